Background: an optimization exercise with open tools, aiming at small area. Do not read the settings as production practice.
At most, simulation tests tie the RTL to the original design; equivalence was not proved.
The runs stand in the order in which they began. Some may have run side by side, so a run need not build on the results above it, and the first need not be the original design.
The series may have gaps, and a smaller design here may also do less where the tests do not look.
Only the layout flow was run in runs 3 to 8; the RTL was not checked for function there.
No activity file was given, so power comes from the tool's default toggle rates.

<file path="flow/run.sh">
#!/bin/bash
# synth_recipe.tcl (not shown) runs the flow's synth.tcl, then flattens the netlist and writes it again
# the make line also repeats each setting of config.mk as NAME=value (left out here)
make -C /OpenROAD-flow-scripts/flow DESIGN_CONFIG=/design/flow/config.mk WORK_HOME=/design/flow/orfs CLKGATE_MAP_FILE= SYNTH_SCRIPT=/design/flow/synth_recipe.tcl finish
</file>
<file path="flow/config.mk">
export PLATFORM = sky130hd
export DESIGN_NAME = car_ctrl
export DESIGN_NICKNAME = car_ctrl
export VERILOG_FILES = /design/flow/design.v
export SDC_FILE = /design/flow/constraint.sdc
export NUM_CORES = 4
export LEC_CHECK = 0
export CAP_MARGIN = 20
export CORE_MARGIN = 2
export CORE_UTILIZATION = 40
export SLEW_MARGIN = 20
</file>
<file path="flow/constraint.sdc">
create_clock -name core_clock -period 10.0 [get_ports {clk}]
set_input_delay 2.0000 -clock core_clock [delete_from_list [all_inputs] [get_ports {clk}]]
set_output_delay 2.0000 -clock core_clock [all_outputs]
set_load 0.01 [all_outputs]
</file>
<file path="flow/design.v">
`timescale 1ns / 1ps
module BCD_to_SEG(
    input [3:0] BCD,
    output reg [7:0] SEG
);
always @* begin
    case (BCD)
        4'b0000: SEG = 8'b1111_1100;
        4'b0001: SEG = 8'b0110_0000;
        4'b0010: SEG = 8'b1101_1010;
        4'b0011: SEG = 8'b1111_0010;
        4'b0100: SEG = 8'b0110_0110;
        4'b0101: SEG = 8'b1011_0110;
        4'b0110: SEG = 8'b1011_1110;
        4'b0111: SEG = 8'b1110_0000;
        4'b1000: SEG = 8'b1111_1110;
        4'b1001: SEG = 8'b1111_0110;
        4'b1010: SEG = 8'b1110_1110;
        4'b1011: SEG = 8'b0011_1110;
        4'b1100: SEG = 8'b1001_1100;
        4'b1101: SEG = 8'b0111_1010;
        4'b1110: SEG = 8'b1001_1110;
        4'b1111: SEG = 8'b1000_1110;
        default: SEG = 8'b0000_0000;
    endcase
end
endmodule
`timescale 1ns / 1ps
module minterm_generator (
    input [1:0] in,
    output reg [3:0] out
);
always @(*) begin
    case (in)
        2'b00 : out = 4'b0001;
        2'b01 : out = 4'b0010;
        2'b10 : out = 4'b0100;
        2'b11 : out = 4'b1000;
    endcase
end
endmodule
`timescale 1ns / 1ps
module mux_2_to_1 (
    input [1:0] in,
    input sel,
    output reg out
);
always @(*) begin
    if (sel == 1'b0) begin
        out = in[0];
    end else begin
        out = in[1];
    end
end
endmodule
`timescale 1ns / 1ps
module mux_4_to_1 (
    input [3:0] in,
    input [1:0] sel,
    output reg out
);
always @(*) begin
    case (sel)
        2'b00 : out = in[0];
        2'b01 : out = in[1];
        2'b10 : out = in[2];
        2'b11 : out = in[3];
    endcase
end
endmodule
`timescale 1ns / 1ps
module auto_turning (
    input clk,  
    input rst,
    input enable,
    input trigger_turn_left,
    input trigger_turn_right,
    input trigger_turn_back,
    output reg turn_left,
    output reg turn_right,
    output reg is_turning
);
parameter TURNING_TIME = 450;  
reg [31:0] max_cnt;
reg [31:0] cnt;
reg is_turning_temp;
reg turn_left_temp;
reg turn_right_temp;
reg [1:0] state;
reg [1:0] next_state;
parameter WAITING = 2'b00, LEFT_TURNING = 2'b01, RIGHT_TURNING = 2'b10, BACK_TURNING = 2'b11;
always @* begin
    case (state)
        WAITING :  {turn_left, turn_right, is_turning} = 3'b000;
        LEFT_TURNING : {turn_left, turn_right, is_turning} = 3'b101;
        RIGHT_TURNING : {turn_left, turn_right, is_turning} = 3'b011;
        BACK_TURNING : {turn_left, turn_right, is_turning} = 3'b011;
    endcase
end
always @* begin
    case (state)
        WAITING : begin
            case ({trigger_turn_left, trigger_turn_right, trigger_turn_back})
                3'b100: next_state = LEFT_TURNING;
                3'b010: next_state = RIGHT_TURNING;
                3'b001: next_state = BACK_TURNING;
                default:  next_state = WAITING;
            endcase
        end
        LEFT_TURNING, RIGHT_TURNING: begin
            if (cnt == TURNING_TIME - 1) begin
                next_state = WAITING;
            end else begin
                next_state = state;
            end
        end 
        BACK_TURNING : begin
            if (cnt == (TURNING_TIME << 1) - 1) begin
                next_state = WAITING;
            end else begin
                next_state = state;
            end
        end
    endcase
end
always @(posedge clk) begin
    if (rst)
        cnt <= 0;
    else
    case (state)
        LEFT_TURNING, RIGHT_TURNING, BACK_TURNING: cnt <= cnt + 1;
        default: cnt <= 0;
    endcase
end
always @(posedge clk) begin
    if (rst) begin
        state <= WAITING;
    end else if (enable) begin
        state <= next_state;
    end else begin
        state <= WAITING;
    end
end
endmodule
`timescale 1ns / 1ps
module start(
    input clk,
    input rst,
    input power,
    input [1:0] mode_selection,
    input brk,
    output reg [1:0] mode
    );
parameter OFF = 2'b00, ON = 2'b01, PRESSING_ON = 2'b10, PRESSING_OFF = 2'b11;
reg [1:0] state;
reg [1:0] next_state;
parameter div = 500;  
reg [31:0] cnt;
always@(*) begin
    case (state)
        OFF, PRESSING_ON: mode = 2'b00;
        ON, PRESSING_OFF: begin
            case (mode_selection)
                2'b00, 2'b10: mode = 2'b01;  
                2'b01: mode = 2'b11;  
                2'b11: mode = 2'b10;  
            endcase
        end
    endcase
end
always @(*) begin
    case (state)
        OFF: begin
            if (power)
                next_state = PRESSING_ON;
            else
                next_state = OFF;
        end
        ON: begin
            if (power)
                next_state = PRESSING_OFF;
            else
                next_state = ON;
        end
        PRESSING_ON: begin
            if (cnt == div - 1)
                next_state = ON;
            else if (power)
                next_state = PRESSING_ON;
            else
                next_state = OFF;
        end
        PRESSING_OFF: begin
            if (cnt == div - 1)
                next_state = OFF;
            else if (power)
                next_state = PRESSING_OFF;
            else
                next_state = ON;
        end
    endcase
end
always @(posedge clk) begin
    if (rst || brk)
        state <= OFF;
    else
        state <= next_state;
end
always @(posedge clk) begin 
    if (rst)
        cnt <= 0;
    else
    case (state)
        PRESSING_ON, PRESSING_OFF: cnt <= cnt + 1;
        default: cnt <= 0;
    endcase
end
endmodule
`timescale 1ns / 1ps
module man(
    input enable,
    input clk,
    input rst,
    input reverse,
    input brake,
    input clutch,
    input throttle,
    input left,
    input right,
    input enable_auto_turing,
    input back,
    output reg brk,
    output reg move_forward,
    output reg move_backward,
    output reg turn_left,
    output reg turn_right,
    output [1:0] out_state
    );
parameter BREAK = 2'b11, NOT_STARTING = 2'b00, STARTING = 2'b01, MOVING = 2'b10;
reg [1:0] state;
reg [1:0] next_state;
assign out_state = state;
always @(*) begin
  case (state)
    MOVING: begin
      if (reverse) begin
        {move_forward, move_backward} = 2'b01;
      end else begin
        {move_forward, move_backward} = 2'b10;
      end
    end
    default: {move_forward, move_backward} = 2'b00;
    endcase
end
wire auto_left, auto_right;
auto_turning auto_inst(
    .clk(clk),
    .rst(rst),
    .enable(enable_auto_turing),
    .trigger_turn_left(left),
    .trigger_turn_right(right),
    .trigger_turn_back(back),
    .turn_left(auto_left),
    .turn_right(auto_right),
    .is_turning()
    );
always @(*) begin
  case (state)
    STARTING, MOVING: begin
      if (enable_auto_turing) {turn_left, turn_right} = {auto_left, auto_right};
      else {turn_left, turn_right} = {left, right};
    end
    default: {turn_left, turn_right} = 2'b00;
  endcase
end
always @(*) begin
  case (state)
    BREAK: brk = 1'b1;
    default: brk = 1'b0;
  endcase
end
reg temp_reverse;
always @(*) begin
  case (state)
    NOT_STARTING: begin
      case ({brake, throttle, clutch})
        3'b010: next_state = BREAK;
        3'b011: next_state = STARTING;
        default: next_state = NOT_STARTING;
      endcase
    end
    STARTING: begin
      case ({brake, throttle, clutch})
        3'b100, 3'b101, 3'b110, 3'b111: next_state = NOT_STARTING;
        3'b010: next_state = MOVING;
        default: next_state = STARTING;
      endcase
    end
    MOVING: begin
      if (temp_reverse != reverse) begin
         next_state = BREAK;
      end else begin
        case ({brake, throttle, clutch})
          3'b100, 3'b101, 3'b110, 3'b111: next_state = NOT_STARTING;
          3'b001, 3'b000, 3'b011: next_state = STARTING;
          3'b010: next_state = MOVING;
        endcase
      end 
    end
    default: next_state = state;
  endcase
end
always@(posedge clk) begin
  temp_reverse <= rst ? 1'b0 : reverse;
  if (rst) begin
    state <= NOT_STARTING;
  end else if (enable) begin
    state <= next_state;
  end else begin
    state <= NOT_STARTING;
  end
end 
endmodule
`timescale 1ns / 1ps
module semi_auto(
    input enable,
    input clk,  
    input rst,
    input move_forward,
    input move_left,
    input move_right,
    input move_backward,
    input [3:0] detector,
    output reg out_move_forward,
    output turn_left,
    output turn_right,
    output [2:0] out_state
    );
parameter WAITING = 3'b001, 
TRIGGER_LEFT = 3'b010, TRIGGER_RIGHT = 3'b011, TRIGGER_BACK = 3'b100, TURNING = 3'b101, 
DIR_MOVING = 3'b110, MOVING = 3'b111, MOVING_END = 3'b000;
reg [2:0] state;
reg [2:0] next_state;
parameter TURNING_TRIGGER = 100;  
parameter MOVING_END_TIME = 50;  
reg [31:0] turn_cnt;
reg [31:0] moving_end_cnt;
assign out_state = state;
reg trigger_turn_left, trigger_turn_right, trigger_turn_back;
wire is_turning;
auto_turning auto_inst(
    .clk(clk),
    .rst(rst),
    .enable(enable),
    .trigger_turn_left(trigger_turn_left),
    .trigger_turn_right(trigger_turn_right),
    .trigger_turn_back(trigger_turn_back),
    .turn_left(turn_left),
    .turn_right(turn_right),
    .is_turning(is_turning)
);
always @* begin
    case (state)
        WAITING, TURNING : begin
            {out_move_forward, trigger_turn_left, trigger_turn_right, trigger_turn_back} = 4'b0000;
        end 
        TRIGGER_LEFT : begin
            {out_move_forward, trigger_turn_left, trigger_turn_right, trigger_turn_back} = 4'b0100;
        end
        TRIGGER_RIGHT : begin
            {out_move_forward, trigger_turn_left, trigger_turn_right, trigger_turn_back} = 4'b0010;
        end
        TRIGGER_BACK : begin
            {out_move_forward, trigger_turn_left, trigger_turn_right, trigger_turn_back} = 4'b0001;
        end
        DIR_MOVING, MOVING, MOVING_END : begin
            {out_move_forward, trigger_turn_left, trigger_turn_right, trigger_turn_back} = 4'b1000;
        end
    endcase
end
always @* begin
    case (state)
        WAITING : begin       
            case ({move_forward, move_left, move_right, move_backward, detector})
                8'b1000_0000, 8'b1000_0001, 8'b1000_0010, 8'b1000_0011, 
                8'b1000_0100, 8'b1000_0101, 8'b1000_0110, 8'b1000_0111: begin
                    next_state = DIR_MOVING;
                end
                8'b0100_0000, 8'b0100_0001, 8'b0100_0100, 8'b0100_0101,
                8'b0100_1000, 8'b0100_1001, 8'b0100_1100, 8'b0100_1101: begin
                    next_state = TRIGGER_LEFT;
                end
                8'b0010_0000, 8'b0010_0010, 8'b0010_0100, 8'b0010_0110,
                8'b0010_1000, 8'b0010_1010, 8'b0010_1100, 8'b0010_1110: begin
                    next_state = TRIGGER_RIGHT;
                end
                8'b0001_0000, 8'b0001_0001, 8'b0001_0010, 8'b0001_0011,
                8'b0001_1000, 8'b0001_1001, 8'b0001_1010, 8'b0001_1011: begin
                    next_state = TRIGGER_BACK;
                end
                default: begin
                    next_state = WAITING;
                end
            endcase
        end
        TRIGGER_LEFT, TRIGGER_RIGHT, TRIGGER_BACK : begin
            if (turn_cnt == TURNING_TRIGGER - 1) begin
                next_state = TURNING;
            end else begin
                next_state = state;
            end
        end
        TURNING : begin
            if (~is_turning) begin
                next_state = DIR_MOVING;
            end else begin
                next_state = TURNING;
            end
        end
        DIR_MOVING : begin
            if (detector == 4'b0011) begin
                next_state = MOVING;
            end else begin
                next_state = DIR_MOVING;
            end
        end
        MOVING : begin
            if (~detector[1] || ~detector[0] || detector[3]) begin 
                next_state = MOVING_END;
            end else begin
                next_state = MOVING;
            end   
        end
        MOVING_END : begin
            if (moving_end_cnt == MOVING_END_TIME - 1) begin
                case (detector)
                    4'b1011: next_state = TRIGGER_BACK;
                    4'b1001: next_state = TRIGGER_LEFT;
                    4'b1010: next_state = TRIGGER_RIGHT;
                    default: next_state = WAITING;
                endcase
            end else begin
                next_state = MOVING_END;
            end
        end
    endcase
end
always @(posedge clk) begin
    if (rst) begin
        state <= WAITING;
    end else if (enable) begin
        state <= next_state;
    end else begin
        state <= WAITING;
    end
end
always @(posedge clk) begin
    if (rst)
        turn_cnt <= 0;
    else
    case (state)
        TRIGGER_LEFT, TRIGGER_RIGHT, TRIGGER_BACK: turn_cnt <= turn_cnt + 1;
        default: turn_cnt <= 0;
    endcase
end
always @(posedge clk) begin
    if (rst)
        moving_end_cnt <= 0;
    else
    case (state)
        MOVING_END: moving_end_cnt <= moving_end_cnt + 1;
        default: moving_end_cnt <= 0;
    endcase
end
endmodule
`timescale 1ns / 1ps
module auto(
    input enable,
    input clk,
    input rst,
    input start,
    input [3:0] detector,
    output move_forward,
    output turn_left,
    output turn_right,
    output reg move_backward,
    output reg place_barrier_signal,
    output destroy_barrier_signal,
    output [3:0] out_state
    ); 
    assign destroy_barrier_signal = 0;
    parameter SEMI_WAITING_STATE = 3'b001, SEMI_DIR_MOVING_STATE = 3'b110,
    SEMI_TRIGGER_TURN_BACK = 3'b100, SEMI_TRIGGER_TURN_LEFT = 3'b010, SEMI_TRIGGER_TURN_RIGHT = 3'b011;
    parameter WAITING = 4'b0000, MAKING_DESICION = 4'b0001, 
    TRIGGER_FRONT = 4'b0010, TRIGGER_LEFT = 4'b0011, TRIGGER_RIGHT = 4'b0100, TRIGGER_BACK = 4'b0101,
    TURNING = 4'b1000, MOVING_FROM_END = 4'b1010, MOVING = 4'b1001, BACKING = 4'b0110, FORWARD = 4'b0111,
    TRIGGER_LOOP = 4'b1100, LOOP_TURN_LEFT = 4'b1101, LOOP_TURN_RIGHT = 4'b1110, LOOP_TURNING = 4'b1111;
    reg [3:0] state;
    reg [3:0] next_state;
    assign out_state = state;
    reg trigger_forward, trigger_left, trigger_right, trigger_back;
    wire semi_turn_left, semi_turn_right;
    reg semi_enable;
    wire semi_forward;
    wire [2:0] semi_state;
    semi_auto semi_inst(
        .enable(semi_enable),
        .clk(clk),
        .rst(rst),
        .move_forward(trigger_forward),
        .move_left(trigger_left),
        .move_right(trigger_right),
        .move_backward(trigger_back),
        .detector(detector),
        .out_move_forward(semi_forward),
        .turn_left(semi_turn_left),
        .turn_right(semi_turn_right),
        .out_state(semi_state)
    );
    reg auto_forward;
    mux_2_to_1 mux_inst(.in({semi_forward, auto_forward}), .sel(semi_enable), .out(move_forward));
    always @(*) begin
        case (state)
            TRIGGER_FRONT: {trigger_forward, trigger_left, trigger_right, trigger_back} = 4'b1000;
            TRIGGER_LEFT: {trigger_forward, trigger_left, trigger_right, trigger_back} = 4'b0100;
            TRIGGER_RIGHT: {trigger_forward, trigger_left, trigger_right, trigger_back} = 4'b0010;
            TRIGGER_BACK: {trigger_forward, trigger_left, trigger_right, trigger_back} = 4'b0001;
            default: {trigger_forward, trigger_left, trigger_right, trigger_back} = 4'b0000;
        endcase
    end
    always @(*) begin
        case (state)
            TRIGGER_FRONT, TRIGGER_LEFT, TRIGGER_RIGHT, TRIGGER_BACK,
            TURNING, MOVING_FROM_END, MOVING: 
                semi_enable = 1'b1;
            default: semi_enable = 1'b0;
        endcase
    end
    wire auto_turn_left, auto_turn_right, auto_is_turning;
    reg auto_turn_trigger_left, auto_turn_trigger_right;
    reg auto_turn_enable;
    auto_turning auto_turn_inst(
        .enable(auto_turn_enable),
        .clk(clk),
        .rst(rst),
        .trigger_turn_left(auto_turn_trigger_left),
        .trigger_turn_right(auto_turn_trigger_right),
        .trigger_turn_back(1'b0),
        .turn_left(auto_turn_left),
        .turn_right(auto_turn_right),
        .is_turning(auto_is_turning)
    );
    mux_4_to_1 mux_turn_left(.in({1'b0, auto_turn_left, semi_turn_left, 1'b0}), 
        .sel({auto_turn_enable, semi_enable}), .out(turn_left));
    mux_4_to_1 mux_turn_right(.in({1'b0, auto_turn_right, semi_turn_right, 1'b0}),
        .sel({auto_turn_enable, semi_enable}), .out(turn_right));
    always @(*) begin
        case (state)
            LOOP_TURN_LEFT: {auto_turn_enable, auto_turn_trigger_left, auto_turn_trigger_right} = 3'b110;
            LOOP_TURN_RIGHT: {auto_turn_enable, auto_turn_trigger_left, auto_turn_trigger_right} = 3'b101;
            LOOP_TURNING: {auto_turn_enable, auto_turn_trigger_left, auto_turn_trigger_right} = 3'b100;
            default: {auto_turn_enable, auto_turn_trigger_left, auto_turn_trigger_right} = 3'b000;
        endcase
    end
    reg [31:0] backward_cnt;
    reg [31:0] forward_cnt;
    parameter BACKWARD_TIME = 750;  
    parameter FORWARD_TIME = 375;  
    reg [15:0] x;
    reg [15:0] y;
    reg [15:0] mark_x;
    reg [15:0] mark_y;
    reg [1:0] dir;
    reg [1:0] mark_dir;
    parameter NORTH = 2'b00, EAST = 2'b01, SOUTH = 2'b10, WEST = 2'b11;
    always @(posedge clk) begin
        if (enable && !rst) begin
            case ({move_forward, move_backward})
                2'b10: begin
                    case (dir)
                        NORTH: x <= x + 1;
                        EAST: y <= y + 1;
                        SOUTH: x <= x - 1;
                        WEST: y <= y - 1;
                    endcase
                end
                2'b01: begin
                    case (dir)
                        NORTH: x <= x - 1;
                        EAST: y <= y - 1;
                        SOUTH: x <= x + 1;
                        WEST: y <= y + 1;
                    endcase
                end
                default: begin
                    x <= x;
                    y <= y;
                end
            endcase
        end else begin
            x <= 0;
            y <= 0;
        end
    end
    reg [3:0] old_state;
    always @(posedge clk) begin
        old_state <= rst ? WAITING : state;
    end
    reg [2:0] old_semi_state;
    always @(posedge clk) begin
        old_semi_state <= rst ? SEMI_WAITING_STATE : semi_state;
    end
    always @(posedge clk) begin
        if (enable && !rst) begin
            if (state == MOVING) begin
                if (old_semi_state != semi_state) begin
                    case (semi_state)
                        SEMI_TRIGGER_TURN_LEFT: dir <= dir - 1;
                        SEMI_TRIGGER_TURN_RIGHT: dir <= dir + 1;
                        default: dir <= dir;
                    endcase
                end else begin
                    dir <= dir;
                end
            end else if (old_state != state && state == TURNING) begin
                case (old_state)
                    TRIGGER_LEFT, LOOP_TURN_LEFT: dir <= dir - 1;
                    TRIGGER_RIGHT, LOOP_TURN_RIGHT: dir <= dir + 1;
                    TRIGGER_BACK, MOVING: dir <= dir + 2;
                    default: dir <= dir;
                endcase
            end else begin
                dir <= dir;
            end
        end else begin
            dir <= NORTH;
        end
    end
    reg remark;
    always @(posedge clk) begin
        if (enable && !rst) begin
            if (old_state != state && state == MAKING_DESICION) begin
                case (old_state)
                    WAITING, FORWARD: remark <= 1'b1;
                    default: remark <= 1'b0;
                endcase
            end else begin
                remark <= remark;
            end
        end else begin
            remark <= 1'b0;
        end
    end
    parameter REMARK_COUNT = 1000;
    reg trigger_remark_delay;
    reg [31:0] remark_count;
    reg [15:0] temp_mark_x;
    reg [15:0] temp_mark_y;
    reg [1:0] temp_mark_dir;
    always @(posedge clk) begin
        if (rst) begin
            temp_mark_x <= 0;
            temp_mark_y <= 0;
            temp_mark_dir <= NORTH;
            trigger_remark_delay <= 1'b0;
        end else if (state != old_state && state == MOVING && remark) begin
            temp_mark_x <= x;
            temp_mark_y <= y;
            temp_mark_dir <= dir;
            trigger_remark_delay <= 1'b1;
        end else begin
            temp_mark_x <= temp_mark_x;
            temp_mark_y <= temp_mark_y;
            temp_mark_dir <= temp_mark_dir;
            trigger_remark_delay <= 1'b0;
        end
    end
    reg trigger_remark;
    always @(posedge clk) begin
        if (enable && !rst) begin 
            if (remark_count != 0 || trigger_remark_delay) begin
                if (remark_count == REMARK_COUNT) begin
                    trigger_remark <= 1'b1;
                    remark_count <= 0;
                end else begin
                    trigger_remark <= 1'b0;
                    remark_count <= remark_count + 1;
                end
            end else begin
                trigger_remark <= 1'b0;
                remark_count <= 0;
            end
        end else begin
            trigger_remark <= 1'b0;
            remark_count <= 0;
        end
    end
    always @(posedge clk) begin
        case ({enable & ~rst, trigger_remark})
            2'b10: begin
                mark_x <= mark_x;
                mark_y <= mark_y;
                mark_dir <= mark_dir;
            end
            2'b11: begin
                mark_x <= temp_mark_x;
                mark_y <= temp_mark_y;
                mark_dir <= temp_mark_dir;
            end
            default: begin
                mark_x <= 1 << 14;
                mark_y <= 1 << 14;
                mark_dir <= NORTH;
            end
        endcase
    end
    wire [15:0] temp_delta_x;
    assign temp_delta_x = x - mark_x;
    wire [15:0] temp_delta_y;
    assign temp_delta_y = y - mark_y;
    reg [15:0] delta_x;
    reg [15:0] delta_y;
    always @(*) begin
        if (temp_delta_x[15]) begin
            delta_x = -temp_delta_x;
        end else begin
            delta_x = temp_delta_x;
        end
    end
    always @(*) begin
        if (temp_delta_y[15]) begin
            delta_y = -temp_delta_y;
        end else begin
            delta_y = temp_delta_y;
        end
    end
    always @(*) begin
        case (state)
            BACKING: {auto_forward, move_backward, place_barrier_signal} = 3'b010;
            FORWARD: {auto_forward, move_backward, place_barrier_signal} = 3'b101;
            default: {auto_forward, move_backward, place_barrier_signal} = 3'b000;
        endcase
    end
    always @(*) begin
        case (state)
            WAITING: begin
                if (start) begin 
                    next_state = MAKING_DESICION;
                end else begin
                    next_state = WAITING;
                end
            end
            MAKING_DESICION : begin
                case (detector)
                    4'b0000, 4'b0010, 4'b0100, 4'b0110, 
                    4'b1100, 4'b1110, 4'b1000, 4'b1010: begin
                        next_state = TRIGGER_RIGHT;
                    end
                    4'b0001, 4'b0011, 4'b0101, 4'b0111: begin
                        next_state = TRIGGER_FRONT;
                    end
                    4'b1101, 4'b1001: begin
                        next_state = TRIGGER_LEFT;
                    end
                    4'b1011: begin
                        next_state = TRIGGER_BACK;
                    end
                    default: next_state = WAITING;
                endcase
            end
            TRIGGER_FRONT, TRIGGER_LEFT, TRIGGER_RIGHT, TRIGGER_BACK: begin
                if (semi_state != SEMI_WAITING_STATE) begin  
                    next_state = TURNING;
                end else begin                                        
                    next_state = state;
                end
            end
            TURNING: begin
                if (semi_state == SEMI_DIR_MOVING_STATE) begin
                    if (detector == 4'b0111) begin
                        next_state = MOVING_FROM_END;
                    end else begin
                        next_state = MOVING;
                    end
                end else begin
                    next_state = TURNING;
                end
            end
            MOVING: begin
                case (semi_state)
                    SEMI_TRIGGER_TURN_BACK: next_state = TURNING; 
                    SEMI_WAITING_STATE: next_state = MAKING_DESICION;
                    default: begin
                        if (delta_x >> 5 == 16'b0 && delta_y >> 5 == 16'b0 && dir == mark_dir) begin
                            next_state = TRIGGER_LOOP;
                        end else begin
                            next_state = MOVING;
                        end
                    end
                endcase
            end
            MOVING_FROM_END: begin
                case (semi_state)
                    SEMI_WAITING_STATE: next_state = BACKING;
                    SEMI_TRIGGER_TURN_BACK: next_state = WAITING;
                    default: next_state = MOVING_FROM_END;
                endcase
            end
            TRIGGER_LOOP: begin
                case (detector)
                    4'b0000, 4'b0010, 4'b0110: next_state = LOOP_TURN_LEFT; 
                    4'b0101: next_state = LOOP_TURN_RIGHT;
                    4'b0001, 4'b0011: next_state = BACKING;
                    default: next_state = WAITING;  
                endcase
            end
            LOOP_TURN_LEFT, LOOP_TURN_RIGHT: begin
                if (auto_is_turning) begin
                    next_state = LOOP_TURNING;
                end else begin
                    next_state = state;
                end
            end
            LOOP_TURNING: begin
                if (auto_is_turning) begin
                    next_state = LOOP_TURNING;
                end else begin
                    next_state = BACKING;
                end
            end
            BACKING: begin
                if (backward_cnt == BACKWARD_TIME) begin
                    next_state = FORWARD;
                end else begin
                    next_state = BACKING;
                end
            end
            FORWARD: begin
                if (forward_cnt == FORWARD_TIME) begin
                    next_state = MAKING_DESICION;
                end else begin
                    next_state = FORWARD;
                end
            end
            default: next_state = WAITING;
        endcase
    end
    always @(posedge clk) begin
        if (rst) begin
            state <= WAITING;
        end else if (enable) begin
            state <= next_state;
        end else begin
            state <= WAITING;
        end
    end
    always @(posedge clk) begin
        if (rst)
            backward_cnt <= 0;
        else
        case (state)
            BACKING: backward_cnt <= backward_cnt + 1;
            default: backward_cnt <= 0;
        endcase
    end
    always @(posedge clk) begin
        if (rst)
            forward_cnt <= 0;
        else
        case (state)
            FORWARD: forward_cnt <= forward_cnt + 1;
            default: forward_cnt <= 0;
        endcase
    end
endmodule
`timescale 1ns / 1ps
module car_LED(
    input clk,
    input rst,
    input stay,
    input twinkle_left,
    input twinkle_right,
    output reg left_light,
    output reg right_light
    );
parameter div = 150;  
reg clk_div;
reg [31:0] cnt;
always @(posedge clk) begin 
    if (rst) begin
        clk_div <= 1'b0;
        cnt <= 0;
    end
    else if (cnt == (div >> 1) - 1) begin
        clk_div <= ~clk_div;
        cnt <= 0;
    end
    else begin
        cnt <= cnt + 1;
    end
end
wire clk_div_rise = (cnt == (div >> 1) - 1) && !clk_div;
always@(posedge clk) begin
  if (rst)
    {left_light, right_light} <= 2'b00;
  else if (clk_div_rise)
  case ({stay, twinkle_left, twinkle_right})
    3'b100, 3'b111: {left_light, right_light} <= 2'b11;
    3'b110, 3'b010: {left_light, right_light} <= {~left_light, 1'b0};
    3'b101, 3'b001: {left_light, right_light} <= {1'b0, ~right_light};
    default: {left_light, right_light} <= 2'b00;
  endcase
end
endmodule
`timescale 1ns / 1ps
module car_mileage(
  input clk,
  input rst,
  input reset,
  input move_forward,
  input move_backward,
  output reg [15:0] mile
  );
parameter FORWARD_COUNT = 46;  
parameter BACKWARD_COUNT = 92;  
reg [1:0] state;
reg [31:0] forward_cnt;
reg [31:0] backward_cnt;
parameter STOP = 2'b00, FORWARD = 2'b01, BACKWARD = 2'b10, CLEAR = 2'b11;
reg [15:0] temp_mile;
always@(*) begin
  case (state)
    CLEAR: temp_mile = 16'b0;
    STOP: temp_mile = mile;
    FORWARD: begin
      if (forward_cnt == FORWARD_COUNT - 1)
        temp_mile = mile + 1;
      else
        temp_mile = mile;
    end
    BACKWARD: begin
      if (backward_cnt == BACKWARD_COUNT - 1)
        temp_mile = mile + 1;
      else
        temp_mile = mile;
    end
  endcase
end
always @(*) begin
  case ({reset, move_forward, move_backward})
    3'b000, 3'b111: state = STOP;
    3'b010: state = FORWARD;
    3'b001: state = BACKWARD;
    default: state = CLEAR;
  endcase
end
always @(posedge clk) begin 
  if (rst) begin
    forward_cnt <= 0;
    backward_cnt <= 0;
  end else
  case (state)
    FORWARD: begin
      backward_cnt <= backward_cnt;
      if (forward_cnt == FORWARD_COUNT - 1)
        forward_cnt <= 0;
      else
        forward_cnt <= forward_cnt + 1;
    end
    BACKWARD: begin
      if (backward_cnt == BACKWARD_COUNT - 1)
        backward_cnt <= 0;
      else
        backward_cnt <= backward_cnt + 1;
    end
    STOP: begin
      forward_cnt <= forward_cnt;
      backward_cnt <= backward_cnt;
    end
    CLEAR: begin
      forward_cnt <= 0;
      backward_cnt <= 0;
    end
  endcase
end
reg [2:0] carry;
wire [3:0] added_mile1;
wire [3:0] added_mile2;
wire [3:0] added_mile3;
assign added_mile1 = temp_mile[7:4] + carry[0];
assign added_mile2 = temp_mile[11:8] + carry[1];
assign added_mile3 = temp_mile[15:12] + carry[2];
always @(posedge clk) begin
  if (rst) begin
    carry <= 3'b0;
    mile <= 16'b0;
  end else begin
  case (temp_mile[3:0]) 
    4'b1010, 4'b1011, 4'b1100, 4'b1101, 
    4'b1110, 4'b1111: {carry[0], mile[3:0]} <= {1'b1, temp_mile[3:0] - 4'b1010};
    default: {carry[0], mile[3:0]} <= {1'b0, temp_mile[3:0]};
  endcase
  case (added_mile1) 
    4'b1010, 4'b1011, 4'b1100, 4'b1101, 
    4'b1110, 4'b1111: {carry[1], mile[7:4]} <= {1'b1, added_mile1 - 4'b1010};
    default: {carry[1], mile[7:4]} <= {1'b0, added_mile1};
  endcase
  case (added_mile2) 
    4'b1010, 4'b1011, 4'b1100, 4'b1101, 
    4'b1110, 4'b1111: {carry[2], mile[11:8]} <= {1'b1, added_mile2 - 4'b1010};
    default: {carry[2], mile[11:8]} <= {1'b0, added_mile2};
  endcase
  case (added_mile3) 
    4'b1010, 4'b1011, 4'b1100, 4'b1101, 
    4'b1110, 4'b1111: mile[15:12] <= added_mile3 - 4'b1010;
    default: mile[15:12] <= added_mile3;
  endcase
  end
end
endmodule
`timescale 1ns / 1ps
module car_seg (
    input clk,  
    input reset,
    input [1:0] mode,
    input [15:0] mile,
    output reg [7:0] seg_en,
    output reg [7:0] seg_out0,
    output reg [7:0] seg_out1
);
parameter 
SEG_null = 8'b0000_0000,
SEG_O = 8'b1111_1100,
SEG_F = 8'b1000_1110,
SEG_H = 8'b0110_1110,
SEG_A = 8'b1110_1110,
SEG_U = 8'b0111_1100,
SEG_S = 8'b1011_0110,
SEG_E = 8'b1001_1110;
reg [31:0] seg0;
wire [31:0] seg1;
reg [3:0] enable;
always @(*) begin
    if (mode == 2'b00) begin
        seg_en = {enable, 4'b0000};
    end else begin
        seg_en = {enable, enable};
    end
end
always@(*) begin
    case(mode)
    2'b00: seg0 = {SEG_null, SEG_O, SEG_F, SEG_F};
    2'b01: seg0 = {SEG_null, SEG_null, SEG_H, SEG_A};
    2'b10: seg0 = {SEG_null, SEG_null, SEG_A, SEG_U};
    2'b11: seg0 = {SEG_null, SEG_null, SEG_S, SEG_E};
    endcase
end
BCD_to_SEG s3(
    .BCD(mile[15:12]),
    .SEG(seg1[31:24])
);
BCD_to_SEG s2(
    .BCD(mile[11:8]),
    .SEG(seg1[23:16])
);
BCD_to_SEG s1(
    .BCD(mile[7:4]),
    .SEG(seg1[15:8])
);
BCD_to_SEG s0(
    .BCD(mile[3:0]),
    .SEG(seg1[7:0])
);
reg[3:0] number_mask;
always@(*) begin
    if (mile >> 12) number_mask = 4'b1111;
    else if (mile >> 8) number_mask = 4'b0111;
    else number_mask = 4'b0011;
end
always@(*) begin
    case (enable)
        4'b1000: begin
            seg_out0 = seg0[31:24];
            if (number_mask[3]) seg_out1 = seg1[31:24];
            else seg_out1 = SEG_null;
        end
        4'b0100: begin
            seg_out0 = seg0[23:16];
            if (number_mask[2]) seg_out1 = seg1[23:16];
            else seg_out1 = SEG_null;
        end
        4'b0010: begin
            seg_out0 = seg0[15:8];
            if (number_mask[1]) seg_out1 = {seg1[15:9], 1'b1};
            else seg_out1 = SEG_null;
        end
        4'b0001: begin
            seg_out0 = seg0[7:0];
            if (number_mask[0]) seg_out1 = seg1[7:0];
            else seg_out1 = SEG_null;
        end
        default: begin
            seg_out0 = SEG_null;
            seg_out1 = SEG_null;
        end
    endcase
end
always@(posedge clk) begin
    if (reset) begin
        enable <= 4'b0000;
    end
    else begin
        if (enable == 4'b0000) enable <= 4'b1000;
        else enable <= enable >> 1;
    end
end
endmodule
`timescale 1ns / 1ps
module car_ctrl(
    input clk,
    input rst,
    input power,
    input [1:0] mode_selection,
    input man_reverse,
    input man_brake,
    input man_clutch,
    input up,
    input right,
    input left,
    input down,
    input middle,
    input middle_click_reverse,
    input [3:0] detector,  
    output left_light,
    output right_light,
    output [3:0] move_signal,  
    output place_barrier,
    output destroy_barrier,
    output [7:0] seg_en,
    output [7:0] seg_out0,
    output [7:0] seg_out1
    );
    wire turn_left, turn_right, move_forward, move_backward;
    assign move_signal = {move_forward, move_backward, turn_left, turn_right};
    wire [1:0] mode;
    parameter MODE_SEMI = 2'b11, MODE_AUTO = 2'b10, MODE_MANUAL = 2'b01, MODE_OFF = 2'b00;
    wire mode_semi, mode_auto, mode_manual, mode_off;
    minterm_generator mode_select(.in(mode), .out({mode_semi, mode_auto, mode_manual, mode_off}));
    wire man_place_barrier, man_destroy_barrier;
    assign man_place_barrier = mode_manual & middle & ~middle_click_reverse;
    assign man_destroy_barrier = mode_manual & middle & middle_click_reverse;
    wire brk;
    start start_inst(
        .clk(clk), 
        .rst(rst),
        .power(~power), 
        .mode_selection(mode_selection), 
        .brk(brk), 
        .mode(mode)
    );
    wire man_move_forward, man_turn_left, man_turn_right, man_move_backward;
    wire [1:0] man_state;
    man man_inst(
        .enable(mode_manual), 
        .clk(clk), 
        .rst(rst),
        .reverse(man_reverse), 
        .brake(man_brake), 
        .clutch(man_clutch), 
        .throttle(up), 
        .left(left), 
        .right(right),
        .back(down),
        .enable_auto_turing(mode_selection[1]),
        .brk(brk), 
        .move_forward(man_move_forward), 
        .move_backward(man_move_backward), 
        .turn_left(man_turn_left), 
        .turn_right(man_turn_right),
        .out_state(man_state)
    );
    wire semi_move_forward, semi_turn_left, semi_turn_right;
    wire [2:0] semi_state;
    semi_auto semi_auto_inst(
        .enable(mode_semi), 
        .clk(clk), 
        .rst(rst),
        .move_forward(up), 
        .move_left(left), 
        .move_right(right), 
        .move_backward(down), 
        .detector(detector),
        .out_move_forward(semi_move_forward), 
        .turn_left(semi_turn_left), 
        .turn_right(semi_turn_right), 
        .out_state(semi_state)
    );
    wire auto_move_forward, auto_turn_left, auto_turn_right, auto_move_backward;
    wire auto_place_barrier, auto_destroy_barrier;
    wire [3:0] auto_state;
    auto auto_inst(
        .enable(mode_auto), 
        .clk(clk), 
        .rst(rst),
        .start(up),
        .detector(detector),
        .move_forward(auto_move_forward),
        .turn_left(auto_turn_left), 
        .turn_right(auto_turn_right), 
        .move_backward(auto_move_backward), 
        .place_barrier_signal(auto_place_barrier), 
        .destroy_barrier_signal(auto_destroy_barrier),
        .out_state(auto_state)
    );
    mux_4_to_1 move_forward_sel(.in({semi_move_forward, auto_move_forward, man_move_forward, 1'b0}), 
        .sel(mode), .out(move_forward));
    mux_4_to_1 turn_left_sel(.in({semi_turn_left, auto_turn_left, man_turn_left, 1'b0}), 
        .sel(mode), .out(turn_left));
    mux_4_to_1 turn_right_sel(.in({semi_turn_right, auto_turn_right, man_turn_right, 1'b0}), 
        .sel(mode), .out(turn_right));
    mux_4_to_1 move_backward_sel(.in({1'b0, auto_move_backward, man_move_backward, 1'b0}), 
        .sel(mode), .out(move_backward));
    mux_4_to_1 place_barrier_sel(.in({1'b0, auto_place_barrier, man_place_barrier, 1'b0}), 
        .sel(mode), .out(place_barrier));
    mux_4_to_1 destroy_barrier_sel(.in({1'b0, auto_destroy_barrier, man_destroy_barrier, 1'b0}), 
        .sel(mode), .out(destroy_barrier));
    wire LED_on;
    assign LED_on = man_state && man_state == 2'b01;
    car_LED LED_inst(
        .clk(clk), 
        .rst(rst),
        .stay(LED_on),
        .twinkle_left(turn_left), 
        .twinkle_right(turn_right), 
        .left_light(left_light), 
        .right_light(right_light)
        );
    wire [15:0] mile;
    car_mileage mileage_inst(
        .clk(clk), 
        .rst(rst),
        .reset(mode_off), 
        .move_forward(move_forward),
        .move_backward(move_backward),
        .mile(mile)
        );
    car_seg seg_inst(
        .clk(clk), 
        .reset(rst),
        .mode(mode), 
        .mile(mile), 
        .seg_en(seg_en), 
        .seg_out0(seg_out0), 
        .seg_out1(seg_out1)
        );
endmodule 
</file>
==> results of run 1 <==
flip-flops by register name (all words and copies together) (netlist names), 32 cells and up, named ones only:
| name | flops |
|---|---|
| auto_inst.backward_cnt | 32 |
| mileage_inst.forward_cnt | 32 |
| auto_inst.forward_cnt | 32 |
| mileage_inst.backward_cnt | 32 |
| semi_auto_inst.auto_inst.cnt | 32 |
| man_inst.auto_inst.cnt | 32 |
| start_inst.cnt | 32 |
| semi_auto_inst.turn_cnt | 32 |
| semi_auto_inst.moving_end_cnt | 32 |
| auto_inst.semi_inst.auto_inst.cnt | 32 |
| auto_inst.semi_inst.moving_end_cnt | 32 |
| auto_inst.remark_count | 32 |
| auto_inst.semi_inst.turn_cnt | 32 |
| LED_inst.cnt | 32 |
| auto_inst.auto_turn_inst.cnt | 32 |
layer usage:
layer  wire (um)  GRT usage [%]
met2       33200           26.7
met1       39500           24.9
met5          27              0
met3        3180           2.48
met4        2090           5.29
worst max-delay path: stages:
cell	delay [ps]
clkdlybuf4s50_1	670
nand2_1	100
nand2_1	150
inv_1	120
ha_1	290
nand2_1	100
a2bb2oi_1	330
and3b_1	470
nand4_1	340
and2_1	280
o21ai_0	160
nand2_1	70
o21ai_0	110
ha_1	240
ha_1	200
xor2_1	370
ha_1	320
a221oi_2	720
nand2b_1	240
a2bb2oi_1	200
cell type report:
type	instances	area share (%)
multi-input combinational	3177	50.2
sequential	677	36.0
clock buffer	111	6.03
tap	1144	3.71
inverter	163	1.60
timing repair buffer	64	1.57
clock inverter	32	0.876
antenna	2	0.0130
cells by family (layout without fill, tap and decap cells):
| family | after synthesis | after routing | share of synthesized area (%) |
|---|---|---|---|
| other cells | 1 | 3 | 0.0109 |
| simple gates | 2007 | 2007 | 28.8 |
| flops | 677 | 677 | 40.4 |
| mux | 33 | 33 | 0.993 |
| fa+ha+maj | 132 | 132 | 4.85 |
| xor+xnor | 462 | 462 | 11.8 |
| buf+inv | 305 | 370 | 3.49 |
| compound gates | 542 | 542 | 9.69 |
cell usage in the layout, fill, tap and decap left out, types with 34 or more instances in the layout:
cell             count
clkbuf_16           83
clkdlybuf4s50_1     47
edfxtp_1            34
o21ai_0            164
ha_1               130
nand3_1            223
dfxtp_1            643
and3_1             146
inv_1              160
nor2_1             639
nand2_1            377
nor4_1             107
nor2b_1             40
nand4_1            106
xor2_1             308
a21oi_1            189
nor3_1              81
xnor2_1            154
or3_1               91
stage by stage:
stage / worst slack, ps / cells / hold WS, ps
2_1_floorplan: 4150 / 4159 / 426
3_3_place_gp: 2610 / 5224 / 437
3_5_place_dp: 2510 / 5224 / 442
4_1_cts: 3050 / 5367 / 449
5_1_grt: 2480 / 5368 / 467
6_report: 3030 / 5370 / 447
worst min path at each step:
stage / endpoint / slack, ps
global route: auto_inst.temp_mark_y[11] / 470
CTS: auto_inst.temp_mark_y[11] / 450
finish: auto_inst.temp_mark_x[5] / 450
detailed placement: auto_inst.temp_mark_x[2] / 440
global placement: auto_inst.temp_mark_x[8] / 440
floorplan: auto_inst.semi_inst.turn_cnt[0] / 430
==> metrics.cfg, run 1 <==
[outcome]
status=complete, no violations

[timing]
fin_crit_sh_pct=69.7
relSlewSlack_pct=29.2
fmax_mhz=143
finalSetupTns_ps=0
slew_violations=0
worst_pin_slew_ps=1060
finalSetupViolations=0
final-hold-violation-count=0
rsz0062_at_grt=false
fin_worst_skew_ps=20.5
finalCriticalPeriod_ps=6970

[synth]
synthTopCellsByArea=dfxtp_1, xor2_1, nor2_1, ha_1, nand2_1
synth_top_area_share_pct=37.4
netlist_instances=4159
synth_common_cells=dfxtp_1, nor2_1, nand2_1, xor2_1, nand3_1
yosys.cell_count.top_type=dfxtp_1
async_flop_share_pct=0
synth_cell_type_count=100
synth_edf_count=34
synth_seq_area_share_pct=40.4
synth_top_flop_cell=dfxtp_1
synth_fp_nets=4309
yosysWarnings=12
synth-seq-cells=677
synth_area_sq_mm=0.0344
synth_area_leader_cell=dfxtp_1
synth_area_per_cell_sq_um=8.27

[global_route]
track_usage_pct=17.3
antenna_found_initial=5
overflow=0
grt_max_degree=71
grt_pass1_vias=25900
grt_pass1_wl_mm=130

[min_path]
hp-start=auto_inst.temp_mark_x[5]
hold_depth=2
holdCritPathClass=reg2reg

[clock_network]
tritoncts=yes
h-tree-depth=3
cts.clk_slew.worst_paths_ps=60
cts_buffer_depth=3
clock_latency_ps=620
cts_resized=0
cts_sinks=677
cts-hold-fix-buffers=0
cts_setup_buffers=0
cts_made_buffers=79
cts_root_buf=clkbuf_16

[drt]
final_antenna_net_count=0
num_vias=28000
drc=0
first_iter_violations=1690
viasPerCell=5.21
finalWirelength_mm=78.0
first_pass_iters=6
wl_per_cell_um=14.5

[floorplan]
dieHeight_um=297
core-area_sq_mm=0.0851
start_util_pct=40.4
dieArea_sq_mm=0.0884
io_pins=50
die_x_um=297
fp-row-count=107

[setup_path]
cp-endpoint=seg_inst.s1.SEG[2]
regToRegEndpoint=seg_inst.s1.SEG[2]
crit_path_start=mode_selection[1]
critPathKind=in2reg
arrival_ps=7500
cp_data_required_time_ps=10530
setup.worst_path.start_class=input port
end_kind=flip-flop
reg2reg_depth=18
r2r_slack_ps=4570
crit_fanout=12

[final_layout]
utilization_pct=45.3
layout-drive-gt1-share_pct=4.90
final_area_sq_mm=0.0385
nets=4312
multi_input_area_sq_mm=0.0193
seqCellArea_sq_mm=0.0139
syn2layout_area_growth_pct=12.1
nFillCells=8470

[placed_design]
gp_congestion=0.874
place_area_sq_mm=0.0359
portBuffers=48
dpl.hpwl_mm=53.8

[run]
cap_violations=0

Power of run 1 is not shown: the default activity estimate is doubtful for this run.
==> run 2: changes to the inputs <==
==> flow/design.v (replaced) <==
`timescale 1ns / 1ps
module car_ctrl #(
    parameter K_PWR  = 499,   
    parameter K_MAL  = 449,   
    parameter K_MAB  = 899,   
    parameter K_TRG  = 99,    
    parameter K_MEND = 49,    
    parameter K_TL   = 450,   
    parameter K_TB   = 900,   
    parameter K_BK   = 750,   
    parameter K_FW   = 375,   
    parameter K_RC   = 1000,  
    parameter K_LED  = 74,    
    parameter K_MF   = 45,    
    parameter K_MB   = 91     
    ) (
    input clk,
    input rst,
    input power,
    input [1:0] mode_selection,
    input man_reverse,
    input man_brake,
    input man_clutch,
    input up,
    input right,
    input left,
    input down,
    input middle,
    input middle_click_reverse,
    input [3:0] detector,  
    output left_light,
    output right_light,
    output [3:0] move_signal,  
    output place_barrier,
    output destroy_barrier,
    output [7:0] seg_en,
    output [7:0] seg_out0,
    output [7:0] seg_out1
    );
    localparam W_PWR = 9, W_MA = 10, W_C = 10, W_RC = 10, W_LED = 7, W_MF = 6, W_MB = 7;
    wire [3:0] d = detector;
    reg p_on, p_pr;
    reg [W_PWR-1:0] p_cnt;
    wire brk;
    wire p_done = p_pr & ((p_cnt & K_PWR) == K_PWR);
    always @(posedge clk) begin
        if (rst | brk) begin
            p_on <= 1'b0;
            p_pr <= 1'b0;
        end else begin
            p_on <= p_on ^ p_done;
            p_pr <= ~power & ~p_done;
        end
        p_cnt <= p_pr ? p_cnt + 1'b1 : 1'b0;
    end
    wire ms0 = mode_selection[0], ms1 = mode_selection[1];
    wire mode_manual = p_on & ~ms0;
    wire mode_semi   = p_on & ms0 & ~ms1;
    wire mode_auto   = p_on & ms0 & ms1;
    localparam M_NS = 2'b00, M_ST = 2'b01, M_MV = 2'b10, M_BRK = 2'b11;
    reg [1:0] m_st;
    reg m_trev;
    assign brk = (m_st == M_BRK);
    reg [1:0] m_next;
    always @(*) begin
        case (m_st)
            M_NS: m_next = (~man_brake & up) ? (man_clutch ? M_ST : M_BRK) : M_NS;
            M_ST: m_next = man_brake ? M_NS : (up & ~man_clutch) ? M_MV : M_ST;
            M_MV: m_next = (m_trev != man_reverse) ? M_BRK : man_brake ? M_NS :
                           (up & ~man_clutch) ? M_MV : M_ST;
            default: m_next = M_BRK;
        endcase
    end
    always @(posedge clk) begin
        m_trev <= man_reverse;
        if (rst | ~mode_manual) m_st <= M_NS;
        else m_st <= m_next;
    end
    localparam T_W = 2'b00, T_L = 2'b01, T_R = 2'b10, T_B = 2'b11;
    reg [1:0] ma_st;
    reg [W_MA-1:0] ma_cnt;
    reg [1:0] ma_next;
    always @(*) begin
        case (ma_st)
            T_W: case ({left, right, down})
                    3'b100: ma_next = T_L;
                    3'b010: ma_next = T_R;
                    3'b001: ma_next = T_B;
                    default: ma_next = T_W;
                 endcase
            T_B: ma_next = ((ma_cnt & K_MAB) == K_MAB) ? T_W : T_B;
            default: ma_next = ((ma_cnt & K_MAL) == K_MAL) ? T_W : ma_st;
        endcase
    end
    always @(posedge clk) begin
        if (rst | ~ms1) ma_st <= T_W;
        else ma_st <= ma_next;
        ma_cnt <= (ma_st != T_W) ? ma_cnt + 1'b1 : 1'b0;
    end
    wire m_drive = (m_st == M_ST) | (m_st == M_MV);
    wire man_fwd = (m_st == M_MV) & ~man_reverse;
    wire man_bwd = (m_st == M_MV) & man_reverse;
    wire man_tl = m_drive & (ms1 ? (ma_st == T_L) : left);
    wire man_tr = m_drive & (ms1 ? ma_st[1] : right);
    localparam A_W = 4'b0000, A_MD = 4'b0001, A_TF = 4'b0010, A_TL = 4'b0011,
               A_TR = 4'b0100, A_TB = 4'b0101, A_BK = 4'b0110, A_FW = 4'b0111,
               A_TURN = 4'b1000, A_MOV = 4'b1001, A_MFE = 4'b1010,
               A_LOOP = 4'b1100, A_LTL = 4'b1101, A_LTR = 4'b1110, A_LTURN = 4'b1111;
    reg [3:0] a_st;
    wire a_se = (a_st == A_TF) | (a_st == A_TL) | (a_st == A_TR) | (a_st == A_TB) |
                (a_st == A_TURN) | (a_st == A_MOV) | (a_st == A_MFE);
    wire a_l3 = (a_st == A_LTL) | (a_st == A_LTR) | (a_st == A_LTURN);
    localparam S_W = 3'b001, S_TL = 3'b010, S_TR = 3'b011, S_TB = 3'b100,
               S_TURN = 3'b101, S_DM = 3'b110, S_MV = 3'b111, S_ME = 3'b000;
    reg [2:0] s_st;
    reg [1:0] t_st;
    reg [W_C-1:0] c;
    reg prev_semi;
    wire force_w = mode_semi & ~prev_semi;
    wire [2:0] s_e = force_w ? S_W : s_st;
    wire [1:0] t_e = force_w ? T_W : t_st;
    wire s_en = mode_semi | a_se;
    wire i_f = mode_semi ? up    : (a_st == A_TF);
    wire i_l = mode_semi ? left  : (a_st == A_TL);
    wire i_r = mode_semi ? right : (a_st == A_TR);
    wire i_b = mode_semi ? down  : (a_st == A_TB);
    wire c99  = (c & K_TRG) == K_TRG;
    wire c49  = (c & K_MEND) == K_MEND;
    wire c450 = (c & K_TL) == K_TL;
    wire c900 = (c & K_TB) == K_TB;
    wire c750 = (c & K_BK) == K_BK;
    wire c375 = (c & K_FW) == K_FW;
    reg [2:0] s_next;
    always @(*) begin
        case (s_e)
            S_W: begin
                if (i_f & ~i_l & ~i_r & ~i_b & ~d[3]) s_next = S_DM;
                else if (~i_f & i_l & ~i_r & ~i_b & ~d[1]) s_next = S_TL;
                else if (~i_f & ~i_l & i_r & ~i_b & ~d[0]) s_next = S_TR;
                else if (~i_f & ~i_l & ~i_r & i_b & ~d[2]) s_next = S_TB;
                else s_next = S_W;
            end
            S_TL, S_TR, S_TB: s_next = c99 ? S_TURN : s_e;
            S_TURN: s_next = (t_e == T_W) ? S_DM : S_TURN;
            S_DM: s_next = (d == 4'b0011) ? S_MV : S_DM;
            S_MV: s_next = (~d[1] | ~d[0] | d[3]) ? S_ME : S_MV;
            default: begin  
                if (c49) begin
                    case (d)
                        4'b1011: s_next = S_TB;
                        4'b1001: s_next = S_TL;
                        4'b1010: s_next = S_TR;
                        default: s_next = S_W;
                    endcase
                end else s_next = S_ME;
            end
        endcase
    end
    wire semi_fwd = (s_e == S_DM) | (s_e == S_MV) | (s_e == S_ME);
    wire loop_own = ~mode_semi;
    wire t_trl = (s_e == S_TL) | (loop_own & (a_st == A_LTL));
    wire t_trr = (s_e == S_TR) | (loop_own & (a_st == A_LTR));
    wire t_trb = (s_e == S_TB);
    wire t_en = s_en | a_l3;
    reg [1:0] t_next;
    always @(*) begin
        case (t_e)
            T_W: case ({t_trl, t_trr, t_trb})
                    3'b100: t_next = T_L;
                    3'b010: t_next = T_R;
                    3'b001: t_next = T_B;
                    default: t_next = T_W;
                 endcase
            T_B: t_next = c900 ? T_W : T_B;
            default: t_next = c450 ? T_W : t_e;
        endcase
    end
    wire c_inc = s_en ? ((s_e == S_TL) | (s_e == S_TR) | (s_e == S_TB) | (s_e == S_TURN) |
                         ((s_e == S_ME) & ~c49))
                      : ((a_st == A_LTL) | (a_st == A_LTR) | (a_st == A_FW) |
                         ((a_st == A_LTURN) & (t_st != T_W)) | ((a_st == A_BK) & ~c750));
    always @(posedge clk) begin
        prev_semi <= mode_semi;
        if (rst | ~s_en) s_st <= S_W;
        else s_st <= s_next;
        if (rst | ~t_en) t_st <= T_W;
        else t_st <= t_next;
        c <= c_inc ? c + 1'b1 : 1'b0;
    end
    wire t_tl = (t_e == T_L);
    wire t_tr = t_e[1];
    wire a_act = mode_auto & ~rst;
    reg [3:0] a_next;
    always @(*) begin
        case (a_st)
            A_W: a_next = up ? A_MD : A_W;
            A_MD: begin
                if (~d[0]) a_next = A_TR;
                else if (~d[3]) a_next = A_TF;
                else if (~d[1]) a_next = A_TL;
                else if (~d[2]) a_next = A_TB;
                else a_next = A_W;
            end
            A_TF, A_TL, A_TR, A_TB: a_next = (s_st != S_W) ? A_TURN : a_st;
            A_TURN: a_next = (s_st == S_DM) ? ((d == 4'b0111) ? A_MFE : A_MOV) : A_TURN;
            A_MOV: begin
                if (s_st == S_TB) a_next = A_TURN;
                else if (s_st == S_W) a_next = A_MD;
                else if (near) a_next = A_LOOP;
                else a_next = A_MOV;
            end
            A_MFE: a_next = (s_st == S_W) ? A_BK : (s_st == S_TB) ? A_W : A_MFE;
            A_LOOP: begin
                case (d)
                    4'b0000, 4'b0010, 4'b0110: a_next = A_LTL;
                    4'b0101: a_next = A_LTR;
                    4'b0001, 4'b0011: a_next = A_BK;
                    default: a_next = A_W;
                endcase
            end
            A_LTL, A_LTR: a_next = (t_st != T_W) ? A_LTURN : a_st;
            A_LTURN: a_next = (t_st != T_W) ? A_LTURN : A_BK;
            A_BK: a_next = c750 ? A_FW : A_BK;
            A_FW: a_next = c375 ? A_MD : A_FW;
            default: a_next = A_W;
        endcase
    end
    wire a_fwd = a_se ? semi_fwd : (a_st == A_FW);
    wire a_bwd = (a_st == A_BK);
    wire a_tl = (a_se | a_l3) & t_tl;
    wire a_tr = (a_se | a_l3) & t_tr;
    reg [15:0] x, y, mark_x, mark_y, tmp_x, tmp_y;
    reg [1:0] dir, mark_dir, tmp_dir;
    reg remark, e_mov, trd, trig;
    reg [W_RC-1:0] rc;
    wire [15:0] dx = x - mark_x;
    wire [15:0] dy = y - mark_y;
    wire near_x = (dx[15:5] == 11'd0) | ((&dx[15:5]) & (|dx[4:0]));
    wire near_y = (dy[15:5] == 11'd0) | ((&dy[15:5]) & (|dy[4:0]));
    wire near = near_x & near_y & (dir == mark_dir);
    wire turn_from = (a_st == A_TL) | (a_st == A_TR) | (a_st == A_TB) | (a_st == A_MOV);
    wire dturn = turn_from & (t_st == T_W);
    reg [1:0] dir_next;
    always @(*) begin
        dir_next = dir;
        if (dturn) begin
            case (s_st)
                S_TL: dir_next = dir - 2'd1;
                S_TR: dir_next = dir + 2'd1;
                S_TB: dir_next = dir + 2'd2;
                default: dir_next = dir;
            endcase
        end
    end
    wire step = a_fwd ^ a_bwd;
    wire plus = a_fwd ^ dir[1];
    wire rc1000 = (rc & K_RC) == K_RC;
    wire cap = e_mov & remark;
    always @(posedge clk) begin
        if (a_act) begin
            if (step & ~dir[0]) x <= plus ? x + 16'd1 : x - 16'd1;
            if (step & dir[0])  y <= plus ? y + 16'd1 : y - 16'd1;
        end else begin
            x <= 16'd0;
            y <= 16'd0;
        end
        dir <= a_act ? dir_next : 2'd0;
        if (~a_act) remark <= 1'b0;
        else if (((a_st == A_W) & up) | ((a_st == A_FW) & c375)) remark <= 1'b1;
        else if ((a_st == A_MOV) & (s_st == S_W)) remark <= 1'b0;
        e_mov <= a_act & (a_st == A_TURN) & (s_st == S_DM) & (d != 4'b0111);
        trd <= ~rst & cap;
        if (cap) begin
            tmp_x <= x;
            tmp_y <= y;
            tmp_dir <= dir;
        end
        if (a_act & ((|rc) | trd) & ~rc1000) rc <= rc + 1'b1;
        else rc <= 1'b0;
        trig <= a_act & rc1000;
        if (~a_act) begin
            mark_x <= 16'h4000;
            mark_y <= 16'h4000;
            mark_dir <= 2'd0;
        end else if (trig) begin
            mark_x <= tmp_x;
            mark_y <= tmp_y;
            mark_dir <= tmp_dir;
        end
        if (rst | ~mode_auto) a_st <= A_W;
        else a_st <= a_next;
    end
    wire move_forward  = mode_semi ? semi_fwd : mode_auto ? a_fwd : (mode_manual & man_fwd);
    wire move_backward = mode_auto ? a_bwd : (mode_manual & man_bwd);
    wire turn_left     = mode_semi ? t_tl : mode_auto ? a_tl : (mode_manual & man_tl);
    wire turn_right    = mode_semi ? t_tr : mode_auto ? a_tr : (mode_manual & man_tr);
    assign move_signal = {move_forward, move_backward, turn_left, turn_right};
    assign place_barrier = mode_auto ? (a_st == A_FW) : (mode_manual & middle & ~middle_click_reverse);
    assign destroy_barrier = mode_manual & middle & middle_click_reverse;
    reg [W_LED-1:0] l_cnt;
    reg l_div, l_left, l_right;
    wire l_end = (l_cnt & K_LED) == K_LED;
    wire stay = (m_st == M_ST);
    always @(posedge clk) begin
        if (rst) begin
            l_div <= 1'b0;
            l_cnt <= 1'b0;
        end else if (l_end) begin
            l_div <= ~l_div;
            l_cnt <= 1'b0;
        end else l_cnt <= l_cnt + 1'b1;
        if (rst) {l_left, l_right} <= 2'b00;
        else if (l_end & ~l_div) begin
            case ({stay, turn_left, turn_right})
                3'b100, 3'b111: {l_left, l_right} <= 2'b11;
                3'b110, 3'b010: {l_left, l_right} <= {~l_left, 1'b0};
                3'b101, 3'b001: {l_left, l_right} <= {1'b0, ~l_right};
                default: {l_left, l_right} <= 2'b00;
            endcase
        end
    end
    assign left_light = l_left;
    assign right_light = l_right;
    reg [W_MF-1:0] f_cnt;
    reg [W_MB-1:0] b_cnt;
    reg [15:0] mile;
    reg [2:0] carry;
    wire f45 = (f_cnt & K_MF) == K_MF;
    wire b91 = (b_cnt & K_MB) == K_MB;
    wire off = ~p_on;
    wire m_inc = (move_forward & f45) | (move_backward & b91);
    wire [3:0] k0 = off ? 4'd0 : mile[3:0];
    wire [3:0] k1 = off ? 4'd0 : mile[7:4];
    wire [3:0] k2 = off ? 4'd0 : mile[11:8];
    wire [3:0] k3 = off ? 4'd0 : mile[15:12];
    wire w0 = m_inc & k0[3] & k0[0];
    wire w1 = carry[0] & k1[3] & k1[0];
    wire w2 = carry[1] & k2[3] & k2[0];
    wire w3 = carry[2] & k3[3] & k3[0];
    always @(posedge clk) begin
        if (off) begin
            f_cnt <= 1'b0;
            b_cnt <= 1'b0;
        end else if (move_forward) begin
            f_cnt <= f45 ? 1'b0 : f_cnt + 1'b1;
        end else if (move_backward) begin
            b_cnt <= b91 ? 1'b0 : b_cnt + 1'b1;
        end
        if (rst) begin
            carry <= 3'b0;
            mile <= 16'd0;
        end else begin
            carry <= {w2, w1, w0};
            mile[3:0]   <= w0 ? 4'd0 : k0 + {3'd0, m_inc};
            mile[7:4]   <= w1 ? 4'd0 : k1 + {3'd0, carry[0]};
            mile[11:8]  <= w2 ? 4'd0 : k2 + {3'd0, carry[1]};
            mile[15:12] <= w3 ? 4'd0 : k3 + {3'd0, carry[2]};
        end
    end
    reg [3:0] en;
    always @(posedge clk) begin
        if (rst) en <= 4'b0000;
        else if (en == 4'b0000) en <= 4'b1000;
        else en <= en >> 1;
    end
    assign seg_en = {en, p_on ? en : 4'b0000};
    wire [1:0] mode = {p_on & ms0, p_on & ~(ms1 & ms0)};
    reg [7:0] txt1, txt0;
    always @(*) begin
        case (mode)
            2'b00: begin txt1 = 8'b1000_1110; txt0 = 8'b1000_1110; end  
            2'b01: begin txt1 = 8'b0110_1110; txt0 = 8'b1110_1110; end  
            2'b10: begin txt1 = 8'b1110_1110; txt0 = 8'b0111_1100; end  
            default: begin txt1 = 8'b1011_0110; txt0 = 8'b1001_1110; end  
        endcase
    end
    assign seg_out0 = ({8{en[2] & ~p_on}} & 8'b1111_1100) | ({8{en[1]}} & txt1) | ({8{en[0]}} & txt0);
    wire show3 = en[3] & (|mile[15:12]);
    wire show2 = en[2] & (|mile[15:8]);
    wire [3:0] dig = ({4{en[3]}} & mile[15:12]) | ({4{en[2]}} & mile[11:8]) |
                     ({4{en[1]}} & mile[7:4]) | ({4{en[0]}} & mile[3:0]);
    wire show = show3 | show2 | en[1] | en[0];
    reg [6:0] seg;
    always @(*) begin
        case (dig)
            4'd0: seg = 7'b1111_110;
            4'd1: seg = 7'b0110_000;
            4'd2: seg = 7'b1101_101;
            4'd3: seg = 7'b1111_001;
            4'd4: seg = 7'b0110_011;
            4'd5: seg = 7'b1011_011;
            4'd6: seg = 7'b1011_111;
            4'd7: seg = 7'b1110_000;
            4'd8: seg = 7'b1111_111;
            default: seg = 7'b1111_011;
        endcase
    end
    assign seg_out1 = {{7{show}} & seg, en[1]};
endmodule
==> metrics.cfg, run 2 <==
[outcome]
status=complete, no violations  ; unchanged

[min_path]
holdCritPathClass=reg2reg  ; unchanged

[setup_path]
setup.worst_path.start_class=input port  ; unchanged
critPathKind=in2reg  ; unchanged
end_kind=flip-flop  ; unchanged
path_cells=clkdlybuf4s50_1, nand4bb_1, a21boi_2, o2111ai_2, a21boi_1, nor2_1, inv_2, ha_1, a211o_1, a2111oi_0, or3_1, a31oi_1, a211oi_1, o21bai_1, xnor2_1, or3_1, a21oi_1  ; was clkdlybuf4s50_1, nand2_1, nand2_1, inv_1, ha_1, nand2_1, a2bb2oi_1, and3b_1, nand4_1, and2_1, o21ai_0, nand2_1, o21ai_0, ha_1, ha_1, xor2_1, ha_1, a221oi_2, nand2b_1, a2bb2oi_1
critPathTopFamily=compound AO/OA/AOI/OAI gates  ; was simple AND/OR/NAND/NOR gates
slowest_stage=clkdlybuf4s50_1  ; was a221oi_2
arrival_ps=7370  ; was 7500 ps
r2r_slack_ps=4650  ; was 4570 ps
timing.critical_path.buf_inv=2  ; unchanged
crit_top_cell=or3_1
cp_data_required_time_ps=10450  ; was 10530 ps
cpPeakStageDelay_ps=620  ; was 720 ps
crit_fanout=31  ; was 12

[timing]
finalCriticalPeriod_ps=6920  ; was 6970 ps
slew_violations=0  ; unchanged
relSlewSlack_pct=31.9  ; was 29.2%
final-hold-violation-count=0  ; unchanged
worst_pin_slew_ps=1020  ; was 1060 ps
fmax_mhz=145  ; was 143 MHz
fin_worst_skew_ps=26.2  ; was 20.5 ps
finalSetupTns_ps=0  ; unchanged
fin_crit_sh_pct=69.2  ; was 69.7%
rsz0062_at_grt=false  ; unchanged
finalSetupViolations=0  ; unchanged

[placed_design]
gp_congestion=0.851  ; was 0.874
place_area_sq_mm=0.0134  ; was 0.0359 sq mm
dpl.hpwl_mm=19.8  ; was 53.8 mm
portBuffers=48  ; unchanged
dp.cells=1887  ; was 5224

[clock_network]
tritoncts=yes  ; unchanged
cts.clk_slew.worst_paths_ps=60  ; about the same
cts_made_buffers=24  ; was 79
cts_sinks=208  ; was 677
cts_setup_buffers=0  ; unchanged
cts-hold-fix-buffers=0  ; unchanged
cts_buffer_depth=3  ; unchanged
clock_latency_ps=530  ; was 620 ps
cts_resized=0  ; unchanged
cts_root_buf=clkbuf_16  ; unchanged
h-tree-depth=1  ; was 3

[synth]
synth_cell_type_count=80  ; was 100
synth_top_area_share_pct=27.6  ; was 37.4%
synth_area_leader_cell=dfxtp_1  ; unchanged
netlist_instances=1488  ; was 4159
synth_seq_area_share_pct=35.6  ; was 40.4%
synth_top_flop_cell=dfxtp_1  ; unchanged
yosys.cell_count.top_type=dfxtp_1  ; unchanged
yosysWarnings=1  ; was 12
synth_common_cells=dfxtp_1, nand2_1, nor2_1, ha_1, a21oi_1  ; was dfxtp_1, nor2_1, nand2_1, xor2_1, nand3_1
synth_edf_count=34  ; unchanged
synth_area_sq_mm=0.0126  ; was 0.0344 sq mm
synth_area_per_cell_sq_um=8.49  ; was 8.27 sq um
synthTopCellsByArea=dfxtp_1, ha_1, edfxtp_1, nand2_1, nor2_1  ; was dfxtp_1, xor2_1, nor2_1, ha_1, nand2_1
synth_fp_nets=1603  ; was 4309
async_flop_share_pct=0  ; unchanged
synth-seq-cells=208  ; was 677

[drt]
final_antenna_net_count=0  ; unchanged
num_vias=10300  ; was 28000
wl_per_cell_um=14.5  ; about the same
first_iter_violations=610  ; was 1690
finalWirelength_mm=28.0  ; was 78.0 mm
drc=0  ; unchanged
first_pass_iters=5  ; was 6
viasPerCell=5.36  ; was 5.21

[floorplan]
dieArea_sq_mm=0.0330  ; was 0.0884 sq mm
io_pins=50  ; unchanged
die_x_um=182  ; was 297 um
core-area_sq_mm=0.0313  ; was 0.0851 sq mm
dieHeight_um=182  ; was 297 um
start_util_pct=40.4  ; about the same
fp-row-count=65  ; was 107

[run]
cap_violations=0  ; unchanged

[global_route]
overflow=0  ; unchanged
track_usage_pct=17.1  ; was 17.3%
grt_pass1_wl_mm=48.1  ; was 130 mm
grt_pass1_vias=9955  ; was 25900
grt_max_degree=74  ; was 71
antenna_found_initial=0  ; was 5

[final_layout]
mostFrequentLayoutCells=dfxtp_1, nand2_1, nor2_1  ; was dfxtp_1, nor2_1, nand2_1
finalNonFillerCells=1930  ; was 5370
final_area_sq_mm=0.0142  ; was 0.0385 sq mm
diodes=0  ; was 2
nets=1626  ; was 4312
layout-drive-gt1-share_pct=4.71  ; was 4.90%
syn2layout_area_growth_pct=12.5  ; was 12.1%
final_common_cell=dfxtp_1  ; unchanged

[pwr]
power.density_mw_per_mm2=125
total_power_uw=1780
vdd_drop_max_mv=0.113
leakage_uw=0.00523

-- run 2: cell count changes in the layout (fill, tap and decap cells not counted), sizes merged, moves of 98 or more --
cell   change
dfxtp    -469
nand3    -160
nand2    -231
xnor2     -98
nor2     -497
nor4     -101
xor2     -263
o21ai    -118
and3     -127
-- run 2: worst reg2reg max path: cells and delay by family, from the launching register on --
family          cells  cell delay (ps)
simple gates        4             1460
xor+xnor            1              130
fa+ha+maj           1              420
flops               1              310
compound gates      9             2200
buf+inv             2              750
-- run 2: layer usage --
| layer | part of all wire, % | vias to the layer above | global-route usage, % |
|---|---|---|---|
| met4 | 1.7 | 0 | 3.41 |
| met3 | 4.3 | 33 | 2.69 |
| met1 | 50 | 4783 | 23.5 |
| li1 | - | 5351 | - |
| met5 | 0 | - | 0 |
| met2 | 44 | 181 | 28.6 |
-- run 2: per-stage QoR --
step / util [%] / setup WS (ps) / hold WS [ps]
after floorplan: - / 4030 / 406
after global placement: 42.9 / 2350 / 427
after detailed placement: 42.9 / 2290 / 436
after CTS: 45.4 / 2820 / 445
after global routing: 45.4 / 2600 / 458
final: 45.4 / 3080 / 439
-- run 2: final cells by class --
type                            instances  area [sq um]
Clock buffer                           29           641
Clock inverter                         14           154
Fill cell                            3006         17100
Inverter                               71           267
Multi-Input combinational cell       1153          7630
Sequential cell                       208          4510
Tap cell                              402           503
Timing Repair Buffer                   53           518
-- run 2: final timing paths --
kind | start | end | cells after the start
min | l_cnt[0] | l_cnt[0] | 1
max reg2reg | p_on | y[15] | 17
max | mode_selection[1] | y[15] | 17
min reg2reg | l_cnt[0] | l_cnt[0] | 1
-- run 2: logic make-up (layout without fill, tap and decap cells) --
| logic type | count (synthesis) | in the layout | share of synthesized area [%] |
|---|---|---|---|
| multiplexers | 46 | 46 | 3.69 |
| AND/OR/NAND/NOR | 599 | 599 | 23.6 |
| AO/OA/AOI/OAI | 309 | 309 | 16.2 |
| buffers and inverters | 127 | 167 | 3.99 |
| adder cells (fa/ha/maj) | 97 | 97 | 9.84 |
| other | 1 | 1 | 0.0297 |
| XOR/XNOR | 101 | 101 | 7.00 |
| flip-flops | 208 | 208 | 35.6 |
-- run 2: where the power goes --
part	switching, uW	internal, uW
clock network	348	533
logic	21.9	23.0
registers	5.39	851
==> run 3: changes to the inputs <==
--- a/flow/design.v
+++ b/flow/design.v
@@ -2,15 +2,16 @@
 module car_ctrl #(
-    parameter K_PWR  = 499,   
-    parameter K_MAL  = 449,   
-    parameter K_MAB  = 899,   
-    parameter K_TRG  = 99,    
-    parameter K_MEND = 49,    
-    parameter K_TL   = 450,   
-    parameter K_TB   = 900,   
-    parameter K_BK   = 750,   
-    parameter K_FW   = 375,   
-    parameter K_RC   = 1000,  
-    parameter K_LED  = 74,    
-    parameter K_MF   = 45,    
-    parameter K_MB   = 91     
+    parameter [8:0] E_PWR  = 9'd33,   M_PWR  = 9'd511,    
+    parameter [9:0] E_MAL  = 10'd274, M_MAL  = 10'd755,   
+    parameter [9:0] E_MAB  = 10'd916, M_MAB  = 10'd511,   
+    parameter [9:0] E_TRG  = 10'd761, M_TRG  = 10'd143,   
+    parameter [9:0] E_MEND = 10'd386, M_MEND = 10'd135,   
+    parameter [9:0] E_TL   = 10'd549, M_TL   = 10'd487,   
+    parameter [9:0] E_TB   = 10'd808, M_TB   = 10'd895,   
+    parameter [9:0] E_BK   = 10'd743, M_BK   = 10'd1019,  
+    parameter [9:0] E_FW   = 10'd294, M_FW   = 10'd695,   
+    parameter [9:0] E_RC   = 10'd356, M_RC   = 10'd1023,  
+    parameter [9:0] M_RCNZ = 10'd511,                     
+    parameter [6:0] E_LED  = 7'd108,  M_LED  = 7'd119,    
+    parameter [5:0] E_MF   = 6'd8,    M_MF   = 6'd29,     
+    parameter [6:0] E_MB   = 7'd9,    M_MB   = 7'd111     
     ) (
@@ -39,8 +40,7 @@
     );
-    localparam W_PWR = 9, W_MA = 10, W_C = 10, W_RC = 10, W_LED = 7, W_MF = 6, W_MB = 7;
     wire [3:0] d = detector;
     reg p_on, p_pr;
-    reg [W_PWR-1:0] p_cnt;
+    reg [8:0] p_cnt;
     wire brk;
-    wire p_done = p_pr & ((p_cnt & K_PWR) == K_PWR);
+    wire p_done = p_pr & (((p_cnt ^ E_PWR) & M_PWR) == 9'd0);
     always @(posedge clk) begin
@@ -53,3 +53,3 @@
         end
-        p_cnt <= p_pr ? p_cnt + 1'b1 : 1'b0;
+        p_cnt <= p_pr ? {p_cnt[7:0], ~(p_cnt[8] ^ p_cnt[4])} : 9'd0;
     end
@@ -80,3 +80,3 @@
     reg [1:0] ma_st;
-    reg [W_MA-1:0] ma_cnt;
+    reg [9:0] ma_cnt;
     reg [1:0] ma_next;
@@ -90,4 +90,4 @@
                  endcase
-            T_B: ma_next = ((ma_cnt & K_MAB) == K_MAB) ? T_W : T_B;
-            default: ma_next = ((ma_cnt & K_MAL) == K_MAL) ? T_W : ma_st;
+            T_B: ma_next = (((ma_cnt ^ E_MAB) & M_MAB) == 10'd0) ? T_W : T_B;
+            default: ma_next = (((ma_cnt ^ E_MAL) & M_MAL) == 10'd0) ? T_W : ma_st;
         endcase
@@ -97,3 +97,3 @@
         else ma_st <= ma_next;
-        ma_cnt <= (ma_st != T_W) ? ma_cnt + 1'b1 : 1'b0;
+        ma_cnt <= (ma_st != T_W) ? {ma_cnt[8:0], ~(ma_cnt[9] ^ ma_cnt[6])} : 10'd0;
     end
@@ -116,3 +116,3 @@
     reg [1:0] t_st;
-    reg [W_C-1:0] c;
+    reg [9:0] c;
     reg prev_semi;
@@ -126,8 +126,8 @@
     wire i_b = mode_semi ? down  : (a_st == A_TB);
-    wire c99  = (c & K_TRG) == K_TRG;
-    wire c49  = (c & K_MEND) == K_MEND;
-    wire c450 = (c & K_TL) == K_TL;
-    wire c900 = (c & K_TB) == K_TB;
-    wire c750 = (c & K_BK) == K_BK;
-    wire c375 = (c & K_FW) == K_FW;
+    wire c99  = ((c ^ E_TRG) & M_TRG) == 10'd0;
+    wire c49  = ((c ^ E_MEND) & M_MEND) == 10'd0;
+    wire c450 = ((c ^ E_TL) & M_TL) == 10'd0;
+    wire c900 = ((c ^ E_TB) & M_TB) == 10'd0;
+    wire c750 = ((c ^ E_BK) & M_BK) == 10'd0;
+    wire c375 = ((c ^ E_FW) & M_FW) == 10'd0;
     reg [2:0] s_next;
@@ -187,3 +187,3 @@
         else t_st <= t_next;
-        c <= c_inc ? c + 1'b1 : 1'b0;
+        c <= c_inc ? {c[8:0], ~(c[9] ^ c[6])} : 10'd0;
     end
@@ -234,3 +234,3 @@
     reg remark, e_mov, trd, trig;
-    reg [W_RC-1:0] rc;
+    reg [9:0] rc;
     wire [15:0] dx = x - mark_x;
@@ -256,3 +256,5 @@
     wire plus = a_fwd ^ dir[1];
-    wire rc1000 = (rc & K_RC) == K_RC;
+    wire [15:0] pos = dir[0] ? y : x;
+    wire [15:0] pos_n = pos + {{15{~plus}}, 1'b1};
+    wire rc1000 = ((rc ^ E_RC) & M_RC) == 10'd0;
     wire cap = e_mov & remark;
@@ -260,4 +262,4 @@
         if (a_act) begin
-            if (step & ~dir[0]) x <= plus ? x + 16'd1 : x - 16'd1;
-            if (step & dir[0])  y <= plus ? y + 16'd1 : y - 16'd1;
+            if (step & ~dir[0]) x <= pos_n;
+            if (step & dir[0])  y <= pos_n;
         end else begin
@@ -277,4 +279,4 @@
         end
-        if (a_act & ((|rc) | trd) & ~rc1000) rc <= rc + 1'b1;
-        else rc <= 1'b0;
+        if (a_act & ((|(rc & M_RCNZ)) | trd) & ~rc1000) rc <= {rc[8:0], ~(rc[9] ^ rc[6])};
+        else rc <= 10'd0;
         trig <= a_act & rc1000;
@@ -299,5 +301,5 @@
     assign destroy_barrier = mode_manual & middle & middle_click_reverse;
-    reg [W_LED-1:0] l_cnt;
+    reg [6:0] l_cnt;
     reg l_div, l_left, l_right;
-    wire l_end = (l_cnt & K_LED) == K_LED;
+    wire l_end = ((l_cnt ^ E_LED) & M_LED) == 7'd0;
     wire stay = (m_st == M_ST);
@@ -306,7 +308,7 @@
             l_div <= 1'b0;
-            l_cnt <= 1'b0;
+            l_cnt <= 7'd0;
         end else if (l_end) begin
             l_div <= ~l_div;
-            l_cnt <= 1'b0;
-        end else l_cnt <= l_cnt + 1'b1;
+            l_cnt <= 7'd0;
+        end else l_cnt <= {l_cnt[5:0], ~(l_cnt[6] ^ l_cnt[5])};
         if (rst) {l_left, l_right} <= 2'b00;
@@ -323,8 +325,8 @@
     assign right_light = l_right;
-    reg [W_MF-1:0] f_cnt;
-    reg [W_MB-1:0] b_cnt;
+    reg [5:0] f_cnt;
+    reg [6:0] b_cnt;
     reg [15:0] mile;
     reg [2:0] carry;
-    wire f45 = (f_cnt & K_MF) == K_MF;
-    wire b91 = (b_cnt & K_MB) == K_MB;
+    wire f45 = ((f_cnt ^ E_MF) & M_MF) == 6'd0;
+    wire b91 = ((b_cnt ^ E_MB) & M_MB) == 7'd0;
     wire off = ~p_on;
@@ -341,8 +343,8 @@
         if (off) begin
-            f_cnt <= 1'b0;
-            b_cnt <= 1'b0;
+            f_cnt <= 6'd0;
+            b_cnt <= 7'd0;
         end else if (move_forward) begin
-            f_cnt <= f45 ? 1'b0 : f_cnt + 1'b1;
+            f_cnt <= f45 ? 6'd0 : {f_cnt[4:0], ~(f_cnt[5] ^ f_cnt[4])};
         end else if (move_backward) begin
-            b_cnt <= b91 ? 1'b0 : b_cnt + 1'b1;
+            b_cnt <= b91 ? 7'd0 : {b_cnt[5:0], ~(b_cnt[6] ^ b_cnt[5])};
         end
--- a/flow/config.mk
+++ b/flow/config.mk
@@ -7,2 +7,3 @@
 export LEC_CHECK = 0
+export ABC_AREA = 1
 export CAP_MARGIN = 20
==> metrics.cfg, run 3 <==
[outcome]
status=complete, no violations  ; unchanged

[final_layout]
final_common_cell=nand2_1  ; was dfxtp_1
nets=1863  ; was 1626
mostFrequentLayoutCells=nand2_1, inv_1, nor2_1  ; was dfxtp_1, nand2_1, nor2_1
syn2layout_area_growth_pct=14.1  ; was 12.5%
diodes=0  ; unchanged
utilization_pct=46.2  ; was 45.4%
layout-drive-gt1-share_pct=5.09  ; was 4.71%

[floorplan]
start_util_pct=40.4  ; about the same
io_pins=50  ; unchanged
fp-row-count=63  ; was 65
dieArea_sq_mm=0.0313  ; was 0.0330 sq mm
dieHeight_um=177  ; was 182 um
die_x_um=177  ; was 182 um
core-area_sq_mm=0.0296  ; was 0.0313 sq mm

[setup_path]
cpPeakStageDelay_ps=560  ; was 620 ps
setup.worst_path.start_class=input port  ; unchanged
cp_data_required_time_ps=8000  ; was 10450 ps
critPathKind=in2out  ; was in2reg
end_kind=output pin  ; was flip-flop
r2r_slack_ps=5840  ; was 4650 ps
slowest_stage=clkdlybuf4s50_1  ; unchanged
crit_top_cell=nand2_2  ; was or3_1
path_cells=clkdlybuf4s50_1, nand2_2, nor2_4, nand2_4, inv_1, nor2_1, inv_1, ha_1, nand2_2, nand2_2, clkdlybuf4s50_1  ; was clkdlybuf4s50_1, nand4bb_1, a21boi_2, o2111ai_2, a21boi_1, nor2_1, inv_2, ha_1, a211o_1, a2111oi_0, or3_1, a31oi_1, a211oi_1, o21bai_1, xnor2_1, or3_1, a21oi_1
timing.rr.start=p_on  ; unchanged
reg2reg_depth=21  ; was 17
crit_fanout=8  ; was 31
arrival_ps=4240  ; was 7370 ps
regToRegEndpoint=y[11]  ; was y[15]

[synth]
synth_fp_nets=1824  ; was 1603
synth_area_per_cell_sq_um=6.91  ; was 8.49 sq um
yosys.cell_count.top_type=nand2_1  ; was dfxtp_1
synth_area_leader_cell=dfxtp_1  ; unchanged
synth_xor_area_share_pct=2.06  ; was 7.00%
synthMuxAreaShare_pct=0  ; was 3.69%
yosysWarnings=1  ; unchanged
synth_compound_area_share_pct=12.3  ; was 16.2%
synth_top_family_by_area=simple AND/OR/NAND/NOR gates  ; unchanged
synth_edf_count=34  ; unchanged
synth_top_area_share_pct=29.1  ; was 27.6%
async_flop_share_pct=0  ; unchanged
synth_area_sq_mm=0.0120  ; was 0.0126 sq mm
synth-seq-cells=208  ; unchanged
synth_top_flop_cell=dfxtp_1  ; unchanged
synth_adder_area_share_pct=8.14  ; was 9.84%
synth_seq_area_share_pct=37.7  ; was 35.6%
synthTopCellsByArea=dfxtp_1, nand2_1, inv_1, edfxtp_1, nor2_1  ; was dfxtp_1, ha_1, edfxtp_1, nand2_1, nor2_1
synthSimpleGateAreaFrac_pct=29.2  ; was 23.6%
synth_common_cells=nand2_1, inv_1, nor2_1, dfxtp_1, a21oi_1  ; was dfxtp_1, nand2_1, nor2_1, ha_1, a21oi_1
netlist_instances=1730  ; was 1488
synth_cell_type_count=61  ; was 80

[min_path]
hold_depth=2  ; was 1
hold_end=l_cnt[4]  ; was l_cnt[0]
hp-start=l_cnt[3]  ; was l_cnt[0]
holdCritPathClass=reg2reg  ; unchanged

[clock_network]
cts_made_buffers=24  ; unchanged
cts_buffer_depth=3  ; unchanged
cts-hold-fix-buffers=0  ; unchanged
h-tree-depth=1  ; unchanged
tritoncts=yes  ; unchanged
clock_latency_ps=520  ; was 530 ps
cts_root_buf=clkbuf_16  ; unchanged
cts_sinks=208  ; unchanged
cts.clk_slew.worst_paths_ps=60  ; about the same
cts_resized=0  ; unchanged
cts_setup_buffers=0  ; unchanged

[timing]
fmax_mhz=160  ; was 145 MHz
fin_crit_sh_pct=62.4  ; was 69.2%
finalCriticalPeriod_ps=6240  ; was 6920 ps
final-hold-violation-count=0  ; unchanged
relSlewSlack_pct=35.8  ; was 31.9%
worst_pin_slew_ps=962  ; was 1020 ps
finalSetupTns_ps=0  ; unchanged
finalSetupViolations=0  ; unchanged
slew_violations=0  ; unchanged
fin_worst_skew_ps=19.6  ; was 26.2 ps
finalWorstSetupSlack_ps=3760  ; was 3080 ps
rsz0062_at_grt=false  ; unchanged

[drt]
viasPerCell=4.89  ; was 5.36
wl_per_cell_um=13.1  ; was 14.5 um
num_vias=10600  ; was 10300
final_antenna_net_count=0  ; unchanged
first_pass_iters=5  ; unchanged
drc=0  ; unchanged
finalWirelength_mm=28.5  ; was 28.0 mm
first_iter_violations=595  ; was 610

[placed_design]
dpl.hpwl_mm=21.3  ; was 19.8 mm
gp_congestion=0.933  ; was 0.851
portBuffers=48  ; unchanged
place_ws_ps=3780  ; was 2290 ps

[global_route]
overflow=0  ; unchanged
antenna_found_initial=0  ; unchanged
grt_pass1_wl_mm=47.2  ; was 48.1 mm
grt_max_degree=47  ; was 74
track_usage_pct=18.3  ; was 17.1%
grt_pass1_vias=9815  ; was 9955

[run]
cap_violations=0  ; unchanged

==> run 3: cells by family after synthesis <==
group                    Yosys count
AND/OR/NAND/NOR                  831
other                              1
adder cells (fa/ha/maj)           76
flip-flops                       208
AO/OA/AOI/OAI                    261
buffers and inverters            327
XOR/XNOR                          26
==> run 3: worst max-delay path, delay by kind of cell <==
family / cells / cell delay (ps)
adder cells (fa/ha/maj): 1 / 180
AND/OR/NAND/NOR: 6 / 700
buffers and inverters: 4 / 1360
==> run 3: worst max-delay path by stage <==
stage | startpoint | end | slack, ps | cells after the start
3_3_place_gp | mode_selection[0] | move_signal[1] | 3830 | 11
5_1_grt | mode_selection[0] | move_signal[1] | 3630 | 11
6_report | mode_selection[0] | move_signal[1] | 3760 | 11
3_5_place_dp | mode_selection[0] | move_signal[1] | 3780 | 11
2_1_floorplan | mode_selection[0] | move_signal[3] | 4930 | 12
4_1_cts | mode_selection[0] | move_signal[1] | 3770 | 11
==> run 3: per-layer routing <==
metal / vias to the layer above / GRT usage [%] / routed length [um]
met5: - / 0 / 0
met4: 0 / 4.79 / 504
met3: 38 / 2.51 / 1260
met2: 217 / 30.7 / 13200
met1: 4777 / 24.7 / 13500
li1: 5616 / - / -
==> run 3: layout make-up <==
type / count / area (sq um)
clock buffer: 30 / 696
inverter: 286 / 1080
fill: 3031 / 15900
tap: 390 / 488
timing repair buffer: 54 / 526
sequential: 208 / 4510
multi-input combinational: 1195 / 6180
clock inverter: 14 / 169
==> run 3: per-stage QoR <==
stage                     hold WS [ps]  area, sq um  cells
after global routing               442        13600   2177
final                              414        13600   2177
after global placement             402        12800   2133
after CTS                          415        13600   2177
after detailed placement           406        12800   2133
after floorplan                    394        12000   1730
Power of run 3 is not shown: the default activity estimate is doubtful for this run.
==> run 4: changes to the inputs <==
--- a/flow/config.mk
+++ b/flow/config.mk
@@ -7,6 +7,6 @@
 export LEC_CHECK = 0
-export ABC_AREA = 1
 export CAP_MARGIN = 20
 export CORE_MARGIN = 2
-export CORE_UTILIZATION = 40
+export CORE_UTILIZATION = 70
+export PLACE_DENSITY = 0.8
 export SLEW_MARGIN = 20
==> metrics.cfg, run 4 <==
[final_layout]
nets=1422  ; was 1863
syn2layout_area_growth_pct=11.8  ; was 14.1%
final_area_sq_mm=0.0127  ; was 0.0136 sq mm
layout-drive-gt1-share_pct=6.54  ; was 5.09%
mostFrequentLayoutCells=dfxtp_1, nand2_1, nor2_1  ; was nand2_1, inv_1, nor2_1
final_common_cell=dfxtp_1  ; was nand2_1
nFillCells=1158  ; was 3031
diodes=0  ; unchanged

[global_route]
met2_usage_pct=51.2  ; was 30.7%
grt_max_degree=72  ; was 47
track_usage_pct=29.8  ; was 18.3%
grt-busiest-layer=met2  ; unchanged
antenna_found_initial=0  ; unchanged
grt_pass1_wl_mm=43.4  ; was 47.2 mm
overflow=0  ; unchanged
use_met1_pct=36.9  ; was 24.7%
grt_pass1_vias=9178  ; was 9815
use_met3_pct=4.09  ; was 2.51%

[run]
cap_violations=0  ; unchanged

[setup_path]
timing.critical_path.buf_inv=2  ; was 4
critPathKind=in2out  ; unchanged
end_kind=output pin  ; unchanged
reg2reg_depth=16  ; was 21
path_cells=clkdlybuf4s50_1, and4bb_2, a21oi_1, o2bb2ai_1, mux2_2, a22oi_1, nor2_2, clkdlybuf4s50_1  ; was clkdlybuf4s50_1, nand2_2, nor2_4, nand2_4, inv_1, nor2_1, inv_1, ha_1, nand2_2, nand2_2, clkdlybuf4s50_1
setup.worst_path.start_class=input port  ; unchanged
slowest_stage=clkdlybuf4s50_1  ; unchanged
arrival_ps=4710  ; was 4240 ps
critPathTopFamily=buffers and inverters  ; unchanged
crit_top_cell=clkdlybuf4s50_1  ; was nand2_2
cp_data_required_time_ps=8000  ; about the same
crit_fanout=9  ; was 8
cpPeakStageDelay_ps=670  ; was 560 ps
cp.depth=8  ; was 11

[floorplan]
dieHeight_um=132  ; was 177 um
die_x_um=132  ; was 177 um
fp-row-count=46  ; was 63
core-area_sq_mm=0.0159  ; was 0.0296 sq mm
io_pins=50  ; unchanged
start_util_pct=71.8  ; was 40.4%
dieArea_sq_mm=0.0173  ; was 0.0313 sq mm

[clock_network]
cts_buffer_depth=3  ; unchanged
cts_root_buf=clkbuf_16  ; unchanged
clock_latency_ps=510  ; was 520 ps
cts-hold-fix-buffers=0  ; unchanged
cts_sinks=208  ; unchanged
cts.clk_slew.worst_paths_ps=60  ; about the same
cts_resized=0  ; unchanged
cts_setup_buffers=0  ; unchanged
tritoncts=yes  ; unchanged
h-tree-depth=1  ; unchanged
cts_made_buffers=23  ; was 24

[synth]
synth_top_flop_cell=dfxtp_1  ; unchanged
synth_area_per_cell_sq_um=8.77  ; was 6.91 sq um
synth_area_sq_mm=0.0114  ; was 0.0120 sq mm
synth_common_cells=dfxtp_1, nand2_1, nor2_1, a21oi_1, ha_1  ; was nand2_1, inv_1, nor2_1, dfxtp_1, a21oi_1
synth_cell_type_count=77  ; was 61
synth_fp_nets=1395  ; was 1824
synth_top_area_share_pct=30.5  ; was 29.1%
synth_seq_area_share_pct=39.5  ; was 37.7%
synth_edf_count=34  ; unchanged
netlist_instances=1301  ; was 1730
synth_area_leader_cell=dfxtp_1  ; unchanged
yosys.cell_count.top_type=dfxtp_1  ; was nand2_1
synth-seq-cells=208  ; unchanged
yosysWarnings=1  ; unchanged
async_flop_share_pct=0  ; unchanged
synthTopCellsByArea=dfxtp_1, edfxtp_1, ha_1, nand2_1, a21oi_1  ; was dfxtp_1, nand2_1, inv_1, edfxtp_1, nor2_1

[min_path]
hold_depth=1  ; was 2
holdCritPathClass=reg2reg  ; unchanged

[timing]
finalSetupViolations=0  ; unchanged
whs_ps=445  ; was 414 ps
relSlewSlack_pct=36.0  ; was 35.8%
fin_crit_sh_pct=67.1  ; was 62.4%
rsz0062_at_grt=false  ; unchanged
worst_pin_slew_ps=947  ; was 962 ps
fin_worst_skew_ps=15.2  ; was 19.6 ps
final-hold-violation-count=0  ; unchanged
finalCriticalPeriod_ps=6710  ; was 6240 ps
fmax_mhz=149  ; was 160 MHz
finalSetupTns_ps=0  ; unchanged
slew_violations=0  ; unchanged

[drt]
viasPerCell=6.04  ; was 4.89
finalWirelength_mm=26.0  ; was 28.5 mm
wl_per_cell_um=16.6  ; was 13.1 um
num_vias=9431  ; was 10600
drc=0  ; unchanged
first_pass_iters=6  ; was 5
first_iter_violations=666  ; was 595
final_antenna_net_count=0  ; unchanged

[placed_design]
portBuffers=48  ; unchanged
dpl.hpwl_mm=17.9  ; was 21.3 mm
gp_congestion=0.916  ; was 0.933
place_area_sq_mm=0.0120  ; was 0.0128 sq mm

[pwr]
vdd_drop_max_mv=0.133
leakage_uw=0.00479
total_power_uw=1750
power.density_mw_per_mm2=137

[outcome]
status=complete, no violations  ; unchanged

## run 4: routing by layer
metal	part of all wire (%)	vias to the layer above
met5	0	-
met4	4.6	0
li1	-	4626
met1	42	4365
met2	48	348
met3	5.8	92
## run 4: worst register-to-register path, stage by stage (launching register included)
cell and delay, ps:
dfxtp_1 710, nand2b_1 470, o22ai_1 230, o2bb2ai_1 260
xnor2_1 170, buf_4 220, fa_1 480, a21o_1 200
a21oi_1 240, o21bai_1 110, a211oi_1 390, o31ai_1 190
o41ai_1 470, o21ai_0 210, xor2_1 200, nand2_1 80
a21oi_1 150
## run 4: cell families after synthesis
kind of cell | count (synthesis) | synth area share [%]
other | 1 | 0.0329
xor gates and xnor gates | 61 | 4.69
and+or+nand+nor | 502 | 22.5
adders and majority gates | 76 | 8.54
muxes | 54 | 4.89
AOI/OAI and AO/OA | 276 | 15.4
buffers and inverters | 123 | 4.53
DFF | 208 | 39.5
## run 4: layout make-up
class                   count  area [sq um]  share of cell area (%)
multi-input cells         970          6390                    50.1
flip-flops and latches    208          4510                    35.4
clock buffers              31           657                    5.15
repair buffers             58           553                    4.34
well taps                 216           270                    2.12
inverters                  67           251                    1.97
clock inverters            11           118                   0.923
## run 4: path summary, 6_finish.rpt
kind                startpoint             end  slack [ps]
max          mode_selection[1]  move_signal[3]        3290
min                      rc[1]            trig         450
max reg2reg            a_st[1]           y[14]        5150
min reg2reg              rc[1]            trig         450
## run 4: power by group
group	total [uW]	switching (uW)	internal (uW)	leakage, uW
sequential	855	4.51	851	0.00172
clock	850	335	515	0.000377
combinational	43.5	20.8	22.7	0.00269
## run 4: metrics by stage
stage,utilization (%),setup WS [ps],instances
floorplan,-,4160,1301
global placement,75.3,3400,1518
detailed placement,75.3,3330,1518
CTS,80.2,3320,1560
global route,80.2,3150,1561
finish,80.2,3290,1561
==> run 5: changes to the inputs <==
--- a/flow/config.mk
+++ b/flow/config.mk
@@ -9,4 +9,6 @@
 export CORE_MARGIN = 2
-export CORE_UTILIZATION = 70
-export PLACE_DENSITY = 0.8
+export CORE_UTILIZATION = 40
+export CTS_BUF_LIST = sky130_fd_sc_hd__clkbuf_8
+export CTS_CLUSTER_DIAMETER = 60
+export CTS_CLUSTER_SIZE = 20
 export SLEW_MARGIN = 20
==> metrics.cfg, run 5 <==
[floorplan]
io_pins=50  ; unchanged
die_x_um=173  ; was 132 um
dieArea_sq_mm=0.0299  ; was 0.0173 sq mm
fp-row-count=61  ; was 46
start_util_pct=40.8  ; was 71.8%
core-area_sq_mm=0.0279  ; was 0.0159 sq mm
dieHeight_um=173  ; was 132 um

[pwr]
vdd_drop_max_mv=0.109  ; was 0.133 mV
swShare_pct=25.4  ; was 20.6%
p_seq_share_pct=55.5  ; was 48.9%
p_clk_share_pct=41.6  ; was 48.6%
p_int_uw=1150  ; was 1390 uW
power.density_mw_per_mm2=121  ; was 137 mW/mm^2
total_power_uw=1540  ; was 1750 uW
leakage_uw=0.00467  ; was 0.00479 uW
p_comb_share_pct=2.8  ; was 2.5%
power_switching_uw=391  ; was 360 uW

[drt]
viasPerCell=5.22  ; was 6.04
first_iter_violations=397  ; was 666
wl_met1_mm=12.1  ; was 10.9 mm
finalWirelength_mm=25.0  ; was 26.0 mm
wl_met2_mm=11.6  ; was 12.4 mm
drc=0  ; unchanged
final_antenna_net_count=0  ; unchanged
wl_per_cell_um=14.6  ; was 16.6 um
top_layer=met4  ; unchanged
first_pass_iters=5  ; was 6
wl_met3_um=970  ; was 1.50 mm
num_vias=8975  ; was 9431

[timing]
relSlewSlack_pct=29.7  ; was 36.0%
worst_pin_slew_ps=1060  ; was 947 ps
finalCriticalPeriod_ps=6710  ; about the same
slew_violations=0  ; unchanged
finalSetupTns_ps=0  ; unchanged
final-hold-violation-count=0  ; unchanged
fin_crit_sh_pct=67.1  ; about the same
finalSetupViolations=0  ; unchanged
fmax_mhz=149  ; about the same
finalWorstSetupSlack_ps=3290  ; about the same
rsz0062_at_grt=false  ; unchanged
fin_worst_skew_ps=44.0  ; was 15.2 ps

[global_route]
grt_pass1_wl_mm=42.3  ; was 43.4 mm
grt_pass1_vias=8818  ; was 9178
antenna_found_initial=0  ; unchanged
overflow=0  ; unchanged
grt_max_degree=72  ; unchanged
track_usage_pct=16.6  ; was 29.8%

[clock_network]
cts_root_buf=clkbuf_8  ; was clkbuf_16
cts_sinks=208  ; unchanged
cts.clk_slew.worst_paths_ps=100  ; was 60 ps
cts_made_buffers=22  ; was 23
tritoncts=yes  ; unchanged
cts_buffer_depth=3  ; unchanged
cts-hold-fix-buffers=0  ; unchanged
clock_latency_ps=560  ; was 510 ps
h-tree-depth=1  ; unchanged
cts_resized=0  ; unchanged
cts_setup_buffers=0  ; unchanged

[placed_design]
dpl.hpwl_mm=17.7  ; was 17.9 mm
place_ws_ps=3300  ; was 3330 ps
portBuffers=48  ; unchanged
place_area_sq_mm=0.0122  ; was 0.0120 sq mm
gp_congestion=0.829  ; was 0.916

[final_layout]
nets=1419  ; was 1422
nFillCells=2810  ; was 1158
seqCellArea_sq_mm=0.00451  ; unchanged
diodes=0  ; unchanged
multi_input_area_sq_mm=0.00639  ; unchanged
mostFrequentLayoutCells=dfxtp_1, nand2_1, nor2_1  ; unchanged
final_area_sq_mm=0.0127  ; about the same
final_common_cell=dfxtp_1  ; unchanged
syn2layout_area_growth_pct=11.3  ; was 11.8%
layout-drive-gt1-share_pct=6.71  ; was 6.54%

[synth]
synth_fp_nets=1395  ; unchanged
yosysWarnings=1  ; unchanged
synth_seq_area_share_pct=39.5  ; unchanged
synthTopCellsByArea=dfxtp_1, edfxtp_1, ha_1, nand2_1, a21oi_1  ; unchanged
synth_area_per_cell_sq_um=8.77  ; unchanged
synth_common_cells=dfxtp_1, nand2_1, nor2_1, a21oi_1, ha_1  ; unchanged
netlist_instances=1301  ; unchanged
async_flop_share_pct=0  ; unchanged
synth_edf_count=34  ; unchanged
synth_area_leader_cell=dfxtp_1  ; unchanged
synth_top_area_share_pct=30.5  ; unchanged
synth_top_flop_cell=dfxtp_1  ; unchanged
synth_cell_type_count=77  ; unchanged
yosys.cell_count.top_type=dfxtp_1  ; unchanged
synth_area_sq_mm=0.0114  ; unchanged
synth-seq-cells=208  ; unchanged

[setup_path]
arrival_ps=4710  ; about the same
setup.worst_path.start_class=input port  ; unchanged
cp_data_required_time_ps=8000  ; about the same
timing.critical_path.buf_inv=2  ; unchanged
critPathKind=in2out  ; unchanged
crit_fanout=9  ; unchanged
critPathTopFamily=buffers and inverters  ; unchanged
end_kind=output pin  ; unchanged
cpPeakStageDelay_ps=680  ; was 670 ps
crit_top_cell=clkdlybuf4s50_1  ; unchanged
path_cells=clkdlybuf4s50_1, and4bb_2, a21oi_1, o2bb2ai_1, mux2_2, a22oi_1, nor2_2, clkdlybuf4s50_1  ; unchanged
slowest_stage=clkdlybuf4s50_1  ; unchanged

[min_path]
holdCritPathClass=reg2reg  ; unchanged

[outcome]
status=complete, no violations  ; unchanged

[run]
cap_violations=0  ; unchanged

## run 5: worst paths after layout
check             cells after the start  slack [ps]              to         startpoint
setup / recovery                      8        3290  move_signal[3]  mode_selection[1]
hold reg to reg                       2         460      mark_x[14]          tmp_x[14]
hold / removal                        2         460      mark_x[14]          tmp_x[14]
setup reg to reg                     16        5230           x[14]            a_st[1]
## run 5: power by group through the flow
stage          Combinational, uW  Clock, uW  Sequential (uW)
6_report                    43.6        641              855
5_1_grt                     47.9        700              856
4_1_cts                     43.8        663              855
3_5_place_dp                43.6          0              874
3_3_place_gp                43.2          0              874
2_1_floorplan               22.0          0              871
## run 5: cell type report
class,instances,share of cell area (%)
Tap cell,378,3.73
Inverter,67,1.98
Multi-Input combinational cell,970,50.3
Timing Repair Buffer,56,4.26
Clock buffer,23,2.49
Sequential cell,208,35.5
Clock inverter,17,1.71
## run 5: cells by family after synthesis
logic type / count (synthesis) / synth area share (%)
other: 1 / 0.0329
and+or+nand+nor: 502 / 22.5
adders and majority gates: 76 / 8.54
buffers and inverters: 123 / 4.53
muxes: 54 / 4.89
AOI/OAI and AO/OA: 276 / 15.4
xor gates and xnor gates: 61 / 4.69
DFF: 208 / 39.5
## run 5: routing by layer
metal	up-vias	GRT usage [%]
li1	4623	-
met1	4198	21.9
met2	124	28.3
met3	30	2.95
met4	0	3.53
met5	-	0
## run 5: tightest hold or removal path, stage by stage (launching register included)
cell and delay [ps]:
edfxtp_1 330, nand2_1 50, o211ai_1 60
## run 5: stage by stage
step,hold slack [ps],std cells,util (%)
2_1_floorplan,406,1301,-
3_3_place_gp,419,1678,43.5
3_5_place_dp,426,1679,43.5
4_1_cts,459,1719,45.4
5_1_grt,475,1719,45.4
6_report,457,1719,45.4
==> run 6: changes to the inputs <==
==> flow/flow/run.sh (new file) <==
#!/bin/bash
# Standard ORFS layout (standard.sh) with three changes:
#  - synthesis maps logic with an area-oriented ABC script (flow/abc.script)
#    and without Yosys's full/half-adder extraction (ADDER_MAP_FILE empty);
#  - port buffers are sky130_fd_sc_hd__buf_1.
# Registers, floorplan, power grid, placement, CTS and routing are as in
# the standard flow. Each step's log is under orfs/logs; make's output goes
# to flow_make.log in the work folder.
set -euo pipefail
W=$PWD
rm -rf "$W/scripts_local"
cp -r "$FLOW_HOME/scripts" "$W/scripts_local"
cp "$W/flow/abc.script" "$W/scripts_local/abc_speed.script"
bash "$W/standard.sh" SCRIPTS_DIR="$W/scripts_local" ADDER_MAP_FILE= \
  "BUFFER_PORTS_ARGS=-buffer_cell sky130_fd_sc_hd__buf_1" finish > "$W/flow_make.log" 2>&1
==> flow/flow/abc.script (new file) <==
strash
ifraig
scorr
dc2
strash
&get -n
&dch -f
&nf -R 1000
&put
topo
dnsize
==> flow/standard.sh (new file) <==
#!/bin/bash
# synth_recipe.tcl (not shown) runs the flow's synth.tcl, then flattens the netlist and writes it again
# the make line also repeats each setting of config.mk as NAME=value (left out here)
make -C /OpenROAD-flow-scripts/flow DESIGN_CONFIG=/design/flow/config.mk WORK_HOME=/design/flow/orfs CLKGATE_MAP_FILE= SYNTH_SCRIPT=/design/flow/synth_recipe.tcl "${@:-finish}"
--- a/flow/config.mk
+++ b/flow/config.mk
@@ -10,5 +10,2 @@
 export CORE_UTILIZATION = 40
-export CTS_BUF_LIST = sky130_fd_sc_hd__clkbuf_8
-export CTS_CLUSTER_DIAMETER = 60
-export CTS_CLUSTER_SIZE = 20
 export SLEW_MARGIN = 20
removed: flow/run.sh
==> metrics.cfg, run 6 <==
[final_layout]
syn2layout_area_growth_pct=13.8  ; was 11.3%
final_common_cell=dfxtp_1  ; unchanged
nets=1207  ; was 1419
layout-drive-gt1-share_pct=4.14  ; was 6.71%
mostFrequentLayoutCells=dfxtp_1, nor2_1, a21oi_1  ; was dfxtp_1, nand2_1, nor2_1
utilization_pct=46.4  ; was 45.4%
nFillCells=2400  ; was 2810
diodes=0  ; unchanged

[floorplan]
die_x_um=161  ; was 173 um
io_pins=50  ; unchanged
dieArea_sq_mm=0.0260  ; was 0.0299 sq mm
fp-row-count=57  ; was 61
start_util_pct=40.7  ; was 40.8%
core-area_sq_mm=0.0242  ; was 0.0279 sq mm
dieHeight_um=161  ; was 173 um

[global_route]
grt_pass1_wl_mm=37.3  ; was 42.3 mm
grt_max_degree=47  ; was 72
grt_pass1_vias=7518  ; was 8818
antenna_found_initial=0  ; unchanged
track_usage_pct=17.0  ; was 16.6%
overflow=0  ; unchanged

[timing]
final-hold-violation-count=0  ; unchanged
finalSetupViolations=0  ; unchanged
whs_ps=447  ; was 457 ps
finalCriticalPeriod_ps=7140  ; was 6710 ps
fin_crit_sh_pct=71.4  ; was 67.1%
fmax_mhz=140  ; was 149 MHz
worst_pin_slew_ps=975  ; was 1060 ps
slew_violations=0  ; unchanged
fin_worst_skew_ps=14.6  ; was 44.0 ps
rsz0062_at_grt=false  ; unchanged
finalSetupTns_ps=0  ; unchanged
relSlewSlack_pct=35.0  ; was 29.7%

[synth]
synth_fp_nets=1131  ; was 1395
synth_edf_count=34  ; unchanged
synth_common_cells=dfxtp_1, nor2_1, a21oi_1, o21ai_0, nand2_1  ; was dfxtp_1, nand2_1, nor2_1, a21oi_1, ha_1
yosys.cell_count.top_type=dfxtp_1  ; unchanged
netlist_instances=1113  ; was 1301
synth_area_per_cell_sq_um=8.87  ; was 8.77 sq um
synth_cell_type_count=56  ; was 77
synthTopCellsByArea=dfxtp_1, edfxtp_1, mux2i_1, nor2_1, xnor2_1  ; was dfxtp_1, edfxtp_1, ha_1, nand2_1, a21oi_1
async_flop_share_pct=0  ; unchanged
synth-seq-cells=208  ; unchanged
synth_seq_area_share_pct=45.6  ; was 39.5%
synth_top_area_share_pct=35.3  ; was 30.5%
synth_area_sq_mm=0.00988  ; was 0.0114 sq mm
synth_area_leader_cell=dfxtp_1  ; unchanged
synth_top_flop_cell=dfxtp_1  ; unchanged
yosysWarnings=1  ; unchanged

[setup_path]
cp_data_required_time_ps=10400  ; was 8000 ps
timing.rr.start=p_on  ; was a_st[1]
critPathKind=in2reg  ; was in2out
end_kind=flip-flop  ; was output pin
arrival_ps=7540  ; was 4710 ps
crit_fanout=34  ; was 9
crit_path_start=mode_selection[0]  ; was mode_selection[1]
setup.worst_path.start_class=input port  ; unchanged

[clock_network]
cts_buffer_depth=3  ; unchanged
cts_root_buf=clkbuf_16  ; was clkbuf_8
cts_sinks=208  ; unchanged
cts_setup_buffers=0  ; unchanged
clock_latency_ps=510  ; was 560 ps
h-tree-depth=1  ; unchanged
cts-hold-fix-buffers=0  ; unchanged
tritoncts=yes  ; unchanged
cts.clk_slew.worst_paths_ps=50  ; was 100 ps
cts_resized=0  ; unchanged
cts_made_buffers=24  ; was 22

[run]
cap_violations=0  ; unchanged

[drt]
num_vias=7925  ; was 8975
wl_per_cell_um=14.3  ; was 14.6 um
final_antenna_net_count=0  ; unchanged
first_iter_violations=326  ; was 397
viasPerCell=5.18  ; was 5.22
drc=0  ; unchanged
first_pass_iters=4  ; was 5
finalWirelength_mm=21.9  ; was 25.0 mm

[placed_design]
gp_congestion=0.853  ; was 0.829
dpl.hpwl_mm=15.0  ; was 17.7 mm
portBuffers=48  ; unchanged

[pwr]
total_power_uw=1700  ; was 1540 uW
power.density_mw_per_mm2=151  ; was 121 mW/mm^2
leakage_uw=0.00394  ; was 0.00467 uW
vdd_drop_max_mv=0.113  ; was 0.109 mV

[min_path]
hp-start=l_cnt[3]  ; was tmp_x[14]
holdCritPathClass=reg2reg  ; unchanged

[outcome]
status=complete, no violations  ; unchanged

-- run 6: cell types whose count changed in the layout (fill, tap and decap cells not counted), moves of 22 or more --
cell / change
and2_1: -60
clkbuf_16: +26
inv_1: -67
ha_1: -73
nor2_1: +25
clkbuf_8: -22
nand2b_1: +29
buf_1: +47
o21ai_0: +33
nand2_1: -60
clkdlybuf4s50_1: -48
clkinv_1: +30
and2_0: +44
-- run 6: logic make-up (layout without fill, tap and decap cells) --
| group | count (synthesis) | after routing | share of synthesized area (%) |
|---|---|---|---|
| AND/OR/NAND/NOR | 489 | 489 | 25.4 |
| AO/OA/AOI/OAI | 243 | 243 | 14.3 |
| flip-flops | 208 | 208 | 45.6 |
| XOR/XNOR | 81 | 81 | 7.18 |
| multiplexers | 55 | 55 | 5.57 |
| buffers and inverters | 32 | 126 | 1.44 |
| adder cells (fa/ha/maj) | 4 | 4 | 0.405 |
| other | 1 | 1 | 0.0380 |
-- run 6: final timing paths --
check,endpoint,slack (ps),cells after the start
min reg2reg,l_cnt[4],450,1
max reg2reg,y[15],4280,24
min,l_cnt[4],450,1
max,y[15],2860,25
-- run 6: power breakdown --
| group | leakage [uW] | switching, uW | internal [uW] | total (uW) |
|---|---|---|---|---|
| sequential | 0.00172 | 4.47 | 851 | 856 |
| combinational | 0.00184 | 19.5 | 10.8 | 30.3 |
| clock | 0.000374 | 339 | 477 | 816 |
| total | 0.00394 | 363 | 1340 | 1700 |
-- run 6: final cells by class --
class	instances	area, sq um	area share, %
inverter	26	97.6	0.868
sequential	208	4510	40.1
timing repair buffer	56	241	2.15
tap	324	405	3.61
clock inverter	13	60.1	0.534
clock buffer	31	679	6.04
multi-input combinational	873	5250	46.7
-- run 6: per-stage QoR --
stage	cells	instance area, sq um	setup slack, ps
after detailed placement	1487	10500	2400
final	1531	11200	2860
after global routing	1531	11200	2420
after global placement	1487	10500	2550
after CTS	1531	11200	2930
after floorplan	1113	9880	1940
-- run 6: metal layers --
| layer | part of all wire (%) | track usage, % |
|---|---|---|
| met5 | 0 | 0 |
| met4 | 2.0 | 4.38 |
| met3 | 3.7 | 2.90 |
| met2 | 44 | 27.7 |
| met1 | 50 | 23.6 |
-- run 6: critical path, cell delays in order --
cell      delay, ps
buf_1           210
nand2_1         110
or3_1           480
nand2_1         180
nor3_1           70
a31oi_1         210
o21a_1          330
xnor2_2         140
buf_4           380
maj3_1          270
a21o_1           90
o21ai_0         140
a311oi_1        450
nor2_1          100
nor3_1          300
and3b_1         220
nor3_1          240
and3b_1         210
or3_1           350
a311oi_1        440
nor2_1           70
o21ai_0         210
xnor2_1         110
o21ai_0         160
nor2_1           60
==> run 7: changes to the inputs <==
--- a/flow/config.mk
+++ b/flow/config.mk
@@ -10,2 +10,5 @@
 export CORE_UTILIZATION = 40
+export CTS_BUF_LIST = sky130_fd_sc_hd__clkbuf_8
+export CTS_CLUSTER_DIAMETER = 60
+export CTS_CLUSTER_SIZE = 16
 export SLEW_MARGIN = 20
==> metrics.cfg, run 7 <==
[placed_design]
dpl.hpwl_mm=15.0  ; unchanged
portBuffers=48  ; unchanged
gp_congestion=0.853  ; unchanged

[timing]
fmax_mhz=141  ; was 140 MHz
finalSetupTns_ps=0  ; unchanged
rsz0062_at_grt=false  ; unchanged
fin_crit_sh_pct=71.0  ; was 71.4%
finalSetupViolations=0  ; unchanged
final-hold-violation-count=0  ; unchanged
slew_violations=0  ; unchanged
relSlewSlack_pct=35.3  ; was 35.0%
fin_worst_skew_ps=15.6  ; was 14.6 ps
worst_pin_slew_ps=970  ; was 975 ps
finalCriticalPeriod_ps=7100  ; was 7140 ps

[outcome]
status=complete, no violations  ; unchanged

[global_route]
grt_pass1_wl_mm=37.0  ; was 37.3 mm
grt_max_degree=47  ; unchanged
overflow=0  ; unchanged
antenna_found_initial=0  ; unchanged
track_usage_pct=17.0  ; about the same
grt_pass1_vias=7474  ; was 7518

[final_layout]
mostFrequentLayoutCells=dfxtp_1, nor2_1, a21oi_1  ; unchanged
final_common_cell=dfxtp_1  ; unchanged
syn2layout_area_growth_pct=10.5  ; was 13.8%
nets=1203  ; was 1207
diodes=0  ; unchanged
layout-drive-gt1-share_pct=3.92  ; was 4.14%
seqCellArea_sq_mm=0.00451  ; unchanged
multi_input_area_sq_mm=0.00525  ; unchanged
utilization_pct=45.0  ; was 46.4%
nFillCells=2445  ; was 2400

[synth]
synth_common_cells=dfxtp_1, nor2_1, a21oi_1, o21ai_0, nand2_1  ; unchanged
async_flop_share_pct=0  ; unchanged
synth_seq_area_share_pct=45.6  ; unchanged
synth_top_flop_cell=dfxtp_1  ; unchanged
synth_area_leader_cell=dfxtp_1  ; unchanged
netlist_instances=1113  ; unchanged
synthTopCellsByArea=dfxtp_1, edfxtp_1, mux2i_1, nor2_1, xnor2_1  ; unchanged
yosys.cell_count.top_type=dfxtp_1  ; unchanged
synth_area_per_cell_sq_um=8.87  ; unchanged
synth_top_area_share_pct=35.3  ; unchanged
synth_cell_type_count=56  ; unchanged
yosysWarnings=1  ; unchanged
synth-seq-cells=208  ; unchanged
synth_area_sq_mm=0.00988  ; unchanged
synth_fp_nets=1131  ; unchanged
synth_edf_count=34  ; unchanged

[pwr]
leakage_uw=0.00377  ; was 0.00394 uW
power.density_mw_per_mm2=130  ; was 151 mW/mm^2
vdd_drop_max_mv=0.100  ; was 0.113 mV
total_power_uw=1420  ; was 1700 uW

[setup_path]
slowest_stage=or3_1  ; unchanged
critPathKind=in2reg  ; unchanged
cp_data_required_time_ps=10430  ; was 10400 ps
setup.worst_path.start_class=input port  ; unchanged
end_kind=flip-flop  ; unchanged
crit_fanout=34  ; unchanged
arrival_ps=7520  ; was 7540 ps
cpPeakStageDelay_ps=480  ; about the same

[floorplan]
dieHeight_um=161  ; unchanged
dieArea_sq_mm=0.0260  ; unchanged
die_x_um=161  ; unchanged
start_util_pct=40.7  ; unchanged
fp-row-count=57  ; unchanged
io_pins=50  ; unchanged
core-area_sq_mm=0.0242  ; unchanged

[drt]
first_iter_violations=318  ; was 326
drc=0  ; unchanged
num_vias=7924  ; was 7925
finalWirelength_mm=21.7  ; was 21.9 mm
first_pass_iters=5  ; was 4
final_antenna_net_count=0  ; unchanged
viasPerCell=5.20  ; was 5.18
wl_per_cell_um=14.3  ; about the same

[run]
cap_violations=0  ; unchanged

[clock_network]
cts_buffer_depth=3  ; unchanged
tritoncts=yes  ; unchanged
cts_resized=0  ; unchanged
cts-hold-fix-buffers=0  ; unchanged
h-tree-depth=1  ; unchanged
cts_sinks=208  ; unchanged
cts_made_buffers=20  ; was 24
cts_setup_buffers=0  ; unchanged
clock_latency_ps=520  ; was 510 ps
cts_root_buf=clkbuf_8  ; was clkbuf_16
cts.clk_slew.worst_paths_ps=100  ; was 50 ps

[min_path]
holdCritPathClass=reg2reg  ; unchanged

[run 7: cell counts after synthesis]
No cell type changed its count.
[run 7: through the flow]
| step | setup WS (ps) | hold WS (ps) | area (sq um) | cells |
|---|---|---|---|---|
| final | 2900 | 454 | 10900 | 1523 |
| after detailed placement | 2400 | 437 | 10500 | 1487 |
| after global placement | 2550 | 415 | 10500 | 1487 |
| after floorplan | 1940 | 407 | 9880 | 1113 |
| after CTS | 2970 | 459 | 10900 | 1523 |
| after global routing | 2460 | 470 | 10900 | 1523 |
[run 7: path summary, 6_finish.rpt]
path	startpoint	end	slack [ps]	cells past startpoint
max	mode_selection[0]	y[15]	2900	25
min	l_cnt[3]	l_cnt[4]	450	1
min reg2reg	l_cnt[3]	l_cnt[4]	450	1
max reg2reg	p_on	y[15]	4300	24
[run 7: kinds of logic after synthesis]
| kind of cell | synth area share [%] |
|---|---|
| buffers and inverters | 1.44 |
| muxes | 5.57 |
| and+or+nand+nor | 25.4 |
| DFF | 45.6 |
| AOI/OAI and AO/OA | 14.3 |
| xor gates and xnor gates | 7.18 |
| other | 0.0380 |
| adders and majority gates | 0.405 |
[run 7: area by class of cell]
| cell class | count | share of cell area (%) |
|---|---|---|
| tap | 324 | 3.72 |
| inverter | 26 | 0.895 |
| sequential | 208 | 41.3 |
| clock buffer | 23 | 2.90 |
| timing repair buffer | 56 | 2.21 |
| multi-input combinational | 873 | 48.1 |
| clock inverter | 13 | 0.826 |
[run 7: critical path, delay by kind of cell]
kind,cells,cell delay [ps]
AO/OA/AOI/OAI,8,2040
XOR/XNOR,2,250
adder cells (fa/ha/maj),1,280
buffers and inverters,2,580
AND/OR/NAND/NOR,12,2370
[run 7: power breakdown]
part	leakage [uW]	switching (uW)	internal [uW]
sequential	0.00172	4.49	850
combinational	0.00184	19.5	10.8
clock	0.000213	314	223
[run 7: metal layers]
metal / routed length [um] / GRT usage (%) / vias up
li1: - / - / 4104
met1: 10700 / 23.3 / 3670
met2: 9730 / 27.9 / 121
met3: 879 / 2.80 / 29
met4: 377 / 4.14 / 0
met5: 0 / 0 / -
==> run 8: changes to the inputs <==
--- a/flow/config.mk
+++ b/flow/config.mk
@@ -10,5 +10,5 @@
 export CORE_UTILIZATION = 40
-export CTS_BUF_LIST = sky130_fd_sc_hd__clkbuf_8
-export CTS_CLUSTER_DIAMETER = 60
-export CTS_CLUSTER_SIZE = 16
+export CTS_BUF_LIST = sky130_fd_sc_hd__clkbuf_16
+export CTS_CLUSTER_DIAMETER = 100
+export CTS_CLUSTER_SIZE = 30
 export SLEW_MARGIN = 20
==> metrics.cfg, run 8 <==
[final_layout]
syn2layout_area_growth_pct=9.59  ; was 10.5%
layout-drive-gt1-share_pct=2.46  ; was 3.92%
nets=1194  ; was 1203
finalNonFillerCells=1504  ; was 1523
utilization_pct=44.6  ; was 45.0%
multi_input_area_sq_mm=0.00525  ; unchanged
nFillCells=2442  ; was 2445
final_common_cell=dfxtp_1  ; unchanged
seqCellArea_sq_mm=0.00451  ; unchanged
mostFrequentLayoutCells=dfxtp_1, nor2_1, a21oi_1  ; unchanged
diodes=0  ; unchanged

[drt]
first_pass_iters=4  ; was 5
num_vias=7826  ; was 7924
viasPerCell=5.20  ; about the same
first_iter_violations=301  ; was 318
wl_per_cell_um=14.2  ; was 14.3 um
finalWirelength_mm=21.4  ; was 21.7 mm
drc=0  ; unchanged
final_antenna_net_count=0  ; unchanged

[synth]
yosys.cell_count.top_type=dfxtp_1  ; unchanged
synth_common_cells=dfxtp_1, nor2_1, a21oi_1, o21ai_0, nand2_1  ; unchanged
netlist_instances=1113  ; unchanged
synth_area_per_cell_sq_um=8.87  ; unchanged
synth_area_leader_cell=dfxtp_1  ; unchanged
synth_area_sq_mm=0.00988  ; unchanged
synthTopCellsByArea=dfxtp_1, edfxtp_1, mux2i_1, nor2_1, xnor2_1  ; unchanged
synth_top_area_share_pct=35.3  ; unchanged
synth-seq-cells=208  ; unchanged
yosysWarnings=1  ; unchanged
synth_edf_count=34  ; unchanged
synth_top_flop_cell=dfxtp_1  ; unchanged
synth_cell_type_count=56  ; unchanged
synth_fp_nets=1131  ; unchanged
synth_seq_area_share_pct=45.6  ; unchanged
async_flop_share_pct=0  ; unchanged

[min_path]
holdCritPathClass=reg2reg  ; unchanged
hp-start=l_cnt[3]  ; unchanged
hold_depth=1  ; unchanged
hold_end=l_cnt[4]  ; unchanged

[global_route]
grt-busiest-layer=met2  ; unchanged
track_usage_pct=16.7  ; was 17.0%
grt_max_degree=47  ; unchanged
grt_pass1_wl_mm=36.6  ; was 37.0 mm
use_met1_pct=23.3  ; about the same
met2_usage_pct=27.5  ; was 27.9%
grt_pass1_vias=7357  ; was 7474
use_met3_pct=2.23  ; was 2.80%
antenna_found_initial=0  ; unchanged
overflow=0  ; unchanged

[timing]
fin_crit_sh_pct=71.2  ; was 71.0%
fmax_mhz=140  ; was 141 MHz
worst_pin_slew_ps=990  ; was 970 ps
slew_violations=0  ; unchanged
relSlewSlack_pct=34.0  ; was 35.3%
finalSetupTns_ps=0  ; unchanged
finalCriticalPeriod_ps=7120  ; was 7100 ps
finalSetupViolations=0  ; unchanged
final-hold-violation-count=0  ; unchanged
fin_worst_skew_ps=20.6  ; was 15.6 ps
rsz0062_at_grt=false  ; unchanged

[clock_network]
cts.clk_slew.worst_paths_ps=110  ; was 100 ps
cts_root_buf=clkbuf_16  ; was clkbuf_8
tritoncts=yes  ; unchanged
cts_resized=0  ; unchanged
h-tree-depth=1  ; unchanged
cts-hold-fix-buffers=0  ; unchanged
cts_buffer_depth=3  ; unchanged
cts_made_buffers=11  ; was 20
clock_latency_ps=470  ; was 520 ps
cts_sinks=208  ; unchanged
cts_setup_buffers=0  ; unchanged

[pwr]
vdd_drop_max_mv=0.100  ; about the same
leakage_uw=0.00373  ; was 0.00377 uW
power.density_mw_per_mm2=127  ; was 130 mW/mm^2

[setup_path]
arrival_ps=7500  ; was 7520 ps
crit_fanout=34  ; unchanged
end_kind=flip-flop  ; unchanged
regToRegEndpoint=y[15]  ; unchanged
reg2reg_depth=24  ; unchanged
timing.rr.start=p_on  ; unchanged
cp_data_required_time_ps=10370  ; was 10430 ps
setup.worst_path.start_class=input port  ; unchanged
critPathKind=in2reg  ; unchanged
r2r_slack_ps=4310  ; was 4300 ps

[floorplan]
dieHeight_um=161  ; unchanged
die_x_um=161  ; unchanged
fp-row-count=57  ; unchanged
core-area_sq_mm=0.0242  ; unchanged
dieArea_sq_mm=0.0260  ; unchanged
io_pins=50  ; unchanged
start_util_pct=40.7  ; unchanged

[placed_design]
gp_congestion=0.853  ; unchanged
dp.cells=1487  ; unchanged
portBuffers=48  ; unchanged
dpl.hpwl_mm=15.0  ; unchanged

[outcome]
status=complete, no violations  ; unchanged

[run]
cap_violations=0  ; unchanged

==> run 8: cell types whose count changed in the layout (fill, tap and decap cells not counted), sizes merged <==
cell / delta
inv: -3
clkinvlp: -3
clkinv: -1
clkbuf: -12
==> run 8: logic make-up (layout without fill, tap and decap cells) <==
logic type                 count (synthesis)  in the layout  share of synthesized area [%]
AOI/OAI and AO/OA                        243            243                           14.3
xor gates and xnor gates                  81             81                           7.18
adders and majority gates                  4              4                          0.405
buffers and inverters                     32             99                           1.44
DFF                                      208            208                           45.6
muxes                                     55             55                           5.57
other                                      1              1                         0.0380
and+or+nand+nor                          489            489                           25.4
==> run 8: per-layer routing <==
metal,wire length (um),vias to the layer above
li1,-,4084
met1,10800,3610
met2,9570,111
met3,706,21
met4,358,0
met5,0,-
==> run 8: area by class of cell <==
type                    count  share of cell area, %
flip-flops and latches    208                   41.6
multi-input cells         873                   48.5
well taps                 324                   3.75
clock inverters             6                  0.428
inverters                  26                  0.902
clock buffers              11                   2.54
repair buffers             56                   2.23
==> run 8: worst max-delay path by stage <==
stage | from | endpoint | slack (ps) | cells past startpoint
6_report | mode_selection[0] | y[15] | 2880 | 25
4_1_cts | mode_selection[0] | y[15] | 2900 | 25
2_1_floorplan | mode_selection[0] | y[15] | 1940 | 23
5_1_grt | mode_selection[0] | y[15] | 2390 | 25
3_3_place_gp | mode_selection[0] | y[15] | 2550 | 25
3_5_place_dp | mode_selection[0] | y[15] | 2400 | 25
==> run 8: report_power, final <==
group          internal (uW)  switching, uW
clock network            211            280
registers                850           4.44
logic                   10.8           19.4
==> run 8: stage by stage <==
| step | total power (uW) | instance area [sq um] | setup WS, ps | hold slack (ps) |
|---|---|---|---|---|
| 6_report | 1380 | 10800 | 2880 | 457 |
| 3_5_place_dp | 904 | 10500 | 2400 | 437 |
| 4_1_cts | 1400 | 10800 | 2900 | 454 |
| 3_3_place_gp | 904 | 10500 | 2550 | 415 |
| 5_1_grt | 1430 | 10800 | 2390 | 467 |
| 2_1_floorplan | 889 | 9880 | 1940 | 407 |
==> run 8: critical path: stages <==
cell      delay, ps
buf_1           210
nand2_1         110
or3_1           470
nand2_1         170
nor3_1           70
a31oi_1         210
o21a_1          330
xnor2_2         140
buf_4           370
maj3_1          270
a21o_1           90
o21ai_0         140
a311oi_1        440
nor2_1           90
nor3_1          300
and3b_1         220
nor3_1          220
and3b_1         200
or3_1           350
a311oi_1        440
nor2_1           70
o21ai_0         210
xnor2_1         110
o21ai_0         160
nor2_1           60
==> run 9: changes to the inputs <==
--- a/flow/design.v
+++ b/flow/design.v
@@ -13,3 +13,2 @@
     parameter [9:0] M_RCNZ = 10'd511,                     
-    parameter [6:0] E_LED  = 7'd108,  M_LED  = 7'd119,    
     parameter [5:0] E_MF   = 6'd8,    M_MF   = 6'd29,     
@@ -301,5 +300,11 @@
     assign destroy_barrier = mode_manual & middle & middle_click_reverse;
-    reg [6:0] l_cnt;
+    reg [3:0] en;
+    always @(posedge clk) begin
+        if (rst) en <= 4'b0000;
+        else if (en == 4'b0000) en <= 4'b1000;
+        else en <= en >> 1;
+    end
+    reg [3:0] l_q;
     reg l_div, l_left, l_right;
-    wire l_end = ((l_cnt ^ E_LED) & M_LED) == 7'd0;
+    wire l_end = en[0] & (l_q == 4'b1000);    
     wire stay = (m_st == M_ST);
@@ -308,7 +313,7 @@
             l_div <= 1'b0;
-            l_cnt <= 7'd0;
-        end else if (l_end) begin
-            l_div <= ~l_div;
-            l_cnt <= 7'd0;
-        end else l_cnt <= {l_cnt[5:0], ~(l_cnt[6] ^ l_cnt[5])};
+            l_q <= 4'd0;
+        end else begin
+            if (l_end) l_div <= ~l_div;
+            if (en[0]) l_q <= {l_q[2:0], ~(l_q[3] ^ l_q[2])};
+        end
         if (rst) {l_left, l_right} <= 2'b00;
@@ -361,8 +366,2 @@
     end
-    reg [3:0] en;
-    always @(posedge clk) begin
-        if (rst) en <= 4'b0000;
-        else if (en == 4'b0000) en <= 4'b1000;
-        else en <= en >> 1;
-    end
     assign seg_en = {en, p_on ? en : 4'b0000};
==> metrics.cfg, run 9 <==
[final_layout]
utilization_pct=44.4  ; was 44.6%
nets=1189  ; was 1194
mostFrequentLayoutCells=dfxtp_1, nor2_1, o21ai_0  ; was dfxtp_1, nor2_1, a21oi_1
final_area_sq_mm=0.0107  ; was 0.0108 sq mm
nFillCells=2400  ; was 2442
final_common_cell=dfxtp_1  ; unchanged
layout-drive-gt1-share_pct=2.39  ; was 2.46%
syn2layout_area_growth_pct=9.67  ; was 9.59%
seqCellArea_sq_mm=0.00445  ; was 0.00451 sq mm
diodes=0  ; unchanged
multi_input_area_sq_mm=0.00516  ; was 0.00525 sq mm

[floorplan]
core-area_sq_mm=0.0242  ; about the same
fp-row-count=57  ; unchanged
io_pins=50  ; unchanged
die_x_um=160  ; was 161 um
dieArea_sq_mm=0.0257  ; was 0.0260 sq mm
start_util_pct=40.4  ; was 40.7%
dieHeight_um=160  ; was 161 um

[drt]
first_pass_iters=5  ; was 4
num_vias=7842  ; was 7826
wl_per_cell_um=14.0  ; was 14.2 um
first_iter_violations=585  ; was 301
viasPerCell=5.24  ; was 5.20
drc=0  ; unchanged
final_antenna_net_count=0  ; unchanged
finalWirelength_mm=20.9  ; was 21.4 mm

[run]
cap_violations=0  ; unchanged

[setup_path]
end_kind=flip-flop  ; unchanged
slowest_stage=or2_0  ; was or3_1
cpPeakStageDelay_ps=550  ; was 470 ps
timing.critical_path.buf_inv=2  ; unchanged
cp-endpoint=y[15]  ; unchanged
critPathKind=in2reg  ; unchanged
crit_path_start=mode_selection[1]  ; was mode_selection[0]
arrival_ps=7430  ; was 7500 ps
crit_top_cell=maj3_1
cp_data_required_time_ps=10330  ; was 10370 ps
path_cells=buf_1, or2_0, nor2_1, nor4_1, a21oi_1, o21a_1, xnor2_2, buf_4, maj3_1, maj3_1, maj3_1, a21o_1, o21ai_0, a311o_1, a211oi_1, o31ai_1, nor2_1, nor3b_1, nor3_1, nand2b_1, o21ai_0, xnor2_1, a21oi_1
crit_fanout=34  ; unchanged
setup.worst_path.start_class=input port  ; unchanged
cp.depth=23  ; was 25
reg2reg_depth=24  ; unchanged
critPathTopFamily=simple AND/OR/NAND/NOR gates  ; unchanged
regToRegEndpoint=y[15]  ; unchanged
r2r_slack_ps=3980  ; was 4310 ps
timing.rr.start=p_on  ; unchanged

[placed_design]
place_area_sq_mm=0.0104  ; was 0.0105 sq mm
gp_congestion=0.902  ; was 0.853
dpl.hpwl_mm=14.7  ; was 15.0 mm
portBuffers=48  ; unchanged

[timing]
fin_worst_skew_ps=25.0  ; was 20.6 ps
slew_violations=0  ; unchanged
relSlewSlack_pct=40.3  ; was 34.0%
final-hold-violation-count=0  ; unchanged
fmax_mhz=141  ; was 140 MHz
finalSetupViolations=0  ; unchanged
worst_pin_slew_ps=895  ; was 990 ps
finalSetupTns_ps=0  ; unchanged
rsz0062_at_grt=false  ; unchanged
finalCriticalPeriod_ps=7100  ; was 7120 ps
fin_crit_sh_pct=71.0  ; was 71.2%

[clock_network]
h-tree-depth=1  ; unchanged
cts_buffer_depth=3  ; unchanged
cts_sinks=205  ; was 208
cts_setup_buffers=0  ; unchanged
cts.clk_slew.worst_paths_ps=110  ; about the same
cts_resized=0  ; unchanged
tritoncts=yes  ; unchanged
cts_root_buf=clkbuf_16  ; unchanged
cts_made_buffers=11  ; unchanged
clock_latency_ps=480  ; was 470 ps
cts-hold-fix-buffers=0  ; unchanged

[global_route]
grt_pass1_vias=7367  ; was 7357
antenna_found_initial=0  ; unchanged
track_usage_pct=16.3  ; was 16.7%
grt_max_degree=48  ; was 47
grt_pass1_wl_mm=35.5  ; was 36.6 mm
overflow=0  ; unchanged

[synth]
synth_cell_type_count=54  ; was 56
synthTopCellsByArea=dfxtp_1, edfxtp_1, mux2i_1, nor2_1, o21ai_0  ; was dfxtp_1, edfxtp_1, mux2i_1, nor2_1, xnor2_1
synth_area_leader_cell=dfxtp_1  ; unchanged
yosys.cell_count.top_type=dfxtp_1  ; unchanged
synth_edf_count=34  ; unchanged
synth_area_per_cell_sq_um=8.84  ; was 8.87 sq um
synth_area_sq_mm=0.00978  ; was 0.00988 sq mm
async_flop_share_pct=0  ; unchanged
synth_common_cells=dfxtp_1, nor2_1, o21ai_0, a21oi_1, nand2_1  ; was dfxtp_1, nor2_1, a21oi_1, o21ai_0, nand2_1
synth_top_flop_cell=dfxtp_1  ; unchanged
synth_seq_area_share_pct=45.5  ; was 45.6%
yosysWarnings=1  ; unchanged
synth_top_area_share_pct=35.0  ; was 35.3%
netlist_instances=1106  ; was 1113
synth_fp_nets=1124  ; was 1131
synth-seq-cells=205  ; was 208

[outcome]
status=complete, no violations  ; unchanged

[pwr]
vdd_drop_max_mv=0.111  ; was 0.100 mV
power.density_mw_per_mm2=127  ; about the same
leakage_uw=0.00363  ; was 0.00373 uW

[min_path]
holdCritPathClass=reg2reg  ; unchanged

==> run 9: cell types whose count changed after synthesis, moves of 5 or more <==
| cell | before | now |
|---|---|---|
| nor3_1 | 38 | 30 |
| o21ai_0 | 84 | 92 |
| maj3_1 | 4 | 9 |
| clkinv_1 | 26 | 37 |
| nor2b_1 | 49 | 44 |
| a31oi_1 | 13 | 23 |
| and3_1 | 16 | 11 |
| nand3_1 | 25 | 20 |
==> run 9: how the worst min path moves through the flow <==
stage / startpoint / slack [ps] / depth (start not counted) / to
2_1_floorplan: p_cnt[2] / 420 / 1 / p_cnt[3]
3_3_place_gp: rc[3] / 440 / 1 / rc[4]
3_5_place_dp: f_cnt[2] / 450 / 2 / f_cnt[3]
4_1_cts: b_cnt[2] / 440 / 2 / b_cnt[3]
5_1_grt: b_cnt[2] / 480 / 2 / b_cnt[3]
6_report: b_cnt[2] / 440 / 2 / b_cnt[3]
==> run 9: cell type report <==
type,count,area share [%]
Multi-Input combinational cell,858,48.1
Sequential cell,205,41.5
Tap cell,324,3.78
Clock buffer,11,2.57
Timing Repair Buffer,58,2.38
Inverter,37,1.30
Clock inverter,4,0.397
==> run 9: kinds of logic (layout without fill, tap and decap cells) <==
| logic type | count (synthesis) | in the layout | share of synthesized area [%] |
|---|---|---|---|
| AND/OR/NAND/NOR | 461 | 461 | 24.1 |
| other | 1 | 1 | 0.0384 |
| multiplexers | 52 | 52 | 5.32 |
| flip-flops | 205 | 205 | 45.5 |
| adder cells (fa/ha/maj) | 9 | 9 | 0.921 |
| AO/OA/AOI/OAI | 254 | 254 | 15.0 |
| buffers and inverters | 43 | 110 | 1.88 |
| XOR/XNOR | 81 | 81 | 7.26 |
==> run 9: tightest hold or removal path, stage by stage (launching register included) <==
cell and delay (ps):
dfxtp_1 330, clkinv_1 40, a21oi_1 40
==> run 9: per-layer routing <==
layer  up-vias  track usage [%]  part of all wire [%]
met5         -                0                     0
li1       4050                -                     -
met4         0             3.36                   1.8
met2       121             27.3                    45
met3        26             2.01                   3.0
met1      3645             22.7                    50
==> run 9: metrics by stage <==
stage	setup slack, ps	std cells	total power (uW)	hold WS [ps]
global placement	2550	1482	892	441
finish	2900	1497	1360	440
floorplan	2080	1106	877	422
CTS	2890	1497	1380	443
global route	2370	1497	1410	476
detailed placement	2410	1482	892	445
==> run 9: report_power, final <==
part,total (uW),internal [uW],switching (uW)
Clock,484,211,273
Combinational,30.8,11.2,19.7
Sequential,842,838,4.49
==> run 10: changes to the inputs <==
==> flow/run.sh (new file) <==
#!/bin/bash
# synth_recipe.tcl (not shown) runs the flow's synth.tcl, then flattens the netlist and writes it again
# the make line also repeats each setting of config.mk as NAME=value (left out here)
make -C /OpenROAD-flow-scripts/flow DESIGN_CONFIG=/design/flow/config.mk WORK_HOME=/design/flow/orfs CLKGATE_MAP_FILE= SYNTH_SCRIPT=/design/flow/synth_recipe.tcl finish
removed: flow/flow/run.sh
removed: flow/flow/abc.script
removed: flow/standard.sh
==> metrics.cfg, run 10 <==
[outcome]
status=complete, no violations  ; unchanged

[final_layout]
nFillCells=2877  ; was 2400
nets=1453  ; was 1189
mostFrequentLayoutCells=dfxtp_1, nor2_1, nand2_1  ; was dfxtp_1, nor2_1, o21ai_0
syn2layout_area_growth_pct=9.65  ; was 9.67%
diodes=0  ; unchanged
layout-drive-gt1-share_pct=4.70  ; was 2.39%
final_common_cell=dfxtp_1  ; unchanged

[setup_path]
setup.worst_path.start_class=input port  ; unchanged
end_kind=output pin  ; was flip-flop
critPathKind=in2out  ; was in2reg
crit_fanout=10  ; was 34
cp_data_required_time_ps=8000  ; was 10330 ps
arrival_ps=5190  ; was 7430 ps

[clock_network]
cts_sinks=205  ; unchanged
cts_resized=0  ; unchanged
h-tree-depth=1  ; unchanged
cts_made_buffers=11  ; unchanged
cts_root_buf=clkbuf_16  ; unchanged
cts_setup_buffers=0  ; unchanged
clock_latency_ps=470  ; was 480 ps
tritoncts=yes  ; unchanged
cts_buffer_depth=3  ; unchanged
cts.clk_slew.worst_paths_ps=100  ; was 110 ps
cts-hold-fix-buffers=0  ; unchanged

[synth]
synth_area_sq_mm=0.0117  ; was 0.00978 sq mm
synth_fp_nets=1440  ; was 1124
synth_top_area_share_pct=29.4  ; was 35.0%
synth-seq-cells=205  ; unchanged
synth_area_leader_cell=dfxtp_1  ; unchanged
synth_top_flop_cell=dfxtp_1  ; unchanged
async_flop_share_pct=0  ; unchanged
synth_edf_count=34  ; unchanged
synth_cell_type_count=83  ; was 54
yosys.cell_count.top_type=dfxtp_1  ; unchanged
synth_area_per_cell_sq_um=8.66  ; was 8.84 sq um
yosysWarnings=1  ; unchanged
synth_common_cells=dfxtp_1, nor2_1, nand2_1, a21oi_1, ha_1  ; was dfxtp_1, nor2_1, o21ai_0, a21oi_1, nand2_1
synth_seq_area_share_pct=38.1  ; was 45.5%
synthTopCellsByArea=dfxtp_1, edfxtp_1, ha_1, mux2i_1, nor2_1  ; was dfxtp_1, edfxtp_1, mux2i_1, nor2_1, o21ai_0
netlist_instances=1346  ; was 1106

[drt]
first_iter_violations=539  ; was 585
drc=0  ; unchanged
first_pass_iters=5  ; unchanged
finalWirelength_mm=25.3  ; was 20.9 mm
num_vias=9325  ; was 7842
final_antenna_net_count=0  ; unchanged
viasPerCell=5.34  ; was 5.24
wl_per_cell_um=14.5  ; was 14.0 um

[pwr]
p_comb_share_pct=3.2  ; was 2.3%
power.density_mw_per_mm2=107  ; was 127 mW/mm^2
swShare_pct=21.8  ; was 21.9%
power_switching_uw=298  ; was 297 uW
total_power_uw=1370  ; was 1360 uW
leakage_uw=0.00459  ; was 0.00363 uW
p_int_uw=1070  ; was 1060 uW
p_seq_share_pct=61.6  ; was 62.1%
vdd_drop_max_mv=0.111  ; about the same
p_clk_share_pct=35.2  ; was 35.7%

[global_route]
antenna_found_initial=0  ; unchanged
track_usage_pct=16.6  ; was 16.3%
grt_max_degree=68  ; was 48
overflow=0  ; unchanged
grt_pass1_vias=8763  ; was 7367
grt_pass1_wl_mm=42.9  ; was 35.5 mm

[floorplan]
fp-row-count=62  ; was 57
dieArea_sq_mm=0.0305  ; was 0.0257 sq mm
dieHeight_um=175  ; was 160 um
die_x_um=175  ; was 160 um
core-area_sq_mm=0.0287  ; was 0.0242 sq mm
start_util_pct=40.6  ; was 40.4%
io_pins=50  ; unchanged

[timing]
relSlewSlack_pct=33.4  ; was 40.3%
finalCriticalPeriod_ps=7190  ; was 7100 ps
worst_pin_slew_ps=998  ; was 895 ps
final-hold-violation-count=0  ; unchanged
slew_violations=0  ; unchanged
fmax_mhz=139  ; was 141 MHz
finalSetupViolations=0  ; unchanged
fin_crit_sh_pct=71.9  ; was 71.0%
fin_worst_skew_ps=34.8  ; was 25.0 ps
rsz0062_at_grt=false  ; unchanged
finalSetupTns_ps=0  ; unchanged

[placed_design]
portBuffers=48  ; unchanged
gp_congestion=0.851  ; was 0.902
dpl.hpwl_mm=18.2  ; was 14.7 mm

[min_path]
holdCritPathClass=reg2reg  ; unchanged

[run]
cap_violations=0  ; unchanged

run 10: changes by cell type after synthesis, sizes merged, moves of 14 or more:
cell / before / now
ha: 0 / 73
inv: 0 / 72
clkbuf: 0 / 44
nand2: 79 / 118
clkinv: 37 / 0
o21ai: 92 / 59
nand2b: 41 / 16
and2: 46 / 68
nor2b: 44 / 24
mux2: 0 / 15
xor2: 30 / 16
run 10: cell type report:
type                            instances  area (sq um)  area share [%]
Inverter                               72           270            2.12
Timing Repair Buffer                   56           541            4.23
Tap cell                              384           480            3.76
Clock buffer                           11           275            2.15
Sequential cell                       205          4450            34.8
Multi-Input combinational cell       1013          6710            52.5
Clock inverter                          6          51.3           0.402
run 10: worst max-delay path: stages:
cell and delay (ps):
clkdlybuf4s50_1 610, nand4bb_1 530, o21ai_1 340, nor3_1 90, o21ai_0 200, a21boi_1 80, o21ai_1 570, inv_1 240
clkdlybuf4s50_1 530
run 10: kinds of logic after synthesis:
group	count (synthesis)	share of synthesized area, %
buf+inv	128	4.34
flops	205	38.1
xor+xnor	62	4.66
simple gates	518	22.5
mux	67	5.95
compound gates	288	15.9
fa+ha+maj	77	8.44
other cells	1	0.0322
run 10: path summary, 6_finish.rpt:
check	from	endpoint	slack, ps	depth (start not counted)
max reg2reg	p_on	y[14]	5150	18
max	mode_selection[1]	move_signal[3]	2810	9
min reg2reg	rc[1]	trig	450	1
min	rc[1]	trig	450	1
run 10: stage by stage:
stage / instances / worst slack, ps / utilization [%] / area [sq um] / hold slack, ps
5_1_grt: 1747 / 2470 / 44.5 / 12800 / 483
6_report: 1747 / 2810 / 44.5 / 12800 / 450
3_3_place_gp: 1730 / 2870 / 43.3 / 12400 / 433
3_5_place_dp: 1730 / 2800 / 43.3 / 12400 / 430
4_1_cts: 1747 / 2790 / 44.5 / 12800 / 457
2_1_floorplan: 1346 / 3820 / - / 11700 / 406
run 10: power groups by stage:
stage / logic (uW) / registers [uW] / clock network [uW]
detailed placement: 43.9 / 861 / 0
CTS: 44.4 / 842 / 503
global placement: 43.9 / 860 / 0
floorplan: 21.1 / 859 / 0
finish: 44.1 / 842 / 481
global route: 47.7 / 843 / 533
run 10: metal layers:
| layer | up-vias | global-route usage, % | wire, um |
|---|---|---|---|
| li1 | 4787 | - | - |
| met1 | 4361 | 22.9 | 12400 |
| met2 | 152 | 27.6 | 11700 |
| met3 | 25 | 2.31 | 867 |
| met4 | 0 | 3.54 | 433 |
| met5 | - | 0 | 0 |
==> run 11: changes to the inputs <==
==> flow/flow/run.sh (new file) <==
#!/bin/bash
# Standard ORFS layout (standard.sh) with three changes:
#  - synthesis restructures and maps logic with an area-oriented ABC script
#    (flow/abc.script: &deepsyn, then &nf area recovery)
#    and without Yosys's full/half-adder extraction (ADDER_MAP_FILE empty);
#  - port buffers are sky130_fd_sc_hd__buf_1.
# Registers, floorplan, power grid, placement, CTS and routing are as in
# the standard flow. Each step's log is under orfs/logs; make's output goes
# to flow_make.log in the work folder.
set -euo pipefail
W=$PWD
rm -rf "$W/scripts_local"
cp -r "$FLOW_HOME/scripts" "$W/scripts_local"
cp "$W/flow/abc.script" "$W/scripts_local/abc_speed.script"
bash "$W/standard.sh" SCRIPTS_DIR="$W/scripts_local" ADDER_MAP_FILE= \
  "BUFFER_PORTS_ARGS=-buffer_cell sky130_fd_sc_hd__buf_1" finish > "$W/flow_make.log" 2>&1
==> flow/flow/abc.script (new file) <==
strash
&get -n
&deepsyn -I 4 -J 50
&put
strash
&get -n
&dch -f
&nf -R 1000
&put
topo
dnsize
==> flow/standard.sh (new file) <==
#!/bin/bash
# synth_recipe.tcl (not shown) runs the flow's synth.tcl, then flattens the netlist and writes it again
# the make line also repeats each setting of config.mk as NAME=value (left out here)
make -C /OpenROAD-flow-scripts/flow DESIGN_CONFIG=/design/flow/config.mk WORK_HOME=/design/flow/orfs CLKGATE_MAP_FILE= SYNTH_SCRIPT=/design/flow/synth_recipe.tcl "${@:-finish}"
removed: flow/run.sh
==> metrics.cfg, run 11 <==
[final_layout]
multi_input_area_sq_mm=0.00460  ; was 0.00671 sq mm
diodes=0  ; unchanged
layout-drive-gt1-share_pct=2.13  ; was 4.70%
nFillCells=2221  ; was 2877
nets=1093  ; was 1453
mostFrequentLayoutCells=dfxtp_1, nor2_1, nand2_1  ; unchanged
finalNonFillerCells=1364  ; was 1747
seqCellArea_sq_mm=0.00444  ; was 0.00445 sq mm
utilization_pct=44.6  ; was 44.5%
final_common_cell=dfxtp_1  ; unchanged
syn2layout_area_growth_pct=9.47  ; was 9.65%

[synth]
synth_seq_area_share_pct=48.1  ; was 38.1%
synth_area_per_cell_sq_um=9.11  ; was 8.66 sq um
synth_edf_count=34  ; unchanged
yosys.cell_count.top_type=dfxtp_1  ; unchanged
async_flop_share_pct=0  ; unchanged
yosysWarnings=1  ; unchanged
synth_area_sq_mm=0.00923  ; was 0.0117 sq mm
synth_top_area_share_pct=37.1  ; was 29.4%
synthTopCellsByArea=dfxtp_1, edfxtp_1, a22o_1, nor2_1, a21oi_1  ; was dfxtp_1, edfxtp_1, ha_1, mux2i_1, nor2_1
netlist_instances=1014  ; was 1346
synth_cell_type_count=64  ; was 83
synth_area_leader_cell=dfxtp_1  ; unchanged
synth_top_flop_cell=dfxtp_1  ; unchanged
synth_fp_nets=1032  ; was 1440
synth-seq-cells=205  ; unchanged
synth_common_cells=dfxtp_1, nor2_1, nand2_1, a21oi_1, o21ai_0  ; was dfxtp_1, nor2_1, nand2_1, a21oi_1, ha_1

[run]
cap_violations=0  ; unchanged

[clock_network]
tritoncts=yes  ; unchanged
cts_buffer_depth=3  ; unchanged
clock_latency_ps=470  ; about the same
cts_root_buf=clkbuf_16  ; unchanged
cts_sinks=205  ; unchanged
cts.clk_slew.worst_paths_ps=100  ; about the same
cts_made_buffers=11  ; unchanged
cts_resized=0  ; unchanged
h-tree-depth=1  ; unchanged
cts_setup_buffers=0  ; unchanged
cts-hold-fix-buffers=0  ; unchanged

[placed_design]
dp.cells=1347  ; was 1730
dpl.hpwl_mm=14.7  ; was 18.2 mm
gp_congestion=0.908  ; was 0.851
portBuffers=48  ; unchanged

[floorplan]
start_util_pct=40.8  ; was 40.6%
die_x_um=156  ; was 175 um
fp-row-count=55  ; was 62
dieHeight_um=156  ; was 175 um
core-area_sq_mm=0.0226  ; was 0.0287 sq mm
io_pins=50  ; unchanged
dieArea_sq_mm=0.0243  ; was 0.0305 sq mm

[timing]
worst_pin_slew_ps=951  ; was 998 ps
finalSetupViolations=0  ; unchanged
finalCriticalPeriod_ps=6410  ; was 7190 ps
final-hold-violation-count=0  ; unchanged
fin_worst_skew_ps=29.7  ; was 34.8 ps
slew_violations=0  ; unchanged
finalSetupTns_ps=0  ; unchanged
rsz0062_at_grt=false  ; unchanged
relSlewSlack_pct=36.6  ; was 33.4%
fin_crit_sh_pct=64.1  ; was 71.9%
fmax_mhz=156  ; was 139 MHz

[setup_path]
regToRegEndpoint=x[15]  ; was y[14]
r2r_slack_ps=5210  ; was 5150 ps
arrival_ps=4410  ; was 5190 ps
path_cells=buf_1, nand2_1, or2_0, nor2_1, a21oi_1, o21ai_0, nor2_1, a221o_1, and2_0, buf_1  ; was clkdlybuf4s50_1, nand4bb_1, o21ai_1, nor3_1, o21ai_0, a21boi_1, o21ai_1, inv_1, clkdlybuf4s50_1
crit_fanout=10  ; unchanged
slowest_stage=a221o_1  ; was clkdlybuf4s50_1
crit_path_start=mode_selection[0]  ; was mode_selection[1]
end_kind=output pin  ; unchanged
cp.depth=10  ; was 9
critPathKind=in2out  ; unchanged
cp_data_required_time_ps=8000  ; about the same
cp-endpoint=move_signal[3]  ; unchanged
timing.critical_path.buf_inv=2  ; was 3
setup.worst_path.start_class=input port  ; unchanged
timing.rr.start=a_st[2]  ; was p_on
critPathTopFamily=simple AND/OR/NAND/NOR gates  ; was buffers and inverters
cpPeakStageDelay_ps=410  ; was 610 ps
reg2reg_depth=17  ; was 18

[drt]
final_antenna_net_count=0  ; unchanged
first_pass_iters=6  ; was 5
viasPerCell=5.55  ; was 5.34
finalWirelength_mm=21.0  ; was 25.3 mm
wl_per_cell_um=15.4  ; was 14.5 um
drc=0  ; unchanged
first_iter_violations=429  ; was 539
num_vias=7569  ; was 9325

[pwr]
power.density_mw_per_mm2=135  ; was 107 mW/mm^2
leakage_uw=0.00346  ; was 0.00459 uW
vdd_drop_max_mv=0.130  ; was 0.111 mV
total_power_uw=1360  ; was 1370 uW

[global_route]
antenna_found_initial=0  ; unchanged
grt_pass1_vias=7170  ; was 8763
grt_max_degree=36  ; was 68
track_usage_pct=17.3  ; was 16.6%
overflow=0  ; unchanged
grt_pass1_wl_mm=35.2  ; was 42.9 mm

[min_path]
holdCritPathClass=reg2reg  ; unchanged
hold_depth=1  ; unchanged

[outcome]
status=complete, no violations  ; unchanged

-- run 11: cell types whose count changed after synthesis, sizes merged, moves of 14 or more --
cell	previous run	this run
a22o	3	49
and2	68	29
clkbuf	44	0
clkinv	0	40
ha	73	0
inv	72	0
mux2	15	1
mux2i	52	3
nand2	118	79
nor2	130	108
nor2b	24	40
xnor2	46	30
-- run 11: cell families after synthesis --
logic type      after synthesis  share of synthesized area [%]
flops                       205                           48.1
mux                           4                          0.447
other cells                   1                         0.0406
buf+inv                      46                           2.11
simple gates                409                           22.7
fa+ha+maj                     4                          0.434
compound gates              295                           21.4
xor+xnor                     50                           4.74
-- run 11: final cells by class --
cell class,instances,share of cell area (%)
Tap cell,285,3.53
Clock buffer,11,2.72
Sequential cell,205,44.0
Inverter,40,1.49
Clock inverter,6,0.557
Multi-Input combinational cell,763,45.5
Timing Repair Buffer,54,2.23
-- run 11: worst min-delay path by stage --
| stage | start | endpoint | slack (ps) |
|---|---|---|---|
| 4_1_cts | p_cnt[5] | p_cnt[6] | 460 |
| 5_1_grt | p_cnt[5] | p_cnt[6] | 470 |
| 3_5_place_dp | p_cnt[0] | p_cnt[1] | 440 |
| 2_1_floorplan | p_cnt[5] | p_cnt[6] | 420 |
| 6_report | ma_cnt[4] | ma_cnt[5] | 460 |
| 3_3_place_gp | p_cnt[0] | p_cnt[1] | 440 |
-- run 11: per-layer routing --
metal / vias up / GRT usage (%) / part of all wire (%)
met4: 0 / 4.06 / 1.4
met2: 149 / 29.5 / 46
met3: 28 / 1.86 / 3.6
li1: 3853 / - / -
met5: - / 0 / 0
met1: 3539 / 23.8 / 49
-- run 11: report_power, final --
| group | switching [uW] | internal, uW |
|---|---|---|
| registers | 4.49 | 838 |
| logic | 20.2 | 10.5 |
| clock network | 279 | 212 |
-- run 11: metrics by stage --
stage | area, sq um | hold WS [ps] | setup WS, ps
floorplan | 9230 | 422 | 4380
global placement | 9780 | 436 | 3680
detailed placement | 9780 | 444 | 3520
CTS | 10100 | 463 | 3570
global route | 10100 | 472 | 3350
finish | 10100 | 460 | 3590
==> run 12: changes to the inputs <==
--- a/flow/config.mk
+++ b/flow/config.mk
@@ -12,3 +12,3 @@
 export CTS_CLUSTER_DIAMETER = 100
-export CTS_CLUSTER_SIZE = 30
+export CTS_CLUSTER_SIZE = 24
 export SLEW_MARGIN = 20
==> metrics.cfg, run 12 <==
[global_route]
overflow=0  ; unchanged
grt_max_degree=36  ; unchanged
grt_pass1_vias=7180  ; was 7170
track_usage_pct=17.4  ; was 17.3%
grt_pass1_wl_mm=35.1  ; was 35.2 mm
antenna_found_initial=0  ; unchanged

[placed_design]
place_ws_ps=3520  ; unchanged
dpl.hpwl_mm=14.7  ; unchanged
portBuffers=48  ; unchanged
dp.cells=1347  ; unchanged
gp_congestion=0.908  ; unchanged

[clock_network]
cts-hold-fix-buffers=0  ; unchanged
tritoncts=yes  ; unchanged
cts_resized=0  ; unchanged
cts_sinks=205  ; unchanged
cts_setup_buffers=0  ; unchanged
cts_root_buf=clkbuf_16  ; unchanged
clock_latency_ps=470  ; about the same
cts.clk_slew.worst_paths_ps=90  ; was 100 ps
cts_buffer_depth=3  ; unchanged
h-tree-depth=1  ; unchanged
cts_made_buffers=12  ; was 11

[setup_path]
cp_data_required_time_ps=8000  ; about the same
critPathKind=in2out  ; unchanged
setup.worst_path.start_class=input port  ; unchanged
arrival_ps=4400  ; was 4410 ps
crit_fanout=10  ; unchanged
end_kind=output pin  ; unchanged

[synth]
async_flop_share_pct=0  ; unchanged
synth_seq_area_share_pct=48.1  ; unchanged
synth_area_per_cell_sq_um=9.11  ; unchanged
synth-seq-cells=205  ; unchanged
synthTopCellsByArea=dfxtp_1, edfxtp_1, a22o_1, nor2_1, a21oi_1  ; unchanged
netlist_instances=1014  ; unchanged
synth_common_cells=dfxtp_1, nor2_1, nand2_1, a21oi_1, o21ai_0  ; unchanged
yosysWarnings=1  ; unchanged
synth_cell_type_count=64  ; unchanged
synth_area_sq_mm=0.00923  ; unchanged
synth_fp_nets=1032  ; unchanged
synth_top_flop_cell=dfxtp_1  ; unchanged
yosys.cell_count.top_type=dfxtp_1  ; unchanged
synth_top_area_share_pct=37.1  ; unchanged
synth_edf_count=34  ; unchanged
synth_area_leader_cell=dfxtp_1  ; unchanged

[timing]
slew_violations=0  ; unchanged
relSlewSlack_pct=35.9  ; was 36.6%
fin_worst_skew_ps=21.1  ; was 29.7 ps
worst_pin_slew_ps=961  ; was 951 ps
rsz0062_at_grt=false  ; unchanged
fin_crit_sh_pct=64.0  ; was 64.1%
finalSetupViolations=0  ; unchanged
whs_ps=454  ; was 460 ps
finalCriticalPeriod_ps=6400  ; was 6410 ps
final-hold-violation-count=0  ; unchanged
finalSetupTns_ps=0  ; unchanged
fmax_mhz=156  ; about the same
finalWorstSetupSlack_ps=3600  ; was 3590 ps

[drt]
drc=0  ; unchanged
final_antenna_net_count=0  ; unchanged
first_iter_violations=455  ; was 429
num_vias=7591  ; was 7569
wl_per_cell_um=15.4  ; about the same
viasPerCell=5.56  ; was 5.55
first_pass_iters=5  ; was 6
finalWirelength_mm=21.0  ; about the same

[floorplan]
dieHeight_um=156  ; unchanged
core-area_sq_mm=0.0226  ; unchanged
start_util_pct=40.8  ; unchanged
die_x_um=156  ; unchanged
io_pins=50  ; unchanged
fp-row-count=55  ; unchanged
dieArea_sq_mm=0.0243  ; unchanged

[final_layout]
utilization_pct=44.8  ; was 44.6%
syn2layout_area_growth_pct=9.93  ; was 9.47%
layout-drive-gt1-share_pct=2.22  ; was 2.13%
finalNonFillerCells=1366  ; was 1364
nets=1094  ; was 1093
final_common_cell=dfxtp_1  ; unchanged
mostFrequentLayoutCells=dfxtp_1, nor2_1, nand2_1  ; unchanged
nFillCells=2216  ; was 2221
diodes=0  ; unchanged

[outcome]
status=complete, no violations  ; unchanged

[pwr]
leakage_uw=0.00348  ; was 0.00346 uW
vdd_drop_max_mv=0.114  ; was 0.130 mV
power.density_mw_per_mm2=138  ; was 135 mW/mm^2

[min_path]
holdCritPathClass=reg2reg  ; unchanged

[run]
cap_violations=0  ; unchanged

## run 12: cell counts after synthesis
Identical to the previous run, type by type.
## run 12: cell type report
type	count	area (sq um)	area share (%)
multi-input combinational	763	4600	45.3
inverter	40	150	1.48
timing repair buffer	54	225	2.22
clock inverter	5	23.8	0.234
sequential	205	4440	43.8
tap	285	357	3.51
clock buffer	14	350	3.45
## run 12: kinds of logic after synthesis
kind of cell / Yosys count / synth area share (%)
other: 1 / 0.0406
adder cells (fa/ha/maj): 4 / 0.434
XOR/XNOR: 50 / 4.74
multiplexers: 4 / 0.447
flip-flops: 205 / 48.1
AND/OR/NAND/NOR: 409 / 22.7
AO/OA/AOI/OAI: 295 / 21.4
buffers and inverters: 46 / 2.11
## run 12: worst paths after layout
kind / start / cells after the start / slack (ps) / end
min: p_cnt[1] / 1 / 450 / p_cnt[2]
min reg2reg: p_cnt[1] / 1 / 450 / p_cnt[2]
max: mode_selection[0] / 10 / 3600 / move_signal[3]
max reg2reg: p_on / 20 / 5240 / x[15]
## run 12: report_power, final
group	total [uW]	internal (uW)	switching [uW]
Clock	524	254	271
Sequential	842	838	4.56
Combinational	30.6	10.4	20.1
## run 12: stage by stage
stage	area, sq um	total power (uW)
after global placement	9780	892
final	10200	1400
after global routing	10200	1450
after floorplan	9230	877
after CTS	10200	1420
after detailed placement	9780	892
## run 12: critical path, stage by stage
cell and delay, ps:
buf_1 320, nand2_1 180, or2_0 370, nor2_1 280
a21oi_1 130, o21ai_0 150, nor2_1 120, a221o_1 400
and2_0 250, buf_1 180
## run 12: routing by layer
metal  up-vias  share of wire, %  global-route usage (%)  wire length, um
met5         -                 0                       0                0
met4         0               1.5                    3.93              307
met3        23               3.9                    2.19              823
met2       163                46                    29.6             9760
met1      3549                48                    23.6            10100
li1       3856                 -                       -                -
==> run 13: changes to the inputs <==
--- a/flow/config.mk
+++ b/flow/config.mk
@@ -12,3 +12,5 @@
 export CTS_CLUSTER_DIAMETER = 100
-export CTS_CLUSTER_SIZE = 24
+export CTS_CLUSTER_SIZE = 30
+export GPL_ROUTABILITY_DRIVEN = 0
+export GPL_TIMING_DRIVEN = 0
 export SLEW_MARGIN = 20
==> metrics.cfg, run 13 <==
[synth]
async_flop_share_pct=0  ; unchanged
synth_cell_type_count=64  ; unchanged
synth_top_flop_cell=dfxtp_1  ; unchanged
synth_area_sq_mm=0.00923  ; unchanged
yosysWarnings=1  ; unchanged
synth_edf_count=34  ; unchanged
synth_compound_area_share_pct=21.4  ; unchanged
synth_seq_area_share_pct=48.1  ; unchanged
netlist_instances=1014  ; unchanged
synth_xor_area_share_pct=4.74  ; unchanged
synthMuxAreaShare_pct=0.447  ; unchanged
synth_adder_area_share_pct=0.434  ; unchanged
synth_top_family_by_area=simple AND/OR/NAND/NOR gates  ; unchanged
synth_area_leader_cell=dfxtp_1  ; unchanged
synth_common_cells=dfxtp_1, nor2_1, nand2_1, a21oi_1, o21ai_0  ; unchanged
synth_fp_nets=1032  ; unchanged
yosys.cell_count.top_type=dfxtp_1  ; unchanged
synth_top_area_share_pct=37.1  ; unchanged
synth-seq-cells=205  ; unchanged
synth_area_per_cell_sq_um=9.11  ; unchanged
synthTopCellsByArea=dfxtp_1, edfxtp_1, a22o_1, nor2_1, a21oi_1  ; unchanged
synthSimpleGateAreaFrac_pct=22.7  ; unchanged

[final_layout]
mostFrequentLayoutCells=dfxtp_1, nor2_1, nand2_1  ; unchanged
layout-drive-gt1-share_pct=2.50  ; was 2.22%
final_common_cell=dfxtp_1  ; unchanged
final_area_sq_mm=0.0102  ; about the same
syn2layout_area_growth_pct=10.2  ; was 9.93%
nets=1096  ; was 1094
diodes=0  ; unchanged

[global_route]
grt_pass1_vias=7121  ; was 7180
grt_max_degree=34  ; was 36
antenna_found_initial=0  ; unchanged
grt_pass1_wl_mm=35.0  ; was 35.1 mm
overflow=0  ; unchanged
track_usage_pct=17.1  ; was 17.4%
use_met1_pct=24.3  ; was 23.6%
grt-busiest-layer=met2  ; unchanged
met2_usage_pct=27.8  ; was 29.6%
use_met3_pct=2.11  ; was 2.19%

[floorplan]
io_pins=50  ; unchanged
die_x_um=156  ; unchanged
start_util_pct=40.8  ; unchanged
dieHeight_um=156  ; unchanged
fp-row-count=55  ; unchanged
dieArea_sq_mm=0.0243  ; unchanged
core-area_sq_mm=0.0226  ; unchanged

[clock_network]
cts.clk_slew.worst_paths_ps=110  ; was 90 ps
cts-hold-fix-buffers=0  ; unchanged
cts_root_buf=clkbuf_16  ; unchanged
cts_sinks=205  ; unchanged
tritoncts=yes  ; unchanged
clock_latency_ps=470  ; about the same
cts_made_buffers=10  ; was 12
cts_buffer_depth=3  ; unchanged
cts_resized=0  ; unchanged
h-tree-depth=1  ; unchanged
cts_setup_buffers=0  ; unchanged

[pwr]
leakage_uw=0.00348  ; about the same
power.density_mw_per_mm2=131  ; was 138 mW/mm^2
vdd_drop_max_mv=0.0887  ; was 0.114 mV
total_power_uw=1330  ; was 1400 uW

[setup_path]
cp_data_required_time_ps=8000  ; about the same
cp.depth=11  ; was 10
end_kind=output pin  ; unchanged
slowest_stage=or2_0  ; was a221o_1
regToRegEndpoint=x[15]  ; unchanged
timing.rr.start=p_on  ; unchanged
timing.critical_path.buf_inv=3  ; was 2
cpPeakStageDelay_ps=440  ; was 400 ps
reg2reg_depth=19  ; was 20
path_cells=buf_1, nand2_1, or2_0, nor2_1, a21oi_1, o21ai_0, nor2_1, a221o_1, and2_0, buf_4, buf_1  ; was buf_1, nand2_1, or2_0, nor2_1, a21oi_1, o21ai_0, nor2_1, a221o_1, and2_0, buf_1
cp-endpoint=move_signal[3]  ; unchanged
r2r_slack_ps=4720  ; was 5240 ps
crit_fanout=10  ; unchanged
critPathTopFamily=simple AND/OR/NAND/NOR gates  ; unchanged
arrival_ps=4860  ; was 4400 ps
setup.worst_path.start_class=input port  ; unchanged
critPathKind=in2out  ; unchanged
crit_path_start=mode_selection[0]  ; unchanged

[timing]
finalSetupViolations=0  ; unchanged
slew_violations=0  ; unchanged
fmax_mhz=146  ; was 156 MHz
finalWorstSetupSlack_ps=3140  ; was 3600 ps
finalSetupTns_ps=0  ; unchanged
relSlewSlack_pct=33.7  ; was 35.9%
fin_crit_sh_pct=68.6  ; was 64.0%
worst_pin_slew_ps=991  ; was 961 ps
final-hold-violation-count=0  ; unchanged
fin_worst_skew_ps=9.65  ; was 21.1 ps
finalCriticalPeriod_ps=6860  ; was 6400 ps
rsz0062_at_grt=false  ; unchanged

[drt]
first_iter_violations=594  ; was 455
first_pass_iters=5  ; unchanged
viasPerCell=5.53  ; was 5.56
num_vias=7561  ; was 7591
final_antenna_net_count=0  ; unchanged
wl_per_cell_um=15.1  ; was 15.4 um
drc=0  ; unchanged
finalWirelength_mm=20.6  ; was 21.0 mm

[min_path]
hold_depth=1  ; unchanged
holdCritPathClass=reg2reg  ; unchanged

[placed_design]
place_ws_ps=3020  ; was 3520 ps
dpl.hpwl_mm=14.5  ; was 14.7 mm
portBuffers=48  ; unchanged
place_area_sq_mm=0.00988  ; was 0.00978 sq mm

[outcome]
status=complete, no violations  ; unchanged

[run]
cap_violations=0  ; unchanged

==> run 13: cell counts after synthesis <==
Identical to the previous run, type by type.
==> run 13: cells by family (layout without fill, tap and decap cells) <==
group	Yosys count	in the layout
AO/OA/AOI/OAI	295	295
XOR/XNOR	50	50
adder cells (fa/ha/maj)	4	4
buffers and inverters	46	114
flip-flops	205	205
multiplexers	4	4
other	1	1
AND/OR/NAND/NOR	409	409
==> run 13: worst min path at each step <==
stage	startpoint	end	slack, ps
after floorplan	p_cnt[5]	p_cnt[6]	420
after global placement	p_cnt[5]	p_cnt[6]	440
after detailed placement	ma_cnt[3]	ma_cnt[4]	440
after CTS	ma_cnt[3]	ma_cnt[4]	470
after global routing	ma_cnt[3]	ma_cnt[4]	480
final	ma_cnt[3]	ma_cnt[4]	470
==> run 13: area by class of cell <==
| cell class | count | area (sq um) |
|---|---|---|
| Buffer | 6 | 45.0 |
| Clock buffer | 11 | 275 |
| Clock inverter | 5 | 20.0 |
| Fill cell | 2158 | 12500 |
| Inverter | 40 | 150 |
| Multi-Input combinational cell | 763 | 4620 |
| Sequential cell | 205 | 4440 |
| Tap cell | 285 | 357 |
| Timing Repair Buffer | 52 | 263 |
==> run 13: where the power goes <==
group	total [uW]	internal [uW]	leakage, uW	switching, uW
clock	458	201	0.000157	257
sequential	842	838	0.00163	4.35
combinational	30.7	10.9	0.00170	19.8
==> run 13: metal layers <==
metal | vias to the layer above | share of wire, %
met2 | 147 | 45
met1 | 3547 | 50
met5 | - | 0
li1 | 3845 | -
met3 | 22 | 3.9
met4 | 0 | 1.1
==> run 13: through the flow <==
step | utilization (%) | cells | hold WS (ps)
floorplan | - | 1014 | 422
finish | 44.9 | 1367 | 466
global placement | 43.2 | 1347 | 435
global route | 44.9 | 1367 | 483
detailed placement | 43.6 | 1351 | 439
CTS | 44.9 | 1367 | 466
==> run 14: changes to the inputs <==
--- a/flow/config.mk
+++ b/flow/config.mk
@@ -9,3 +9,3 @@
 export CORE_MARGIN = 2
-export CORE_UTILIZATION = 40
+export CORE_UTILIZATION = 65
 export CTS_BUF_LIST = sky130_fd_sc_hd__clkbuf_16
@@ -13,4 +13,3 @@
 export CTS_CLUSTER_SIZE = 30
-export GPL_ROUTABILITY_DRIVEN = 0
-export GPL_TIMING_DRIVEN = 0
+export PLACE_DENSITY = 0.75
 export SLEW_MARGIN = 20
==> metrics.cfg, run 14 <==
[clock_network]
cts-hold-fix-buffers=0  ; unchanged
h-tree-depth=1  ; unchanged
tritoncts=yes  ; unchanged
cts_made_buffers=10  ; unchanged
cts_buffer_depth=3  ; unchanged
cts_root_buf=clkbuf_16  ; unchanged
cts_setup_buffers=0  ; unchanged
cts_sinks=205  ; unchanged
cts_resized=0  ; unchanged
cts.clk_slew.worst_paths_ps=100  ; was 110 ps
clock_latency_ps=470  ; about the same

[setup_path]
arrival_ps=4420  ; was 4860 ps
critPathKind=in2out  ; unchanged
crit_fanout=10  ; unchanged
setup.worst_path.start_class=input port  ; unchanged
crit_path_start=mode_selection[0]  ; unchanged
cp_data_required_time_ps=8000  ; about the same
end_kind=output pin  ; unchanged
timing.rr.start=p_on  ; unchanged

[synth]
synth_area_sq_mm=0.00923  ; unchanged
synth_edf_count=34  ; unchanged
synth_top_flop_cell=dfxtp_1  ; unchanged
yosysWarnings=1  ; unchanged
async_flop_share_pct=0  ; unchanged
synth_top_area_share_pct=37.1  ; unchanged
yosys.cell_count.top_type=dfxtp_1  ; unchanged
synthTopCellsByArea=dfxtp_1, edfxtp_1, a22o_1, nor2_1, a21oi_1  ; unchanged
synth_fp_nets=1032  ; unchanged
netlist_instances=1014  ; unchanged
synth_area_leader_cell=dfxtp_1  ; unchanged
synth_area_per_cell_sq_um=9.11  ; unchanged
synth_common_cells=dfxtp_1, nor2_1, nand2_1, a21oi_1, o21ai_0  ; unchanged
synth_cell_type_count=64  ; unchanged
synth-seq-cells=205  ; unchanged
synth_seq_area_share_pct=48.1  ; unchanged

[global_route]
antenna_found_initial=1  ; was 0
grt_pass1_wl_mm=32.4  ; was 35.0 mm
overflow=0  ; unchanged
grt_pass1_vias=6801  ; was 7121
grt_max_degree=36  ; was 34
track_usage_pct=26.2  ; was 17.1%

[pwr]
total_power_uw=1320  ; was 1330 uW
p_comb_share_pct=2.3  ; about the same
leakage_uw=0.00344  ; was 0.00348 uW
power_switching_uw=272  ; was 281 uW
vdd_drop_max_mv=0.163  ; was 0.0887 mV
power.density_mw_per_mm2=133  ; was 131 mW/mm^2
p_clk_share_pct=33.9  ; was 34.4%
p_seq_share_pct=63.8  ; was 63.3%
p_int_uw=1050  ; about the same
swShare_pct=20.6  ; was 21.1%

[floorplan]
die_x_um=123  ; was 156 um
fp-row-count=43  ; was 55
start_util_pct=66.5  ; was 40.8%
core-area_sq_mm=0.0139  ; was 0.0226 sq mm
io_pins=50  ; unchanged
dieHeight_um=123  ; was 156 um
dieArea_sq_mm=0.0152  ; was 0.0243 sq mm

[final_layout]
syn2layout_area_growth_pct=7.71  ; was 10.2%
nets=1092  ; was 1096
mostFrequentLayoutCells=dfxtp_1, nor2_1, nand2_1  ; unchanged
final_common_cell=dfxtp_1  ; unchanged
layout-drive-gt1-share_pct=1.95  ; was 2.50%

[run]
cap_violations=0  ; unchanged

[timing]
fmax_mhz=156  ; was 146 MHz
fin_crit_sh_pct=64.2  ; was 68.6%
final-hold-violation-count=0  ; unchanged
slew_violations=0  ; unchanged
finalSetupTns_ps=0  ; unchanged
whs_ps=461  ; was 466 ps
worst_pin_slew_ps=888  ; was 991 ps
finalCriticalPeriod_ps=6420  ; was 6860 ps
finalSetupViolations=0  ; unchanged
rsz0062_at_grt=false  ; unchanged
fin_worst_skew_ps=20.4  ; was 9.65 ps
relSlewSlack_pct=40.8  ; was 33.7%

[drt]
first_iter_violations=690  ; was 594
wl_per_cell_um=15.8  ; was 15.1 um
finalWirelength_mm=19.9  ; was 20.6 mm
num_vias=7640  ; was 7561
final_antenna_net_count=0  ; unchanged
first_pass_iters=5  ; unchanged
viasPerCell=6.07  ; was 5.53
drc=0  ; unchanged

[placed_design]
gp_congestion=0.951
portBuffers=48  ; unchanged
dpl.hpwl_mm=14.0  ; was 14.5 mm

[min_path]
hp-start=rc[3]  ; was ma_cnt[3]
holdCritPathClass=reg2reg  ; unchanged

[outcome]
status=complete, no violations  ; unchanged

-- run 14: cell counts after synthesis --
Identical to the previous run, type by type.
-- run 14: worst paths after layout --
| check | endpoint | cells past startpoint | slack [ps] |
|---|---|---|---|
| hold / removal | rc[4] | 1 | 460 |
| setup reg to reg | x[15] | 20 | 5200 |
| setup / recovery | move_signal[3] | 10 | 3580 |
| hold reg to reg | rc[4] | 1 | 460 |
-- run 14: layer usage --
| metal | wire (um) | global-route usage, % | up-vias |
|---|---|---|---|
| li1 | - | - | 3846 |
| met1 | 9250 | 36.2 | 3564 |
| met2 | 9340 | 43.8 | 197 |
| met4 | 350 | 5.82 | 0 |
| met5 | 0 | 0 | - |
| met3 | 987 | 3.64 | 33 |
-- run 14: per-stage QoR --
| stage | utilization, % | std cells | worst slack (ps) | cell area, sq um |
|---|---|---|---|---|
| 2_1_floorplan | - | 1014 | 4380 | 9230 |
| 3_3_place_gp | 69.5 | 1242 | 3720 | 9650 |
| 3_5_place_dp | 69.5 | 1242 | 3590 | 9650 |
| 4_1_cts | 71.6 | 1258 | 3660 | 9940 |
| 5_1_grt | 71.6 | 1258 | 3340 | 9940 |
| 6_report | 71.7 | 1259 | 3580 | 9950 |
-- run 14: power groups by stage --
stage          clock, uW  combinational, uW  sequential (uW)
3_3_place_gp           0               30.1              861
6_report             448               30.4              842
4_1_cts              459               30.2              842
2_1_floorplan          0               16.9              860
5_1_grt              488               33.9              843
3_5_place_dp           0               30.1              861
-- run 14: cell type report --
type                       count  area [sq um]
clock inverter                 5          22.5
multi-input combinational    763          4600
timing repair buffer          54           225
fill                        1120          3940
sequential                   205          4440
clock buffer                  11           275
inverter                      40           150
antenna                        1          2.50
tap                          180           225
-- run 14: kinds of logic after synthesis --
kind of cell    Yosys count  share of synthesized area, %
simple gates            409                          22.7
compound gates          295                          21.4
flops                   205                          48.1
xor+xnor                 50                          4.74
buf+inv                  46                          2.11
fa+ha+maj                 4                         0.434
mux                       4                         0.447
other cells               1                        0.0406
-- run 14: worst max-delay path, cell delays in order --
cell and delay [ps]:
buf_1 310, nand2_1 190, or2_0 370, nor2_1 300, a21oi_1 130, o21ai_0 160
nor2_1 140, a221o_1 380, and2_0 260, buf_1 180
==> run 15: changes to the inputs <==
--- a/flow/flow/run.sh
+++ b/flow/flow/run.sh
@@ -15,2 +15,3 @@
 bash "$W/standard.sh" SCRIPTS_DIR="$W/scripts_local" ADDER_MAP_FILE= \
-  "BUFFER_PORTS_ARGS=-buffer_cell sky130_fd_sc_hd__buf_1" finish > "$W/flow_make.log" 2>&1
+  "BUFFER_PORTS_ARGS=-buffer_cell sky130_fd_sc_hd__buf_1" \
+  "CTS_ARGS=-sink_clustering_enable -repair_clock_nets -sink_clustering_size 30 -sink_clustering_max_diameter 100 -buf_list sky130_fd_sc_hd__clkbuf_16 -dont_use_dummy_load" finish > "$W/flow_make.log" 2>&1
--- a/flow/config.mk
+++ b/flow/config.mk
@@ -9,3 +9,3 @@
 export CORE_MARGIN = 2
-export CORE_UTILIZATION = 65
+export CORE_UTILIZATION = 40
 export CTS_BUF_LIST = sky130_fd_sc_hd__clkbuf_16
@@ -13,3 +13,2 @@
 export CTS_CLUSTER_SIZE = 30
-export PLACE_DENSITY = 0.75
 export SLEW_MARGIN = 20
==> metrics.cfg, run 15 <==
[outcome]
status=complete, no violations  ; unchanged

[min_path]
holdCritPathClass=reg2reg  ; unchanged
hold_end=ma_cnt[5]  ; was rc[4]
hold_depth=1  ; unchanged
hp-start=ma_cnt[4]  ; was rc[3]

[pwr]
power.density_mw_per_mm2=132  ; was 133 mW/mm^2
p_clk_share_pct=34.2  ; was 33.9%
power_switching_uw=280  ; was 272 uW
p_seq_share_pct=63.5  ; was 63.8%
p_int_uw=1050  ; about the same
leakage_uw=0.00342  ; was 0.00344 uW
swShare_pct=21.1  ; was 20.6%
p_comb_share_pct=2.3  ; about the same
vdd_drop_max_mv=0.105  ; was 0.163 mV

[synth]
synth-seq-cells=205  ; unchanged
synth_cell_type_count=64  ; unchanged
synth_area_sq_mm=0.00923  ; unchanged
synth_area_leader_cell=dfxtp_1  ; unchanged
synth_fp_nets=1032  ; unchanged
async_flop_share_pct=0  ; unchanged
synth_area_per_cell_sq_um=9.11  ; unchanged
synth_seq_area_share_pct=48.1  ; unchanged
synth_common_cells=dfxtp_1, nor2_1, nand2_1, a21oi_1, o21ai_0  ; unchanged
synth_top_area_share_pct=37.1  ; unchanged
synth_top_flop_cell=dfxtp_1  ; unchanged
synthTopCellsByArea=dfxtp_1, edfxtp_1, a22o_1, nor2_1, a21oi_1  ; unchanged
yosys.cell_count.top_type=dfxtp_1  ; unchanged
yosysWarnings=1  ; unchanged
netlist_instances=1014  ; unchanged
synth_edf_count=34  ; unchanged

[floorplan]
dieHeight_um=156  ; was 123 um
fp-row-count=55  ; was 43
io_pins=50  ; unchanged
core-area_sq_mm=0.0226  ; was 0.0139 sq mm
dieArea_sq_mm=0.0243  ; was 0.0152 sq mm
die_x_um=156  ; was 123 um
start_util_pct=40.8  ; was 66.5%

[clock_network]
cts.clk_slew.worst_paths_ps=80  ; was 100 ps
clock_latency_ps=470  ; about the same
cts_root_buf=clkbuf_16  ; unchanged
h-tree-depth=1  ; unchanged
tritoncts=yes  ; unchanged
cts_sinks=205  ; unchanged
cts-hold-fix-buffers=0  ; unchanged
cts_made_buffers=11  ; was 10
cts_buffer_depth=3  ; unchanged
cts_setup_buffers=0  ; unchanged
cts_resized=0  ; unchanged

[setup_path]
setup.worst_path.start_class=input port  ; unchanged
slowest_stage=a221o_1  ; unchanged
timing.rr.start=p_on  ; unchanged
arrival_ps=4400  ; was 4420 ps
path_cells=buf_1, nand2_1, or2_0, nor2_1, a21oi_1, o21ai_0, nor2_1, a221o_1, and2_0, buf_1  ; unchanged
reg2reg_depth=20  ; unchanged
cp_data_required_time_ps=8000  ; about the same
r2r_slack_ps=5230  ; was 5200 ps
crit_fanout=10  ; unchanged
end_kind=output pin  ; unchanged
cpPeakStageDelay_ps=400  ; was 380 ps
critPathKind=in2out  ; unchanged
regToRegEndpoint=x[15]  ; unchanged

[final_layout]
mostFrequentLayoutCells=dfxtp_1, nor2_1, nand2_1  ; unchanged
nets=1093  ; was 1092
final_common_cell=dfxtp_1  ; unchanged
final_area_sq_mm=0.0101  ; was 0.00995 sq mm
diodes=0  ; was 1
layout-drive-gt1-share_pct=1.86  ; was 1.95%
utilization_pct=44.4  ; was 71.7%
syn2layout_area_growth_pct=8.86  ; was 7.71%
finalNonFillerCells=1358  ; was 1259
nFillCells=2227  ; was 1120

[global_route]
antenna_found_initial=0  ; was 1
grt_max_degree=36  ; unchanged
grt_pass1_wl_mm=35.2  ; was 32.4 mm
overflow=0  ; unchanged
track_usage_pct=17.3  ; was 26.2%
grt_pass1_vias=7161  ; was 6801

[timing]
final-hold-violation-count=0  ; unchanged
relSlewSlack_pct=35.5  ; was 40.8%
worst_pin_slew_ps=967  ; was 888 ps
finalSetupViolations=0  ; unchanged
finalCriticalPeriod_ps=6400  ; was 6420 ps
fin_worst_skew_ps=53.4  ; was 20.4 ps
rsz0062_at_grt=false  ; unchanged
fin_crit_sh_pct=64.0  ; was 64.2%
slew_violations=0  ; unchanged
finalSetupTns_ps=0  ; unchanged
fmax_mhz=156  ; about the same
finalWorstSetupSlack_ps=3600  ; was 3580 ps

[drt]
first_iter_violations=394  ; was 690
viasPerCell=5.58  ; was 6.07
first_pass_iters=5  ; unchanged
drc=0  ; unchanged
final_antenna_net_count=0  ; unchanged
wl_per_cell_um=15.4  ; was 15.8 um
num_vias=7576  ; was 7640
finalWirelength_mm=21.0  ; was 19.9 mm

[placed_design]
dp.cells=1347  ; was 1242
place_ws_ps=3520  ; was 3590 ps
dpl.hpwl_mm=14.7  ; was 14.0 mm
portBuffers=48  ; unchanged
place_area_sq_mm=0.00978  ; was 0.00965 sq mm
gp_congestion=0.908  ; was 0.951

[run]
cap_violations=0  ; unchanged

==> run 15: cell count changes in the layout (fill, tap and decap cells not counted) <==
| cell | previous run | this run |
|---|---|---|
| diode_2 | 1 | 0 |
| inv_1 | 4 | 0 |
| clkinvlp_4 | 1 | 0 |
==> run 15: worst max-delay path by stage <==
stage	depth (start not counted)	end	start
CTS	10	move_signal[3]	mode_selection[0]
detailed placement	20	x[15]	mode_selection[0]
finish	10	move_signal[3]	mode_selection[0]
global route	10	move_signal[3]	mode_selection[0]
floorplan	8	move_signal[3]	mode_selection[0]
global placement	20	x[15]	mode_selection[0]
==> run 15: layout make-up <==
type                       count  area [sq um]  area share, %
multi-input combinational    763          4600           45.8
tap                          285           357           3.55
sequential                   205          4440           44.2
clock buffer                  11           275           2.74
inverter                      40           150           1.49
timing repair buffer          54           225           2.24
==> run 15: power by group through the flow <==
stage                     clock network [uW]  logic [uW]  registers [uW]
after floorplan                            0        16.9             860
after CTS                                469        30.7             843
after global placement                     0        30.5             861
after detailed placement                   0        30.6             861
after global routing                     499        33.9             843
final                                    454        30.6             843
==> run 15: logic make-up after synthesis <==
kind of cell               count (synthesis)  share of synthesized area, %
and+or+nand+nor                          409                          22.7
AOI/OAI and AO/OA                        295                          21.4
buffers and inverters                     46                          2.11
adders and majority gates                  4                         0.434
DFF                                      205                          48.1
xor gates and xnor gates                  50                          4.74
muxes                                      4                         0.447
other                                      1                        0.0406
==> run 15: worst max-delay path: cells and delay by family <==
kind / cells / cell delay (ps)
AO/OA/AOI/OAI: 3 / 680
buffers and inverters: 2 / 500
AND/OR/NAND/NOR: 5 / 1210
==> run 15: routing by layer <==
metal	track usage, %	vias up	part of all wire, %
met4	4.06	0	1.4
li1	-	3849	-
met2	29.5	155	46
met3	1.86	29	4.1
met1	23.8	3543	48
met5	0	-	0
==> run 15: stage by stage <==
| stage | total power (uW) | hold slack (ps) |
|---|---|---|
| 2_1_floorplan | 877 | 422 |
| 3_3_place_gp | 892 | 436 |
| 3_5_place_dp | 892 | 444 |
| 4_1_cts | 1340 | 445 |
| 5_1_grt | 1380 | 460 |
| 6_report | 1330 | 436 |
==> run 16: changes to the inputs <==
--- a/flow/flow/run.sh
+++ b/flow/flow/run.sh
@@ -16,2 +16,2 @@
   "BUFFER_PORTS_ARGS=-buffer_cell sky130_fd_sc_hd__buf_1" \
-  "CTS_ARGS=-sink_clustering_enable -repair_clock_nets -sink_clustering_size 30 -sink_clustering_max_diameter 100 -buf_list sky130_fd_sc_hd__clkbuf_16 -dont_use_dummy_load" finish > "$W/flow_make.log" 2>&1
+  "CTS_ARGS=-sink_clustering_enable -repair_clock_nets -sink_clustering_size 30 -sink_clustering_max_diameter 100 -buf_list sky130_fd_sc_hd__clkbuf_16 -dont_use_dummy_load -root_buf sky130_fd_sc_hd__clkbuf_4 -tree_buf sky130_fd_sc_hd__clkbuf_4" finish > "$W/flow_make.log" 2>&1
==> metrics.cfg, run 16 <==
[final_layout]
utilization_pct=44.2  ; was 44.4%
mostFrequentLayoutCells=dfxtp_1, nor2_1, nand2_1  ; unchanged
final_common_cell=dfxtp_1  ; unchanged
final_area_sq_mm=0.0100  ; was 0.0101 sq mm
syn2layout_area_growth_pct=8.32  ; was 8.86%
layout-drive-gt1-share_pct=1.86  ; unchanged
nets=1093  ; unchanged
nFillCells=2237  ; was 2227
multi_input_area_sq_mm=0.00460  ; unchanged
finalNonFillerCells=1359  ; was 1358
seqCellArea_sq_mm=0.00444  ; unchanged

[placed_design]
dp.cells=1347  ; unchanged
place_area_sq_mm=0.00978  ; unchanged
gp_congestion=0.908  ; unchanged
portBuffers=48  ; unchanged
dpl.hpwl_mm=14.7  ; unchanged

[synth]
synthMuxAreaShare_pct=0.447  ; unchanged
netlist_instances=1014  ; unchanged
synth_cell_type_count=64  ; unchanged
synth_fp_nets=1032  ; unchanged
synthTopCellsByArea=dfxtp_1, edfxtp_1, a22o_1, nor2_1, a21oi_1  ; unchanged
synth-seq-cells=205  ; unchanged
synthSimpleGateAreaFrac_pct=22.7  ; unchanged
synth_top_area_share_pct=37.1  ; unchanged
yosysWarnings=1  ; unchanged
synth_compound_area_share_pct=21.4  ; unchanged
synth_edf_count=34  ; unchanged
async_flop_share_pct=0  ; unchanged
synth_area_leader_cell=dfxtp_1  ; unchanged
synth_area_per_cell_sq_um=9.11  ; unchanged
synth_xor_area_share_pct=4.74  ; unchanged
synth_top_flop_cell=dfxtp_1  ; unchanged
synth_top_family_by_area=simple AND/OR/NAND/NOR gates  ; unchanged
synth_seq_area_share_pct=48.1  ; unchanged
yosys.cell_count.top_type=dfxtp_1  ; unchanged
synth_adder_area_share_pct=0.434  ; unchanged
synth_area_sq_mm=0.00923  ; unchanged
synth_common_cells=dfxtp_1, nor2_1, nand2_1, a21oi_1, o21ai_0  ; unchanged

[floorplan]
io_pins=50  ; unchanged
fp-row-count=55  ; unchanged
dieHeight_um=156  ; unchanged
dieArea_sq_mm=0.0243  ; unchanged
start_util_pct=40.8  ; unchanged
core-area_sq_mm=0.0226  ; unchanged
die_x_um=156  ; unchanged

[setup_path]
arrival_ps=4410  ; was 4400 ps
reg2reg_depth=20  ; unchanged
timing.rr.start=p_on  ; unchanged
critPathKind=in2out  ; unchanged
end_kind=output pin  ; unchanged
regToRegEndpoint=x[15]  ; unchanged
crit_fanout=10  ; unchanged
setup.worst_path.start_class=input port  ; unchanged
r2r_slack_ps=5230  ; about the same
cp_data_required_time_ps=8000  ; about the same

[pwr]
p_clk_share_pct=31.9  ; was 34.2%
p_seq_share_pct=65.7  ; was 63.5%
vdd_drop_max_mv=0.105  ; about the same
p_int_uw=1010  ; was 1050 uW
p_comb_share_pct=2.4  ; was 2.3%
power.density_mw_per_mm2=128  ; was 132 mW/mm^2
leakage_uw=0.00340  ; was 0.00342 uW
swShare_pct=21.5  ; was 21.1%
power_switching_uw=276  ; was 280 uW

[timing]
fin_crit_sh_pct=64.1  ; was 64.0%
fmax_mhz=156  ; about the same
finalSetupViolations=0  ; unchanged
whs_ps=440  ; was 436 ps
final-hold-violation-count=0  ; unchanged
relSlewSlack_pct=35.6  ; was 35.5%
finalSetupTns_ps=0  ; unchanged
rsz0062_at_grt=false  ; unchanged
slew_violations=0  ; unchanged
worst_pin_slew_ps=967  ; about the same
finalCriticalPeriod_ps=6410  ; was 6400 ps
fin_worst_skew_ps=65.8  ; was 53.4 ps

[global_route]
antenna_found_initial=1  ; was 0
overflow=0  ; unchanged
grt_pass1_wl_mm=35.2  ; about the same
grt_max_degree=36  ; unchanged
grt_pass1_vias=7159  ; was 7161
track_usage_pct=17.4  ; was 17.3%

[outcome]
status=complete, no violations  ; unchanged

[clock_network]
cts_made_buffers=11  ; unchanged
cts.clk_slew.worst_paths_ps=80  ; about the same
cts-hold-fix-buffers=0  ; unchanged
tritoncts=yes  ; unchanged
cts_root_buf=clkbuf_4  ; was clkbuf_16
cts_setup_buffers=0  ; unchanged
clock_latency_ps=610  ; was 470 ps
cts_resized=0  ; unchanged
cts_buffer_depth=3  ; unchanged
h-tree-depth=1  ; unchanged
cts_sinks=205  ; unchanged

[drt]
wl_per_cell_um=15.4  ; about the same
first_pass_iters=5  ; unchanged
finalWirelength_mm=21.0  ; about the same
num_vias=7580  ; was 7576
first_iter_violations=426  ; was 394
drc=0  ; unchanged
viasPerCell=5.58  ; about the same
final_antenna_net_count=0  ; unchanged

[min_path]
hold_end=ma_cnt[5]  ; unchanged
hold_depth=1  ; unchanged
hp-start=ma_cnt[4]  ; unchanged
holdCritPathClass=reg2reg  ; unchanged

[run]
cap_violations=0  ; unchanged

==> run 16: cell counts after synthesis <==
No cell type changed its count.
==> run 16: power by group through the flow <==
stage                     clock [uW]  sequential [uW]  combinational (uW)
after global placement             0              861                30.5
after CTS                        425              843                30.7
final                            409              842                30.6
after detailed placement           0              861                30.6
after global routing             455              843                33.9
after floorplan                    0              860                16.9
==> run 16: routing by layer <==
metal | GRT usage (%) | share of wire [%] | vias to the layer above
li1 | - | - | 3855
met1 | 23.7 | 48 | 3539
met2 | 29.5 | 46 | 152
met3 | 2.00 | 3.9 | 34
met4 | 4.19 | 1.6 | 0
met5 | 0 | 0 | -
==> run 16: worst max-delay path, stage by stage <==
cell and delay, ps:
buf_1 320, nand2_1 180, or2_0 380, nor2_1 280
a21oi_1 130, o21ai_0 150, nor2_1 130, a221o_1 400
and2_0 250, buf_1 180
==> run 16: area by class of cell <==
cell class	instances	share of cell area [%]
multi-input combinational	763	46.0
sequential	205	44.4
tap	285	3.57
timing repair buffer	54	2.25
clock buffer	11	2.23
inverter	40	1.50
antenna	1	0.0250
==> run 16: metrics by stage <==
stage	total power [uW]	setup WS, ps
global placement	892	3680
floorplan	877	4380
CTS	1300	3570
detailed placement	892	3520
finish	1280	3590
global route	1330	3350
==> run 16: kinds of logic (layout without fill, tap and decap cells) <==
group,Yosys count,after routing
xor gates and xnor gates,50,50
DFF,205,205
adders and majority gates,4,4
and+or+nand+nor,409,409
other,1,2
muxes,4,4
AOI/OAI and AO/OA,295,295
buffers and inverters,46,105
==> run 16: worst max-delay path by stage <==
stage | cells past startpoint | end | slack (ps) | start
final | 10 | move_signal[3] | 3590 | mode_selection[0]
after global routing | 10 | move_signal[3] | 3350 | mode_selection[0]
after CTS | 10 | move_signal[3] | 3570 | mode_selection[0]
after detailed placement | 20 | x[15] | 3520 | mode_selection[0]
after global placement | 20 | x[15] | 3680 | mode_selection[0]
after floorplan | 8 | move_signal[3] | 4380 | mode_selection[0]
==> run 17: changes to the inputs <==
--- a/flow/flow/run.sh
+++ b/flow/flow/run.sh
@@ -1,3 +1,3 @@
 #!/bin/bash
-# Standard ORFS layout (standard.sh) with three changes:
+# Standard ORFS layout (standard.sh) with these changes:
 #  - synthesis restructures and maps logic with an area-oriented ABC script
@@ -5,5 +5,7 @@
 #    and without Yosys's full/half-adder extraction (ADDER_MAP_FILE empty);
-#  - port buffers are sky130_fd_sc_hd__buf_1.
-# Registers, floorplan, power grid, placement, CTS and routing are as in
-# the standard flow. Each step's log is under orfs/logs; make's output goes
+#  - port buffers are sky130_fd_sc_hd__buf_1;
+#  - clock tree: clkbuf_16 at the leaves (up to 30 flip-flops within 100 um),
+#    clkbuf_4 above them, no dummy loads.
+# Registers, floorplan, power grid, placement and routing are as in the
+# standard flow. Each step's log is under orfs/logs; make's output goes
 # to flow_make.log in the work folder.
--- a/flow/config.mk
+++ b/flow/config.mk
@@ -9,6 +9,4 @@
 export CORE_MARGIN = 2
-export CORE_UTILIZATION = 40
-export CTS_BUF_LIST = sky130_fd_sc_hd__clkbuf_16
-export CTS_CLUSTER_DIAMETER = 100
-export CTS_CLUSTER_SIZE = 30
+export CORE_UTILIZATION = 65
+export PLACE_DENSITY = 0.75
 export SLEW_MARGIN = 20
==> metrics.cfg, run 17 <==
[placed_design]
dp.cells=1242  ; was 1347
dpl.hpwl_mm=14.0  ; was 14.7 mm
gp_congestion=0.951  ; was 0.908
place_ws_ps=3590  ; was 3520 ps
portBuffers=48  ; unchanged

[clock_network]
cts_made_buffers=10  ; was 11
cts_sinks=205  ; unchanged
tritoncts=yes  ; unchanged
h-tree-depth=1  ; unchanged
cts_setup_buffers=0  ; unchanged
cts-hold-fix-buffers=0  ; unchanged
clock_latency_ps=570  ; was 610 ps
cts.clk_slew.worst_paths_ps=110  ; was 80 ps
cts_buffer_depth=3  ; unchanged
cts_root_buf=clkbuf_4  ; unchanged
cts_resized=0  ; unchanged

[synth]
yosys.cell_count.top_type=dfxtp_1  ; unchanged
synth_edf_count=34  ; unchanged
synth_seq_area_share_pct=48.1  ; unchanged
synth_area_sq_mm=0.00923  ; unchanged
synth_fp_nets=1032  ; unchanged
yosysWarnings=1  ; unchanged
netlist_instances=1014  ; unchanged
synth-seq-cells=205  ; unchanged
synth_cell_type_count=64  ; unchanged
async_flop_share_pct=0  ; unchanged
synth_top_flop_cell=dfxtp_1  ; unchanged
synth_area_per_cell_sq_um=9.11  ; unchanged
synth_common_cells=dfxtp_1, nor2_1, nand2_1, a21oi_1, o21ai_0  ; unchanged
synth_top_area_share_pct=37.1  ; unchanged
synthTopCellsByArea=dfxtp_1, edfxtp_1, a22o_1, nor2_1, a21oi_1  ; unchanged
synth_area_leader_cell=dfxtp_1  ; unchanged

[final_layout]
nets=1092  ; was 1093
syn2layout_area_growth_pct=6.63  ; was 8.32%
layout-drive-gt1-share_pct=1.77  ; was 1.86%
final_common_cell=dfxtp_1  ; unchanged
finalNonFillerCells=1253  ; was 1359
utilization_pct=70.9  ; was 44.2%
mostFrequentLayoutCells=dfxtp_1, nor2_1, nand2_1  ; unchanged

[global_route]
grt_pass1_wl_mm=32.3  ; was 35.2 mm
use_met1_pct=36.2  ; was 23.7%
grt_pass1_vias=6792  ; was 7159
antenna_found_initial=1  ; unchanged
met2_usage_pct=43.3  ; was 29.5%
track_usage_pct=26.1  ; was 17.4%
grt-busiest-layer=met2  ; unchanged
overflow=0  ; unchanged
grt_max_degree=36  ; unchanged
use_met3_pct=3.41  ; was 2.00%

[drt]
first_pass_iters=7  ; was 5
first_iter_violations=630  ; was 426
viasPerCell=6.13  ; was 5.58
final_antenna_net_count=0  ; unchanged
drc=0  ; unchanged
finalWirelength_mm=19.8  ; was 21.0 mm
num_vias=7681  ; was 7580
wl_per_cell_um=15.8  ; was 15.4 um

[timing]
relSlewSlack_pct=40.6  ; was 35.6%
fmax_mhz=156  ; about the same
finalCriticalPeriod_ps=6390  ; was 6410 ps
slew_violations=0  ; unchanged
finalWorstSetupSlack_ps=3610  ; was 3590 ps
fin_worst_skew_ps=54.0  ; was 65.8 ps
final-hold-violation-count=0  ; unchanged
finalSetupTns_ps=0  ; unchanged
rsz0062_at_grt=false  ; unchanged
whs_ps=439  ; was 440 ps
fin_crit_sh_pct=63.9  ; was 64.1%
finalSetupViolations=0  ; unchanged
worst_pin_slew_ps=891  ; was 967 ps

[floorplan]
dieArea_sq_mm=0.0152  ; was 0.0243 sq mm
start_util_pct=66.5  ; was 40.8%
die_x_um=123  ; was 156 um
io_pins=50  ; unchanged
core-area_sq_mm=0.0139  ; was 0.0226 sq mm
dieHeight_um=123  ; was 156 um
fp-row-count=43  ; was 55

[min_path]
holdCritPathClass=reg2reg  ; unchanged

[setup_path]
setup.worst_path.start_class=input port  ; unchanged
cp_data_required_time_ps=8000  ; about the same
arrival_ps=4390  ; was 4410 ps
path_cells=buf_1, nand2_1, or2_0, nor2_1, a21oi_1, o21ai_0, nor2_1, a221o_1, and2_0, buf_1  ; unchanged
cpPeakStageDelay_ps=380  ; was 400 ps
slowest_stage=a221o_1  ; unchanged
end_kind=output pin  ; unchanged
crit_fanout=10  ; unchanged
critPathKind=in2out  ; unchanged
critPathTopFamily=simple AND/OR/NAND/NOR gates  ; unchanged
timing.critical_path.buf_inv=2  ; unchanged

[pwr]
leakage_uw=0.00339  ; was 0.00340 uW
vdd_drop_max_mv=0.162  ; was 0.105 mV
power.density_mw_per_mm2=127  ; was 128 mW/mm^2

[outcome]
status=complete, no violations  ; unchanged

[run]
cap_violations=0  ; unchanged

## run 17: cell counts after synthesis
Identical to the previous run, type by type.
## run 17: stage by stage
step                total power (uW)  area (sq um)
global route                    1290          9840
finish                          1250          9850
CTS                             1260          9840
detailed placement               891          9650
global placement                 891          9650
floorplan                        877          9230
## run 17: report_power, final
part | leakage (uW) | internal, uW | switching, uW | total [uW]
sequential | 0.00163 | 838 | 4.49 | 842
combinational | 0.00166 | 10.5 | 19.9 | 30.4
clock | 0.000100 | 141 | 235 | 376
total | 0.00339 | 989 | 260 | 1250
## run 17: layout make-up
class / count / area, sq um
inverter: 40 / 150
timing repair buffer: 54 / 225
multi-input combinational: 763 / 4600
sequential: 205 / 4440
tap: 180 / 225
antenna: 1 / 2.50
clock buffer: 10 / 198
fill: 1132 / 4040
## run 17: worst paths after layout
path | start | endpoint | slack (ps) | cells after the start
min reg2reg | p_cnt[8] | p_cnt[0] | 440 | 1
max reg2reg | p_on | x[15] | 5200 | 20
min | p_cnt[8] | p_cnt[0] | 440 | 1
max | mode_selection[0] | move_signal[3] | 3610 | 10
## run 17: cells by family (layout without fill, tap and decap cells)
family / Yosys count / count (layout) / synth area share, %
multiplexers: 4 / 4 / 0.447
AO/OA/AOI/OAI: 295 / 295 / 21.4
adder cells (fa/ha/maj): 4 / 4 / 0.434
AND/OR/NAND/NOR: 409 / 409 / 22.7
other: 1 / 2 / 0.0406
XOR/XNOR: 50 / 50 / 4.74
flip-flops: 205 / 205 / 48.1
buffers and inverters: 46 / 104 / 2.11
## run 17: per-layer routing
metal	share of wire [%]	routed length, um	up-vias
met4	1.8	349	0
met1	46	9100	3589
li1	-	-	3836
met3	5.4	1080	26
met2	47	9300	230
met5	0	0	-
==> run 18: changes to the inputs <==
--- a/flow/config.mk
+++ b/flow/config.mk
@@ -9,4 +9,4 @@
 export CORE_MARGIN = 2
-export CORE_UTILIZATION = 65
-export PLACE_DENSITY = 0.75
+export CORE_UTILIZATION = 80
+export PLACE_DENSITY = 0.88
 export SLEW_MARGIN = 20
==> metrics.cfg, run 18 <==
[outcome]
status=complete, no violations  ; unchanged

[final_layout]
diodes=0  ; was 1
syn2layout_area_growth_pct=6.08  ; was 6.63%
nFillCells=627  ; was 1132
mostFrequentLayoutCells=dfxtp_1, nor2_1, nand2_1  ; unchanged
final_common_cell=dfxtp_1  ; unchanged
nets=1092  ; unchanged
final_area_sq_mm=0.00980  ; was 0.00985 sq mm
utilization_pct=86.5  ; was 70.9%
seqCellArea_sq_mm=0.00444  ; unchanged
multi_input_area_sq_mm=0.00460  ; about the same
layout-drive-gt1-share_pct=1.68  ; was 1.77%

[synth]
synth_cell_type_count=64  ; unchanged
synth_area_leader_cell=dfxtp_1  ; unchanged
synthTopCellsByArea=dfxtp_1, edfxtp_1, a22o_1, nor2_1, a21oi_1  ; unchanged
synth_area_sq_mm=0.00923  ; unchanged
synth_fp_nets=1032  ; unchanged
synth-seq-cells=205  ; unchanged
synth_common_cells=dfxtp_1, nor2_1, nand2_1, a21oi_1, o21ai_0  ; unchanged
async_flop_share_pct=0  ; unchanged
synth_top_area_share_pct=37.1  ; unchanged
synth_seq_area_share_pct=48.1  ; unchanged
synth_top_flop_cell=dfxtp_1  ; unchanged
synth_area_per_cell_sq_um=9.11  ; unchanged
yosys.cell_count.top_type=dfxtp_1  ; unchanged
yosysWarnings=1  ; unchanged
synth_edf_count=34  ; unchanged
netlist_instances=1014  ; unchanged

[clock_network]
tritoncts=yes  ; unchanged
clock_latency_ps=570  ; about the same
cts_setup_buffers=0  ; unchanged
cts_sinks=205  ; unchanged
cts-hold-fix-buffers=0  ; unchanged
cts_buffer_depth=3  ; unchanged
cts_root_buf=clkbuf_4  ; unchanged
cts_resized=0  ; unchanged
cts.clk_slew.worst_paths_ps=110  ; about the same
h-tree-depth=1  ; unchanged
cts_made_buffers=10  ; unchanged

[floorplan]
io_pins=50  ; unchanged
core-area_sq_mm=0.0113  ; was 0.0139 sq mm
die_x_um=111  ; was 123 um
fp-row-count=39  ; was 43
dieHeight_um=111  ; was 123 um
dieArea_sq_mm=0.0124  ; was 0.0152 sq mm
start_util_pct=81.6  ; was 66.5%

[placed_design]
portBuffers=48  ; unchanged
dpl.hpwl_mm=14.7  ; was 14.0 mm
place_ws_ps=3630  ; was 3590 ps
place_area_sq_mm=0.00960  ; was 0.00965 sq mm
gp_congestion=0.983  ; was 0.951

[timing]
finalSetupTns_ps=0  ; unchanged
finalSetupViolations=0  ; unchanged
relSlewSlack_pct=44.9  ; was 40.6%
finalCriticalPeriod_ps=6410  ; was 6390 ps
fmax_mhz=156  ; about the same
fin_worst_skew_ps=37.1  ; was 54.0 ps
slew_violations=0  ; unchanged
worst_pin_slew_ps=825  ; was 891 ps
finalWorstSetupSlack_ps=3590  ; was 3610 ps
final-hold-violation-count=0  ; unchanged
rsz0062_at_grt=false  ; unchanged
fin_crit_sh_pct=64.1  ; was 63.9%

[drt]
viasPerCell=6.63  ; was 6.13
first_pass_iters=8  ; was 7
wl_met2_mm=10.5  ; was 9.30 mm
top_layer=met4  ; unchanged
first_iter_violations=812  ; was 630
drc=0  ; unchanged
wl_met3_mm=1.45  ; was 1.08 mm
num_vias=8055  ; was 7681
finalWirelength_mm=21.3  ; was 19.8 mm
final_antenna_net_count=0  ; unchanged
wl_per_cell_um=17.6  ; was 15.8 um
wl_met1_mm=8.67  ; was 9.10 mm

[setup_path]
slowest_stage=a221o_1  ; unchanged
end_kind=output pin  ; unchanged
path_cells=buf_1, nand2_1, or2_0, nor2_1, a21oi_1, o21ai_0, nor2_1, a221o_1, and2_0, buf_1  ; unchanged
timing.critical_path.buf_inv=2  ; unchanged
crit_fanout=10  ; unchanged
critPathTopFamily=simple AND/OR/NAND/NOR gates  ; unchanged
arrival_ps=4410  ; was 4390 ps
critPathKind=in2out  ; unchanged
cp_data_required_time_ps=8000  ; about the same
setup.worst_path.start_class=input port  ; unchanged
cpPeakStageDelay_ps=390  ; was 380 ps

[global_route]
grt_pass1_wl_mm=35.5  ; was 32.3 mm
grt_max_degree=36  ; unchanged
overflow=0  ; unchanged
antenna_found_initial=0  ; was 1
grt_pass1_vias=7614  ; was 6792
track_usage_pct=33.8  ; was 26.1%

[pwr]
vdd_drop_max_mv=0.144  ; was 0.162 mV
power.density_mw_per_mm2=127  ; about the same
leakage_uw=0.00338  ; was 0.00339 uW

[run]
cap_violations=0  ; unchanged

[min_path]
holdCritPathClass=reg2reg  ; unchanged

run 18: cell families (layout without fill, tap and decap cells):
family,count (synthesis),count (layout),share of synthesized area (%)
DFF,205,205,48.1
and+or+nand+nor,409,409,22.7
adders and majority gates,4,4,0.434
other,1,1,0.0406
muxes,4,4,0.447
AOI/OAI and AO/OA,295,295,21.4
xor gates and xnor gates,50,50,4.74
buffers and inverters,46,104,2.11
run 18: worst register-to-register path: stages (launching register included):
cell and delay, ps:
dfxtp_1 490, nand2_1 220, or2_0 370, nor2_1 160
a21oi_1 260, o21ai_0 170, nor2_1 200, a21o_1 200
nor2b_1 400, o21a_1 240, nand2_1 130, a2111o_1 350
or3_1 380, or2_0 250, nor4_1 290, nor2_1 70
a21oi_1 180, nor2b_1 190, o21ai_0 90, a21oi_1 120
run 18: routing by layer:
layer / vias up / track usage [%]
met5: - / 0
met1: 3755 / 43.0
met4: 0 / 11.4
met2: 387 / 59.8
li1: 3833 / -
met3: 80 / 4.41
run 18: where the power goes:
part           switching, uW  internal, uW
Sequential              4.65           838
Combinational           20.4          10.5
Clock                    234           141
Total                    259           989
run 18: final timing paths:
check | start | end | slack [ps] | cells past startpoint
max reg2reg | p_on | x[15] | 5200 | 19
min reg2reg | ma_cnt[0] | ma_cnt[1] | 460 | 1
max | mode_selection[0] | move_signal[3] | 3590 | 10
min | ma_cnt[0] | ma_cnt[1] | 460 | 1
run 18: area by class of cell:
class | count | area share (%)
inverter | 40 | 1.53
tap | 143 | 1.83
timing repair buffer | 54 | 2.30
multi-input combinational | 763 | 47.0
sequential | 205 | 45.4
clock buffer | 10 | 2.02
run 18: through the flow:
stage,hold slack (ps),std cells,total power (uW)
2_1_floorplan,422,1014,877
3_3_place_gp,436,1205,890
3_5_place_dp,446,1205,891
4_1_cts,468,1215,1250
5_1_grt,477,1215,1280
6_report,463,1215,1250
==> run 19: changes to the inputs <==
--- a/flow/design.v
+++ b/flow/design.v
@@ -2,15 +2,27 @@
 module car_ctrl #(
-    parameter [8:0] E_PWR  = 9'd33,   M_PWR  = 9'd511,    
-    parameter [9:0] E_MAL  = 10'd274, M_MAL  = 10'd755,   
-    parameter [9:0] E_MAB  = 10'd916, M_MAB  = 10'd511,   
-    parameter [9:0] E_TRG  = 10'd761, M_TRG  = 10'd143,   
-    parameter [9:0] E_MEND = 10'd386, M_MEND = 10'd135,   
-    parameter [9:0] E_TL   = 10'd549, M_TL   = 10'd487,   
-    parameter [9:0] E_TB   = 10'd808, M_TB   = 10'd895,   
-    parameter [9:0] E_BK   = 10'd743, M_BK   = 10'd1019,  
-    parameter [9:0] E_FW   = 10'd294, M_FW   = 10'd695,   
-    parameter [9:0] E_RC   = 10'd356, M_RC   = 10'd1023,  
-    parameter [9:0] M_RCNZ = 10'd511,                     
-    parameter [5:0] E_MF   = 6'd8,    M_MF   = 6'd29,     
-    parameter [6:0] E_MB   = 7'd9,    M_MB   = 7'd111     
+    parameter T_PWR = 4,                                    
+    parameter [8:0] S0_PWR = 9'd238,
+    parameter [8:0] E_PWR  = 9'd479,  M_PWR  = 9'd477,     
+    parameter T_MA = 3,                                     
+    parameter [9:0] S0_MA  = 10'd441,
+    parameter [9:0] E_MAL  = 10'd1002, M_MAL = 10'd993,    
+    parameter [9:0] E_MAB  = 10'd64,  M_MAB  = 10'd957,    
+    parameter T_C = 7,                                      
+    parameter [9:0] S0_C   = 10'd41,
+    parameter [9:0] E_TRG  = 10'd255, M_TRG  = 10'd836,    
+    parameter [9:0] E_MEND = 10'd973, M_MEND = 10'd176,    
+    parameter [9:0] E_TL   = 10'd728, M_TL   = 10'd487,    
+    parameter [9:0] E_TB   = 10'd640, M_TB   = 10'd639,    
+    parameter [9:0] E_BK   = 10'd408, M_BK   = 10'd957,    
+    parameter [9:0] E_FW   = 10'd116, M_FW   = 10'd717,    
+    parameter T_RC = 3,                                     
+    parameter [9:0] S0_RC  = 10'd731,
+    parameter [9:0] E_RC   = 10'd475, M_RC   = 10'd479,    
+    parameter [9:0] M_RCNZ = 10'd763,                       
+    parameter T_MF = 1,                                     
+    parameter [5:0] S0_MF  = 6'd0,
+    parameter [5:0] E_MF   = 6'd23,   M_MF   = 6'd23,      
+    parameter T_MB = 1,                                     
+    parameter [6:0] S0_MB  = 7'd0,
+    parameter [6:0] E_MB   = 7'd93,   M_MB   = 7'd61       
     ) (
@@ -52,3 +64,3 @@
         end
-        p_cnt <= p_pr ? {p_cnt[7:0], ~(p_cnt[8] ^ p_cnt[4])} : 9'd0;
+        p_cnt <= p_pr ? {p_cnt[7:0], ~(p_cnt[8] ^ p_cnt[T_PWR-1])} : S0_PWR;
     end
@@ -96,3 +108,3 @@
         else ma_st <= ma_next;
-        ma_cnt <= (ma_st != T_W) ? {ma_cnt[8:0], ~(ma_cnt[9] ^ ma_cnt[6])} : 10'd0;
+        ma_cnt <= (ma_st != T_W) ? {ma_cnt[8:0], ~(ma_cnt[9] ^ ma_cnt[T_MA-1])} : S0_MA;
     end
@@ -186,3 +198,3 @@
         else t_st <= t_next;
-        c <= c_inc ? {c[8:0], ~(c[9] ^ c[6])} : 10'd0;
+        c <= c_inc ? {c[8:0], ~(c[9] ^ c[T_C-1])} : S0_C;
     end
@@ -278,4 +290,4 @@
         end
-        if (a_act & ((|(rc & M_RCNZ)) | trd) & ~rc1000) rc <= {rc[8:0], ~(rc[9] ^ rc[6])};
-        else rc <= 10'd0;
+        if (a_act & ((|((rc ^ S0_RC) & M_RCNZ)) | trd) & ~rc1000) rc <= {rc[8:0], ~(rc[9] ^ rc[T_RC-1])};
+        else rc <= S0_RC;
         trig <= a_act & rc1000;
@@ -348,8 +360,8 @@
         if (off) begin
-            f_cnt <= 6'd0;
-            b_cnt <= 7'd0;
+            f_cnt <= S0_MF;
+            b_cnt <= S0_MB;
         end else if (move_forward) begin
-            f_cnt <= f45 ? 6'd0 : {f_cnt[4:0], ~(f_cnt[5] ^ f_cnt[4])};
+            f_cnt <= f45 ? S0_MF : {f_cnt[4:0], ~(f_cnt[5] ^ f_cnt[T_MF-1])};
         end else if (move_backward) begin
-            b_cnt <= b91 ? 7'd0 : {b_cnt[5:0], ~(b_cnt[6] ^ b_cnt[5])};
+            b_cnt <= b91 ? S0_MB : {b_cnt[5:0], ~(b_cnt[6] ^ b_cnt[T_MB-1])};
         end
--- a/flow/config.mk
+++ b/flow/config.mk
@@ -9,4 +9,4 @@
 export CORE_MARGIN = 2
-export CORE_UTILIZATION = 80
-export PLACE_DENSITY = 0.88
+export CORE_UTILIZATION = 65
+export PLACE_DENSITY = 0.75
 export SLEW_MARGIN = 20
==> metrics.cfg, run 19 <==
[placed_design]
gp_congestion=0.907  ; was 0.983
dp.cells=1218  ; was 1205
dpl.hpwl_mm=14.3  ; was 14.7 mm
portBuffers=48  ; unchanged
place_area_sq_mm=0.00961  ; was 0.00960 sq mm

[pwr]
power.density_mw_per_mm2=130  ; was 127 mW/mm^2
leakage_uw=0.00334  ; was 0.00338 uW
vdd_drop_max_mv=0.159  ; was 0.144 mV
total_power_uw=1280  ; was 1250 uW

[setup_path]
regToRegEndpoint=y[15]  ; was x[15]
cp_data_required_time_ps=10520  ; was 8000 ps
critPathKind=in2reg  ; was in2out
arrival_ps=6730  ; was 4410 ps
timing.rr.start=p_on  ; unchanged
reg2reg_depth=22  ; was 19
crit_fanout=18  ; was 10
setup.worst_path.start_class=input port  ; unchanged
r2r_slack_ps=4690  ; was 5200 ps
end_kind=flip-flop  ; was output pin

[final_layout]
mostFrequentLayoutCells=dfxtp_1, nand2_1, nor2_1  ; was dfxtp_1, nor2_1, nand2_1
utilization_pct=71.1  ; was 86.5%
layout-drive-gt1-share_pct=2.00  ; was 1.68%
final_common_cell=dfxtp_1  ; unchanged
final_area_sq_mm=0.00983  ; was 0.00980 sq mm
syn2layout_area_growth_pct=7.01  ; was 6.08%
nets=1069  ; was 1092
finalNonFillerCells=1230  ; was 1215

[drt]
final_antenna_net_count=0  ; unchanged
finalWirelength_mm=20.2  ; was 21.3 mm
viasPerCell=6.11  ; was 6.63
first_pass_iters=6  ; was 8
first_iter_violations=572  ; was 812
wl_per_cell_um=16.5  ; was 17.6 um
drc=0  ; unchanged
num_vias=7510  ; was 8055

[synth]
synth_cell_type_count=58  ; was 64
synth_seq_area_share_pct=48.4  ; was 48.1%
netlist_instances=989  ; was 1014
async_flop_share_pct=0  ; unchanged
synth_area_leader_cell=dfxtp_1  ; unchanged
synthTopCellsByArea=dfxtp_1, edfxtp_1, a22o_1, xnor2_1, a21oi_1  ; was dfxtp_1, edfxtp_1, a22o_1, nor2_1, a21oi_1
synth_top_area_share_pct=37.2  ; was 37.1%
yosysWarnings=1  ; unchanged
synth_area_per_cell_sq_um=9.29  ; was 9.11 sq um
synth_fp_nets=1007  ; was 1032
synth_common_cells=dfxtp_1, nand2_1, nor2_1, a21oi_1, o21ai_0  ; was dfxtp_1, nor2_1, nand2_1, a21oi_1, o21ai_0
synth_area_sq_mm=0.00919  ; was 0.00923 sq mm
synth_top_flop_cell=dfxtp_1  ; unchanged
synth_edf_count=34  ; unchanged
synth-seq-cells=205  ; unchanged
yosys.cell_count.top_type=dfxtp_1  ; unchanged

[timing]
slew_violations=0  ; unchanged
rsz0062_at_grt=false  ; unchanged
finalSetupViolations=0  ; unchanged
fmax_mhz=161  ; was 156 MHz
fin_crit_sh_pct=62.1  ; was 64.1%
finalSetupTns_ps=0  ; unchanged
fin_worst_skew_ps=35.4  ; was 37.1 ps
finalCriticalPeriod_ps=6210  ; was 6410 ps
worst_pin_slew_ps=909  ; was 825 ps
relSlewSlack_pct=39.4  ; was 44.9%
final-hold-violation-count=0  ; unchanged

[floorplan]
fp-row-count=43  ; was 39
io_pins=50  ; unchanged
die_x_um=123  ; was 111 um
core-area_sq_mm=0.0138  ; was 0.0113 sq mm
start_util_pct=66.5  ; was 81.6%
dieHeight_um=123  ; was 111 um
dieArea_sq_mm=0.0151  ; was 0.0124 sq mm

[run]
cap_violations=0  ; unchanged

[global_route]
track_usage_pct=26.3  ; was 33.8%
grt_pass1_vias=6492  ; was 7614
antenna_found_initial=1  ; was 0
grt_pass1_wl_mm=32.1  ; was 35.5 mm
overflow=0  ; unchanged
grt_max_degree=36  ; unchanged

[clock_network]
h-tree-depth=1  ; unchanged
cts.clk_slew.worst_paths_ps=110  ; about the same
cts_sinks=205  ; unchanged
cts-hold-fix-buffers=0  ; unchanged
cts_made_buffers=11  ; was 10
clock_latency_ps=570  ; about the same
cts_resized=0  ; unchanged
tritoncts=yes  ; unchanged
cts_setup_buffers=0  ; unchanged
cts_buffer_depth=3  ; unchanged
cts_root_buf=clkbuf_4  ; unchanged

[min_path]
hold_end=p_cnt[6]  ; was ma_cnt[1]
hold_depth=1  ; unchanged
hp-start=p_cnt[5]  ; was ma_cnt[0]
holdCritPathClass=reg2reg  ; unchanged

[outcome]
status=complete, no violations  ; unchanged

==> run 19: area by class of cell <==
| cell class | instances | area, sq um |
|---|---|---|
| inverter | 40 | 150 |
| fill | 1104 | 3990 |
| clock buffer | 11 | 223 |
| antenna | 1 | 2.50 |
| sequential | 205 | 4440 |
| timing repair buffer | 55 | 233 |
| multi-input combinational | 738 | 4560 |
| tap | 180 | 225 |
==> run 19: critical path: stages <==
cell      delay [ps]
buf_1            160
clkinv_1         170
nand3_1          260
nor2_1           160
nor2_1           210
o21ai_0          160
a21oi_1          280
o21a_1           200
xnor2_1           70
buf_4            210
or4_1            580
mux2_1           360
nor2_1           170
nand2_1           80
or2_0            240
mux2i_1          250
nand2_1          140
nor2_1           110
nor2_1            60
a21oi_1          190
nand2_1          190
nor3_1           270
o21ai_0          100
a21oi_1          120
==> run 19: kinds of logic after synthesis <==
| logic type | synth area share [%] |
|---|---|
| adders and majority gates | 0.762 |
| other | 0.0408 |
| muxes | 1.99 |
| AOI/OAI and AO/OA | 18.8 |
| xor gates and xnor gates | 5.91 |
| buffers and inverters | 2.12 |
| and+or+nand+nor | 22.0 |
| DFF | 48.4 |
==> run 19: where the power goes <==
part	switching (uW)	internal, uW	leakage, uW	total, uW
clock	243	157	0.000112	400
sequential	6.25	840	0.00162	847
combinational	19.5	11.7	0.00161	31.2
total	268	1010	0.00334	1280
==> run 19: stage by stage <==
stage	worst slack (ps)	hold WS (ps)
2_1_floorplan	3720	386
3_5_place_dp	3270	400
3_3_place_gp	3490	392
5_1_grt	3280	443
4_1_cts	3850	426
6_report	3790	420
==> run 19: metal layers <==
layer  vias to the layer above  global-route usage [%]  wire (um)
met1                      3499                    37.2       9270
met5                         -                       0          0
met2                       235                    43.2       9370
met4                         0                    6.97        388
met3                        32                    2.95       1210
li1                       3744                       -          -
==> run 19: worst max-delay path by stage <==
stage	start	endpoint	slack, ps
after floorplan	mode_selection[1]	y[15]	3720
after global placement	mode_selection[1]	x[15]	3490
after detailed placement	mode_selection[1]	x[15]	3270
after CTS	mode_selection[1]	y[15]	3850
after global routing	mode_selection[1]	x[15]	3280
final	mode_selection[1]	y[15]	3790

[port drivers added, routing unchanged]
Ports are ideal in the flow. The routed layouts listed here were re-timed in OpenROAD.
Step 1 sets driving cells, clkbuf_16 on the clock port and buf_2 on the other inputs (assumed; they add their load-dependent delay and slew).
Step 2 times the ports against the registers' clock, not the clock port: input delays grow and output delays shrink by t, the midpoint of the rising clock arrivals with the driver on.
Slacks: ideal / step 1 / step 2; pairs: ideal / step 1.
| run | t (ns) | setup WS [ns] | hold WS [ns] | worst slew at a driven data input, ns | pins driven straight from the clock port |
|---|---|---|---|---|---|
| run 1 | 0.673 | 3.027 / 3.033 / 2.379 | 0.447 / 0.447 / 0.447 | 0.17 | 1 |
| run 2 | 0.561 | 3.084 / 3.068 / 2.548 | 0.439 / 0.439 / 0.439 | 0.06 | 1 |
| run 3 | 0.558 | 3.761 / 3.736 / 3.736 | 0.414 / 0.414 / 0.414 | 0.06 | 1 |
| run 4 | 0.550 | 3.288 / 3.255 / 3.255 | 0.445 / 0.445 / 0.445 | 0.05 | 1 |
| run 5 | 0.586 | 3.292 / 3.259 / 3.259 | 0.457 / 0.457 / 0.457 | 0.06 | 1 |
| run 6 | 0.552 | 2.856 / 2.878 / 2.327 | 0.447 / 0.447 / 0.447 | 0.05 | 1 |
| run 7 | 0.557 | 2.904 / 2.921 / 2.363 | 0.454 / 0.454 / 0.454 | 0.05 | 1 |
| run 8 | 0.506 | 2.876 / 2.897 / 2.391 | 0.457 / 0.457 / 0.457 | 0.05 | 1 |
| run 9 | 0.508 | 2.902 / 2.911 / 2.403 | 0.440 / 0.440 / 0.440 | 0.05 | 1 |
| run 10 | 0.508 | 2.813 / 2.792 / 2.792 | 0.450 / 0.450 / 0.450 | 0.05 | 1 |
| run 11 | 0.504 | 3.585 / 3.562 / 3.478 | 0.460 / 0.460 / 0.460 | 0.05 | 1 |
| run 12 | 0.508 | 3.604 / 3.581 / 3.468 | 0.454 / 0.454 / 0.454 | 0.05 | 1 |
| run 13 | 0.509 | 3.141 / 3.120 / 2.997 | 0.466 / 0.466 / 0.466 | 0.05 | 1 |
| run 14 | 0.501 | 3.578 / 3.554 / 3.457 | 0.461 / 0.461 / 0.461 | 0.07 | 1 |
| run 15 | 0.491 | 3.596 / 3.573 / 3.493 | 0.436 / 0.436 / 0.436 | 0.05 | 1 |
| run 16 | 0.621 | 3.591 / 3.568 / 3.493 | 0.440 / 0.440 / 0.440 | 0.05 | 1 |
| run 17 | 0.584 | 3.609 / 3.584 / 3.485 | 0.439 / 0.439 / 0.439 | 0.06 | 1 |
| run 18 | 0.583 | 3.592 / 3.568 / 3.510 | 0.463 / 0.463 / 0.463 | 0.05 | 1 |
| run 19 | 0.591 | 3.789 / 3.786 / 3.194 | 0.420 / 0.420 / 0.420 | 0.07 | 1 |
After both steps every run listed still meets setup and hold. The setup slack of run 1, which loses most, moves by +0.006 ns with the drivers and by -0.648 ns with both steps.
